This is an optimization exercise on Yosys and OpenROAD, whose aim is small area, not a production implementation.
RTL that was checked went through simulation tests only; none was proved equivalent to the original.
Order is by start time. A run may have started before the one above it ended, and the first run may already hold edits.
Some runs may be left out. An edit can pass the tests and still lose a function that they never use.
For runs 3 to 5 and 10, only the layout was checked, not whether the RTL still works.

`flow/design.v`:
```
`timescale 1ns / 1ps
module bpm_from_interval(
    input [31:0] counter, 			   
	 input wire [7:0] default_bpm,   
    output wire [7:0] counted_bpm   
    );
	assign counted_bpm = (counter < 32'd23529 ) ? 254 :  
								(counter < 32'd23622 ) ? 253 :  
								(counter < 32'd23715 ) ? 252 :  
								(counter < 32'd23809 ) ? 251 : 
								(counter < 32'd23904 ) ? 250 :
								(counter < 32'd24000 ) ? 249 :
								(counter < 32'd24096 ) ? 248 :
								(counter < 32'd24193 ) ? 247 :
								(counter < 32'd24291 ) ? 246 :
								(counter < 32'd24390 ) ? 245 :
								(counter < 32'd24489 ) ? 244 :
								(counter < 32'd24590 ) ? 243 :
								(counter < 32'd24691 ) ? 242 :
								(counter < 32'd24793 ) ? 241 :
								(counter < 32'd24896 ) ? 240 :
								(counter < 32'd25000 ) ? 239 :
								(counter < 32'd25104 ) ? 238 :
								(counter < 32'd25210 ) ? 237 :
								(counter < 32'd25316 ) ? 236 :
								(counter < 32'd25423 ) ? 235 :
								(counter < 32'd25531 ) ? 234 :
								(counter < 32'd25641 ) ? 233 :
								(counter < 32'd25751 ) ? 232 :
								(counter < 32'd25862 ) ? 231 :
								(counter < 32'd25974 ) ? 230 :
								(counter < 32'd26086 ) ? 229 :
								(counter < 32'd26200 ) ? 228 :
								(counter < 32'd26315 ) ? 227 :
								(counter < 32'd26431 ) ? 226 :
								(counter < 32'd26548 ) ? 225 :
								(counter < 32'd26666 ) ? 224 :
								(counter < 32'd26785 ) ? 223 :
								(counter < 32'd26905 ) ? 222 :
								(counter < 32'd27027 ) ? 221 :
								(counter < 32'd27149 ) ? 220 :
								(counter < 32'd27272 ) ? 219 :
								(counter < 32'd27397 ) ? 218 :
								(counter < 32'd27522 ) ? 217 :
								(counter < 32'd27649 ) ? 216 :
								(counter < 32'd27777 ) ? 215 :
								(counter < 32'd27906 ) ? 214 :
								(counter < 32'd28037 ) ? 213 :
								(counter < 32'd28169 ) ? 212 :
								(counter < 32'd28301 ) ? 211 :
								(counter < 32'd28436 ) ? 210 :
								(counter < 32'd28571 ) ? 209 :
								(counter < 32'd28708 ) ? 208 :
								(counter < 32'd28846 ) ? 207 :
								(counter < 32'd28985 ) ? 206 :
								(counter < 32'd29126 ) ? 205 :
								(counter < 32'd29268 ) ? 204 :
								(counter < 32'd29411 ) ? 203 :
								(counter < 32'd29556 ) ? 202 :
								(counter < 32'd29702 ) ? 201 :
								(counter < 32'd29850 ) ? 200 :
								(counter < 32'd30000 ) ? 199 :
								(counter < 32'd30150 ) ? 198 :
								(counter < 32'd30303 ) ? 197 :
								(counter < 32'd30456 ) ? 196 :
								(counter < 32'd30612 ) ? 195 :
								(counter < 32'd30769 ) ? 194 :
								(counter < 32'd30927 ) ? 193 :
								(counter < 32'd31088 ) ? 192 :
								(counter < 32'd31250 ) ? 191 :
								(counter < 32'd31413 ) ? 190 :
								(counter < 32'd31578 ) ? 189 :
								(counter < 32'd31746 ) ? 188 :
								(counter < 32'd31914 ) ? 187 :
								(counter < 32'd32085 ) ? 186 :
								(counter < 32'd32258 ) ? 185 :
								(counter < 32'd32432 ) ? 184 :
								(counter < 32'd32608 ) ? 183 :
								(counter < 32'd32786 ) ? 182 :
								(counter < 32'd32967 ) ? 181 :
								(counter < 32'd33149 ) ? 180 :
								(counter < 32'd33333 ) ? 179 :
								(counter < 32'd33519 ) ? 178 :
								(counter < 32'd33707 ) ? 177 :
								(counter < 32'd33898 ) ? 176 :
								(counter < 32'd34090 ) ? 175 :
								(counter < 32'd34285 ) ? 174 :
								(counter < 32'd34482 ) ? 173 :
								(counter < 32'd34682 ) ? 172 :
								(counter < 32'd34883 ) ? 171 :
								(counter < 32'd35087 ) ? 170 :
								(counter < 32'd35294 ) ? 169 :
								(counter < 32'd35502 ) ? 168 :
								(counter < 32'd35714 ) ? 167 :
								(counter < 32'd35928 ) ? 166 :
								(counter < 32'd36144 ) ? 165 :
								(counter < 32'd36363 ) ? 164 :
								(counter < 32'd36585 ) ? 163 :
								(counter < 32'd36809 ) ? 162 :
								(counter < 32'd37037 ) ? 161 :
								(counter < 32'd37267 ) ? 160 :
								(counter < 32'd37500 ) ? 159 :
								(counter < 32'd37735 ) ? 158 :
								(counter < 32'd37974 ) ? 157 :
								(counter < 32'd38216 ) ? 156 :
								(counter < 32'd38461 ) ? 155 :
								(counter < 32'd38709 ) ? 154 :
								(counter < 32'd38961 ) ? 153 :
								(counter < 32'd39215 ) ? 152 :
								(counter < 32'd39473 ) ? 151 :
								(counter < 32'd39735 ) ? 150 :
								(counter < 32'd40000 ) ? 149 :
								(counter < 32'd40268 ) ? 148 :
								(counter < 32'd40540 ) ? 147 :
								(counter < 32'd40816 ) ? 146 :
								(counter < 32'd41095 ) ? 145 :
								(counter < 32'd41379 ) ? 144 :
								(counter < 32'd41666 ) ? 143 :
								(counter < 32'd41958 ) ? 142 :
								(counter < 32'd42253 ) ? 141 :
								(counter < 32'd42553 ) ? 140 :
								(counter < 32'd42857 ) ? 139 :
								(counter < 32'd43165 ) ? 138 :
								(counter < 32'd43478 ) ? 137 :
								(counter < 32'd43795 ) ? 136 :
								(counter < 32'd44117 ) ? 135 :
								(counter < 32'd44444 ) ? 134 :
								(counter < 32'd44776 ) ? 133 :
								(counter < 32'd45112 ) ? 132 :
								(counter < 32'd45454 ) ? 131 :
								(counter < 32'd45801 ) ? 130 :
								(counter < 32'd46153 ) ? 129 :
								(counter < 32'd46511 ) ? 128 :
								(counter < 32'd46875 ) ? 127 :
								(counter < 32'd47244 ) ? 126 :
								(counter < 32'd47619 ) ? 125 :
								(counter < 32'd48000 ) ? 124 :
								(counter < 32'd48387 ) ? 123 :
								(counter < 32'd48780 ) ? 122 :
								(counter < 32'd49180 ) ? 121 :
								(counter < 32'd49586 ) ? 120 :
								(counter < 32'd50000 ) ? 119 :
								(counter < 32'd50420 ) ? 118 :
								(counter < 32'd50847 ) ? 117 :
								(counter < 32'd51282 ) ? 116 :
								(counter < 32'd51724 ) ? 115 :
								(counter < 32'd52173 ) ? 114 :
								(counter < 32'd52631 ) ? 113 :
								(counter < 32'd53097 ) ? 112 :
								(counter < 32'd53571 ) ? 111 :
								(counter < 32'd54054 ) ? 110 :
								(counter < 32'd54545 ) ? 109 :
								(counter < 32'd55045 ) ? 108 :
								(counter < 32'd55555 ) ? 107 :
								(counter < 32'd56074 ) ? 106 :
								(counter < 32'd56603 ) ? 105 :
								(counter < 32'd57142 ) ? 104 :
								(counter < 32'd57692 ) ? 103 :
								(counter < 32'd58252 ) ? 102 :
								(counter < 32'd58823 ) ? 101 :
								(counter < 32'd59405 ) ? 100 :
								(counter < 32'd60000 ) ? 99 :
								(counter < 32'd60606 ) ? 98 :
								(counter < 32'd61224 ) ? 97 :
								(counter < 32'd61855 ) ? 96 :
								(counter < 32'd62500 ) ? 95 :
								(counter < 32'd63157 ) ? 94 :
								(counter < 32'd63829 ) ? 93 :
								(counter < 32'd64516 ) ? 92 :
								(counter < 32'd65217 ) ? 91 :
								(counter < 32'd65934 ) ? 90 :
								(counter < 32'd66666 ) ? 89 :
								(counter < 32'd67415 ) ? 88 :
								(counter < 32'd68181 ) ? 87 :
								(counter < 32'd68965 ) ? 86 :
								(counter < 32'd69767 ) ? 85 :
								(counter < 32'd70588 ) ? 84 :
								(counter < 32'd71428 ) ? 83 :
								(counter < 32'd72289 ) ? 82 :
								(counter < 32'd73170 ) ? 81 :
								(counter < 32'd74074 ) ? 80 :
								(counter < 32'd75000 ) ? 79 :
								(counter < 32'd75949 ) ? 78 :
								(counter < 32'd76923 ) ? 77 :
								(counter < 32'd77922 ) ? 76 :
								(counter < 32'd78947 ) ? 75 :
								(counter < 32'd80000 ) ? 74 :
								(counter < 32'd81081 ) ? 73 :
								(counter < 32'd82191 ) ? 72 :
								(counter < 32'd83333 ) ? 71 :
								(counter < 32'd84507 ) ? 70 :
								(counter < 32'd85714 ) ? 69 :
								(counter < 32'd86956 ) ? 68 :
								(counter < 32'd88235 ) ? 67 :
								(counter < 32'd89552 ) ? 66 :
								(counter < 32'd90909 ) ? 65 :
								(counter < 32'd92307 ) ? 64 :
								(counter < 32'd93750 ) ? 63 :
								(counter < 32'd95238 ) ? 62 :
								(counter < 32'd96774 ) ? 61 :
								(counter < 32'd98360 ) ? 60 :
								(counter < 32'd100000 ) ? 59 :
								(counter < 32'd101694 ) ? 58 :
								(counter < 32'd103448 ) ? 57 :
								(counter < 32'd105263 ) ? 56 :
								(counter < 32'd107142 ) ? 55 :
								(counter < 32'd109090 ) ? 54 :
								(counter < 32'd111111 ) ? 53 :
								(counter < 32'd113207 ) ? 52 :
								(counter < 32'd115384 ) ? 51 :
								(counter < 32'd117647 ) ? 50 :
								(counter < 32'd120000 ) ? 49 :
								(counter < 32'd122448 ) ? 48 :
								(counter < 32'd125000 ) ? 47 :
								(counter < 32'd127659 ) ? 46 :
								(counter < 32'd130434 ) ? 45 :
								(counter < 32'd133333 ) ? 44 :
								(counter < 32'd136363 ) ? 43 :
								(counter < 32'd139534 ) ? 42 :
								(counter < 32'd142857 ) ? 41 :
								(counter < 32'd146341 ) ? 40 :
								(counter < 32'd150000 ) ? 39 :
								(counter < 32'd153846 ) ? 38 :
								(counter < 32'd157894 ) ? 37 :
								(counter < 32'd162162 ) ? 36 :
								(counter < 32'd166666 ) ? 35 :
								(counter < 32'd171428 ) ? 34 :
								(counter < 32'd176470 ) ? 33 :
								(counter < 32'd181818 ) ? 32 :
								(counter < 32'd187500 ) ? 31 :
								(counter < 32'd193548 ) ? 30 : default_bpm;
endmodule
`timescale 1ns / 1ps
module bpmcalculator(
	 input wire clk,  		 	 	  
	 input wire rst,  		 	 	  
	 input wire tick,  		 	 	  
    input wire beat, 				  
	 input wire [7:0] default_bpm,  
    output wire [7:0] bpm_out  	  
    );
	parameter SMALLEST_ALLOWABLE_INTERVAL = 32'd23529;
	parameter LONGEST_ALLOWABLE_INTERVAL = 32'd200000;
	parameter STARTING_BPM = 8'd80; 
	reg [31:0] counter; 
	wire [7:0] counted_bpm; 
	reg [7:0] buffer[0:3]; 
	reg [1:0] oldest_index; 
	reg [9:0] bpm_sum; 
	reg prev_beat; 
	assign bpm_out = bpm_sum[9:2]; 
	bpm_from_interval bfi (
    .counter(counter), 
    .default_bpm(default_bpm), 
    .counted_bpm(counted_bpm)
    );
	always @(posedge clk) begin 
		if (rst) begin 
		bpm_sum <= STARTING_BPM*4; 
		buffer[0] <= STARTING_BPM; 
		buffer[1] <= STARTING_BPM; 
		buffer[2] <= STARTING_BPM; 
		buffer[3] <= STARTING_BPM; 
		counter <= 0; 
		oldest_index <= 0; 
		prev_beat <= 0; 
		end else if (!tick) begin 
		end else if ((counter > LONGEST_ALLOWABLE_INTERVAL) ||    
			 (beat && ~prev_beat && (counter >= SMALLEST_ALLOWABLE_INTERVAL)))   
		begin 
			bpm_sum <= bpm_sum + ({2'b00, counted_bpm} - {2'b00, buffer[oldest_index]}); 
			buffer[oldest_index] <= counted_bpm; 
			oldest_index <= (oldest_index == 3) ? 2'd0 : oldest_index+2'd1; 
			prev_beat <= 1; 
			counter <= 0; 
		end else begin 
			counter <= counter + 1; 
			prev_beat <= beat; 
		end 
	end
endmodule
`timescale 1ns / 1ps
module beatmaker(
	 input clk,
	 input rst,
    input signed [15:0] accel,
    output reg beat
    );
	reg signed [15:0] prev_accel; 
	always @(posedge clk) begin 
		if (rst) begin
			beat <= 0; 
			prev_accel <= 0; 
		end else if ( (accel > 10000 && prev_accel < 10000) || (accel < 10000 && prev_accel > 10000) ) begin
			beat <= ~beat;
			prev_accel <= accel;
		end else begin
			prev_accel <= accel;
		end
	end
endmodule
module BPM_lut(lookup, scaler);
	input [7:0] lookup;
	output [19:0] scaler;
	assign scaler =(lookup == 8'd1)   ? 10000 :
						(lookup == 8'd2)   ? 5000  :
						(lookup == 8'd3)   ? 3333  :
						(lookup == 8'd4)   ? 2500  :
						(lookup == 8'd5)   ? 2000  :
						(lookup == 8'd6)   ? 1667  :
						(lookup == 8'd7)   ? 1429  :
						(lookup == 8'd8)   ? 1250  :
						(lookup == 8'd9)   ? 1111  :
						(lookup == 8'd10)  ? 1000  :
						(lookup == 8'd11)  ? 909   :
						(lookup == 8'd12)  ? 833   : 
						(lookup == 8'd13)  ? 769   :
						(lookup == 8'd14)  ? 714   : 
						(lookup == 8'd15)  ? 667   :
						(lookup == 8'd16)  ? 625   :
						(lookup == 8'd17)  ? 588 :
						(lookup == 8'd18)  ? 556 :
						(lookup == 8'd19)  ? 526 : 
						(lookup == 8'd20)  ? 500 :
						(lookup == 8'd21)  ? 476 : 
						(lookup == 8'd22)  ? 455 :
						(lookup == 8'd23)  ? 435 :
						(lookup == 8'd24)  ? 417 :
						(lookup == 8'd25)  ? 400 :
						(lookup == 8'd26)  ? 385 :
						(lookup == 8'd27)  ? 370 :
						(lookup == 8'd28)  ? 357 :
						(lookup == 8'd29)  ? 345 :
						(lookup == 8'd30)  ? 333 : 
						(lookup == 8'd31)  ? 323 : 
						(lookup == 8'd32)  ? 313 :
						(lookup == 8'd33)  ? 303 :
						(lookup == 8'd34)  ? 294 :
						(lookup == 8'd35)  ? 286 :
						(lookup == 8'd36)  ? 278 :
						(lookup == 8'd37)  ? 270 :
						(lookup == 8'd38)  ? 263 :
						(lookup == 8'd39)  ? 256 :
						(lookup == 8'd40)  ? 250 :
						(lookup == 8'd41)  ? 244 :
						(lookup == 8'd42)  ? 238 :
						(lookup == 8'd43)  ? 233 :
						(lookup == 8'd44)  ? 227 :
						(lookup == 8'd45)  ? 222 :
						(lookup == 8'd46)  ? 217 :
						(lookup == 8'd47)  ? 213 :
						(lookup == 8'd48)  ? 208 :
						(lookup == 8'd49)  ? 204 :
						(lookup == 8'd50)  ? 200 :
						(lookup == 8'd51)  ? 196 :
						(lookup == 8'd52)  ? 192 : 
						(lookup == 8'd53)  ? 189 :
						(lookup == 8'd54)  ? 185 : 
						(lookup == 8'd55)  ? 182 :
						(lookup == 8'd56)  ? 179 :
						(lookup == 8'd57)  ? 175 : 
						(lookup == 8'd58)  ? 172 :
						(lookup == 8'd59)  ? 169 :
						(lookup == 8'd60)  ? 167 :
						(lookup == 8'd61)  ? 164 :
						(lookup == 8'd62)  ? 161 :
						(lookup == 8'd63)  ? 159 :
						(lookup == 8'd64)  ? 156 :
						(lookup == 8'd65)  ? 154 :
						(lookup == 8'd66)  ? 152 :
						(lookup == 8'd67)  ? 149 :
						(lookup == 8'd68)  ? 147 :
						(lookup == 8'd69)  ? 145 :
						(lookup == 8'd70)  ? 143 :
						(lookup == 8'd71)  ? 141 :
						(lookup == 8'd72)  ? 139 :
						(lookup == 8'd73)  ? 137 :
						(lookup == 8'd74)  ? 135 :
						(lookup == 8'd75)  ? 133 :
						(lookup == 8'd76)  ? 132 :
						(lookup == 8'd77)  ? 130 :
						(lookup == 8'd78)  ? 128 :
						(lookup == 8'd79)  ? 127 :
						(lookup == 8'd80)  ? 125 :
						(lookup == 8'd81)  ? 123 :
						(lookup == 8'd82)  ? 122 :
						(lookup == 8'd83)  ? 120 :
						(lookup == 8'd84)  ? 119 :
						(lookup == 8'd85)  ? 118 :
						(lookup == 8'd86)  ? 116 :
						(lookup == 8'd87)  ? 115 :
						(lookup == 8'd88)  ? 114 :
						(lookup == 8'd89)  ? 112 :
						(lookup == 8'd90)  ? 111 :
						(lookup == 8'd91)  ? 110 :
						(lookup == 8'd92)  ? 109 :
						(lookup == 8'd93)  ? 108 :
						(lookup == 8'd94)  ? 106 :
						(lookup == 8'd95)  ? 105 :
						(lookup == 8'd96)  ? 104 : 
						(lookup == 8'd97)  ? 103 :
						(lookup == 8'd98)  ? 102 :
						(lookup == 8'd99)  ? 101 :
						(lookup == 8'd100) ? 100 :
						(lookup == 8'd101) ? 99 : 
						(lookup == 8'd102) ? 98 :
						(lookup == 8'd103) ? 97 :
						(lookup == 8'd104) ? 96 :
						(lookup == 8'd105) ? 95 :
						(lookup == 8'd106) ? 94 :
						(lookup == 8'd107) ? 93 :
						(lookup == 8'd108) ? 93 :
						(lookup == 8'd109) ? 92 :
						(lookup == 8'd110) ? 91 :
						(lookup == 8'd111) ? 90 :
						(lookup == 8'd112) ? 89 :
						(lookup == 8'd113) ? 89 :
						(lookup == 8'd114) ? 88 :
						(lookup == 8'd115) ? 87 :
						(lookup == 8'd116) ? 86 :
						(lookup == 8'd117) ? 85 :
						(lookup == 8'd118) ? 85 :
						(lookup == 8'd119) ? 84 :
						(lookup == 8'd120) ? 83 :
						(lookup == 8'd121) ? 83 :
						(lookup == 8'd122) ? 82 :
						(lookup == 8'd123) ? 81 :
						(lookup == 8'd124) ? 81 :
						(lookup == 8'd125) ? 80 :
						(lookup == 8'd126) ? 79 :
						(lookup == 8'd127) ? 79 :
						(lookup == 8'd128) ? 78 :
						(lookup == 8'd129) ? 78 :
						(lookup == 8'd130) ? 77 :
						(lookup == 8'd131) ? 76 :
						(lookup == 8'd132) ? 76 :
						(lookup == 8'd133) ? 75 :
						(lookup == 8'd134) ? 75 :
						(lookup == 8'd135) ? 74 :
						(lookup == 8'd136) ? 74 :
						(lookup == 8'd137) ? 73 :
						(lookup == 8'd138) ? 72 :
						(lookup == 8'd139) ? 72 : 
						(lookup == 8'd140) ? 71 :
						(lookup == 8'd141) ? 71 :
						(lookup == 8'd142) ? 70 :
						(lookup == 8'd143) ? 70 :
						(lookup == 8'd144) ? 69 :
						(lookup == 8'd145) ? 69 :
						(lookup == 8'd146) ? 68 :
						(lookup == 8'd147) ? 68 :
						(lookup == 8'd148) ? 68 :
						(lookup == 8'd149) ? 67 :
						(lookup == 8'd150) ? 67 :
						(lookup == 8'd151) ? 66 :
						(lookup == 8'd152) ? 66 :
						(lookup == 8'd153) ? 65 :
						(lookup == 8'd154) ? 65 :
						(lookup == 8'd155) ? 65 :
						(lookup == 8'd156) ? 64 :
						(lookup == 8'd157) ? 64 :
						(lookup == 8'd158) ? 63 :
						(lookup == 8'd159) ? 63 :
						(lookup == 8'd160) ? 63 :
						(lookup == 8'd161) ? 62 :
						(lookup == 8'd162) ? 62 :
						(lookup == 8'd163) ? 61 :
						(lookup == 8'd164) ? 61 :
						(lookup == 8'd165) ? 61 : 
						(lookup == 8'd166) ? 60 :
						(lookup == 8'd167) ? 60 :
						(lookup == 8'd168) ? 60 :
						(lookup == 8'd169) ? 59 :
						(lookup == 8'd170) ? 59 :
						(lookup == 8'd171) ? 58 :
						(lookup == 8'd172) ? 58 :
						(lookup == 8'd173) ? 58 :
						(lookup == 8'd174) ? 57 :
						(lookup == 8'd175) ? 57 :
						(lookup == 8'd176) ? 57 :
						(lookup == 8'd177) ? 57 :
						(lookup == 8'd178) ? 56 :
						(lookup == 8'd179) ? 56 :
						(lookup == 8'd180) ? 56 :
						(lookup == 8'd181) ? 55 :
						(lookup == 8'd182) ? 55 :
						(lookup == 8'd183) ? 55 :
						(lookup == 8'd184) ? 54 :
						(lookup == 8'd185) ? 54 :
						(lookup == 8'd186) ? 54 :
						(lookup == 8'd187) ? 53 :
						(lookup == 8'd188) ? 53 :
						(lookup == 8'd189) ? 53 :
						(lookup == 8'd190) ? 53 :
						(lookup == 8'd191) ? 52 :
						(lookup == 8'd192) ? 52 :
						(lookup == 8'd193) ? 52 :
						(lookup == 8'd194) ? 52 :
						(lookup == 8'd195) ? 51 : 
						(lookup == 8'd196) ? 51 :
						(lookup == 8'd197) ? 51 :
						(lookup == 8'd198) ? 51 :
						(lookup == 8'd199) ? 50 :
						(lookup == 8'd200) ? 50 :
						(lookup == 8'd201) ? 50 :
						(lookup == 8'd202) ? 50 :
						(lookup == 8'd203) ? 49 :
						(lookup == 8'd204) ? 49 :
						(lookup == 8'd205) ? 49 :
						(lookup == 8'd206) ? 49 :
						(lookup == 8'd207) ? 48 :
						(lookup == 8'd208) ? 48 :
						(lookup == 8'd209) ? 48 :
						(lookup == 8'd210) ? 48 :
						(lookup == 8'd211) ? 47 :
						(lookup == 8'd212) ? 47 :
						(lookup == 8'd213) ? 47 :
						(lookup == 8'd214) ? 47 :
						(lookup == 8'd215) ? 47 :
						(lookup == 8'd216) ? 46 :
						(lookup == 8'd217) ? 46 :
						(lookup == 8'd218) ? 46 :
						(lookup == 8'd219) ? 46 :
						(lookup == 8'd220) ? 45 :
						(lookup == 8'd221) ? 45 : 
						(lookup == 8'd222) ? 45 :
						(lookup == 8'd223) ? 45 :
						(lookup == 8'd224) ? 45 :
						(lookup == 8'd225) ? 44 :
						(lookup == 8'd226) ? 44 :
						(lookup == 8'd227) ? 44 :
						(lookup == 8'd228) ? 44 :
						(lookup == 8'd229) ? 44 :
						(lookup == 8'd230) ? 43 :
						(lookup == 8'd231) ? 43 :
						(lookup == 8'd232) ? 43 :
						(lookup == 8'd233) ? 43 :
						(lookup == 8'd234) ? 43 :
						(lookup == 8'd235) ? 43 :
						(lookup == 8'd236) ? 42 :
						(lookup == 8'd237) ? 42 :
						(lookup == 8'd238) ? 42 :
						(lookup == 8'd239) ? 42 :
						(lookup == 8'd240) ? 42 :
						(lookup == 8'd241) ? 41 :
						(lookup == 8'd242) ? 41 :
						(lookup == 8'd243) ? 41 :
						(lookup == 8'd244) ? 41 :
						(lookup == 8'd245) ? 41 :
						(lookup == 8'd246) ? 41 :
						(lookup == 8'd247) ? 40 :
						(lookup == 8'd248) ? 40 : 
						(lookup == 8'd249) ? 40 :
						(lookup == 8'd250) ? 40 :
						(lookup == 8'd251) ? 40 :
						(lookup == 8'd252) ? 40 :
						(lookup == 8'd253) ? 40 :
						(lookup == 8'd254) ? 39 :
						(lookup == 8'd255) ? 39 :
						  20'hFFFFF;
endmodule
module BPM_prescaler(CLK, RST, TICK, BPM, slowCLK, slowRise);
	input CLK;
	input RST;
	input TICK;	 
	output slowRise;	 
	input [7:0] BPM;
	output reg slowCLK;
	wire [19:0] scaler;
	BPM_lut U1 (BPM, scaler);
	reg [19:0] counter;  
	wire [19:0] counter_inc = counter + 20'd1;
	assign slowRise = !RST && TICK && !slowCLK && (counter_inc >= scaler/2);
	always @ (posedge CLK) begin
		if (RST) begin
			counter <= 0;
			slowCLK <= 0;
		end else if (TICK) begin
		counter <= counter_inc;
		if (counter_inc >= scaler/2) begin
			counter <= 0;
			slowCLK <= ~slowCLK;
		end
		end
	end
endmodule
module  duration_lut (input [3:0] lookup, output [15:0] duration);
	parameter
		BREVE     			= 16'd48000,		 
		SEMIBREVE			= 16'd24000,		 
		DOTTED_MINIM		= 16'd18000,		 
		MINIM					= 16'd12000,		 
		DOTTED_CROTCHET	= 16'd9000,			 
		CROTCHET 			= 16'd6000,			 
		DOTTED_QUAVER 		= 16'd4500,			 
		QUAVER  				= 16'd3000,			 
		TUPLET				= 16'd2000,			 
		SEMIQUAVER			= 16'd1500,			 
		UNDEF					= 16'd1000;			 
	assign duration = (lookup == 4'd1)  ? SEMIQUAVER 	   :
						   (lookup == 4'd2)  ? TUPLET			   :
							(lookup == 4'd3)  ? QUAVER			   :
							(lookup == 4'd4)  ? DOTTED_QUAVER   :
							(lookup == 4'd5)  ? CROTCHET		   :
							(lookup == 4'd6)  ? DOTTED_CROTCHET :
							(lookup == 4'd7)  ? MINIM			   :
							(lookup == 4'd8)  ? DOTTED_MINIM	   :
							(lookup == 4'd9)  ? SEMIBREVE		   :
							(lookup == 4'd10) ? BREVE			   :
							    UNDEF			   ;
endmodule
module timing_controller (CLK, RST, TICK, BPM, MODE, NOTE, START, EN, DONE);
	input 				 CLK; 	 
	input 				 RST; 	 
	input 				 TICK; 	 
	input [1:0]		   MODE;		 
	input [3:0]			NOTE;		 
	input 			  START;     
	input [7:0] 	 	 BPM;		 
	output reg 			  EN;		 
	wire [15:0]	  DURATION;		 
	output reg 			DONE;		 
	reg [15:0] counter;
	parameter
		NORMAL   = 2'b00,
		STACCATO = 2'b01,
		SLURRED  = 2'b10,
		BPM_COMM = 2'b11;
	duration_lut dur_lut_blk (NOTE[3:0],  DURATION);
	wire slowCLK, slowRise;
	BPM_prescaler bpm_pre_blk (CLK, RST, TICK, BPM, slowCLK, slowRise);
	always @ (posedge CLK) begin
		if (RST) begin
			EN 	  <= 1;
			counter <= 0;
			DONE 	  <= 0;
		end else if (slowRise && START) begin
			DONE <= 0;
			counter <= counter + 1;
			case (MODE) 
				NORMAL  : begin if (counter <= DURATION/128*125) EN <= 1; else EN <= 0; end
				STACCATO: begin if (counter <= DURATION/128*102) EN <= 1; else EN <= 0; end
				SLURRED : begin if (counter <= DURATION)         EN <= 1; end
			endcase
			if (counter == DURATION) begin
				counter <= 0;
				DONE <= 1;
			end
		end
	end
endmodule
module sin_lut (input [5:0] lookup, output [7:0] value);
	assign value = (lookup == 6'd0)  ? 128 :
						(lookup == 6'd1)  ? 140 :
						(lookup == 6'd2)  ? 152 :
						(lookup == 6'd3)  ? 165 :
						(lookup == 6'd4)  ? 176 :
						(lookup == 6'd5)  ? 188 :
						(lookup == 6'd6)  ? 198 :
						(lookup == 6'd7)  ? 208 :
						(lookup == 6'd8)  ? 218 :
						(lookup == 6'd9)  ? 226 :
						(lookup == 6'd10) ? 234 :
						(lookup == 6'd11) ? 240 :
						(lookup == 6'd12) ? 245 :
						(lookup == 6'd13) ? 250 :
						(lookup == 6'd14) ? 253 :
						(lookup == 6'd15) ? 254 :
						(lookup == 6'd16) ? 255 :
						(lookup == 6'd17) ? 254 :
						(lookup == 6'd18) ? 253 :
						(lookup == 6'd19) ? 250 :
						(lookup == 6'd20) ? 245 :
						(lookup == 6'd21) ? 240 :
						(lookup == 6'd22) ? 234 :
						(lookup == 6'd23) ? 226 :
						(lookup == 6'd24) ? 218 :
						(lookup == 6'd25) ? 208 :
						(lookup == 6'd26) ? 198 :
						(lookup == 6'd27) ? 188 :
						(lookup == 6'd28) ? 176 : 
						(lookup == 6'd29) ? 165 : 
						(lookup == 6'd30) ? 152 :
						(lookup == 6'd31) ? 140 :
						(lookup == 6'd32) ? 128 :
						(lookup == 6'd33) ? 115 :
						(lookup == 6'd34) ? 103 :
						(lookup == 6'd35) ? 90  :
						(lookup == 6'd36) ? 79  :
						(lookup == 6'd37) ? 67  :
						(lookup == 6'd38) ? 57  : 
						(lookup == 6'd39) ? 47  :
						(lookup == 6'd40) ? 37  :
						(lookup == 6'd41) ? 29  :
						(lookup == 6'd42) ? 21  :
						(lookup == 6'd43) ? 15  :
						(lookup == 6'd44) ? 10  :
						(lookup == 6'd45) ? 5   :
						(lookup == 6'd46) ? 2   :
						(lookup == 6'd47) ? 1   :
						(lookup == 6'd48) ? 0   :
						(lookup == 6'd49) ? 1   :
						(lookup == 6'd50) ? 2   : 
						(lookup == 6'd51) ? 5   :
						(lookup == 6'd52) ? 10  :
						(lookup == 6'd53) ? 15  :
						(lookup == 6'd54) ? 21  :
						(lookup == 6'd55) ? 29  :
						(lookup == 6'd56) ? 37  :
						(lookup == 6'd57) ? 47  :
						(lookup == 6'd58) ? 57  :
						(lookup == 6'd59) ? 67  :
						(lookup == 6'd60) ? 79  : 
						(lookup == 6'd61) ? 90  : 
						(lookup == 6'd62) ? 103 :
						(lookup == 6'd63) ? 115 :
						  0  ;
endmodule
module tone_lut64 (input [5:0] tone, output [13:0] sixty_fourth_period);
	parameter
				REST= 14'd1000,	 
				C3  = 14'd11945,
				C3S = 14'd11275,
				D3  = 14'd10642,
				D3S = 14'd10045,
				E3  = 14'd9481,
				F3  = 14'd8949,
				F3S = 14'd8446,
				G3  = 14'd7972,
				G3S = 14'd7525,
				A3  = 14'd7103,
				A3S = 14'd6704,
				B3  = 14'd6328,
				C4  = 14'd5973,
				C4S = 14'd5638,
				D4  = 14'd5321,
				D4S = 14'd5022,
				E4  = 14'd4741,
				F4  = 14'd4475,
				F4S = 14'd4223,
				G4  = 14'd3986,
				G4S = 14'd3763,
				A4  = 14'd3552,
				A4S = 14'd3352,
				B4  = 14'd3164,
				C5  = 14'd2987,
				C5S = 14'd2819,
				D5  = 14'd2661,
				D5S = 14'd2511,
				E5  = 14'd2370,
				F5  = 14'd2237,
				F5S = 14'd2112,
				G5  = 14'd1993,
				G5S = 14'd1882,
				A5  = 14'd1776,
				A5S = 14'd1676,
				B5  = 14'd1582,
				C6  = 14'd1493,
				C6S = 14'd1410,
				D6  = 14'd1331,
				D6S = 14'd1256,
				E6  = 14'd1185,
				F6  = 14'd1119,
				F6S = 14'd1056,
				G6  = 14'd997,
				G6S = 14'd941,
				A6  = 14'd888,
				A6S = 14'd838,
				B6  = 14'd791;
	assign sixty_fourth_period =
										(tone == 6'd0)  ? REST:
									   (tone == 6'd1)  ? C3  :
									   (tone == 6'd2)  ? C3S :
									   (tone == 6'd3)  ? D3  :
										(tone == 6'd4)  ? D3S :
										(tone == 6'd5)  ? E3  :
										(tone == 6'd6)  ? F3  :
										(tone == 6'd7)  ? F3S :
										(tone == 6'd8)  ? G3  :
										(tone == 6'd9)  ? G3S :
										(tone == 6'd10)  ? A3  :
										(tone == 6'd11) ? A3S :
										(tone == 6'd12) ? B3  :
										(tone == 6'd13) ? C4  :
										(tone == 6'd14) ? C4S :
										(tone == 6'd15) ? D4  :
										(tone == 6'd16) ? D4S :
										(tone == 6'd17) ? E4  :
										(tone == 6'd18) ? F4  :
										(tone == 6'd19) ? F4S :
										(tone == 6'd20) ? G4  :
										(tone == 6'd21) ? G4S :
										(tone == 6'd22) ? A4  :
										(tone == 6'd23) ? A4S :
										(tone == 6'd24) ? B4  :
										(tone == 6'd25) ? C5  :
										(tone == 6'd26) ? C5S :
										(tone == 6'd27) ? D5  :
										(tone == 6'd28) ? D5S :
										(tone == 6'd29) ? E5  :
										(tone == 6'd30) ? F5  :
										(tone == 6'd31) ? F5S :
										(tone == 6'd32) ? G5  :
										(tone == 6'd33) ? G5S :
										(tone == 6'd34) ? A5  :
										(tone == 6'd35) ? A5S :
										(tone == 6'd36) ? B5  :
										(tone == 6'd37) ? C6  :
										(tone == 6'd38) ? C6S :
										(tone == 6'd39) ? D6  :
										(tone == 6'd40) ? D6S :
										(tone == 6'd41) ? E6  :
										(tone == 6'd42) ? F6  :
										(tone == 6'd43) ? F6S :
										(tone == 6'd44) ? G6  :
										(tone == 6'd45) ? G6S :
										(tone == 6'd46) ? A6  :
										(tone == 6'd47) ? A6S :
										(tone == 6'd48) ? B6  :
										   0 ;
endmodule
module pwm (input CLK, input RST, input [7:0] duty, input [3:0] VOL, output P);
	reg [11:0] counter;
	reg [11:0] latched_comp;
	assign P = (counter[11:0] < latched_comp) ? 1 : 0;
	always @ (posedge CLK) begin
		if (RST) begin
		counter <= 0;
		latched_comp <= 0;
		end else begin
		counter <= counter + 1;
		if (counter == 12'hFFF) begin
			latched_comp <= VOL*duty;
		end
		end
	end	
endmodule
module tone(CLK, RST, TONE, EN, VOL, P);
	input 				 CLK;		 
	input 				 RST;		 
	input 		[5:0] TONE; 	 
	input					  EN;		 
	input			[3:0]  VOL;		 
	output 					P;		 
	reg [5:0] lookup_value;		 
	wire [13:0] 	 period;			 
	wire [7:0] 	  duty_cmp;
	reg [13:0] 		counter;			 
	parameter TONE_MAX = 6'd48;
	pwm pwm_block (CLK, RST, duty_cmp, VOL, P);
	tone_lut64 tone_lut_block (TONE, period);
	sin_lut sin_lut_block (lookup_value, duty_cmp);
	parameter counter_max = 14'd11945;
	always @(posedge CLK) begin
		if (RST) begin
			counter <= 0;
			lookup_value <= 0;
		end else if (EN && (VOL != 4'h0) && (TONE != 6'd0 && TONE <= TONE_MAX)) begin
			counter <= counter + 1;
			if (counter > counter_max) counter <= 0;
			if (counter >= period) begin
				counter <= 14'd0;
				lookup_value <= lookup_value + 1;
			end	
		end
	end
endmodule
module byte_to_BCD(input [7:0] bin, output reg [11:0] BCD);
   reg [19:0] shift;
   integer i;
   always @(*)
   begin
      shift[19:8] = 0;
      shift[7:0] = bin;
      for (i=0; i<8; i=i+1) begin
         if (shift[11:8] >= 5)
            shift[11:8] = shift[11:8] + 3;
         if (shift[15:12] >= 5)
            shift[15:12] = shift[15:12] + 3;
         if (shift[19:16] >= 5)
            shift[19:16] = shift[19:16] + 3;
         shift = shift << 1;
      end
		BCD[11:0] = shift[19:8];
   end
endmodule
module bcdtoseg(nLT, nRBI, A3, A2, A1, A0, nBI,
				nRBO, nA, nB, nC, nD, nE, nF, nG);
	input  nLT, nRBI, A3, A2, A1, A0, nBI;
	output nRBO, nA, nB, nC, nD, nE, nF, nG;
	wire  [3:0] SEGIN;
	reg   [6:0] nSEGOUT;
	assign   SEGIN[3] = A3;
	assign   SEGIN[2] = A2;
	assign   SEGIN[1] = A1;
	assign   SEGIN[0] = A0;
	assign   nA = nSEGOUT[6];
	assign   nB = nSEGOUT[5];
	assign   nC = nSEGOUT[4];
	assign   nD = nSEGOUT[3];
	assign   nE = nSEGOUT[2];
	assign   nF = nSEGOUT[1];
	assign   nG = nSEGOUT[0];
	assign nRBO = ~(~nBI || (~nRBI && (SEGIN == 4'd0) && nLT));
	always @ (nRBO or nLT or SEGIN) begin
		if (~nRBO) begin
			nSEGOUT = ~7'b0000000; 
		end else if (~nLT) begin
			nSEGOUT = ~7'b1111111; 
		end else begin 
			case (SEGIN)
				4'd0:     nSEGOUT = ~7'b1111110; 
				4'd1:     nSEGOUT = ~7'b0110000;
				4'd2:     nSEGOUT = ~7'b1101101;
				4'd3:     nSEGOUT = ~7'b1111001;
				4'd4:     nSEGOUT = ~7'b0110011;
				4'd5:     nSEGOUT = ~7'b1011011;
				4'd6:     nSEGOUT = ~7'b1011111;
				4'd7:     nSEGOUT = ~7'b1110000;
				4'd8:     nSEGOUT = ~7'b1111111;
				4'd9:     nSEGOUT = ~7'b1111011;
				4'hF:		 nSEGOUT = ~7'b1100111;	 
				default:  nSEGOUT = ~7'b0000000;
			endcase
		end
	end
endmodule
module display(CLK, RST, BPM, PLAY, SEGA, SEGD);
	input 			CLK;		 
	input 			RST;		 
	input [7:0]		BPM;		 
	input 		  PLAY;		 
	output reg [3:0] 	SEGA; 		 
	output [7:0] 	SEGD; 		    
	wire [11:0] BCD;
	reg [3:0]			CURRENT_DIG; 
	byte_to_BCD btb_blk (BPM, BCD);
	bcdtoseg seg_disp_blk (1'b1, 1'b1, CURRENT_DIG[3], CURRENT_DIG[2], CURRENT_DIG[1], CURRENT_DIG[0], 1'b1,  
				, SEGD[7], SEGD[6], SEGD[5], SEGD[4], SEGD[3], SEGD[2], SEGD[1]);
	assign SEGD[0] = 1;
	reg [16:0] waveCount;
	wire [16:0] waveNext = waveCount + 17'd1;
	parameter
		KHZ_WAVE = 17'd100000,  
		DISP_D0  = ~4'b0001,
		DISP_D1  = ~4'b0010,
		DISP_D2  = ~4'b0100,
		DISP_D3  = ~4'b1000,
		DISP_OFF = ~4'b0000;
	always @(posedge CLK) begin
		if (RST) begin
		waveCount <= 0;
		SEGA <= ~4'h0;
		CURRENT_DIG[3:0] <= 4'h0;
		end else begin
		waveCount <= waveNext;
	if (waveNext < KHZ_WAVE/4) begin
			if (~PLAY)  begin
				SEGA <= DISP_D0;
				CURRENT_DIG <= 4'hF;
			end else begin
				SEGA <= DISP_OFF;
				CURRENT_DIG <= 4'd0;
			end
		end else if (waveNext < KHZ_WAVE/2) begin
			SEGA <= DISP_D1;
			CURRENT_DIG <= BCD[11:8];
		end else if (waveNext < KHZ_WAVE*3/4) begin
			SEGA <= DISP_D2;
			CURRENT_DIG <= BCD[7:4];
		end else if (waveNext < KHZ_WAVE)begin
			SEGA <= DISP_D3;
			CURRENT_DIG <= BCD[3:0];		
		end else 
			waveCount <= 0;
		end
	end
endmodule
`timescale 1ns / 1ps
module double_thermometer(
    input signed [15:0] accel,
    output wire [7:0] out
    );
	 assign out = 	(accel == 16'd0)     ? 8'b00011000 :
						(accel < -16'd24576) ? 8'b10000000 : 
						(accel < -16'd16384) ? 8'b01000000 : 
						(accel < -16'd8192 ) ? 8'b00100000 : 
						(accel <  16'd0    ) ? 8'b00010000 : 
						(accel <  16'd8192 ) ? 8'b00001000 : 
						(accel <  16'd16384) ? 8'b00000100 : 
						(accel <  16'd24576) ? 8'b00000010 : 8'b00000001;
endmodule
`timescale 1ns / 1ps
module audio_core(
	input clk,          
	input rst,          
	input tick,         
	input tick_1m,      
	input [15:0] accel_z,     
	input accel_valid,        
	output wire beat,   
	output [7:0] LED,   
	input PB_PLY, 	     
	input [3:0]  VOL,	  
	output P,		     
	output [3:0] SEGA,  
	output [7:0] SEGD,  
	output [7:0] BPM,   
	input [15:0] DATA,	  
	output note_req,      
	output song_end       
	);
	parameter
		NORMAL   = 2'b00,
		STACCATO = 2'b01,
		SLURRED  = 2'b10,
		BPM_COMM = 2'b11;
	reg [15:0] accel_out;        
	wire  [1:0] MODE;    
	wire  [3:0] NOTE;	   
	wire  [5:0] TONE;	   
	wire        DONE;   
	wire 	  END_SONG;
	wire 			  EN;
	reg PLAY;
	wire [7:0] DEFAULT_BPM = 8'd80;  
	reg LATCH_PB_PLY;      
	always @(posedge clk) begin
		if (rst) begin
			PLAY <= 0;
			LATCH_PB_PLY <= 0;
		end else begin
			if (PB_PLY && ~LATCH_PB_PLY)
				PLAY <= ~PLAY;
			LATCH_PB_PLY <= PB_PLY;
		end
	end
	always @ (posedge clk) begin
		if (rst)
			accel_out <= 0;
		else if (accel_valid)
			accel_out <= accel_z; 
	end
	assign MODE 	 = (DATA[15:14] == BPM_COMM) ? NORMAL :  DATA[15:14];
	assign NOTE 	 = (DATA[15:14] == BPM_COMM) ? 4'b0	 :  DATA[3:0];
	assign TONE 	 = DATA[13:8];
	assign END_SONG = PLAY && (DATA[15:14] == BPM_COMM) && (DATA[7:0] == 0);
	assign song_end = END_SONG;
	assign note_req = DONE & PLAY;
	double_thermometer LED_display (
		.accel(accel_out), 
		.out(LED)
		);
	beatmaker bm (
		 .clk(clk), 
		 .rst(rst),
		 .accel(accel_out), 
		 .beat(beat)
		 );
	bpmcalculator bpmcalc (
		.clk(clk), 
		.rst(rst),
		.tick(tick),
		.beat(beat), 
		.default_bpm(DEFAULT_BPM),
		.bpm_out(BPM)
	);
	timing_controller timing_ctrl_blk (clk, rst, tick_1m, BPM, MODE, NOTE, PLAY, EN, DONE);
	display  disp_blk (clk, rst, BPM, PLAY, SEGA, SEGD);
	tone     tone_blk (clk, rst, TONE, EN & PLAY ,VOL, P);
endmodule
```
`flow/config.mk`:
```
export PLATFORM = sky130hd
export DESIGN_NAME = audio_core
export DESIGN_NICKNAME = audio_core
export VERILOG_FILES = /design/flow/design.v
export SDC_FILE = /design/flow/constraint.sdc
export NUM_CORES = 4
export LEC_CHECK = 0
export CAP_MARGIN = 20
export CORE_MARGIN = 2
export CORE_UTILIZATION = 35
export PLACE_DENSITY = 0.55
export SLEW_MARGIN = 20
```
`flow/constraint.sdc`:
```
create_clock -name core_clock -period 10.0 [get_ports {clk}]
set_input_delay 2.0000 -clock core_clock [delete_from_list [all_inputs] [get_ports {clk}]]
set_output_delay 2.0000 -clock core_clock [all_outputs]
set_load 0.01 [all_outputs]
```
`flow/run.sh`:
```
#!/bin/bash
# synth_recipe.tcl (not shown) runs the flow's synth.tcl, then flattens the netlist and writes it again
# the make line also repeats each setting of config.mk as NAME=value (left out here)
make -C /OpenROAD-flow-scripts/flow DESIGN_CONFIG=/design/flow/config.mk WORK_HOME=/design/flow/orfs CLKGATE_MAP_FILE= SYNTH_SCRIPT=/design/flow/synth_recipe.tcl finish
```
==> flow_metrics.tcl, run 1 <==
set metrics [dict create \
    ys_seq_area_frac 0.174 \
    min_period_over_period 0.848 \
    r2r-end "bpmcalc.bpm_sum[9]$_SDFFE_PP0P_" \
    rows 103 \
    yosysTopAreaCell "dfxtp_1" \
    hpwl_um 90200 \
    hold_buffers 0 \
    relSlewSlack 0.154 \
    antenna_found_initial 5 \
    fin_crit_ps 8480 \
    drtIter0Drc 3607 \
    synth.distinct_cells 112 \
    area_growth_pct 9.91 \
    finalMaxSlewViolations 0 \
    fill_cells 8420 \
    grt_pass1_vias 29500 \
    pin_count 74 \
    die_h_um 287 \
    hold_violations 0 \
    postRouteAntennaNets 0 \
    via_per_inst 6.30 \
    grt_first_pass_wirelength_um 187000 \
    wl_per_cell_um 25.1 \
    synth-xor-area-share 0.0405 \
    min_from "tone_blk.pwm_block.counter[0]$_SDFF_PP0_" \
    synth_area_um2 28100 \
    drive_gt1_frac 0.0685 \
    synth_compound_area_frac 0.311 \
    vias 31000 \
    muxShareOfSynthArea 0.0229 \
    clockBufferDepth 3 \
    clock_sinks 229 \
    htree_levels 1 \
    fin_tns_setup_ps 0 \
    r2r_start "bpmcalc.counter[0]$_SDFFE_PP0P_" \
    skew_ps 19.1 \
    post-cts-setup-buffers 0 \
    synthAdderAreaFrac 0.135 \
    max_clock_freq_ghz 0.118 \
    min_to "tone_blk.pwm_block.counter[0]$_SDFF_PP0_" \
    synthSimpleGateAreaFrac 0.247 \
    reg2reg_depth 28 \
    port_buffers 70 \
    grt_usage 0.292 \
    cp_data_arrival_time_ps 8980 \
    async_reset_ff_frac 0 \
    critPathCaptureType "register" \
    whs_ps 472 \
    coreArea_um2 79300 \
    r2r_slack_ps 2230 \
    hold_class "reg -> reg" \
    ys_ff_latch 229 \
    numCtsBuffers 27 \
    die_x_um 287 \
    nets 4160 \
    synth_edf_count 32 \
    yosys-top-cells-count "410 x nor2_1, 367 x a21oi_1, 340 x o21ai_0" \
    firstDrtPassIters 8 \
    synthFlopType "dfxtp_1" \
    cts_resized 0 \
    root_buffer "clkbuf_16" \
    crit_type "in -> reg" \
    critPathMaxFanout 10 \
    clk_latency_ps 590 \
    worstMarginPinSlew_ps 1270 \
    synth_warnings 10 \
    cts_tree "yes" \
    whs_path_depth 1 \
    synth_top_area_share 0.140 \
    rsz0062_at_grt "false" \
    gp_congestion 1.08 \
    cp.required_ps 10500 \
    yosysMostFrequentCell "nor2_1" \
    overflow 0 \
    grt_max_degree 69 \
    setup_viol 0 \
    cap_violations 0 \
    synth_top_family_by_area "compound AO/OA/AOI/OAI gates" \
    status "finished clean" \
    dieArea_um2 82600 \
    syn_avg_cell_area_um2 7.15 \
    wirelength_um 124000 \
    start_util 0.355 \
    synth.area.top_cells "dfxtp_1 14%, ha_1 9.9%, a21oi_1 6.5%, o21ai_0 6.1%, nor2_1 5.5%" \
    drc 0 \
    clk_pin_slew_worst_paths_ps 70 \
    cp-start-kind "input pin" \
    syn-instance-count 3930 \
]
[worst max-delay path, stage by stage]
cell and delay [ps]:
clkdlybuf4s50_1 590, nor2_1 310, nand2_1 110, a211oi_1 500
inv_1 290, fa_1 560, fa_1 520, inv_1 50
fa_1 530, inv_1 50, fa_1 450, ha_1 320
o21ai_0 110, a21oi_1 130, o21ai_0 300, a21oi_1 130
o21ai_0 220, a21oi_1 120, o21a_1 170, nor2_1 140
o21ai_0 130, xnor2_1 140, ha_1 300, nand4_1 130
o41ai_1 370, a21oi_1 70, o31ai_1 220
[metal layers]
| layer | part of all wire | GRT usage | wire (µm) | vias to the layer above |
|---|---|---|---|---|
| met5 | 0.00028 | 0 | 35 | - |
| met4 | 0.063 | 0.152 | 7760 | 6 |
| met3 | 0.095 | 0.0700 | 11800 | 450 |
| met1 | 0.41 | 0.375 | 50300 | 14500 |
| li1 | - | - | - | 14300 |
| met2 | 0.43 | 0.454 | 53700 | 1738 |
[state kept, by name (all words and copies together), names as in the netlist, 2 cells and up, named ones only]
signal,count
timing_ctrl_blk.bpm_pre_blk.counter,20
tone_blk.pwm_block.counter,12
bpmcalc.counter,32
disp_blk.CURRENT_DIG,4
disp_blk.waveCount,17
bpmcalc.buffer,32
tone_blk.counter,14
disp_blk.SEGA,4
bpmcalc.bpm_sum,10
tone_blk.pwm_block.latched_comp,12
bpmcalc.oldest_index,2
tone_blk.lookup_value,6
bm.prev_accel,16
disp_blk.seg_disp_blk.nSEGOUT,7
accel_out,16
timing_ctrl_blk.counter,16
[worst max path at each step]
stage | start | to | slack [ps]
after floorplan | DATA[0] | timing_ctrl_blk.EN$_SDFFE_PP1P_ | 2150
after global placement | DATA[0] | timing_ctrl_blk.EN$_SDFFE_PP1P_ | 940
after detailed placement | DATA[0] | timing_ctrl_blk.EN$_SDFFE_PP1P_ | 960
after CTS | DATA[0] | timing_ctrl_blk.EN$_SDFFE_PP1P_ | 1560
after global routing | DATA[0] | timing_ctrl_blk.EN$_SDFFE_PP1P_ | 960
final | DATA[0] | timing_ctrl_blk.EN$_SDFFE_PP1P_ | 1520
[cells by family (layout without fill, tap and decap cells)]
family	Yosys count	in the layout
muxes	53	53
buffers and inverters	487	422
adders and majority gates	273	273
xor gates and xnor gates	130	130
and+or+nand+nor	1410	1410
other	2	9
DFF	229	229
AOI/OAI and AO/OA	1346	1346
[final cells by class]
cell class                 count  area (µm²)  share of cell area
timing repair buffer         181        1530              0.0494
antenna                        6        15.0            0.000486
tap                         1050        1310              0.0425
clock buffer                  34         786              0.0254
clock inverter                16         285             0.00923
sequential                   229        4910               0.159
multi-input combinational   3215       21300               0.691
inverter                     191         722              0.0234
[metrics by stage]
| stage | worst slack (ps) | instances | util | instance area (µm²) |
|---|---|---|---|---|
| 6_report | 1520 | 4922 | 0.390 | 30900 |
| 5_1_grt | 956 | 4916 | 0.390 | 30900 |
| 4_1_cts | 1560 | 4914 | 0.389 | 30900 |
| 3_5_place_dp | 958 | 4864 | 0.376 | 29800 |
| 3_3_place_gp | 945 | 4864 | 0.376 | 29800 |
| 2_1_floorplan | 2150 | 3931 | - | 28100 |
[layout by cell type (no fill, tap or decap), types with 18 or more instances in the layout]
cell,netlist,layout
a2111oi_0,20,19
a211oi_1,44,42
a21o_1,58,58
a21oi_1,367,367
a22o_1,23,23
a22oi_1,21,21
a31oi_1,61,60
a32oi_1,18,18
and2_1,33,33
and3_1,35,35
buf_4,20,112
clkbuf_16,0,29
clkdlybuf4s50_1,0,68
dfxtp_1,197,192
edfxtp_1,32,32
fa_1,50,50
ha_1,223,223
inv_1,183,183
mux2i_1,40,40
nand2_1,334,334
nand2b_1,73,73
nand3_1,114,114
nand4_1,55,55
nor2_1,410,409
nor2b_1,72,72
nor3_1,93,90
nor4_1,38,36
o2111ai_1,19,19
o211ai_1,40,40
o21a_1,33,33
o21ai_0,340,339
o21bai_1,21,21
o22ai_1,28,28
o31ai_1,37,36
or2_2,22,22
or3_1,45,45
xnor2_1,79,79
xor2_1,51,51
Power of run 1 is not shown: the default activity estimate is doubtful for this run.
==> run 2, diff against run 1 <==
==> flow/design.v (replaced) <==
module bpm_from_interval(input [7:0] b, output reg [12:0] reload);
	always @(*) begin
		case (b)
			8'd0: reload = 13'd7842;
			8'd1: reload = 13'd7842;
			8'd2: reload = 13'd7842;
			8'd3: reload = 13'd7842;
			8'd4: reload = 13'd7842;
			8'd5: reload = 13'd7842;
			8'd6: reload = 13'd7842;
			8'd7: reload = 13'd7842;
			8'd8: reload = 13'd7842;
			8'd9: reload = 13'd7842;
			8'd10: reload = 13'd7842;
			8'd11: reload = 13'd7842;
			8'd12: reload = 13'd7842;
			8'd13: reload = 13'd7842;
			8'd14: reload = 13'd7842;
			8'd15: reload = 13'd7842;
			8'd16: reload = 13'd6453;
			8'd17: reload = 13'd6453;
			8'd18: reload = 13'd6453;
			8'd19: reload = 13'd6453;
			8'd20: reload = 13'd6453;
			8'd21: reload = 13'd6453;
			8'd22: reload = 13'd6453;
			8'd23: reload = 13'd6453;
			8'd24: reload = 13'd6453;
			8'd25: reload = 13'd6453;
			8'd26: reload = 13'd6453;
			8'd27: reload = 13'd6453;
			8'd28: reload = 13'd6453;
			8'd29: reload = 13'd6453;
			8'd30: reload = 13'd6453;
			8'd31: reload = 13'd6047;
			8'd32: reload = 13'd5681;
			8'd33: reload = 13'd5347;
			8'd34: reload = 13'd5041;
			8'd35: reload = 13'd4761;
			8'd36: reload = 13'd4503;
			8'd37: reload = 13'd4267;
			8'd38: reload = 13'd4047;
			8'd39: reload = 13'd3845;
			8'd40: reload = 13'd3658;
			8'd41: reload = 13'd3483;
			8'd42: reload = 13'd3322;
			8'd43: reload = 13'd3170;
			8'd44: reload = 13'd3029;
			8'd45: reload = 13'd2898;
			8'd46: reload = 13'd2774;
			8'd47: reload = 13'd2658;
			8'd48: reload = 13'd2551;
			8'd49: reload = 13'd2447;
			8'd50: reload = 13'd2352;
			8'd51: reload = 13'd2262;
			8'd52: reload = 13'd2176;
			8'd53: reload = 13'd2095;
			8'd54: reload = 13'd2020;
			8'd55: reload = 13'd1947;
			8'd56: reload = 13'd1878;
			8'd57: reload = 13'd1814;
			8'd58: reload = 13'd1753;
			8'd59: reload = 13'd1693;
			8'd60: reload = 13'd1639;
			8'd61: reload = 13'd1585;
			8'd62: reload = 13'd1535;
			8'd63: reload = 13'd1487;
			8'd64: reload = 13'd1442;
			8'd65: reload = 13'd1397;
			8'd66: reload = 13'd1356;
			8'd67: reload = 13'd1316;
			8'd68: reload = 13'd1278;
			8'd69: reload = 13'd1241;
			8'd70: reload = 13'd1206;
			8'd71: reload = 13'd1173;
			8'd72: reload = 13'd1141;
			8'd73: reload = 13'd1109;
			8'd74: reload = 13'd1080;
			8'd75: reload = 13'd1052;
			8'd76: reload = 13'd1024;
			8'd77: reload = 13'd998;
			8'd78: reload = 13'd973;
			8'd79: reload = 13'd948;
			8'd80: reload = 13'd925;
			8'd81: reload = 13'd903;
			8'd82: reload = 13'd880;
			8'd83: reload = 13'd860;
			8'd84: reload = 13'd839;
			8'd85: reload = 13'd820;
			8'd86: reload = 13'd801;
			8'd87: reload = 13'd783;
			8'd88: reload = 13'd765;
			8'd89: reload = 13'd748;
			8'd90: reload = 13'd731;
			8'd91: reload = 13'd716;
			8'd92: reload = 13'd700;
			8'd93: reload = 13'd686;
			8'd94: reload = 13'd671;
			8'd95: reload = 13'd656;
			8'd96: reload = 13'd644;
			8'd97: reload = 13'd630;
			8'd98: reload = 13'd617;
			8'd99: reload = 13'd605;
			8'd100: reload = 13'd594;
			8'd101: reload = 13'd581;
			8'd102: reload = 13'd570;
			8'd103: reload = 13'd559;
			8'd104: reload = 13'd549;
			8'd105: reload = 13'd538;
			8'd106: reload = 13'd528;
			8'd107: reload = 13'd518;
			8'd108: reload = 13'd509;
			8'd109: reload = 13'd499;
			8'd110: reload = 13'd490;
			8'd111: reload = 13'd482;
			8'd112: reload = 13'd473;
			8'd113: reload = 13'd465;
			8'd114: reload = 13'd457;
			8'd115: reload = 13'd448;
			8'd116: reload = 13'd441;
			8'd117: reload = 13'd434;
			8'd118: reload = 13'd426;
			8'd119: reload = 13'd419;
			8'd120: reload = 13'd413;
			8'd121: reload = 13'd405;
			8'd122: reload = 13'd399;
			8'd123: reload = 13'd392;
			8'd124: reload = 13'd386;
			8'd125: reload = 13'd380;
			8'd126: reload = 13'd374;
			8'd127: reload = 13'd368;
			8'd128: reload = 13'd363;
			8'd129: reload = 13'd357;
			8'd130: reload = 13'd351;
			8'd131: reload = 13'd346;
			8'd132: reload = 13'd341;
			8'd133: reload = 13'd335;
			8'd134: reload = 13'd331;
			8'd135: reload = 13'd326;
			8'd136: reload = 13'd321;
			8'd137: reload = 13'd316;
			8'd138: reload = 13'd312;
			8'd139: reload = 13'd307;
			8'd140: reload = 13'd303;
			8'd141: reload = 13'd299;
			8'd142: reload = 13'd294;
			8'd143: reload = 13'd291;
			8'd144: reload = 13'd286;
			8'd145: reload = 13'd283;
			8'd146: reload = 13'd278;
			8'd147: reload = 13'd275;
			8'd148: reload = 13'd271;
			8'd149: reload = 13'd267;
			8'd150: reload = 13'd264;
			8'd151: reload = 13'd261;
			8'd152: reload = 13'd257;
			8'd153: reload = 13'd253;
			8'd154: reload = 13'd251;
			8'd155: reload = 13'd247;
			8'd156: reload = 13'd244;
			8'd157: reload = 13'd241;
			8'd158: reload = 13'd238;
			8'd159: reload = 13'd234;
			8'd160: reload = 13'd232;
			8'd161: reload = 13'd229;
			8'd162: reload = 13'd227;
			8'd163: reload = 13'd223;
			8'd164: reload = 13'd221;
			8'd165: reload = 13'd218;
			8'd166: reload = 13'd215;
			8'd167: reload = 13'd213;
			8'd168: reload = 13'd211;
			8'd169: reload = 13'd207;
			8'd170: reload = 13'd206;
			8'd171: reload = 13'd203;
			8'd172: reload = 13'd200;
			8'd173: reload = 13'd199;
			8'd174: reload = 13'd196;
			8'd175: reload = 13'd194;
			8'd176: reload = 13'd191;
			8'd177: reload = 13'd190;
			8'd178: reload = 13'd187;
			8'd179: reload = 13'd185;
			8'd180: reload = 13'd183;
			8'd181: reload = 13'd181;
			8'd182: reload = 13'd180;
			8'd183: reload = 13'd177;
			8'd184: reload = 13'd175;
			8'd185: reload = 13'd173;
			8'd186: reload = 13'd172;
			8'd187: reload = 13'd170;
			8'd188: reload = 13'd167;
			8'd189: reload = 13'd167;
			8'd190: reload = 13'd164;
			8'd191: reload = 13'd162;
			8'd192: reload = 13'd161;
			8'd193: reload = 13'd160;
			8'd194: reload = 13'd157;
			8'd195: reload = 13'd156;
			8'd196: reload = 13'd155;
			8'd197: reload = 13'd152;
			8'd198: reload = 13'd152;
			8'd199: reload = 13'd149;
			8'd200: reload = 13'd149;
			8'd201: reload = 13'd147;
			8'd202: reload = 13'd145;
			8'd203: reload = 13'd144;
			8'd204: reload = 13'd142;
			8'd205: reload = 13'd141;
			8'd206: reload = 13'd140;
			8'd207: reload = 13'd138;
			8'd208: reload = 13'd137;
			8'd209: reload = 13'd136;
			8'd210: reload = 13'd134;
			8'd211: reload = 13'd134;
			8'd212: reload = 13'd131;
			8'd213: reload = 13'd131;
			8'd214: reload = 13'd130;
			8'd215: reload = 13'd128;
			8'd216: reload = 13'd127;
			8'd217: reload = 13'd126;
			8'd218: reload = 13'd124;
			8'd219: reload = 13'd124;
			8'd220: reload = 13'd122;
			8'd221: reload = 13'd121;
			8'd222: reload = 13'd121;
			8'd223: reload = 13'd119;
			8'd224: reload = 13'd118;
			8'd225: reload = 13'd117;
			8'd226: reload = 13'd116;
			8'd227: reload = 13'd115;
			8'd228: reload = 13'd114;
			8'd229: reload = 13'd113;
			8'd230: reload = 13'd111;
			8'd231: reload = 13'd111;
			8'd232: reload = 13'd110;
			8'd233: reload = 13'd109;
			8'd234: reload = 13'd109;
			8'd235: reload = 13'd107;
			8'd236: reload = 13'd106;
			8'd237: reload = 13'd105;
			8'd238: reload = 13'd105;
			8'd239: reload = 13'd103;
			8'd240: reload = 13'd103;
			8'd241: reload = 13'd102;
			8'd242: reload = 13'd101;
			8'd243: reload = 13'd100;
			8'd244: reload = 13'd100;
			8'd245: reload = 13'd98;
			8'd246: reload = 13'd98;
			8'd247: reload = 13'd97;
			8'd248: reload = 13'd96;
			8'd249: reload = 13'd95;
			8'd250: reload = 13'd95;
			8'd251: reload = 13'd94;
			8'd252: reload = 13'd93;
			8'd253: reload = 13'd92;
			8'd254: reload = 13'd92;
			8'd255: reload = 13'd7842;
			default: reload = 13'd0;
		endcase
	end
endmodule
`timescale 1ns / 1ps
module bpmcalculator(
	input wire clk,
	input wire rst,
	input wire tick,
	input wire beat,
	output wire [7:0] bpm_out
	);
	parameter STARTING_BPM = 8'd80;
	parameter DEFAULT_BPM  = 8'd80;
	reg [7:0]  b;
	reg [12:0] d;
	reg [7:0]  buf0, buf1, buf2, buf3;
	reg        prev_beat;
	wire [12:0] reload;
	bpm_from_interval bfi (.b(b), .reload(reload));
	wire early   = (b == 8'd0) | (b[7:1] == 7'h7F);    
	wire dflt    = (b == 8'd29);
	wire timeout = dflt & (d == 13'd0);
	wire [7:0] counted_bpm = dflt ? DEFAULT_BPM : b;
	wire event_  = timeout | (beat & ~prev_beat & ~early);
	wire [9:0] bpm_sum = ({2'b00, buf0} + {2'b00, buf1}) + ({2'b00, buf2} + {2'b00, buf3});
	assign bpm_out = bpm_sum[9:2];
	always @(posedge clk) begin
		if (rst) begin
			buf0 <= STARTING_BPM;
			buf1 <= STARTING_BPM;
			buf2 <= STARTING_BPM;
			buf3 <= STARTING_BPM;
			b <= 8'd0;
			d <= 13'd7842;
			prev_beat <= 0;
		end else if (tick) begin
			if (event_) begin
				buf0 <= counted_bpm;
				buf1 <= buf0;
				buf2 <= buf1;
				buf3 <= buf2;
				prev_beat <= 1;
				b <= 8'd0;
				d <= 13'd7842;
			end else begin
				prev_beat <= beat;
				if (d == 13'd0) begin
					b <= b - 8'd1;
					d <= reload;
				end else
					d <= d - 13'd1;
			end
		end
	end
endmodule
`timescale 1ns / 1ps
module beatmaker(
	input clk,
	input rst,
	input [15:0] accel_z,
	input accel_valid,
	input [2:0] cls,        
	output reg beat
	);
	wire signed [15:0] a = accel_z;
	wire new_gt = a > 16'sd10000;
	wire new_lt = a < 16'sd10000;
	wire old_gt = (cls == 3'd3);
	wire old_lt = cls[2] | ~cls[1];
	reg xing;
	always @(posedge clk) begin
		if (rst) begin
			beat <= 0;
			xing <= 0;
		end else begin
			xing <= accel_valid & ((new_gt & old_lt) | (new_lt & old_gt));
			if (xing)
				beat <= ~beat;
		end
	end
endmodule
module BPM_lut(input [7:0] bpm, output reg [7:0] half);
	always @(*) begin
		case (bpm)
			8'd0: half = 8'd166;
			8'd1: half = 8'd166;
			8'd2: half = 8'd166;
			8'd3: half = 8'd166;
			8'd4: half = 8'd166;
			8'd5: half = 8'd166;
			8'd6: half = 8'd166;
			8'd7: half = 8'd166;
			8'd8: half = 8'd166;
			8'd9: half = 8'd166;
			8'd10: half = 8'd166;
			8'd11: half = 8'd166;
			8'd12: half = 8'd166;
			8'd13: half = 8'd166;
			8'd14: half = 8'd166;
			8'd15: half = 8'd166;
			8'd16: half = 8'd166;
			8'd17: half = 8'd166;
			8'd18: half = 8'd166;
			8'd19: half = 8'd166;
			8'd20: half = 8'd166;
			8'd21: half = 8'd166;
			8'd22: half = 8'd166;
			8'd23: half = 8'd166;
			8'd24: half = 8'd166;
			8'd25: half = 8'd166;
			8'd26: half = 8'd166;
			8'd27: half = 8'd166;
			8'd28: half = 8'd166;
			8'd29: half = 8'd166;
			8'd30: half = 8'd166;
			8'd31: half = 8'd161;
			8'd32: half = 8'd156;
			8'd33: half = 8'd151;
			8'd34: half = 8'd147;
			8'd35: half = 8'd143;
			8'd36: half = 8'd139;
			8'd37: half = 8'd135;
			8'd38: half = 8'd131;
			8'd39: half = 8'd128;
			8'd40: half = 8'd125;
			8'd41: half = 8'd122;
			8'd42: half = 8'd119;
			8'd43: half = 8'd116;
			8'd44: half = 8'd113;
			8'd45: half = 8'd111;
			8'd46: half = 8'd108;
			8'd47: half = 8'd106;
			8'd48: half = 8'd104;
			8'd49: half = 8'd102;
			8'd50: half = 8'd100;
			8'd51: half = 8'd98;
			8'd52: half = 8'd96;
			8'd53: half = 8'd94;
			8'd54: half = 8'd92;
			8'd55: half = 8'd91;
			8'd56: half = 8'd89;
			8'd57: half = 8'd87;
			8'd58: half = 8'd86;
			8'd59: half = 8'd84;
			8'd60: half = 8'd83;
			8'd61: half = 8'd82;
			8'd62: half = 8'd80;
			8'd63: half = 8'd79;
			8'd64: half = 8'd78;
			8'd65: half = 8'd77;
			8'd66: half = 8'd76;
			8'd67: half = 8'd74;
			8'd68: half = 8'd73;
			8'd69: half = 8'd72;
			8'd70: half = 8'd71;
			8'd71: half = 8'd70;
			8'd72: half = 8'd69;
			8'd73: half = 8'd68;
			8'd74: half = 8'd67;
			8'd75: half = 8'd66;
			8'd76: half = 8'd66;
			8'd77: half = 8'd65;
			8'd78: half = 8'd64;
			8'd79: half = 8'd63;
			8'd80: half = 8'd62;
			8'd81: half = 8'd61;
			8'd82: half = 8'd61;
			8'd83: half = 8'd60;
			8'd84: half = 8'd59;
			8'd85: half = 8'd59;
			8'd86: half = 8'd58;
			8'd87: half = 8'd57;
			8'd88: half = 8'd57;
			8'd89: half = 8'd56;
			8'd90: half = 8'd55;
			8'd91: half = 8'd55;
			8'd92: half = 8'd54;
			8'd93: half = 8'd54;
			8'd94: half = 8'd53;
			8'd95: half = 8'd52;
			8'd96: half = 8'd52;
			8'd97: half = 8'd51;
			8'd98: half = 8'd51;
			8'd99: half = 8'd50;
			8'd100: half = 8'd50;
			8'd101: half = 8'd49;
			8'd102: half = 8'd49;
			8'd103: half = 8'd48;
			8'd104: half = 8'd48;
			8'd105: half = 8'd47;
			8'd106: half = 8'd47;
			8'd107: half = 8'd46;
			8'd108: half = 8'd46;
			8'd109: half = 8'd46;
			8'd110: half = 8'd45;
			8'd111: half = 8'd45;
			8'd112: half = 8'd44;
			8'd113: half = 8'd44;
			8'd114: half = 8'd44;
			8'd115: half = 8'd43;
			8'd116: half = 8'd43;
			8'd117: half = 8'd42;
			8'd118: half = 8'd42;
			8'd119: half = 8'd42;
			8'd120: half = 8'd41;
			8'd121: half = 8'd41;
			8'd122: half = 8'd41;
			8'd123: half = 8'd40;
			8'd124: half = 8'd40;
			8'd125: half = 8'd40;
			8'd126: half = 8'd39;
			8'd127: half = 8'd39;
			8'd128: half = 8'd39;
			8'd129: half = 8'd39;
			8'd130: half = 8'd38;
			8'd131: half = 8'd38;
			8'd132: half = 8'd38;
			8'd133: half = 8'd37;
			8'd134: half = 8'd37;
			8'd135: half = 8'd37;
			8'd136: half = 8'd37;
			8'd137: half = 8'd36;
			8'd138: half = 8'd36;
			8'd139: half = 8'd36;
			8'd140: half = 8'd35;
			8'd141: half = 8'd35;
			8'd142: half = 8'd35;
			8'd143: half = 8'd35;
			8'd144: half = 8'd34;
			8'd145: half = 8'd34;
			8'd146: half = 8'd34;
			8'd147: half = 8'd34;
			8'd148: half = 8'd34;
			8'd149: half = 8'd33;
			8'd150: half = 8'd33;
			8'd151: half = 8'd33;
			8'd152: half = 8'd33;
			8'd153: half = 8'd32;
			8'd154: half = 8'd32;
			8'd155: half = 8'd32;
			8'd156: half = 8'd32;
			8'd157: half = 8'd32;
			8'd158: half = 8'd31;
			8'd159: half = 8'd31;
			8'd160: half = 8'd31;
			8'd161: half = 8'd31;
			8'd162: half = 8'd31;
			8'd163: half = 8'd30;
			8'd164: half = 8'd30;
			8'd165: half = 8'd30;
			8'd166: half = 8'd30;
			8'd167: half = 8'd30;
			8'd168: half = 8'd30;
			8'd169: half = 8'd29;
			8'd170: half = 8'd29;
			8'd171: half = 8'd29;
			8'd172: half = 8'd29;
			8'd173: half = 8'd29;
			8'd174: half = 8'd28;
			8'd175: half = 8'd28;
			8'd176: half = 8'd28;
			8'd177: half = 8'd28;
			8'd178: half = 8'd28;
			8'd179: half = 8'd28;
			8'd180: half = 8'd28;
			8'd181: half = 8'd27;
			8'd182: half = 8'd27;
			8'd183: half = 8'd27;
			8'd184: half = 8'd27;
			8'd185: half = 8'd27;
			8'd186: half = 8'd27;
			8'd187: half = 8'd26;
			8'd188: half = 8'd26;
			8'd189: half = 8'd26;
			8'd190: half = 8'd26;
			8'd191: half = 8'd26;
			8'd192: half = 8'd26;
			8'd193: half = 8'd26;
			8'd194: half = 8'd26;
			8'd195: half = 8'd25;
			8'd196: half = 8'd25;
			8'd197: half = 8'd25;
			8'd198: half = 8'd25;
			8'd199: half = 8'd25;
			8'd200: half = 8'd25;
			8'd201: half = 8'd25;
			8'd202: half = 8'd25;
			8'd203: half = 8'd24;
			8'd204: half = 8'd24;
			8'd205: half = 8'd24;
			8'd206: half = 8'd24;
			8'd207: half = 8'd24;
			8'd208: half = 8'd24;
			8'd209: half = 8'd24;
			8'd210: half = 8'd24;
			8'd211: half = 8'd23;
			8'd212: half = 8'd23;
			8'd213: half = 8'd23;
			8'd214: half = 8'd23;
			8'd215: half = 8'd23;
			8'd216: half = 8'd23;
			8'd217: half = 8'd23;
			8'd218: half = 8'd23;
			8'd219: half = 8'd23;
			8'd220: half = 8'd22;
			8'd221: half = 8'd22;
			8'd222: half = 8'd22;
			8'd223: half = 8'd22;
			8'd224: half = 8'd22;
			8'd225: half = 8'd22;
			8'd226: half = 8'd22;
			8'd227: half = 8'd22;
			8'd228: half = 8'd22;
			8'd229: half = 8'd22;
			8'd230: half = 8'd21;
			8'd231: half = 8'd21;
			8'd232: half = 8'd21;
			8'd233: half = 8'd21;
			8'd234: half = 8'd21;
			8'd235: half = 8'd21;
			8'd236: half = 8'd21;
			8'd237: half = 8'd21;
			8'd238: half = 8'd21;
			8'd239: half = 8'd21;
			8'd240: half = 8'd21;
			8'd241: half = 8'd20;
			8'd242: half = 8'd20;
			8'd243: half = 8'd20;
			8'd244: half = 8'd20;
			8'd245: half = 8'd20;
			8'd246: half = 8'd20;
			8'd247: half = 8'd20;
			8'd248: half = 8'd20;
			8'd249: half = 8'd20;
			8'd250: half = 8'd20;
			8'd251: half = 8'd20;
			8'd252: half = 8'd20;
			8'd253: half = 8'd20;
			8'd254: half = 8'd19;
			8'd255: half = 8'd19;
			default: half = 8'd0;
		endcase
	end
endmodule
 module BPM_prescaler(CLK, RST, TICK, BPM, slowCLK, slowRise);
	input CLK;
	input RST;
	input TICK;	 
	output slowRise;	 
	input [7:0] BPM;
	output reg slowCLK;
	wire [7:0] half;
	BPM_lut U1 (BPM, half);
	reg [7:0] counter;
	wire [7:0] counter_inc = counter + 8'd1;
	wire wrap = (counter_inc >= half);
	assign slowRise = !RST && TICK && !slowCLK && wrap;
	always @ (posedge CLK) begin
		if (RST) begin
			counter <= 0;
			slowCLK <= 0;
		end else if (TICK) begin
			counter <= counter_inc;
			if (wrap) begin
				counter <= 0;
				slowCLK <= ~slowCLK;
			end
		end
	end
endmodule
module  duration_lut (input [3:0] lookup, input [1:0] mode, output reg [15:0] duration, output reg [15:0] on_limit);
	always @(*) begin
		case (lookup)
			4'd0: duration = 16'd1000;
			4'd1: duration = 16'd1500;
			4'd2: duration = 16'd2000;
			4'd3: duration = 16'd3000;
			4'd4: duration = 16'd4500;
			4'd5: duration = 16'd6000;
			4'd6: duration = 16'd9000;
			4'd7: duration = 16'd12000;
			4'd8: duration = 16'd18000;
			4'd9: duration = 16'd24000;
			4'd10: duration = 16'd48000;
			4'd11: duration = 16'd1000;
			4'd12: duration = 16'd1000;
			4'd13: duration = 16'd1000;
			4'd14: duration = 16'd1000;
			4'd15: duration = 16'd1000;
		endcase
		case ({mode[1], mode[0], lookup})
			6'd0: on_limit = 16'd875;
			6'd1: on_limit = 16'd1375;
			6'd2: on_limit = 16'd1875;
			6'd3: on_limit = 16'd2875;
			6'd4: on_limit = 16'd4375;
			6'd5: on_limit = 16'd5750;
			6'd6: on_limit = 16'd8750;
			6'd7: on_limit = 16'd11625;
			6'd8: on_limit = 16'd17500;
			6'd9: on_limit = 16'd23375;
			6'd10: on_limit = 16'd46875;
			6'd11: on_limit = 16'd875;
			6'd12: on_limit = 16'd875;
			6'd13: on_limit = 16'd875;
			6'd14: on_limit = 16'd875;
			6'd15: on_limit = 16'd875;
			6'd16: on_limit = 16'd714;
			6'd17: on_limit = 16'd1122;
			6'd18: on_limit = 16'd1530;
			6'd19: on_limit = 16'd2346;
			6'd20: on_limit = 16'd3570;
			6'd21: on_limit = 16'd4692;
			6'd22: on_limit = 16'd7140;
			6'd23: on_limit = 16'd9486;
			6'd24: on_limit = 16'd14280;
			6'd25: on_limit = 16'd19074;
			6'd26: on_limit = 16'd38250;
			6'd27: on_limit = 16'd714;
			6'd28: on_limit = 16'd714;
			6'd29: on_limit = 16'd714;
			6'd30: on_limit = 16'd714;
			6'd31: on_limit = 16'd714;
			6'd32: on_limit = 16'd1000;
			6'd33: on_limit = 16'd1500;
			6'd34: on_limit = 16'd2000;
			6'd35: on_limit = 16'd3000;
			6'd36: on_limit = 16'd4500;
			6'd37: on_limit = 16'd6000;
			6'd38: on_limit = 16'd9000;
			6'd39: on_limit = 16'd12000;
			6'd40: on_limit = 16'd18000;
			6'd41: on_limit = 16'd24000;
			6'd42: on_limit = 16'd48000;
			6'd43: on_limit = 16'd1000;
			6'd44: on_limit = 16'd1000;
			6'd45: on_limit = 16'd1000;
			6'd46: on_limit = 16'd1000;
			6'd47: on_limit = 16'd1000;
			default: on_limit = 16'd0;
		endcase
	end
endmodule
module timing_controller (CLK, RST, TICK, BPM, MODE, NOTE, START, EN, DONE);
	input 				 CLK; 	 
	input 				 RST; 	 
	input 				 TICK; 	 
	input [1:0]		   MODE;		 
	input [3:0]			NOTE;		 
	input 			  START;     
	input [7:0] 	 	 BPM;		 
	output reg 			  EN;		 
	output reg 			DONE;		 
	wire [15:0] DURATION, ON_LIMIT;
	reg [15:0] counter;
	duration_lut dur_lut_blk (NOTE, MODE, DURATION, ON_LIMIT);
	wire slowCLK, slowRise;
	BPM_prescaler bpm_pre_blk (CLK, RST, TICK, BPM, slowCLK, slowRise);
	wire at_end = (counter == DURATION);
	wire on = (counter <= ON_LIMIT);
	always @ (posedge CLK) begin
		if (RST) begin
			EN 	  <= 1;
			counter <= 0;
			DONE 	  <= 0;
		end else if (slowRise && START) begin
			DONE <= at_end;
			counter <= at_end ? 16'd0 : counter + 16'd1;
			if (on)
				EN <= 1;
			else if (!MODE[1])
				EN <= 0;
		end
	end
endmodule
module sin_lut (input [5:0] lookup, output [7:0] value);
	assign value = (lookup == 6'd0)  ? 128 :
						(lookup == 6'd1)  ? 140 :
						(lookup == 6'd2)  ? 152 :
						(lookup == 6'd3)  ? 165 :
						(lookup == 6'd4)  ? 176 :
						(lookup == 6'd5)  ? 188 :
						(lookup == 6'd6)  ? 198 :
						(lookup == 6'd7)  ? 208 :
						(lookup == 6'd8)  ? 218 :
						(lookup == 6'd9)  ? 226 :
						(lookup == 6'd10) ? 234 :
						(lookup == 6'd11) ? 240 :
						(lookup == 6'd12) ? 245 :
						(lookup == 6'd13) ? 250 :
						(lookup == 6'd14) ? 253 :
						(lookup == 6'd15) ? 254 :
						(lookup == 6'd16) ? 255 :
						(lookup == 6'd17) ? 254 :
						(lookup == 6'd18) ? 253 :
						(lookup == 6'd19) ? 250 :
						(lookup == 6'd20) ? 245 :
						(lookup == 6'd21) ? 240 :
						(lookup == 6'd22) ? 234 :
						(lookup == 6'd23) ? 226 :
						(lookup == 6'd24) ? 218 :
						(lookup == 6'd25) ? 208 :
						(lookup == 6'd26) ? 198 :
						(lookup == 6'd27) ? 188 :
						(lookup == 6'd28) ? 176 : 
						(lookup == 6'd29) ? 165 : 
						(lookup == 6'd30) ? 152 :
						(lookup == 6'd31) ? 140 :
						(lookup == 6'd32) ? 128 :
						(lookup == 6'd33) ? 115 :
						(lookup == 6'd34) ? 103 :
						(lookup == 6'd35) ? 90  :
						(lookup == 6'd36) ? 79  :
						(lookup == 6'd37) ? 67  :
						(lookup == 6'd38) ? 57  : 
						(lookup == 6'd39) ? 47  :
						(lookup == 6'd40) ? 37  :
						(lookup == 6'd41) ? 29  :
						(lookup == 6'd42) ? 21  :
						(lookup == 6'd43) ? 15  :
						(lookup == 6'd44) ? 10  :
						(lookup == 6'd45) ? 5   :
						(lookup == 6'd46) ? 2   :
						(lookup == 6'd47) ? 1   :
						(lookup == 6'd48) ? 0   :
						(lookup == 6'd49) ? 1   :
						(lookup == 6'd50) ? 2   : 
						(lookup == 6'd51) ? 5   :
						(lookup == 6'd52) ? 10  :
						(lookup == 6'd53) ? 15  :
						(lookup == 6'd54) ? 21  :
						(lookup == 6'd55) ? 29  :
						(lookup == 6'd56) ? 37  :
						(lookup == 6'd57) ? 47  :
						(lookup == 6'd58) ? 57  :
						(lookup == 6'd59) ? 67  :
						(lookup == 6'd60) ? 79  : 
						(lookup == 6'd61) ? 90  : 
						(lookup == 6'd62) ? 103 :
						(lookup == 6'd63) ? 115 :
						  0  ;
endmodule
module tone_lut64 (input [5:0] tone, output reg [13:0] sixty_fourth_period);
	always @(*) begin
		case (tone)
			6'd0: sixty_fourth_period = 14'd11945;
			6'd1: sixty_fourth_period = 14'd11945;
			6'd2: sixty_fourth_period = 14'd11275;
			6'd3: sixty_fourth_period = 14'd10642;
			6'd4: sixty_fourth_period = 14'd10045;
			6'd5: sixty_fourth_period = 14'd9481;
			6'd6: sixty_fourth_period = 14'd8949;
			6'd7: sixty_fourth_period = 14'd8446;
			6'd8: sixty_fourth_period = 14'd7972;
			6'd9: sixty_fourth_period = 14'd7525;
			6'd10: sixty_fourth_period = 14'd7103;
			6'd11: sixty_fourth_period = 14'd6704;
			6'd12: sixty_fourth_period = 14'd6328;
			6'd13: sixty_fourth_period = 14'd5973;
			6'd14: sixty_fourth_period = 14'd5638;
			6'd15: sixty_fourth_period = 14'd5321;
			6'd16: sixty_fourth_period = 14'd5022;
			6'd17: sixty_fourth_period = 14'd4741;
			6'd18: sixty_fourth_period = 14'd4475;
			6'd19: sixty_fourth_period = 14'd4223;
			6'd20: sixty_fourth_period = 14'd3986;
			6'd21: sixty_fourth_period = 14'd3763;
			6'd22: sixty_fourth_period = 14'd3552;
			6'd23: sixty_fourth_period = 14'd3352;
			6'd24: sixty_fourth_period = 14'd3164;
			6'd25: sixty_fourth_period = 14'd2987;
			6'd26: sixty_fourth_period = 14'd2819;
			6'd27: sixty_fourth_period = 14'd2661;
			6'd28: sixty_fourth_period = 14'd2511;
			6'd29: sixty_fourth_period = 14'd2370;
			6'd30: sixty_fourth_period = 14'd2237;
			6'd31: sixty_fourth_period = 14'd2112;
			6'd32: sixty_fourth_period = 14'd1993;
			6'd33: sixty_fourth_period = 14'd1882;
			6'd34: sixty_fourth_period = 14'd1776;
			6'd35: sixty_fourth_period = 14'd1676;
			6'd36: sixty_fourth_period = 14'd1582;
			6'd37: sixty_fourth_period = 14'd1493;
			6'd38: sixty_fourth_period = 14'd1410;
			6'd39: sixty_fourth_period = 14'd1331;
			6'd40: sixty_fourth_period = 14'd1256;
			6'd41: sixty_fourth_period = 14'd1185;
			6'd42: sixty_fourth_period = 14'd1119;
			6'd43: sixty_fourth_period = 14'd1056;
			6'd44: sixty_fourth_period = 14'd997;
			6'd45: sixty_fourth_period = 14'd941;
			6'd46: sixty_fourth_period = 14'd888;
			6'd47: sixty_fourth_period = 14'd838;
			6'd48: sixty_fourth_period = 14'd791;
			6'd49: sixty_fourth_period = 14'd791;
			6'd50: sixty_fourth_period = 14'd791;
			6'd51: sixty_fourth_period = 14'd791;
			6'd52: sixty_fourth_period = 14'd791;
			6'd53: sixty_fourth_period = 14'd791;
			6'd54: sixty_fourth_period = 14'd791;
			6'd55: sixty_fourth_period = 14'd791;
			6'd56: sixty_fourth_period = 14'd791;
			6'd57: sixty_fourth_period = 14'd791;
			6'd58: sixty_fourth_period = 14'd791;
			6'd59: sixty_fourth_period = 14'd791;
			6'd60: sixty_fourth_period = 14'd791;
			6'd61: sixty_fourth_period = 14'd791;
			6'd62: sixty_fourth_period = 14'd791;
			6'd63: sixty_fourth_period = 14'd791;
		endcase
	end
endmodule
module pwm (input CLK, input RST, input [7:0] duty, input [3:0] VOL, input [4:0] cnt_lo, output P);
	reg [6:0] cnt_hi;        
	reg [7:0] x;
	reg [3:0] r;
	reg [3:0] vm1;           
	wire lo_end = &cnt_lo;
	wire last = lo_end & (&cnt_hi);
	wire step = (r == 4'd0);
	assign P = |x;
	always @ (posedge CLK) begin
		if (RST) begin
			cnt_hi <= 0;
			x <= 0;
		end else begin
			if (lo_end)
				cnt_hi <= cnt_hi + 7'd1;
			if (last)
				x <= (VOL == 4'd0) ? 8'd0 : duty;
			else if (step && P)
				x <= x - 8'd1;
		end
	end
	always @ (posedge CLK) begin
		if (last) begin
			r <= VOL - 4'd1;
			vm1 <= VOL - 4'd1;
		end else
			r <= step ? vm1 : r - 4'd1;
	end
endmodule
module tone(CLK, RST, TONE, EN, VOL, CNT_LO, P);
	input 				 CLK;		 
	input 				 RST;		 
	input 		[5:0] TONE; 	 
	input					  EN;		 
	input			[3:0]  VOL;		 
	input			[4:0]  CNT_LO;	 
	output 					P;		 
	reg [5:0] lookup_value;		 
	wire [13:0] 	 period;			 
	wire [7:0] 	  duty_cmp;
	reg [13:0] 		counter;			 
	parameter TONE_MAX = 6'd48;
	pwm pwm_block (CLK, RST, duty_cmp, VOL, CNT_LO, P);
	tone_lut64 tone_lut_block (TONE, period);
	sin_lut sin_lut_block (lookup_value, duty_cmp);
	always @(posedge CLK) begin
		if (RST) begin
			counter <= 0;
			lookup_value <= 0;
		end else if (EN && (VOL != 4'h0) && (TONE != 6'd0 && TONE <= TONE_MAX)) begin
			counter <= counter + 14'd1;
			if (counter >= period) begin
				counter <= 14'd0;
				lookup_value <= lookup_value + 6'd1;
			end
		end
	end
endmodule
module byte_to_BCD(input [7:0] bin, output reg [11:0] BCD);
   reg [19:0] shift;
   integer i;
   always @(*)
   begin
      shift[19:8] = 0;
      shift[7:0] = bin;
      for (i=0; i<8; i=i+1) begin
         if (shift[11:8] >= 5)
            shift[11:8] = shift[11:8] + 3;
         if (shift[15:12] >= 5)
            shift[15:12] = shift[15:12] + 3;
         if (shift[19:16] >= 5)
            shift[19:16] = shift[19:16] + 3;
         shift = shift << 1;
      end
		BCD[11:0] = shift[19:8];
   end
endmodule
module bcdtoseg(input [3:0] dig, output reg [6:0] nseg);
	always @(*) begin
		case (dig)
			4'd0:     nseg = ~7'b1111110;
			4'd1:     nseg = ~7'b0110000;
			4'd2:     nseg = ~7'b1101101;
			4'd3:     nseg = ~7'b1111001;
			4'd4:     nseg = ~7'b0110011;
			4'd5:     nseg = ~7'b1011011;
			4'd6:     nseg = ~7'b1011111;
			4'd7:     nseg = ~7'b1110000;
			4'd8:     nseg = ~7'b1111111;
			4'd9:     nseg = ~7'b1111011;
			4'hF:     nseg = ~7'b1100111;	 
			default:  nseg = ~7'b0000000;
		endcase
	end
endmodule
module display(CLK, RST, BPM, PLAY, SEGA, SEGD, CNT_LO);
	input 			CLK;		 
	input 			RST;		 
	input [7:0]		BPM;		 
	input 		  PLAY;		 
	output reg [3:0] 	SEGA; 		 
	output [7:0] 	SEGD; 		    
	output [4:0]   CNT_LO;      
	wire [11:0] BCD;
	reg [3:0]			CURRENT_DIG; 
	byte_to_BCD btb_blk (BPM, BCD);
	bcdtoseg seg_disp_blk (CURRENT_DIG, SEGD[7:1]);
	assign SEGD[0] = 1;
	reg [16:0] waveCount;
	wire [16:0] waveNext = waveCount + 17'd1;
	assign CNT_LO = waveCount[4:0];
	parameter
		KHZ_WAVE = 17'd100000,
		DISP_D0  = ~4'b0001,
		DISP_D1  = ~4'b0010,
		DISP_D2  = ~4'b0100,
		DISP_D3  = ~4'b1000,
		DISP_OFF = ~4'b0000;
	always @(posedge CLK) begin
		if (RST) begin
			waveCount <= 0;
			SEGA <= ~4'h0;
			CURRENT_DIG[3:0] <= 4'h0;
		end else begin
			waveCount <= waveNext;
			if (waveNext < KHZ_WAVE/4) begin
				if (~PLAY)  begin
					SEGA <= DISP_D0;
					CURRENT_DIG <= 4'hF;
				end else begin
					SEGA <= DISP_OFF;
					CURRENT_DIG <= 4'd0;
				end
			end else if (waveNext < KHZ_WAVE/2) begin
				SEGA <= DISP_D1;
				CURRENT_DIG <= BCD[11:8];
			end else if (waveNext < KHZ_WAVE*3/4) begin
				SEGA <= DISP_D2;
				CURRENT_DIG <= BCD[7:4];
			end else if (waveNext < KHZ_WAVE) begin
				SEGA <= DISP_D3;
				CURRENT_DIG <= BCD[3:0];
			end else
				waveCount <= 0;
		end
	end
endmodule
`timescale 1ns / 1ps
module double_thermometer(
	input clk,
	input rst,
	input [15:0] accel_z,
	input accel_valid,
	output reg [2:0] cls,
	output wire [7:0] out
	);
	wire signed [15:0] a = accel_z;
	reg [2:0] ncls;
	always @(*) begin
		if (a == 16'd0)            ncls = 3'd0;
		else if (a[15:13] == 3'b101) ncls = 3'd4;
		else if (a[15:13] == 3'b110) ncls = 3'd5;
		else if (a[15:13] == 3'b111) ncls = 3'd6;
		else if (a > 16'sd10000)   ncls = 3'd3;
		else if (a == 16'sd10000)  ncls = 3'd2;
		else                       ncls = 3'd1;
	end
	always @(posedge clk) begin
		if (rst)
			cls <= 3'd0;
		else if (accel_valid)
			cls <= ncls;
	end
	wire z = (cls == 3'd0);
	assign out = {~cls[2] & (cls[1] | cls[0]), cls == 3'd4, cls == 3'd5, z, z, 2'b00, cls[2] & cls[1]};
endmodule
`timescale 1ns / 1ps
module audio_core(
	input clk,          
	input rst,          
	input tick,         
	input tick_1m,      
	input [15:0] accel_z,     
	input accel_valid,        
	output wire beat,   
	output [7:0] LED,   
	input PB_PLY, 	     
	input [3:0]  VOL,	  
	output P,		     
	output [3:0] SEGA,  
	output [7:0] SEGD,  
	output [7:0] BPM,   
	input [15:0] DATA,	  
	output note_req,      
	output song_end       
	);
	wire [1:0] MODE;
	wire [3:0] NOTE;
	wire [5:0] TONE;
	wire       DONE;
	wire       EN;
	reg PLAY;
	reg LATCH_PB_PLY;
	always @(posedge clk) begin
		if (rst) begin
			PLAY <= 0;
			LATCH_PB_PLY <= 0;
		end else begin
			if (PB_PLY && ~LATCH_PB_PLY)
				PLAY <= ~PLAY;
			LATCH_PB_PLY <= PB_PLY;
		end
	end
	wire cmd = DATA[15] & DATA[14];
	assign MODE     = cmd ? 2'b00 : DATA[15:14];
	assign NOTE     = cmd ? 4'b0  : DATA[3:0];
	assign TONE     = DATA[13:8];
	assign song_end = PLAY && cmd && (DATA[7:0] == 0);
	assign note_req = DONE & PLAY;
	wire [2:0] acls;
	double_thermometer LED_display (
		.clk(clk), .rst(rst), .accel_z(accel_z), .accel_valid(accel_valid),
		.cls(acls), .out(LED));
	beatmaker bm (
		.clk(clk), .rst(rst), .accel_z(accel_z), .accel_valid(accel_valid),
		.cls(acls), .beat(beat));
	bpmcalculator bpmcalc (
		.clk(clk), .rst(rst), .tick(tick), .beat(beat), .bpm_out(BPM));
	timing_controller timing_ctrl_blk (clk, rst, tick_1m, BPM, MODE, NOTE, PLAY, EN, DONE);
	wire [4:0] cnt_lo;
	display  disp_blk (clk, rst, BPM, PLAY, SEGA, SEGD, cnt_lo);
	tone     tone_blk (clk, rst, TONE, EN & PLAY, VOL, cnt_lo, P);
endmodule
==> run 2 against run 1 <==
  * Still clean
  * Utilization rose by 0.74 points
  * Fmax fell by 12%
  * Routed wire length fell by 53%
  * Die area fell by 35%
  * Synthesized cell count fell by 35%
  * Register-to-register slack got worse by 1800 ps
  * Clock-buffer cell count fell by 16
  * First-iteration DRC count fell by 47%
  * Global-route usage fell by 7.9 points
  * Highest routed layer is now met4
==> flow_metrics.tcl, run 2 <==
set metrics [dict create \
    reg2reg_depth 50 \
    coreArea_um2 51200 \
    crit_type "reg -> reg" \
    synth.distinct_cells 103 \
    cp_data_arrival_time_ps 9940 \
    critPathCaptureType "register" \
    whs_ps 464 \
    fin_crit_ps 9590 \
    ys_seq_area_frac 0.197 \
    finalWorstSetupSlack_ps 410 \
    largest_reg_flops 17 \
    skew_ps 8.20 \
    synth_edf_count 4 \
    finalMaxSlewViolations 0 \
    dieArea_um2 53400 \
    relSlewSlack 0.322 \
    numCtsBuffers 17 \
    synth-xor-area-share 0.0504 \
    grt_max_degree 61 \
    cp.required_ps 10360 \
    firstDrtPassIters 7 \
    hold_class "reg -> reg" \
    max_clock_freq_ghz 0.104 \
    diodes 0 \
    wl_per_cell_um 18.1 \
    yosysTopAreaCell "dfxtp_1" \
    gp_congestion 0.954 \
    drtIter0Drc 1916 \
    ys_ff_latch 176 \
    r2r-end "disp_blk.seg_disp_blk.nseg[6]$_DFF_P_" \
    rows 83 \
    cp.depth 50 \
    cts_tree "yes" \
    crit_path_start "bpmcalc.buf1[0]$_SDFFE_PP0P_" \
    muxShareOfSynthArea 0.0195 \
    final_common_cell "nand2_1" \
    hold_buffers 0 \
    endpoint "disp_blk.seg_disp_blk.nseg[6]$_DFF_P_" \
    synth_top_area_share 0.191 \
    dp_slack_ps -83.7 \
    drc 0 \
    final_cell_area_um2 20300 \
    regMostFlops "disp_blk.waveCount" \
    slowest_stage "or4b_4" \
    postRouteAntennaNets 0 \
    clockBufferDepth 2 \
    root_buffer "clkbuf_16" \
    synthFlopType "dfxtp_1" \
    htree_levels 4 \
    cap_violations 0 \
    top_regs "disp_blk.waveCount (17), timing_ctrl_blk.counter (16), tone_blk.counter (14)" \
    hpwl_um 41000 \
    cpMostUsedCell "inv_1" \
    synth_compound_area_frac 0.325 \
    clk_latency_ps 470 \
    drive_gt1_frac 0.0855 \
    clock_sinks 176 \
    async_reset_ff_frac 0 \
    clk_pin_slew_worst_paths_ps 70 \
    syn_avg_cell_area_um2 7.05 \
    r2r_slack_ps 410 \
    synth_area_um2 18100 \
    pin_count 74 \
    wirelength_um 58300 \
    via_per_inst 6.02 \
    cp-start-kind "register" \
    die_x_um 231 \
    vias 19400 \
    layout_common_cells "275 x nand2_1, 255 x nor2_1, 221 x a21oi_1" \
    synth.area.top_cells "dfxtp_1 19%, ha_1 9.9%, a21oi_1 6.5%, nand2_1 5.7%, o21ai_0 5.3%" \
    hold_violations 0 \
    antenna_found_initial 1 \
    overflow 0 \
    setup_viol 0 \
    status "finished clean" \
    slowest_delay_ps 550 \
    crit_family "compound AO/OA/AOI/OAI gates" \
    grt_first_pass_wirelength_um 95200 \
    synth_top_family_by_area "compound AO/OA/AOI/OAI gates" \
    nets 2723 \
    cp_num_buf_inv 6 \
    port_buffers 70 \
    yosysMostFrequentCell "nand2_1" \
    min_period_over_period 0.959 \
    synthAdderAreaFrac 0.101 \
    yosys-top-cells-count "275 x nand2_1, 255 x nor2_1, 235 x a21oi_1" \
    grt_usage 0.213 \
    syn-instance-count 2560 \
    critPathMaxFanout 6 \
    place_area_um2 19400 \
    synthSimpleGateAreaFrac 0.244 \
    synth_warnings 15 \
    worstMarginPinSlew_ps 1020 \
    die_h_um 231 \
    r2r_start "bpmcalc.buf1[0]$_SDFFE_PP0P_" \
    grt_pass1_vias 18200 \
    start_util 0.353 \
    final_core_util 0.397 \
    area_growth_pct 12.6 \
]
## run 2: per-stage QoR
stage               TNS [ps]  std cells
global placement           0       3181
CTS                        0       3213
finish                     0       3229
floorplan                  0       2561
global route            -141       3229
detailed placement      -162       3181
## run 2: area by class of cell
cell class	count	area, µm²
timing repair buffer	148	1280
multi-input combinational	2097	13600
inverter	96	360
clock inverter	14	204
fill	5318	30900
clock buffer	18	439
tap	680	851
sequential	176	3570
## run 2: what timing repair did
item | CTS | global route
pin swaps | 1 | 21
setup endpoints to repair | 4 | 7
gates resized for setup | 3 | 46
cloned | 0 | 0
setup buffers | 0 | 16
## run 2: logic make-up after synthesis
family | after synthesis
other | 2
muxes | 33
adders and majority gates | 145
xor gates and xnor gates | 103
buffers and inverters | 288
AOI/OAI and AO/OA | 889
and+or+nand+nor | 924
DFF | 176
## run 2: worst min-delay path by stage
stage                                                                   start                                             endpoint  slack, ps  depth (start not counted)
final                                       timing_ctrl_blk.DONE$_SDFFE_PP0P_                    timing_ctrl_blk.DONE$_SDFFE_PP0P_        460                          2
after global routing      timing_ctrl_blk.bpm_pre_blk.counter[1]$_SDFFE_PP0P_  timing_ctrl_blk.bpm_pre_blk.counter[1]$_SDFFE_PP0P_        500                          2
after CTS                                   timing_ctrl_blk.DONE$_SDFFE_PP0P_                    timing_ctrl_blk.DONE$_SDFFE_PP0P_        470                          2
after detailed placement                    timing_ctrl_blk.DONE$_SDFFE_PP0P_                    timing_ctrl_blk.DONE$_SDFFE_PP0P_        460                          2
after global placement                      timing_ctrl_blk.DONE$_SDFFE_PP0P_                    timing_ctrl_blk.DONE$_SDFFE_PP0P_        450                          2
after floorplan                             timing_ctrl_blk.DONE$_SDFFE_PP0P_                    timing_ctrl_blk.DONE$_SDFFE_PP0P_        430                          2
## run 2: routing by layer
layer  share of wire  track usage  vias to the layer above
li1                -            -                     9387
met2            0.45        0.339                      813
met1            0.45        0.290                     9106
met5               0            0                        -
met3           0.064       0.0273                      130
met4           0.027       0.0885                        0
## run 2: worst register-to-register path: cells and delay by family, from the launching register on
kind / cells / cell delay (ps)
AO/OA/AOI/OAI: 18 / 3280
AND/OR/NAND/NOR: 13 / 2700
adder cells (fa/ha/maj): 10 / 2110
buffers and inverters: 6 / 410
XOR/XNOR: 2 / 390
flip-flops: 1 / 330
multiplexers: 1 / 290
Power of run 2 is not shown: the default activity estimate is doubtful for this run.
==> run 3, diff against run 2 <==
--- a/flow/design.v
+++ b/flow/design.v
@@ -735,69 +735,30 @@
 endmodule
 module sin_lut (input [5:0] lookup, output [7:0] value);
-	assign value = (lookup == 6'd0)  ? 128 :
-						(lookup == 6'd1)  ? 140 :
-						(lookup == 6'd2)  ? 152 :
-						(lookup == 6'd3)  ? 165 :
-						(lookup == 6'd4)  ? 176 :
-						(lookup == 6'd5)  ? 188 :
-						(lookup == 6'd6)  ? 198 :
-						(lookup == 6'd7)  ? 208 :
-						(lookup == 6'd8)  ? 218 :
-						(lookup == 6'd9)  ? 226 :
-						(lookup == 6'd10) ? 234 :
-						(lookup == 6'd11) ? 240 :
-						(lookup == 6'd12) ? 245 :
-						(lookup == 6'd13) ? 250 :
-						(lookup == 6'd14) ? 253 :
-						(lookup == 6'd15) ? 254 :
-						(lookup == 6'd16) ? 255 :
-						(lookup == 6'd17) ? 254 :
-						(lookup == 6'd18) ? 253 :
-						(lookup == 6'd19) ? 250 :
-						(lookup == 6'd20) ? 245 :
-						(lookup == 6'd21) ? 240 :
-						(lookup == 6'd22) ? 234 :
-						(lookup == 6'd23) ? 226 :
-						(lookup == 6'd24) ? 218 :
-						(lookup == 6'd25) ? 208 :
-						(lookup == 6'd26) ? 198 :
-						(lookup == 6'd27) ? 188 :
-						(lookup == 6'd28) ? 176 : 
-						(lookup == 6'd29) ? 165 : 
-						(lookup == 6'd30) ? 152 :
-						(lookup == 6'd31) ? 140 :
-						(lookup == 6'd32) ? 128 :
-						(lookup == 6'd33) ? 115 :
-						(lookup == 6'd34) ? 103 :
-						(lookup == 6'd35) ? 90  :
-						(lookup == 6'd36) ? 79  :
-						(lookup == 6'd37) ? 67  :
-						(lookup == 6'd38) ? 57  : 
-						(lookup == 6'd39) ? 47  :
-						(lookup == 6'd40) ? 37  :
-						(lookup == 6'd41) ? 29  :
-						(lookup == 6'd42) ? 21  :
-						(lookup == 6'd43) ? 15  :
-						(lookup == 6'd44) ? 10  :
-						(lookup == 6'd45) ? 5   :
-						(lookup == 6'd46) ? 2   :
-						(lookup == 6'd47) ? 1   :
-						(lookup == 6'd48) ? 0   :
-						(lookup == 6'd49) ? 1   :
-						(lookup == 6'd50) ? 2   : 
-						(lookup == 6'd51) ? 5   :
-						(lookup == 6'd52) ? 10  :
-						(lookup == 6'd53) ? 15  :
-						(lookup == 6'd54) ? 21  :
-						(lookup == 6'd55) ? 29  :
-						(lookup == 6'd56) ? 37  :
-						(lookup == 6'd57) ? 47  :
-						(lookup == 6'd58) ? 57  :
-						(lookup == 6'd59) ? 67  :
-						(lookup == 6'd60) ? 79  : 
-						(lookup == 6'd61) ? 90  : 
-						(lookup == 6'd62) ? 103 :
-						(lookup == 6'd63) ? 115 :
-						  0  ;
+	wire [4:0] idx = lookup[4:0];
+	wire [4:0] j = lookup[4] ? (5'd0 - idx) : idx;     
+	reg [6:0] q;
+	always @(*) begin
+		case (j)
+			5'd0:  q = 7'd0;
+			5'd1:  q = 7'd12;
+			5'd2:  q = 7'd24;
+			5'd3:  q = 7'd37;
+			5'd4:  q = 7'd48;
+			5'd5:  q = 7'd60;
+			5'd6:  q = 7'd70;
+			5'd7:  q = 7'd80;
+			5'd8:  q = 7'd90;
+			5'd9:  q = 7'd98;
+			5'd10: q = 7'd106;
+			5'd11: q = 7'd112;
+			5'd12: q = 7'd117;
+			5'd13: q = 7'd122;
+			5'd14: q = 7'd125;
+			5'd15: q = 7'd126;
+			default: q = 7'd127;
+		endcase
+	end
+	wire zero = (idx == 5'd0);
+	assign value = zero ? 8'd128 : {~lookup[5], q ^ {7{lookup[5]}}};
 endmodule
 module tone_lut64 (input [5:0] tone, output reg [13:0] sixty_fourth_period);
@@ -871,20 +832,19 @@
 	end
 endmodule
-module pwm (input CLK, input RST, input [7:0] duty, input [3:0] VOL, input [4:0] cnt_lo, output P);
-	reg [6:0] cnt_hi;        
+module pwm (input CLK, input RST, input [7:0] duty, input [3:0] VOL, output P);
+	reg [11:0] cnt;
 	reg [7:0] x;
 	reg [3:0] r;
 	reg [3:0] vm1;           
-	wire lo_end = &cnt_lo;
-	wire last = lo_end & (&cnt_hi);
+	wire last = (cnt == 12'h800);
+	wire fb = cnt[11] ^ cnt[10] ^ cnt[9] ^ cnt[3] ^ (cnt[10:0] == 11'd0);
 	wire step = (r == 4'd0);
 	assign P = |x;
 	always @ (posedge CLK) begin
 		if (RST) begin
-			cnt_hi <= 0;
+			cnt <= 0;
 			x <= 0;
 		end else begin
-			if (lo_end)
-				cnt_hi <= cnt_hi + 7'd1;
+			cnt <= {cnt[10:0], fb};
 			if (last)
 				x <= (VOL == 4'd0) ? 8'd0 : duty;
@@ -901,5 +861,5 @@
 	end
 endmodule
-module tone(CLK, RST, TONE, EN, VOL, CNT_LO, P);
+module tone(CLK, RST, TONE, EN, VOL, P);
 	input 				 CLK;		 
 	input 				 RST;		 
@@ -907,5 +867,4 @@
 	input					  EN;		 
 	input			[3:0]  VOL;		 
-	input			[4:0]  CNT_LO;	 
 	output 					P;		 
 	reg [5:0] lookup_value;		 
@@ -914,5 +873,5 @@
 	reg [13:0] 		counter;			 
 	parameter TONE_MAX = 6'd48;
-	pwm pwm_block (CLK, RST, duty_cmp, VOL, CNT_LO, P);
+	pwm pwm_block (CLK, RST, duty_cmp, VOL, P);
 	tone_lut64 tone_lut_block (TONE, period);
 	sin_lut sin_lut_block (lookup_value, duty_cmp);
@@ -967,5 +926,5 @@
 	end
 endmodule
-module display(CLK, RST, BPM, PLAY, SEGA, SEGD, CNT_LO);
+module display(CLK, RST, BPM, PLAY, SEGA, SEGD);
 	input 			CLK;		 
 	input 			RST;		 
@@ -974,5 +933,4 @@
 	output reg [3:0] 	SEGA; 		 
 	output [7:0] 	SEGD; 		    
-	output [4:0]   CNT_LO;      
 	wire [11:0] BCD;
 	reg [3:0]			CURRENT_DIG; 
@@ -980,40 +938,39 @@
 	bcdtoseg seg_disp_blk (CURRENT_DIG, SEGD[7:1]);
 	assign SEGD[0] = 1;
-	reg [16:0] waveCount;
-	wire [16:0] waveNext = waveCount + 17'd1;
-	assign CNT_LO = waveCount[4:0];
-	parameter
-		KHZ_WAVE = 17'd100000,
-		DISP_D0  = ~4'b0001,
-		DISP_D1  = ~4'b0010,
-		DISP_D2  = ~4'b0100,
-		DISP_D3  = ~4'b1000,
-		DISP_OFF = ~4'b0000;
+	reg [16:0] wave;
+	wire at_0     = (wave == 17'h00001);    
+	wire at_24999 = (wave == 17'h0A094);
+	wire at_49999 = (wave == 17'h0E622);
+	wire at_74999 = (wave == 17'h01E56);
+	wire at_99999 = (wave == 17'h0FCBC);    
+	reg [1:0] q;
+	always @(*) begin
+		if (at_0)           q = 2'd0;
+		else if (at_24999)  q = 2'd1;
+		else if (at_49999)  q = 2'd2;
+		else if (at_74999)  q = 2'd3;
+		else if (!SEGA[1])  q = 2'd1;
+		else if (!SEGA[2])  q = 2'd2;
+		else if (!SEGA[3])  q = 2'd3;
+		else                q = 2'd0;
+	end
 	always @(posedge CLK) begin
 		if (RST) begin
-			waveCount <= 0;
-			SEGA <= ~4'h0;
-			CURRENT_DIG[3:0] <= 4'h0;
+			wave <= 17'h00001;
+			SEGA <= 4'b1111;
+			CURRENT_DIG <= 4'h0;
+		end else if (at_99999) begin
+			wave <= 17'h00001;
 		end else begin
-			waveCount <= waveNext;
-			if (waveNext < KHZ_WAVE/4) begin
-				if (~PLAY)  begin
-					SEGA <= DISP_D0;
-					CURRENT_DIG <= 4'hF;
-				end else begin
-					SEGA <= DISP_OFF;
-					CURRENT_DIG <= 4'd0;
+			wave <= {wave[15:0], wave[16] ^ wave[13]};
+			case (q)
+				2'd0: begin
+					SEGA <= PLAY ? 4'b1111 : 4'b1110;
+					CURRENT_DIG <= PLAY ? 4'h0 : 4'hF;
 				end
-			end else if (waveNext < KHZ_WAVE/2) begin
-				SEGA <= DISP_D1;
-				CURRENT_DIG <= BCD[11:8];
-			end else if (waveNext < KHZ_WAVE*3/4) begin
-				SEGA <= DISP_D2;
-				CURRENT_DIG <= BCD[7:4];
-			end else if (waveNext < KHZ_WAVE) begin
-				SEGA <= DISP_D3;
-				CURRENT_DIG <= BCD[3:0];
-			end else
-				waveCount <= 0;
+				2'd1: begin SEGA <= 4'b1101; CURRENT_DIG <= BCD[11:8]; end
+				2'd2: begin SEGA <= 4'b1011; CURRENT_DIG <= BCD[7:4]; end
+				default: begin SEGA <= 4'b0111; CURRENT_DIG <= BCD[3:0]; end
+			endcase
 		end
 	end
@@ -1101,6 +1058,5 @@
 		.clk(clk), .rst(rst), .tick(tick), .beat(beat), .bpm_out(BPM));
 	timing_controller timing_ctrl_blk (clk, rst, tick_1m, BPM, MODE, NOTE, PLAY, EN, DONE);
-	wire [4:0] cnt_lo;
-	display  disp_blk (clk, rst, BPM, PLAY, SEGA, SEGD, cnt_lo);
-	tone     tone_blk (clk, rst, TONE, EN & PLAY, VOL, cnt_lo, P);
+	display  disp_blk (clk, rst, BPM, PLAY, SEGA, SEGD);
+	tone     tone_blk (clk, rst, TONE, EN & PLAY, VOL, P);
 endmodule
==> flow/flow/run.sh (new file) <==
#!/bin/bash
# The standard layout (standard.sh) with two changes to its synthesis, both in
# how the logic between the registers is mapped to cells:
#  - Yosys's abc step runs flow/area.abc (ABC's area-oriented mapping with
#    area recovery) instead of ORFS's script;
#  - adders are not first cut out into half/full-adder cells
#    (ADDER_MAP_FILE empty), so that ABC maps them with the rest.
# The synthesis is otherwise synth_recipe.tcl as it is, so the registers, their
# names and their cells are the standard synthesis's. Every step after
# synthesis is the standard one.
set -euo pipefail
W=$(pwd)
F=$W/flow
# synthesis script: an abc wrapper put in front of synth_recipe.tcl
{
	echo "proc abc {args} {"
	echo "  set i [lsearch -exact \$args -script]"
	echo "  if {\$i >= 0} { lset args [expr {\$i + 1}] {$F/area.abc} }"
	echo "  yosys abc {*}\$args"
	echo "}"
	cat "$W/synth_recipe.tcl"
} > "$W/area_synth.tcl"
# standard.sh with the synthesis script replaced
sed "s#SYNTH_SCRIPT=[^ ]*#SYNTH_SCRIPT=$W/area_synth.tcl ADDER_MAP_FILE=#" "$W/standard.sh" > "$W/area_standard.sh"
grep -q "SYNTH_SCRIPT=$W/area_synth.tcl ADDER_MAP_FILE=" "$W/area_standard.sh"
bash "$W/area_standard.sh" "${@:-finish}" > "$W/flow_make.log" 2>&1
==> flow/flow/area.abc (new file) <==
strash
&get -n
&fraig -x
&put
dc2
strash
&get -n
&dch -f
&nf -R 1000
&put
==> flow/standard.sh (new file) <==
#!/bin/bash
# synth_recipe.tcl (not shown) runs the flow's synth.tcl, then flattens the netlist and writes it again
# the make line also repeats each setting of config.mk as NAME=value (left out here)
make -C /OpenROAD-flow-scripts/flow DESIGN_CONFIG=/design/flow/config.mk WORK_HOME=/design/flow/orfs CLKGATE_MAP_FILE= SYNTH_SCRIPT=/design/flow/synth_recipe.tcl "${@:-finish}"
removed: flow/run.sh
==> run 3 against run 2 <==
  * Worst setup slack improved by 640 ps
  * Global-route usage fell by 0.26 points
  * Register-to-register slack better by 640 ps
  * Routed wire length down 30%
  * Critical path depth shrank 10
  * Synthesized cell count decreased by 28%
  * First-iteration DRC count shrank 25%
  * Sequential share of layout area grew 7.4 points
  * Critical path type unchanged
==> flow_metrics.tcl, run 3 <==
set metrics [dict create \
    status "finished clean" \
    worstMarginPinSlew_ps 1110 \
    cp_data_arrival_time_ps 9270 \
    overflow 0 \
    diodes 0 \
    cts_tree "yes" \
    dieArea_um2 37700 \
    cpMostUsedCell "nor2_1" \
    wl_per_cell_um 16.8 \
    synth.distinct_cells 59 \
    cap_violations 0 \
    die_h_um 194 \
    firstDrtPassIters 6 \
    antenna_found_initial 0 \
    drc 0 \
    synth_edf_count 4 \
    clk_latency_ps 440 \
    slowest_delay_ps 450 \
    setup_viol 0 \
    hold_class "reg -> reg" \
    clockBufferDepth 2 \
    clk_pin_slew_worst_paths_ps 80 \
    die_x_um 194 \
    hold_violations 0 \
    yosys-top-cells-count "297 x nand2_1, 253 x nor2_1, 190 x a21oi_1" \
    yosysMostFrequentCell "nand2_1" \
    cp-start-kind "register" \
    root_buffer "clkbuf_16" \
    synth_area_um2 12700 \
    relSlewSlack 0.254 \
    top_regs "disp_blk.wave (17), timing_ctrl_blk.counter (16), tone_blk.counter (14)" \
    nets 1985 \
    critPathCaptureType "register" \
    syn-instance-count 1838 \
    drtIter0Drc 1440 \
    slowest_stage "o21ai_1" \
    finalMaxSlewViolations 0 \
    numCtsBuffers 17 \
    clock_sinks 181 \
    area_growth_pct 15.8 \
    port_buffers 70 \
    largest_reg_flops 17 \
    regMostFlops "disp_blk.wave" \
    vias 14000 \
    syn_avg_cell_area_um2 6.89 \
    grt_max_degree 60 \
    hpwl_um 29900 \
    fin_tns_setup_ps 0 \
    rsz0062_at_grt "false" \
    gp_congestion 0.994 \
    drive_gt1_frac 0.0281 \
    cp.required_ps 10310 \
    hold_buffers 0 \
    final_core_util 0.413 \
    max_clock_freq_ghz 0.112 \
    crit_type "reg -> reg" \
    via_per_inst 5.80 \
    crit_path_start "bpmcalc.buf2[1]$_SDFFE_PP0P_" \
    synthFlopType "dfxtp_1" \
    fill_cells 3746 \
    synth_warnings 16 \
    grt_usage 0.211 \
    min_period_over_period 0.895 \
    fin_crit_ps 8950 \
    grt_first_pass_wirelength_um 66500 \
    synth_top_area_share 0.280 \
    post-cts-setup-buffers 0 \
    wirelength_um 40700 \
    final_common_cell "nand2_1" \
    grt_pass1_vias 12900 \
    ys_seq_area_frac 0.289 \
    ys_ff_latch 181 \
    r2r_start "bpmcalc.buf2[1]$_SDFFE_PP0P_" \
    cts_resized 0 \
    layout_common_cells "296 x nand2_1, 253 x nor2_1, 190 x a21oi_1" \
    synth.area.top_cells "dfxtp_1 28%, nand2_1 8.8%, a21oi_1 7.5%, nor2_1 7.5%, o21ai_0 7.1%" \
    min_from "tone_blk.pwm_block.cnt[5]$_SDFF_PP0_" \
    skew_ps 12.7 \
    start_util 0.356 \
    coreArea_um2 35600 \
    pin_count 74 \
    htree_levels 4 \
    postRouteAntennaNets 0 \
    async_reset_ff_frac 0 \
    critPathMaxFanout 19 \
    rows 69 \
    yosysTopAreaCell "dfxtp_1" \
]
run 3: cell count changes after synthesis, sizes merged, moves of 25 or more:
cell and change:
clkbuf -148, clkinv +42, ha -143, mux2i -25, a21oi -47, maj3 +26
inv -94, o22ai -28, buf -39, o211ai -32, nand3 -31
run 3: worst paths after layout:
path	end	slack (ps)	cells past startpoint
worst max-delay path	disp_blk.seg_disp_blk.nseg[5]$_DFF_P_	1050	40
worst min-delay path	tone_blk.pwm_block.cnt[6]$_SDFF_PP0_	460	1
worst max register to register	disp_blk.seg_disp_blk.nseg[5]$_DFF_P_	1050	40
worst min register to register	tone_blk.pwm_block.cnt[6]$_SDFF_PP0_	460	1
run 3: logic make-up after synthesis:
logic type      share of synthesized area
compound gates                      0.278
xor+xnor                           0.0774
flops                               0.289
other cells                      0.000593
simple gates                        0.319
fa+ha+maj                          0.0205
buf+inv                            0.0160
run 3: routing by layer:
layer	up-vias	part of all wire	GRT usage	wire (µm)
met5	-	0	0	0
met4	0	0.039	0.0951	1600
met3	110	0.062	0.0303	2520
met2	532	0.45	0.338	18300
met1	6475	0.45	0.280	18200
li1	6907	-	-	-
run 3: cell type report:
class	count	area (µm²)	share of cell area
timing repair buffer	90	848	0.0578
clock inverter	14	168	0.0114
inverter	44	165	0.0113
clock buffer	18	429	0.0292
sequential	181	3660	0.250
multi-input combinational	1609	8820	0.601
tap	461	577	0.0393
run 3: worst max-delay path: cells and delay by family, from the launching register on:
| kind | cells | cell delay (ps) |
|---|---|---|
| AND/OR/NAND/NOR | 15 | 2420 |
| AO/OA/AOI/OAI | 11 | 2200 |
| adder cells (fa/ha/maj) | 5 | 2070 |
| buffers and inverters | 5 | 960 |
| XOR/XNOR | 4 | 800 |
| flip-flops | 1 | 360 |
run 3: stage by stage:
stage          setup WS (ps)  cell area (µm²)  cells  hold WS (ps)
4_1_cts                  885            14700   2417           467
3_3_place_gp            1220            14100   2385           447
6_report                1050            14700   2417           458
3_5_place_dp             920            14100   2385           456
5_1_grt                  219            14700   2417           475
2_1_floorplan           1130            12700   1839           419
Power of run 3 is not shown: the default activity estimate is doubtful for this run.
==> run 4, diff against run 3 <==
--- a/flow/design.v
+++ b/flow/design.v
@@ -17,5 +17,5 @@
 			8'd13: reload = 13'd7842;
 			8'd14: reload = 13'd7842;
-			8'd15: reload = 13'd7842;
+			8'd15: reload = 13'd6453;
 			8'd16: reload = 13'd6453;
 			8'd17: reload = 13'd6453;
@@ -32,229 +32,229 @@
 			8'd28: reload = 13'd6453;
 			8'd29: reload = 13'd6453;
-			8'd30: reload = 13'd6453;
-			8'd31: reload = 13'd6047;
-			8'd32: reload = 13'd5681;
-			8'd33: reload = 13'd5347;
-			8'd34: reload = 13'd5041;
-			8'd35: reload = 13'd4761;
-			8'd36: reload = 13'd4503;
-			8'd37: reload = 13'd4267;
-			8'd38: reload = 13'd4047;
-			8'd39: reload = 13'd3845;
-			8'd40: reload = 13'd3658;
-			8'd41: reload = 13'd3483;
-			8'd42: reload = 13'd3322;
-			8'd43: reload = 13'd3170;
-			8'd44: reload = 13'd3029;
-			8'd45: reload = 13'd2898;
-			8'd46: reload = 13'd2774;
-			8'd47: reload = 13'd2658;
-			8'd48: reload = 13'd2551;
-			8'd49: reload = 13'd2447;
-			8'd50: reload = 13'd2352;
-			8'd51: reload = 13'd2262;
-			8'd52: reload = 13'd2176;
-			8'd53: reload = 13'd2095;
-			8'd54: reload = 13'd2020;
-			8'd55: reload = 13'd1947;
-			8'd56: reload = 13'd1878;
-			8'd57: reload = 13'd1814;
-			8'd58: reload = 13'd1753;
-			8'd59: reload = 13'd1693;
-			8'd60: reload = 13'd1639;
-			8'd61: reload = 13'd1585;
-			8'd62: reload = 13'd1535;
-			8'd63: reload = 13'd1487;
-			8'd64: reload = 13'd1442;
-			8'd65: reload = 13'd1397;
-			8'd66: reload = 13'd1356;
-			8'd67: reload = 13'd1316;
-			8'd68: reload = 13'd1278;
-			8'd69: reload = 13'd1241;
-			8'd70: reload = 13'd1206;
-			8'd71: reload = 13'd1173;
-			8'd72: reload = 13'd1141;
-			8'd73: reload = 13'd1109;
-			8'd74: reload = 13'd1080;
-			8'd75: reload = 13'd1052;
-			8'd76: reload = 13'd1024;
-			8'd77: reload = 13'd998;
-			8'd78: reload = 13'd973;
-			8'd79: reload = 13'd948;
-			8'd80: reload = 13'd925;
-			8'd81: reload = 13'd903;
-			8'd82: reload = 13'd880;
-			8'd83: reload = 13'd860;
-			8'd84: reload = 13'd839;
-			8'd85: reload = 13'd820;
-			8'd86: reload = 13'd801;
-			8'd87: reload = 13'd783;
-			8'd88: reload = 13'd765;
-			8'd89: reload = 13'd748;
-			8'd90: reload = 13'd731;
-			8'd91: reload = 13'd716;
-			8'd92: reload = 13'd700;
-			8'd93: reload = 13'd686;
-			8'd94: reload = 13'd671;
-			8'd95: reload = 13'd656;
-			8'd96: reload = 13'd644;
-			8'd97: reload = 13'd630;
-			8'd98: reload = 13'd617;
-			8'd99: reload = 13'd605;
-			8'd100: reload = 13'd594;
-			8'd101: reload = 13'd581;
-			8'd102: reload = 13'd570;
-			8'd103: reload = 13'd559;
-			8'd104: reload = 13'd549;
-			8'd105: reload = 13'd538;
-			8'd106: reload = 13'd528;
-			8'd107: reload = 13'd518;
-			8'd108: reload = 13'd509;
-			8'd109: reload = 13'd499;
-			8'd110: reload = 13'd490;
-			8'd111: reload = 13'd482;
-			8'd112: reload = 13'd473;
-			8'd113: reload = 13'd465;
-			8'd114: reload = 13'd457;
-			8'd115: reload = 13'd448;
-			8'd116: reload = 13'd441;
-			8'd117: reload = 13'd434;
-			8'd118: reload = 13'd426;
-			8'd119: reload = 13'd419;
-			8'd120: reload = 13'd413;
-			8'd121: reload = 13'd405;
-			8'd122: reload = 13'd399;
-			8'd123: reload = 13'd392;
-			8'd124: reload = 13'd386;
-			8'd125: reload = 13'd380;
-			8'd126: reload = 13'd374;
-			8'd127: reload = 13'd368;
-			8'd128: reload = 13'd363;
-			8'd129: reload = 13'd357;
-			8'd130: reload = 13'd351;
-			8'd131: reload = 13'd346;
-			8'd132: reload = 13'd341;
-			8'd133: reload = 13'd335;
-			8'd134: reload = 13'd331;
-			8'd135: reload = 13'd326;
-			8'd136: reload = 13'd321;
-			8'd137: reload = 13'd316;
-			8'd138: reload = 13'd312;
-			8'd139: reload = 13'd307;
-			8'd140: reload = 13'd303;
-			8'd141: reload = 13'd299;
-			8'd142: reload = 13'd294;
-			8'd143: reload = 13'd291;
-			8'd144: reload = 13'd286;
-			8'd145: reload = 13'd283;
-			8'd146: reload = 13'd278;
-			8'd147: reload = 13'd275;
-			8'd148: reload = 13'd271;
-			8'd149: reload = 13'd267;
-			8'd150: reload = 13'd264;
-			8'd151: reload = 13'd261;
-			8'd152: reload = 13'd257;
-			8'd153: reload = 13'd253;
-			8'd154: reload = 13'd251;
-			8'd155: reload = 13'd247;
-			8'd156: reload = 13'd244;
-			8'd157: reload = 13'd241;
-			8'd158: reload = 13'd238;
-			8'd159: reload = 13'd234;
-			8'd160: reload = 13'd232;
-			8'd161: reload = 13'd229;
-			8'd162: reload = 13'd227;
-			8'd163: reload = 13'd223;
-			8'd164: reload = 13'd221;
-			8'd165: reload = 13'd218;
-			8'd166: reload = 13'd215;
-			8'd167: reload = 13'd213;
-			8'd168: reload = 13'd211;
-			8'd169: reload = 13'd207;
-			8'd170: reload = 13'd206;
-			8'd171: reload = 13'd203;
-			8'd172: reload = 13'd200;
-			8'd173: reload = 13'd199;
-			8'd174: reload = 13'd196;
-			8'd175: reload = 13'd194;
-			8'd176: reload = 13'd191;
-			8'd177: reload = 13'd190;
-			8'd178: reload = 13'd187;
-			8'd179: reload = 13'd185;
-			8'd180: reload = 13'd183;
-			8'd181: reload = 13'd181;
-			8'd182: reload = 13'd180;
-			8'd183: reload = 13'd177;
-			8'd184: reload = 13'd175;
-			8'd185: reload = 13'd173;
-			8'd186: reload = 13'd172;
-			8'd187: reload = 13'd170;
+			8'd30: reload = 13'd6047;
+			8'd31: reload = 13'd5681;
+			8'd32: reload = 13'd5347;
+			8'd33: reload = 13'd5041;
+			8'd34: reload = 13'd4761;
+			8'd35: reload = 13'd4503;
+			8'd36: reload = 13'd4267;
+			8'd37: reload = 13'd4047;
+			8'd38: reload = 13'd3845;
+			8'd39: reload = 13'd3658;
+			8'd40: reload = 13'd3483;
+			8'd41: reload = 13'd3322;
+			8'd42: reload = 13'd3170;
+			8'd43: reload = 13'd3029;
+			8'd44: reload = 13'd2898;
+			8'd45: reload = 13'd2774;
+			8'd46: reload = 13'd2658;
+			8'd47: reload = 13'd2551;
+			8'd48: reload = 13'd2447;
+			8'd49: reload = 13'd2352;
+			8'd50: reload = 13'd2262;
+			8'd51: reload = 13'd2176;
+			8'd52: reload = 13'd2095;
+			8'd53: reload = 13'd2020;
+			8'd54: reload = 13'd1947;
+			8'd55: reload = 13'd1878;
+			8'd56: reload = 13'd1814;
+			8'd57: reload = 13'd1753;
+			8'd58: reload = 13'd1693;
+			8'd59: reload = 13'd1639;
+			8'd60: reload = 13'd1585;
+			8'd61: reload = 13'd1535;
+			8'd62: reload = 13'd1487;
+			8'd63: reload = 13'd1442;
+			8'd64: reload = 13'd1397;
+			8'd65: reload = 13'd1356;
+			8'd66: reload = 13'd1316;
+			8'd67: reload = 13'd1278;
+			8'd68: reload = 13'd1241;
+			8'd69: reload = 13'd1206;
+			8'd70: reload = 13'd1173;
+			8'd71: reload = 13'd1141;
+			8'd72: reload = 13'd1109;
+			8'd73: reload = 13'd1080;
+			8'd74: reload = 13'd1052;
+			8'd75: reload = 13'd1024;
+			8'd76: reload = 13'd998;
+			8'd77: reload = 13'd973;
+			8'd78: reload = 13'd948;
+			8'd79: reload = 13'd925;
+			8'd80: reload = 13'd903;
+			8'd81: reload = 13'd880;
+			8'd82: reload = 13'd860;
+			8'd83: reload = 13'd839;
+			8'd84: reload = 13'd820;
+			8'd85: reload = 13'd801;
+			8'd86: reload = 13'd783;
+			8'd87: reload = 13'd765;
+			8'd88: reload = 13'd748;
+			8'd89: reload = 13'd731;
+			8'd90: reload = 13'd716;
+			8'd91: reload = 13'd700;
+			8'd92: reload = 13'd686;
+			8'd93: reload = 13'd671;
+			8'd94: reload = 13'd656;
+			8'd95: reload = 13'd644;
+			8'd96: reload = 13'd630;
+			8'd97: reload = 13'd617;
+			8'd98: reload = 13'd605;
+			8'd99: reload = 13'd594;
+			8'd100: reload = 13'd581;
+			8'd101: reload = 13'd570;
+			8'd102: reload = 13'd559;
+			8'd103: reload = 13'd549;
+			8'd104: reload = 13'd538;
+			8'd105: reload = 13'd528;
+			8'd106: reload = 13'd518;
+			8'd107: reload = 13'd509;
+			8'd108: reload = 13'd499;
+			8'd109: reload = 13'd490;
+			8'd110: reload = 13'd482;
+			8'd111: reload = 13'd473;
+			8'd112: reload = 13'd465;
+			8'd113: reload = 13'd457;
+			8'd114: reload = 13'd448;
+			8'd115: reload = 13'd441;
+			8'd116: reload = 13'd434;
+			8'd117: reload = 13'd426;
+			8'd118: reload = 13'd419;
+			8'd119: reload = 13'd413;
+			8'd120: reload = 13'd405;
+			8'd121: reload = 13'd399;
+			8'd122: reload = 13'd392;
+			8'd123: reload = 13'd386;
+			8'd124: reload = 13'd380;
+			8'd125: reload = 13'd374;
+			8'd126: reload = 13'd368;
+			8'd127: reload = 13'd363;
+			8'd128: reload = 13'd357;
+			8'd129: reload = 13'd351;
+			8'd130: reload = 13'd346;
+			8'd131: reload = 13'd341;
+			8'd132: reload = 13'd335;
+			8'd133: reload = 13'd331;
+			8'd134: reload = 13'd326;
+			8'd135: reload = 13'd321;
+			8'd136: reload = 13'd316;
+			8'd137: reload = 13'd312;
+			8'd138: reload = 13'd307;
+			8'd139: reload = 13'd303;
+			8'd140: reload = 13'd299;
+			8'd141: reload = 13'd294;
+			8'd142: reload = 13'd291;
+			8'd143: reload = 13'd286;
+			8'd144: reload = 13'd283;
+			8'd145: reload = 13'd278;
+			8'd146: reload = 13'd275;
+			8'd147: reload = 13'd271;
+			8'd148: reload = 13'd267;
+			8'd149: reload = 13'd264;
+			8'd150: reload = 13'd261;
+			8'd151: reload = 13'd257;
+			8'd152: reload = 13'd253;
+			8'd153: reload = 13'd251;
+			8'd154: reload = 13'd247;
+			8'd155: reload = 13'd244;
+			8'd156: reload = 13'd241;
+			8'd157: reload = 13'd238;
+			8'd158: reload = 13'd234;
+			8'd159: reload = 13'd232;
+			8'd160: reload = 13'd229;
+			8'd161: reload = 13'd227;
+			8'd162: reload = 13'd223;
+			8'd163: reload = 13'd221;
+			8'd164: reload = 13'd218;
+			8'd165: reload = 13'd215;
+			8'd166: reload = 13'd213;
+			8'd167: reload = 13'd211;
+			8'd168: reload = 13'd207;
+			8'd169: reload = 13'd206;
+			8'd170: reload = 13'd203;
+			8'd171: reload = 13'd200;
+			8'd172: reload = 13'd199;
+			8'd173: reload = 13'd196;
+			8'd174: reload = 13'd194;
+			8'd175: reload = 13'd191;
+			8'd176: reload = 13'd190;
+			8'd177: reload = 13'd187;
+			8'd178: reload = 13'd185;
+			8'd179: reload = 13'd183;
+			8'd180: reload = 13'd181;
+			8'd181: reload = 13'd180;
+			8'd182: reload = 13'd177;
+			8'd183: reload = 13'd175;
+			8'd184: reload = 13'd173;
+			8'd185: reload = 13'd172;
+			8'd186: reload = 13'd170;
+			8'd187: reload = 13'd167;
 			8'd188: reload = 13'd167;
-			8'd189: reload = 13'd167;
-			8'd190: reload = 13'd164;
-			8'd191: reload = 13'd162;
-			8'd192: reload = 13'd161;
-			8'd193: reload = 13'd160;
-			8'd194: reload = 13'd157;
-			8'd195: reload = 13'd156;
-			8'd196: reload = 13'd155;
+			8'd189: reload = 13'd164;
+			8'd190: reload = 13'd162;
+			8'd191: reload = 13'd161;
+			8'd192: reload = 13'd160;
+			8'd193: reload = 13'd157;
+			8'd194: reload = 13'd156;
+			8'd195: reload = 13'd155;
+			8'd196: reload = 13'd152;
 			8'd197: reload = 13'd152;
-			8'd198: reload = 13'd152;
+			8'd198: reload = 13'd149;
 			8'd199: reload = 13'd149;
-			8'd200: reload = 13'd149;
-			8'd201: reload = 13'd147;
-			8'd202: reload = 13'd145;
-			8'd203: reload = 13'd144;
-			8'd204: reload = 13'd142;
-			8'd205: reload = 13'd141;
-			8'd206: reload = 13'd140;
-			8'd207: reload = 13'd138;
-			8'd208: reload = 13'd137;
-			8'd209: reload = 13'd136;
+			8'd200: reload = 13'd147;
+			8'd201: reload = 13'd145;
+			8'd202: reload = 13'd144;
+			8'd203: reload = 13'd142;
+			8'd204: reload = 13'd141;
+			8'd205: reload = 13'd140;
+			8'd206: reload = 13'd138;
+			8'd207: reload = 13'd137;
+			8'd208: reload = 13'd136;
+			8'd209: reload = 13'd134;
 			8'd210: reload = 13'd134;
-			8'd211: reload = 13'd134;
+			8'd211: reload = 13'd131;
 			8'd212: reload = 13'd131;
-			8'd213: reload = 13'd131;
-			8'd214: reload = 13'd130;
-			8'd215: reload = 13'd128;
-			8'd216: reload = 13'd127;
-			8'd217: reload = 13'd126;
+			8'd213: reload = 13'd130;
+			8'd214: reload = 13'd128;
+			8'd215: reload = 13'd127;
+			8'd216: reload = 13'd126;
+			8'd217: reload = 13'd124;
 			8'd218: reload = 13'd124;
-			8'd219: reload = 13'd124;
-			8'd220: reload = 13'd122;
+			8'd219: reload = 13'd122;
+			8'd220: reload = 13'd121;
 			8'd221: reload = 13'd121;
-			8'd222: reload = 13'd121;
-			8'd223: reload = 13'd119;
-			8'd224: reload = 13'd118;
-			8'd225: reload = 13'd117;
-			8'd226: reload = 13'd116;
-			8'd227: reload = 13'd115;
-			8'd228: reload = 13'd114;
-			8'd229: reload = 13'd113;
+			8'd222: reload = 13'd119;
+			8'd223: reload = 13'd118;
+			8'd224: reload = 13'd117;
+			8'd225: reload = 13'd116;
+			8'd226: reload = 13'd115;
+			8'd227: reload = 13'd114;
+			8'd228: reload = 13'd113;
+			8'd229: reload = 13'd111;
 			8'd230: reload = 13'd111;
-			8'd231: reload = 13'd111;
-			8'd232: reload = 13'd110;
+			8'd231: reload = 13'd110;
+			8'd232: reload = 13'd109;
 			8'd233: reload = 13'd109;
-			8'd234: reload = 13'd109;
-			8'd235: reload = 13'd107;
-			8'd236: reload = 13'd106;
+			8'd234: reload = 13'd107;
+			8'd235: reload = 13'd106;
+			8'd236: reload = 13'd105;
 			8'd237: reload = 13'd105;
-			8'd238: reload = 13'd105;
+			8'd238: reload = 13'd103;
 			8'd239: reload = 13'd103;
-			8'd240: reload = 13'd103;
-			8'd241: reload = 13'd102;
-			8'd242: reload = 13'd101;
+			8'd240: reload = 13'd102;
+			8'd241: reload = 13'd101;
+			8'd242: reload = 13'd100;
 			8'd243: reload = 13'd100;
-			8'd244: reload = 13'd100;
+			8'd244: reload = 13'd98;
 			8'd245: reload = 13'd98;
-			8'd246: reload = 13'd98;
-			8'd247: reload = 13'd97;
-			8'd248: reload = 13'd96;
+			8'd246: reload = 13'd97;
+			8'd247: reload = 13'd96;
+			8'd248: reload = 13'd95;
 			8'd249: reload = 13'd95;
-			8'd250: reload = 13'd95;
-			8'd251: reload = 13'd94;
-			8'd252: reload = 13'd93;
+			8'd250: reload = 13'd94;
+			8'd251: reload = 13'd93;
+			8'd252: reload = 13'd92;
 			8'd253: reload = 13'd92;
-			8'd254: reload = 13'd92;
+			8'd254: reload = 13'd7842;
 			8'd255: reload = 13'd7842;
 			default: reload = 13'd0;
@@ -277,5 +277,6 @@
 	reg        prev_beat;
 	wire [12:0] reload;
-	bpm_from_interval bfi (.b(b), .reload(reload));
+	wire [7:0] bm1 = b - 8'd1;
+	bpm_from_interval bfi (.b(bm1), .reload(reload));
 	wire early   = (b == 8'd0) | (b[7:1] == 7'h7F);    
 	wire dflt    = (b == 8'd29);
@@ -306,5 +307,5 @@
 				prev_beat <= beat;
 				if (d == 13'd0) begin
-					b <= b - 8'd1;
+					b <= bm1;
 					d <= reload;
 				end else
@@ -908,21 +909,18 @@
    end
 endmodule
-module bcdtoseg(input [3:0] dig, output reg [6:0] nseg);
-	always @(*) begin
-		case (dig)
-			4'd0:     nseg = ~7'b1111110;
-			4'd1:     nseg = ~7'b0110000;
-			4'd2:     nseg = ~7'b1101101;
-			4'd3:     nseg = ~7'b1111001;
-			4'd4:     nseg = ~7'b0110011;
-			4'd5:     nseg = ~7'b1011011;
-			4'd6:     nseg = ~7'b1011111;
-			4'd7:     nseg = ~7'b1110000;
-			4'd8:     nseg = ~7'b1111111;
-			4'd9:     nseg = ~7'b1111011;
-			4'hF:     nseg = ~7'b1100111;	 
-			default:  nseg = ~7'b0000000;
-		endcase
-	end
+module bcdtoseg(input [3:0] dig, output [6:0] nseg);
+	assign nseg =
+		(dig == 4'd0) ? ~7'b1111110 :
+		(dig == 4'd1) ? ~7'b0110000 :
+		(dig == 4'd2) ? ~7'b1101101 :
+		(dig == 4'd3) ? ~7'b1111001 :
+		(dig == 4'd4) ? ~7'b0110011 :
+		(dig == 4'd5) ? ~7'b1011011 :
+		(dig == 4'd6) ? ~7'b1011111 :
+		(dig == 4'd7) ? ~7'b1110000 :
+		(dig == 4'd8) ? ~7'b1111111 :
+		(dig == 4'd9) ? ~7'b1111011 :
+		(dig == 4'hF) ? ~7'b1100111 :	 
+		~7'b0000000;
 endmodule
 module display(CLK, RST, BPM, PLAY, SEGA, SEGD);
==> flow/flow/run.sh (replaced) <==
#!/bin/bash
# The standard layout (standard.sh) with these changes:
#  - synthesis: Yosys's abc step, which maps the logic between the registers
#    to cells, runs flow/area.abc (ABC's area-oriented mapping with area
#    recovery) instead of ORFS's script, and adders are not first cut out into
#    half/full-adder cells (ADDER_MAP_FILE empty), so that ABC maps them with
#    the rest. The synthesis is otherwise synth_recipe.tcl as it is, so the
#    registers, their names and their cells are the standard synthesis's.
#  - placement: every input and output port still gets a buffer, but a buf_1
#    (BUFFER_PORTS_ARGS) rather than the delay buffer buffer_ports picks.
# Every other step is the standard one. Make's output goes to flow_make.log,
# each step's log to orfs/logs/.
set -euo pipefail
W=$(pwd)
F=$W/flow
# synthesis script: an abc wrapper put in front of synth_recipe.tcl
{
	echo "proc abc {args} {"
	echo "  set i [lsearch -exact \$args -script]"
	echo "  if {\$i >= 0} { lset args [expr {\$i + 1}] {$F/area.abc} }"
	echo "  yosys abc {*}\$args"
	echo "}"
	cat "$W/synth_recipe.tcl"
} > "$W/area_synth.tcl"
# standard.sh with the synthesis script replaced and the extra settings
EXTRA="ADDER_MAP_FILE= 'BUFFER_PORTS_ARGS=-buffer_cell sky130_fd_sc_hd__buf_1'"
sed "s#SYNTH_SCRIPT=[^ ]*#SYNTH_SCRIPT=$W/area_synth.tcl $EXTRA#" "$W/standard.sh" > "$W/area_standard.sh"
grep -q "SYNTH_SCRIPT=$W/area_synth.tcl ADDER_MAP_FILE=" "$W/area_standard.sh"
bash "$W/area_standard.sh" "${@:-finish}" > "$W/flow_make.log" 2>&1
==> flow/flow/area.abc (replaced) <==
strash
&get -n
&fraig -x
&put
dc2
strash
&get -n
&deepsyn -T 100
&dch -f
&nf -R 1000
&put
--- a/flow/config.mk
+++ b/flow/config.mk
@@ -9,4 +9,6 @@
 export CORE_MARGIN = 2
 export CORE_UTILIZATION = 35
+export CTS_BUF_LIST = sky130_fd_sc_hd__clkbuf_8
+export GPL_TIMING_DRIVEN = 0
 export PLACE_DENSITY = 0.55
 export SLEW_MARGIN = 20
==> run 4 against run 3 <==
  * Still clean on timing, DRC and antenna
  * Die area is 6.8% lower
  * Utilization is 0.91 points lower
  * Global-route usage is 0.96 points lower
  * Sequential share of layout area is 0.72 points lower
  * Register-to-register slack worse by 110 ps
  * Synthesized cell count is 6.7% lower
  * Routed wire length is 10% lower
  * Highest routed layer unchanged
==> flow_metrics.tcl, run 4 <==
set metrics [dict create \
    critPathCaptureType "register" \
    port_buffers 70 \
    synth_top_area_share 0.267 \
    skew_ps 17.5 \
    cp.required_ps 10330 \
    grt_usage 0.201 \
    cp-start-kind "register" \
    relSlewSlack 0.246 \
    worstMarginPinSlew_ps 1130 \
    yosysTopAreaCell "dfxtp_1" \
    hold_violations 0 \
    cpMostUsedCell "maj3_1" \
    area_growth_pct 14.2 \
    r2r-end "timing_ctrl_blk.counter[15]$_SDFFE_PP0P_" \
    fin_crit_ps 9070 \
    cp_data_arrival_time_ps 9400 \
    crit_type "reg -> reg" \
    async_reset_ff_frac 0 \
    clock_sinks 161 \
    final_common_cell "nand2_1" \
    wirelength_um 36400 \
    vias 13300 \
    synth_warnings 15 \
    synthFlopType "dfxtp_1" \
    overflow 0 \
    slowest_stage "maj3_1" \
    nets 1868 \
    htree_levels 4 \
    cts_tree "yes" \
    syn-instance-count 1715 \
    grt_first_pass_wirelength_um 59800 \
    min_period_over_period 0.907 \
    setup_viol 0 \
    crit_path_start "bpmcalc.buf2[1]$_SDFFE_PP0P_" \
    min_from "timing_ctrl_blk.DONE$_SDFFE_PP0P_" \
    rsz0062_at_grt "false" \
    largest_reg_flops 17 \
    slowest_delay_ps 430 \
    grt_pass1_vias 12200 \
    synth_edf_count 4 \
    die_x_um 188 \
    r2r_slack_ps 930 \
    syn_avg_cell_area_um2 6.88 \
    status "finished clean" \
    root_buffer "clkbuf_8" \
    firstDrtPassIters 6 \
    ys_seq_area_frac 0.277 \
    dieArea_um2 35200 \
    clockBufferDepth 2 \
    clk_latency_ps 460 \
    yosysMostFrequentCell "nand2_1" \
    rows 67 \
    die_h_um 188 \
    reg2reg_depth 37 \
    coreArea_um2 33400 \
    gp_congestion 0.988 \
    postRouteAntennaNets 0 \
    antenna_found_initial 0 \
    via_per_inst 5.82 \
    cap_violations 0 \
    fill_cells 3572 \
    wl_per_cell_um 15.9 \
    critPathMaxFanout 12 \
    numCtsBuffers 17 \
    yosys-top-cells-count "269 x nand2_1, 231 x nor2_1, 194 x a21oi_1" \
    finalMaxSlewViolations 0 \
    r2r_start "bpmcalc.buf2[1]$_SDFFE_PP0P_" \
    regMostFlops "disp_blk.wave" \
    hold_buffers 0 \
    diodes 0 \
    fin_tns_setup_ps 0 \
    hold_class "reg -> reg" \
    synth_area_um2 11800 \
    drive_gt1_frac 0.0419 \
    min_to "timing_ctrl_blk.DONE$_SDFFE_PP0P_" \
    top_regs "disp_blk.wave (17), timing_ctrl_blk.counter (16), tone_blk.counter (14)" \
    synth.distinct_cells 64 \
    whs_path_depth 2 \
    pin_count 74 \
    hpwl_um 26100 \
    synth.area.top_cells "dfxtp_1 27%, nand2_1 8.6%, a21oi_1 8.2%, nor2_1 7.4%, o21ai_0 5.8%" \
    clk_pin_slew_worst_paths_ps 90 \
    layout_common_cells "268 x nand2_1, 228 x nor2_1, 193 x a21oi_1" \
    drc 0 \
    grt_max_degree 35 \
    drtIter0Drc 1237 \
    start_util 0.353 \
    max_clock_freq_ghz 0.110 \
    ys_ff_latch 161 \
]
==> run 4: cell types whose count changed in the layout (fill, tap and decap cells not counted), moves of 20 or more <==
cell	change
buf_1	+69
clkdlybuf4s50_1	-69
o21ai_0	-43
nand2_1	-28
nor2_1	-25
dfxtp_1	-20
==> run 4: cell families after synthesis <==
logic type	synth area share
fa+ha+maj	0.0144
other cells	0.000637
mux	0.00361
simple gates	0.326
buf+inv	0.0153
flops	0.277
xor+xnor	0.0691
compound gates	0.294
==> run 4: how the worst max path moves through the flow <==
stage	end	slack [ps]	cells past startpoint
5_1_grt	timing_ctrl_blk.counter[15]$_SDFFE_PP0P_	20	37
2_1_floorplan	timing_ctrl_blk.counter[15]$_SDFFE_PP0P_	1300	37
4_1_cts	timing_ctrl_blk.counter[15]$_SDFFE_PP0P_	90	39
6_report	timing_ctrl_blk.counter[15]$_SDFFE_PP0P_	930	37
3_3_place_gp	timing_ctrl_blk.counter[15]$_SDFFE_PP0P_	-500	37
3_5_place_dp	timing_ctrl_blk.counter[15]$_SDFFE_PP0P_	30	38
==> run 4: repair_timing <==
item                       4_1_cts  5_1_grt
cloned                           0        1
resized for setup                1       16
setup buffers                    0       11
setup endpoints to repair        1        7
==> run 4: layout make-up <==
cell class / count / area (µm²) / share of cell area
Buffer: 5 / 37.5 / 0.00279
Multi-Input combinational cell: 1513 / 8520 / 0.633
Timing Repair Buffer: 90 / 520 / 0.0387
Sequential cell: 161 / 3260 / 0.242
Tap cell: 448 / 561 / 0.0416
Inverter: 38 / 156 / 0.0116
Clock buffer: 18 / 248 / 0.0184
Clock inverter: 13 / 159 / 0.0118
==> run 4: critical path, delay by kind of cell, from the launching register on <==
| kind | cells | cell delay [ps] |
|---|---|---|
| simple gates | 17 | 3310 |
| flops | 1 | 350 |
| buf+inv | 2 | 220 |
| compound gates | 8 | 1570 |
| xor+xnor | 4 | 1040 |
| fa+ha+maj | 6 | 2460 |
==> run 4: metrics by stage <==
stage / area, µm² / setup slack, ps / hold slack [ps] / util / instances
after global routing: 13500 / 23.1 / 479 / 0.403 / 2286
final: 13500 / 933 / 445 / 0.403 / 2286
after global placement: 12600 / -501 / 435 / 0.378 / 2234
after detailed placement: 12900 / 28.9 / 439 / 0.385 / 2243
after CTS: 13300 / 87.5 / 454 / 0.398 / 2274
after floorplan: 11800 / 1300 / 416 / - / 1716
==> run 4: metal layers <==
metal / share of wire / GRT usage / vias up
met5: 0 / 0 / -
met4: 0.033 / 0.0860 / 0
met3: 0.072 / 0.0314 / 110
met2: 0.44 / 0.318 / 620
met1: 0.46 / 0.271 / 6014
li1: - / - / 6552
Power of run 4 is not shown: the default activity estimate is doubtful for this run.
==> run 5, diff against run 4 <==
--- a/flow/flow/run.sh
+++ b/flow/flow/run.sh
@@ -9,4 +9,6 @@
 #  - placement: every input and output port still gets a buffer, but a buf_1
 #    (BUFFER_PORTS_ARGS) rather than the delay buffer buffer_ports picks.
+#  - clock tree: no dummy loads (CTS_ARGS: the standard arguments and the
+#    buffer list, with -dont_use_dummy_load).
 # Every other step is the standard one. Make's output goes to flow_make.log,
 # each step's log to orfs/logs/.
@@ -27,3 +29,4 @@
 sed "s#SYNTH_SCRIPT=[^ ]*#SYNTH_SCRIPT=$W/area_synth.tcl $EXTRA#" "$W/standard.sh" > "$W/area_standard.sh"
 grep -q "SYNTH_SCRIPT=$W/area_synth.tcl ADDER_MAP_FILE=" "$W/area_standard.sh"
+export CTS_ARGS="-sink_clustering_enable -repair_clock_nets -buf_list {sky130_fd_sc_hd__clkbuf_4 sky130_fd_sc_hd__clkbuf_8} -dont_use_dummy_load"
 bash "$W/area_standard.sh" "${@:-finish}" > "$W/flow_make.log" 2>&1
--- a/flow/config.mk
+++ b/flow/config.mk
@@ -9,5 +9,5 @@
 export CORE_MARGIN = 2
 export CORE_UTILIZATION = 35
-export CTS_BUF_LIST = sky130_fd_sc_hd__clkbuf_8
+export CTS_BUF_LIST = sky130_fd_sc_hd__clkbuf_4 sky130_fd_sc_hd__clkbuf_8
 export GPL_TIMING_DRIVEN = 0
 export PLACE_DENSITY = 0.55
==> run 5 against run 4 <==
  * Global-route usage hardly changed
  * Worst setup slack lost 4.9 ps
  * Non-clock buffer count unchanged
  * Hold slack hardly changed
  * Fmax about the same
  * Still clean
  * Largest cell class unchanged
  * Design area down 1.3%
  * Routed wire length is essentially flat
  * Highest routed layer unchanged
  * Register-to-register slack about the same
==> flow_metrics.tcl, run 5 <==
set metrics [dict create \
    fin_crit_ps 9070 \
    muxShareOfSynthArea 0.00361 \
    start_util 0.353 \
    hold_violations 0 \
    relSlewSlack 0.238 \
    numCtsBuffers 17 \
    grt_first_pass_wirelength_um 59600 \
    clock_sinks 161 \
    rows 67 \
    coreArea_um2 33400 \
    cp.required_ps 10320 \
    postRouteAntennaNets 0 \
    hpwl_um 26100 \
    worstMarginPinSlew_ps 1140 \
    die_h_um 188 \
    final_common_cell "nand2_1" \
    synth_top_family_by_area "simple AND/OR/NAND/NOR gates" \
    diodes 0 \
    critPathMaxFanout 12 \
    cts_tree "yes" \
    grt_usage 0.201 \
    synth.area.top_cells "dfxtp_1 27%, nand2_1 8.6%, a21oi_1 8.2%, nor2_1 7.4%, o21ai_0 5.8%" \
    yosysMostFrequentCell "nand2_1" \
    die_x_um 188 \
    slowest_stage "maj3_1" \
    instances_no_fill 2272 \
    async_reset_ff_frac 0 \
    synthFlopType "dfxtp_1" \
    largest_reg_flops 17 \
    synthAdderAreaFrac 0.0144 \
    cap_violations 0 \
    clockBufferDepth 2 \
    area_growth_pct 12.7 \
    synth_area_um2 11800 \
    grt_max_degree 35 \
    syn_avg_cell_area_um2 6.88 \
    status "finished clean" \
    yosysTopAreaCell "dfxtp_1" \
    top_regs "disp_blk.wave (17), timing_ctrl_blk.counter (16), tone_blk.counter (14)" \
    whs_ps 445 \
    hold_buffers 0 \
    ys_seq_area_frac 0.277 \
    slowest_delay_ps 430 \
    drtIter0Drc 1340 \
    skew_ps 37.2 \
    whs_path_depth 2 \
    yosys-top-cells-count "269 x nand2_1, 231 x nor2_1, 194 x a21oi_1" \
    pin_count 74 \
    cp-start-kind "register" \
    synth_compound_area_frac 0.294 \
    clk_latency_ps 460 \
    port_buffers 70 \
    synth_edf_count 4 \
    setup_viol 0 \
    dp_slack_ps 28.9 \
    gp_congestion 0.988 \
    crit_type "reg -> reg" \
    min_period_over_period 0.907 \
    drc 0 \
    nets 1868 \
    drive_gt1_frac 0.0362 \
    vias 13300 \
    antenna_found_initial 0 \
    cp_data_arrival_time_ps 9390 \
    dieArea_um2 35200 \
    overflow 0 \
    wl_per_cell_um 16.0 \
    critPathCaptureType "register" \
    via_per_inst 5.85 \
    cpMostUsedCell "maj3_1" \
    hold_class "reg -> reg" \
    syn-instance-count 1715 \
    root_buffer "clkbuf_8" \
    max_clock_freq_ghz 0.110 \
    firstDrtPassIters 6 \
    place_inst 2243 \
    reg2reg_depth 36 \
    synth_top_area_share 0.267 \
    synth_warnings 15 \
    fin_tns_setup_ps 0 \
    clk_pin_slew_worst_paths_ps 90 \
    regMostFlops "disp_blk.wave" \
    finalWorstSetupSlack_ps 928 \
    synth.distinct_cells 64 \
    grt_pass1_vias 12100 \
    finalMaxSlewViolations 0 \
    wirelength_um 36400 \
    layout_common_cells "268 x nand2_1, 228 x nor2_1, 193 x a21oi_1" \
    rsz0062_at_grt "false" \
    synth-xor-area-share 0.0691 \
    synthSimpleGateAreaFrac 0.326 \
    ys_ff_latch 161 \
    htree_levels 4 \
]
run 5: cell type report:
cell class              count  area (µm²)
fillers                  3588       20100
plain buffers               5        37.5
well taps                 448         561
clock buffers              17         234
flip-flops and latches    161        3260
inverters                  38         156
repair buffers             90         520
multi-input cells        1513        8520
run 5: what timing repair did:
item | 4_1_cts | 5_1_grt
endpoints found under the setup margin | 1 | 7
resized for setup | 1 | 16
setup buffers | 0 | 11
endpoints found under the hold margin | 0 | 0
gates cloned | 0 | 1
run 5: path summary, 6_finish.rpt:
| path | startpoint | end | slack, ps |
|---|---|---|---|
| hold / removal | timing_ctrl_blk.DONE$_SDFFE_PP0P_ | timing_ctrl_blk.DONE$_SDFFE_PP0P_ | 450 |
| hold reg to reg | timing_ctrl_blk.DONE$_SDFFE_PP0P_ | timing_ctrl_blk.DONE$_SDFFE_PP0P_ | 450 |
| setup reg to reg | bpmcalc.buf2[1]$_SDFFE_PP0P_ | timing_ctrl_blk.counter[15]$_SDFFE_PP0P_ | 930 |
| setup / recovery | bpmcalc.buf2[1]$_SDFFE_PP0P_ | timing_ctrl_blk.counter[15]$_SDFFE_PP0P_ | 930 |
run 5: critical path, delay by kind of cell (launching register included):
family	cells	cell delay, ps
simple gates	17	3350
compound gates	6	1050
xor+xnor	4	1220
flops	1	340
fa+ha+maj	6	2450
buf+inv	3	530
run 5: kinds of logic after synthesis:
family          count (synthesis)
simple gates                  831
xor+xnor                       93
buf+inv                        43
fa+ha+maj                      17
mux                             4
flops                         161
other cells                     2
compound gates                564
run 5: layer usage:
layer  wire length (µm)  part of all wire  global-route usage  up-vias
li1                   -                 -                   -     6524
met1              16700              0.46               0.271     6041
met2              15700              0.43               0.318      618
met3               2700             0.074              0.0318      113
met4               1260             0.035              0.0845        0
met5                  0                 0                   0        -
run 5: through the flow:
step                      utilization  area, µm²
after floorplan                     -      11800
after global placement          0.378      12600
after detailed placement        0.385      12900
after CTS                       0.392      13100
after global routing            0.398      13300
final                           0.398      13300
Power of run 5 is not shown: the default activity estimate is doubtful for this run.
==> run 6, diff against run 5 <==
--- a/flow/design.v
+++ b/flow/design.v
@@ -2,19 +2,19 @@
 	always @(*) begin
 		case (b)
-			8'd0: reload = 13'd7842;
-			8'd1: reload = 13'd7842;
-			8'd2: reload = 13'd7842;
-			8'd3: reload = 13'd7842;
-			8'd4: reload = 13'd7842;
-			8'd5: reload = 13'd7842;
-			8'd6: reload = 13'd7842;
-			8'd7: reload = 13'd7842;
-			8'd8: reload = 13'd7842;
-			8'd9: reload = 13'd7842;
-			8'd10: reload = 13'd7842;
-			8'd11: reload = 13'd7842;
-			8'd12: reload = 13'd7842;
-			8'd13: reload = 13'd7842;
-			8'd14: reload = 13'd7842;
+			8'd0: reload = 13'd6453;
+			8'd1: reload = 13'd6453;
+			8'd2: reload = 13'd6453;
+			8'd3: reload = 13'd6453;
+			8'd4: reload = 13'd6453;
+			8'd5: reload = 13'd6453;
+			8'd6: reload = 13'd6453;
+			8'd7: reload = 13'd6453;
+			8'd8: reload = 13'd6453;
+			8'd9: reload = 13'd6453;
+			8'd10: reload = 13'd6453;
+			8'd11: reload = 13'd6453;
+			8'd12: reload = 13'd6453;
+			8'd13: reload = 13'd6453;
+			8'd14: reload = 13'd6453;
 			8'd15: reload = 13'd6453;
 			8'd16: reload = 13'd6453;
@@ -936,39 +936,29 @@
 	bcdtoseg seg_disp_blk (CURRENT_DIG, SEGD[7:1]);
 	assign SEGD[0] = 1;
-	reg [16:0] wave;
-	wire at_0     = (wave == 17'h00001);    
-	wire at_24999 = (wave == 17'h0A094);
-	wire at_49999 = (wave == 17'h0E622);
-	wire at_74999 = (wave == 17'h01E56);
-	wire at_99999 = (wave == 17'h0FCBC);    
-	reg [1:0] q;
-	always @(*) begin
-		if (at_0)           q = 2'd0;
-		else if (at_24999)  q = 2'd1;
-		else if (at_49999)  q = 2'd2;
-		else if (at_74999)  q = 2'd3;
-		else if (!SEGA[1])  q = 2'd1;
-		else if (!SEGA[2])  q = 2'd2;
-		else if (!SEGA[3])  q = 2'd3;
-		else                q = 2'd0;
-	end
+	reg [14:0] wave;
+	reg [1:0]  quart;
+	wire qend = (wave == 15'h18CA);
+	wire last = qend & (&quart);            
+	wire [1:0] q = quart + {1'b0, qend};
 	always @(posedge CLK) begin
 		if (RST) begin
-			wave <= 17'h00001;
+			wave <= 15'h0001;
+			quart <= 2'd0;
 			SEGA <= 4'b1111;
 			CURRENT_DIG <= 4'h0;
-		end else if (at_99999) begin
-			wave <= 17'h00001;
 		end else begin
-			wave <= {wave[15:0], wave[16] ^ wave[13]};
-			case (q)
-				2'd0: begin
-					SEGA <= PLAY ? 4'b1111 : 4'b1110;
-					CURRENT_DIG <= PLAY ? 4'h0 : 4'hF;
-				end
-				2'd1: begin SEGA <= 4'b1101; CURRENT_DIG <= BCD[11:8]; end
-				2'd2: begin SEGA <= 4'b1011; CURRENT_DIG <= BCD[7:4]; end
-				default: begin SEGA <= 4'b0111; CURRENT_DIG <= BCD[3:0]; end
-			endcase
+			wave <= qend ? 15'h0001 : {wave[13:0], wave[14] ^ wave[13]};
+			quart <= q;
+			if (!last) begin
+				case (q)
+					2'd0: begin
+						SEGA <= PLAY ? 4'b1111 : 4'b1110;
+						CURRENT_DIG <= PLAY ? 4'h0 : 4'hF;
+					end
+					2'd1: begin SEGA <= 4'b1101; CURRENT_DIG <= BCD[11:8]; end
+					2'd2: begin SEGA <= 4'b1011; CURRENT_DIG <= BCD[7:4]; end
+					default: begin SEGA <= 4'b0111; CURRENT_DIG <= BCD[3:0]; end
+				endcase
+			end
 		end
 	end
--- a/flow/config.mk
+++ b/flow/config.mk
@@ -6,5 +6,5 @@
 export NUM_CORES = 4
 export LEC_CHECK = 0
-export CAP_MARGIN = 20
+export CAP_MARGIN = 10
 export CORE_MARGIN = 2
 export CORE_UTILIZATION = 35
@@ -12,3 +12,3 @@
 export GPL_TIMING_DRIVEN = 0
 export PLACE_DENSITY = 0.55
-export SLEW_MARGIN = 20
+export SLEW_MARGIN = 10
==> run 6 against run 5 <==
  * Register-to-register slack got worse by 30 ps
  * Critical path depth rose by 3
  * Via count fell by 5.0%
  * Critical path type unchanged
==> flow_metrics.tcl, run 6 <==
set metrics [dict create \
    critPathMaxFanout 15 \
    finalMaxSlewViolations 0 \
    vias 12600 \
    drc 0 \
    syn-instance-count 1659 \
    top_layer_used "met4" \
    synth_warnings 15 \
    r2r_slack_ps 900 \
    clock_sinks 161 \
    die_h_um 186 \
    syn_avg_cell_area_um2 6.98 \
    min_period_over_period 0.910 \
    start_util 0.356 \
    setup_viol 0 \
    final_common_cell "nand2_1" \
    grt_usage 0.199 \
    top_regs "timing_ctrl_blk.counter (16), disp_blk.wave (15), tone_blk.counter (14)" \
    overflow 0 \
    m1WireLength_um 15700 \
    rsz0062_at_grt "false" \
    grt_max_degree 46 \
    hold_violations 0 \
    synth_top_area_share 0.271 \
    crit_family "simple AND/OR/NAND/NOR gates" \
    port_buffers 70 \
    max_clock_freq_ghz 0.110 \
    wirelength_um 34500 \
    route.met2.wl_um 15600 \
    drive_gt1_frac 0.0240 \
    crit_type "reg -> reg" \
    area_growth_pct 10.7 \
    clk_latency_ps 460 \
    cap_violations 0 \
    numCtsBuffers 17 \
    nets 1797 \
    wl_per_cell_um 15.7 \
    worstMarginPinSlew_ps 1330 \
    yosysTopAreaCell "dfxtp_1" \
    final_cell_area_um2 12800 \
    skew_ps 35.1 \
    cp.required_ps 10290 \
    rows 66 \
    reg2reg_depth 39 \
    postRouteAntennaNets 0 \
    antenna_found_initial 0 \
    status "finished clean" \
    grt_pass1_vias 11300 \
    crit_path_start "bpmcalc.buf0[1]$_SDFFE_PP0P_" \
    coreArea_um2 32500 \
    slowest_delay_ps 430 \
    layout_common_cells "256 x nand2_1, 223 x nor2_1, 164 x a21oi_1" \
    r2r_start "bpmcalc.buf0[1]$_SDFFE_PP0P_" \
    firstDrtPassIters 6 \
    dieArea_um2 34600 \
    post-cts-setup-buffers 0 \
    largest_reg_flops 16 \
    drtIter0Drc 1113 \
    clockBufferDepth 2 \
    die_x_um 186 \
    root_buffer "clkbuf_8" \
    hold_class "reg -> reg" \
    cp-start-kind "register" \
    synth_area_um2 11600 \
    pin_count 74 \
    gp_congestion 0.959 \
    hpwl_um 25300 \
    synth.area.top_cells "dfxtp_1 27%, nand2_1 8.3%, nor2_1 7.3%, a21oi_1 7.1%, o21ai_0 6.2%" \
    synth_edf_count 4 \
    endpoint "timing_ctrl_blk.counter[15]$_SDFFE_PP0P_" \
    via_per_inst 5.75 \
    synthFlopType "dfxtp_1" \
    async_reset_ff_frac 0 \
    diodes 0 \
    ys_seq_area_frac 0.282 \
    htree_levels 4 \
    place_area_um2 12500 \
    cp.depth 39 \
    clk_pin_slew_worst_paths_ps 90 \
    cts_tree "yes" \
    relSlewSlack 0.113 \
    r2r-end "timing_ctrl_blk.counter[15]$_SDFFE_PP0P_" \
    cp_num_buf_inv 1 \
    regMostFlops "timing_ctrl_blk.counter" \
    synth.distinct_cells 63 \
    cp_data_arrival_time_ps 9400 \
    fin_crit_ps 9100 \
    critPathCaptureType "register" \
    grt_first_pass_wirelength_um 56500 \
    ys_ff_latch 161 \
    yosys-top-cells-count "256 x nand2_1, 224 x nor2_1, 165 x a21oi_1" \
    yosysMostFrequentCell "nand2_1" \
    slowest_stage "xor2_4" \
    met3_wirelength_um 2240 \
]
run 6: cell types whose count changed in the layout (fill, tap and decap cells not counted), moves of 7 or more:
cell     delta
xnor2_1     +9
a22oi_1    +10
buf_4      -10
nor3_1     -12
nand2_1    -12
a21oi_1    -29
nand3_1    -10
o22ai_1     +7
nor2b_1     -8
run 6: worst min path at each step:
stage,start,to,depth (start not counted),slack (ps)
2_1_floorplan,disp_blk.wave[8]$_SDFF_PP0_,disp_blk.wave[9]$_SDFF_PP0_,1,420
3_3_place_gp,disp_blk.wave[1]$_SDFF_PP0_,disp_blk.wave[2]$_SDFF_PP0_,1,430
3_5_place_dp,disp_blk.wave[2]$_SDFF_PP0_,disp_blk.wave[3]$_SDFF_PP0_,1,440
4_1_cts,tone_blk.pwm_block.cnt[1]$_SDFF_PP0_,tone_blk.pwm_block.cnt[2]$_SDFF_PP0_,1,450
5_1_grt,tone_blk.pwm_block.cnt[1]$_SDFF_PP0_,tone_blk.pwm_block.cnt[2]$_SDFF_PP0_,1,450
6_report,disp_blk.wave[2]$_SDFF_PP0_,disp_blk.wave[3]$_SDFF_PP0_,1,440
run 6: worst register-to-register path: cells and delay by family, from the launching register on:
family                     cells  cell delay [ps]
and+or+nand+nor               18             3640
AOI/OAI and AO/OA             10             1640
adders and majority gates      4             1510
xor gates and xnor gates       6             1440
DFF                            1              400
buffers and inverters          1              380
run 6: area by class of cell:
cell class | count | area, µm²
fill | 3510 | 19700
multi-input combinational | 1458 | 8230
sequential | 161 | 3260
tap | 442 | 553
timing repair buffer | 76 | 358
clock buffer | 17 | 234
inverter | 36 | 143
buffer | 5 | 37.5
run 6: cells by family after synthesis:
| kind of cell | Yosys count | share of synthesized area |
|---|---|---|
| simple gates | 773 | 0.308 |
| compound gates | 558 | 0.298 |
| flops | 161 | 0.282 |
| xor+xnor | 99 | 0.0749 |
| buf+inv | 41 | 0.0149 |
| fa+ha+maj | 19 | 0.0164 |
| mux | 6 | 0.00540 |
| other cells | 2 | 0.000648 |
run 6: per-stage QoR:
step	setup slack, ps	setup TNS (ps)	hold WS (ps)	std cells	utilization
after floorplan	1760	0	422	1660	-
after global placement	-187	-287	434	2172	0.381
after detailed placement	23.0	0	436	2178	0.385
after CTS	18.2	0	447	2195	0.393
after global routing	27.0	0	455	2195	0.394
final	897	0	440	2195	0.394
run 6: what timing repair did:
item,4_1_cts,5_1_grt
hold buffers,0,0
endpoints found under the hold margin,0,0
setup endpoints to repair,0,6
resized for setup,0,7
run 6: per-layer routing:
metal / GRT usage / up-vias
li1: - / 6277
met1: 0.269 / 5781
met2: 0.313 / 489
met3: 0.0317 / 85
met4: 0.0816 / 0
met5: 0 / -
Power of run 6 is not shown: the default activity estimate is doubtful for this run.
==> run 7, diff against run 6 <==
--- a/flow/config.mk
+++ b/flow/config.mk
@@ -8,7 +8,7 @@
 export CAP_MARGIN = 10
 export CORE_MARGIN = 2
-export CORE_UTILIZATION = 35
+export CORE_UTILIZATION = 60
 export CTS_BUF_LIST = sky130_fd_sc_hd__clkbuf_4 sky130_fd_sc_hd__clkbuf_8
 export GPL_TIMING_DRIVEN = 0
-export PLACE_DENSITY = 0.55
+export PLACE_DENSITY = 0.7
 export SLEW_MARGIN = 10
==> run 7 against run 6 <==
  * Still clean on timing, DRC and antenna
  * Sequential share of layout area is 0.43 points higher
  * Routed wire length is 2.4% lower
  * Via count up 4.1%
  * Flip-flop and latch count unchanged
  * Utilization increased by 28 points
  * Hold slack gained 8.4 ps
  * Global-route usage up 13 points
  * Critical path depth fell by 2
  * Critical path type unchanged
  * Critical endpoint unchanged
  * Largest cell class unchanged
==> flow_metrics.tcl, run 7 <==
set metrics [dict create \
    min_period_over_period 0.906 \
    place_area_um2 12300 \
    start_util 0.615 \
    die_h_um 143 \
    status "finished clean" \
    largest_reg_flops 16 \
    gp_congestion 1.02 \
    top_layer_used "met4" \
    rows 50 \
    hold_class "reg -> reg" \
    pin_count 74 \
    regMostFlops "timing_ctrl_blk.counter" \
    synth_area_um2 11600 \
    cts_resized 0 \
    slowest_stage "xor2_4" \
    ys_ff_latch 161 \
    synth-xor-area-share 0.0749 \
    fin_tns_setup_ps 0 \
    yosys-top-cells-count "256 x nand2_1, 224 x nor2_1, 165 x a21oi_1" \
    dp_slack_ps 130 \
    syn_avg_cell_area_um2 6.98 \
    setup_viol 0 \
    crit_type "reg -> reg" \
    yosysTopAreaCell "dfxtp_1" \
    whs_path_depth 1 \
    muxShareOfSynthArea 0.00540 \
    synth_top_area_share 0.271 \
    layout_common_cells "256 x nand2_1, 223 x nor2_1, 164 x a21oi_1" \
    drtIter0Drc 1445 \
    synth_warnings 15 \
    r2r_start "bpmcalc.buf0[0]$_SDFFE_PP0P_" \
    synthAdderAreaFrac 0.0164 \
    wl_per_cell_um 16.7 \
    finalMaxSlewViolations 0 \
    post-cts-setup-buffers 0 \
    final_common_cell "nand2_1" \
    vias 13100 \
    multi_input_area_um2 8240 \
    relSlewSlack 0.155 \
    synth_top_family_by_area "simple AND/OR/NAND/NOR gates" \
    synth.distinct_cells 63 \
    finalWorstSetupSlack_ps 943 \
    synth_edf_count 4 \
    clk_latency_ps 450 \
    ys_seq_area_frac 0.282 \
    route.met2.wl_um 15400 \
    grt_max_degree 44 \
    numCtsBuffers 17 \
    antenna_found_initial 0 \
    cap_violations 0 \
    place_inst 1998 \
    htree_levels 4 \
    fin_crit_ps 9060 \
    instances_no_fill 2015 \
    wirelength_um 33700 \
    async_reset_ff_frac 0 \
    coreArea_um2 18800 \
    cpMostUsedCell "and3_1" \
    cp_data_arrival_time_ps 9390 \
    grt_usage 0.330 \
    reg2reg_depth 37 \
    min_from "disp_blk.wave[7]$_SDFF_PP0_" \
    via_per_inst 6.52 \
    synth.area.top_cells "dfxtp_1 27%, nand2_1 8.3%, nor2_1 7.3%, a21oi_1 7.1%, o21ai_0 6.2%" \
    grt_pass1_vias 11700 \
    overflow 0 \
    skew_ps 41.4 \
    clk_pin_slew_worst_paths_ps 100 \
    diodes 0 \
    cp.required_ps 10330 \
    area_growth_pct 8.86 \
    dieArea_um2 20400 \
    drc 0 \
    synth_compound_area_frac 0.298 \
    yosysMostFrequentCell "nand2_1" \
    fill_cells 1665 \
    slowest_delay_ps 440 \
    clockBufferDepth 2 \
    min_to "disp_blk.wave[8]$_SDFF_PP0_" \
    nets 1799 \
    syn-instance-count 1659 \
    synthSimpleGateAreaFrac 0.308 \
    cp-start-kind "register" \
    hold_violations 0 \
    synthFlopType "dfxtp_1" \
    hpwl_um 24600 \
    firstDrtPassIters 5 \
    max_clock_freq_ghz 0.110 \
    hold_buffers 0 \
    clock_sinks 161 \
    seq_area_um2 3260 \
    root_buffer "clkbuf_8" \
    final_cell_area_um2 12600 \
    die_x_um 143 \
    m1WireLength_um 13900 \
    worstMarginPinSlew_ps 1270 \
    critPathCaptureType "register" \
    top_regs "timing_ctrl_blk.counter (16), disp_blk.wave (15), tone_blk.counter (14)" \
    cts_tree "yes" \
    drive_gt1_frac 0.0251 \
    port_buffers 70 \
    postRouteAntennaNets 0 \
    rsz0062_at_grt "false" \
    r2r_slack_ps 940 \
    r2r-end "timing_ctrl_blk.counter[15]$_SDFFE_PP0P_" \
    critPathMaxFanout 15 \
    met3_wirelength_um 3260 \
    grt_first_pass_wirelength_um 56200 \
]
-- run 7: area by class of cell --
| cell class | count | area share |
|---|---|---|
| clock buffers | 17 | 0.0186 |
| inverters | 36 | 0.0110 |
| multi-input cells | 1458 | 0.653 |
| plain buffers | 5 | 0.00298 |
| well taps | 260 | 0.0258 |
| repair buffers | 78 | 0.0296 |
| flip-flops and latches | 161 | 0.259 |
-- run 7: kinds of logic after synthesis --
logic type,Yosys count
buffers and inverters,41
multiplexers,6
flip-flops,161
adder cells (fa/ha/maj),19
AO/OA/AOI/OAI,558
XOR/XNOR,99
AND/OR/NAND/NOR,773
other,2
-- run 7: per-layer routing --
metal	global-route usage	up-vias
met2	0.535	752
met5	0	-
met3	0.0617	128
met4	0.124	0
li1	-	6288
met1	0.435	5979
-- run 7: stage by stage --
stage / utilization / hold slack [ps]
5_1_grt: 0.670 / 463
4_1_cts: 0.666 / 453
2_1_floorplan: - / 422
3_3_place_gp: 0.647 / 433
6_report: 0.670 / 448
3_5_place_dp: 0.654 / 443
-- run 7: worst max path at each step --
stage	slack (ps)	depth (start not counted)	to	startpoint
finish	940	37	timing_ctrl_blk.counter[15]$_SDFFE_PP0P_	bpmcalc.buf0[0]$_SDFFE_PP0P_
global route	4	39	timing_ctrl_blk.counter[15]$_SDFFE_PP0P_	bpmcalc.buf1[1]$_SDFFE_PP0P_
CTS	120	39	timing_ctrl_blk.counter[15]$_SDFFE_PP0P_	bpmcalc.buf0[1]$_SDFFE_PP0P_
detailed placement	130	39	timing_ctrl_blk.counter[15]$_SDFFE_PP0P_	bpmcalc.buf0[1]$_SDFFE_PP0P_
global placement	50	38	timing_ctrl_blk.counter[15]$_SDFFE_PP0P_	bpmcalc.buf0[0]$_SDFFE_PP0P_
floorplan	1760	40	timing_ctrl_blk.counter[15]$_SDFFE_PP0P_	bpmcalc.buf1[1]$_SDFFE_PP0P_
-- run 7: critical path: cells and delay by family, from the launching register on --
kind / cells / cell delay, ps
buffers and inverters: 2 / 480
DFF: 1 / 360
AOI/OAI and AO/OA: 11 / 1640
xor gates and xnor gates: 4 / 1200
adders and majority gates: 5 / 1990
and+or+nand+nor: 15 / 3260
Power of run 7 is not shown: the default activity estimate is doubtful for this run.
==> run 8, diff against run 7 <==
==> flow/flow/area.abc (replaced) <==
strash
&get -n
&fraig -x
&put
dc2
strash
&get -n
&deepsyn -T 100
&dch -f
&nf -R 1000
&put
strash
&get -n
&dch -f
&nf -R 1000
&put
--- a/flow/config.mk
+++ b/flow/config.mk
@@ -8,7 +8,7 @@
 export CAP_MARGIN = 10
 export CORE_MARGIN = 2
-export CORE_UTILIZATION = 60
+export CORE_UTILIZATION = 35
 export CTS_BUF_LIST = sky130_fd_sc_hd__clkbuf_4 sky130_fd_sc_hd__clkbuf_8
 export GPL_TIMING_DRIVEN = 0
-export PLACE_DENSITY = 0.7
+export PLACE_DENSITY = 0.55
 export SLEW_MARGIN = 10
==> run 8 against run 7 <==
  * Global-route usage shrank 12 points
  * Die area rose by 68%
  * Critical path depth decreased by 2
  * Hold slack got worse by 10 ps
  * First-iteration DRC count shrank 3.6%
  * Synthesized cell count about the same
  * Cell count grew 9.2%
  * Flip-flop and latch count stayed put
  * Largest cell class unchanged
==> flow_metrics.tcl, run 8 <==
set metrics [dict create \
    status "finished clean" \
    htree_levels 4 \
    instances_no_fill 2201 \
    place_inst 2178 \
    drc 0 \
    gp_congestion 0.969 \
    cts_tree "yes" \
    yosysTopAreaCell "dfxtp_1" \
    overflow 0 \
    die_h_um 185 \
    area_growth_pct 11.5 \
    clock_sinks 161 \
    skew_ps 35.5 \
    regMostFlops "timing_ctrl_blk.counter" \
    async_reset_ff_frac 0 \
    final_common_cell "nor2_1" \
    cp_data_arrival_time_ps 9390 \
    synthFlopType "dfxtp_1" \
    nets 1802 \
    root_buffer "clkbuf_8" \
    grt_pass1_vias 11600 \
    yosys-top-cells-count "255 x nor2_1, 241 x nand2_1, 159 x o21ai_0" \
    cap_violations 0 \
    die_x_um 185 \
    firstDrtPassIters 8 \
    synth.area.top_cells "dfxtp_1 27%, nor2_1 8.3%, nand2_1 7.9%, o21ai_0 6.9%, a21oi_1 6.6%" \
    cp.required_ps 10310 \
    synth.distinct_cells 62 \
    postRouteAntennaNets 0 \
    rows 66 \
    synth_warnings 15 \
    max_clock_freq_ghz 0.110 \
    drive_gt1_frac 0.0279 \
    syn-instance-count 1658 \
    wl_per_cell_um 16.4 \
    slowest_stage "maj3_1" \
    setup_viol 0 \
    hold_buffers 0 \
    finalMaxSlewViolations 0 \
    fin_crit_ps 9080 \
    pin_count 74 \
    via_per_inst 5.88 \
    numCtsBuffers 17 \
    worstMarginPinSlew_ps 1270 \
    dieArea_um2 34200 \
    fill_cells 3434 \
    dp_slack_ps 513 \
    clockBufferDepth 2 \
    synth_area_um2 11500 \
    ys_seq_area_frac 0.285 \
    crit_type "reg -> reg" \
    yosysMostFrequentCell "nor2_1" \
    layout_common_cells "253 x nor2_1, 241 x nand2_1, 158 x o21ai_0" \
    finalWorstSetupSlack_ps 924 \
    critPathMaxFanout 7 \
    wirelength_um 36100 \
    start_util 0.354 \
    grt_first_pass_wirelength_um 58100 \
    drtIter0Drc 1393 \
    critPathCaptureType "register" \
    syn_avg_cell_area_um2 6.92 \
    coreArea_um2 32400 \
    synth_edf_count 4 \
    final_core_util 0.395 \
    antenna_found_initial 1 \
    synth_top_area_share 0.274 \
    ys_ff_latch 161 \
    grt_max_degree 38 \
    clk_latency_ps 470 \
    hpwl_um 26100 \
    grt_usage 0.207 \
    cp-start-kind "register" \
    clk_pin_slew_worst_paths_ps 100 \
    port_buffers 70 \
    largest_reg_flops 16 \
    relSlewSlack 0.152 \
    vias 12900 \
    slowest_delay_ps 440 \
    rsz0062_at_grt "false" \
    hold_class "reg -> reg" \
    top_regs "timing_ctrl_blk.counter (16), disp_blk.wave (15), tone_blk.counter (14)" \
    hold_violations 0 \
    min_period_over_period 0.908 \
]
## run 8: cell types whose count changed after synthesis, sizes merged, moves of 13 or more
| cell | before | now |
|---|---|---|
| a21oi | 165 | 151 |
| o21ai | 143 | 159 |
| nor2 | 224 | 255 |
| nand3 | 29 | 44 |
| nor3 | 62 | 77 |
| nand2b | 35 | 22 |
| nand2 | 256 | 241 |
## run 8: logic make-up (layout without fill, tap and decap cells)
kind of cell / Yosys count / in the layout / synth area share
other: 2 / 4 / 0.000655
AOI/OAI and AO/OA: 549 / 549 / 0.298
adders and majority gates: 14 / 14 / 0.0122
xor gates and xnor gates: 83 / 84 / 0.0634
buffers and inverters: 30 / 128 / 0.0115
DFF: 161 / 161 / 0.285
and+or+nand+nor: 813 / 813 / 0.324
muxes: 6 / 6 / 0.00535
## run 8: layout make-up
type                    count  area [µm²]  share of cell area
repair buffers             81         432              0.0338
inverters                  25         101             0.00793
multi-input cells        1469        8160               0.638
clock buffers              17         234              0.0183
plain buffers               5        37.5             0.00294
diodes                      1        2.50            0.000196
flip-flops and latches    161        3260               0.255
well taps                 442         553              0.0432
## run 8: metal layers
layer | GRT usage | vias up | part of all wire
li1 | - | 6328 | -
met1 | 0.270 | 5870 | 0.44
met2 | 0.329 | 606 | 0.44
met3 | 0.0399 | 139 | 0.080
met4 | 0.0946 | 0 | 0.041
met5 | 0 | - | 0
## run 8: path summary, 6_finish.rpt
path	slack [ps]	depth (start not counted)	end	from
worst min-delay path	440	1	tone_blk.pwm_block.cnt[6]$_SDFF_PP0_	tone_blk.pwm_block.cnt[5]$_SDFF_PP0_
worst min register to register	440	1	tone_blk.pwm_block.cnt[6]$_SDFF_PP0_	tone_blk.pwm_block.cnt[5]$_SDFF_PP0_
worst max-delay path	920	35	timing_ctrl_blk.counter[15]$_SDFFE_PP0P_	bpmcalc.buf2[0]$_SDFFE_PP0P_
worst max register to register	920	35	timing_ctrl_blk.counter[15]$_SDFFE_PP0P_	bpmcalc.buf2[0]$_SDFFE_PP0P_
## run 8: worst max-delay path, delay by kind of cell, from the launching register on
family	cells	cell delay [ps]
and+or+nand+nor	18	3710
adders and majority gates	6	2510
AOI/OAI and AO/OA	8	1760
xor gates and xnor gates	2	510
DFF	1	330
buffers and inverters	1	110
## run 8: what timing repair did
item,in CTS,in global routing
buffers inserted,0,4
hold endpoints to repair,0,0
gates resized for setup,0,9
setup endpoints to repair,0,4
## run 8: stage by stage
stage               setup TNS (ps)  hold slack [ps]  cell area, µm²
floorplan                        0              428           11500
finish                           0              438           12800
detailed placement               0              443           12500
global placement             -21.4              436           12300
CTS                              0              440           12700
global route                     0              462           12800
Power of run 8 is not shown: the default activity estimate is doubtful for this run.
==> run 9, diff against run 8 <==
--- a/flow/flow/run.sh
+++ b/flow/flow/run.sh
@@ -29,4 +29,4 @@
 sed "s#SYNTH_SCRIPT=[^ ]*#SYNTH_SCRIPT=$W/area_synth.tcl $EXTRA#" "$W/standard.sh" > "$W/area_standard.sh"
 grep -q "SYNTH_SCRIPT=$W/area_synth.tcl ADDER_MAP_FILE=" "$W/area_standard.sh"
-export CTS_ARGS="-sink_clustering_enable -repair_clock_nets -buf_list {sky130_fd_sc_hd__clkbuf_4 sky130_fd_sc_hd__clkbuf_8} -dont_use_dummy_load"
+export CTS_ARGS="-sink_clustering_enable -repair_clock_nets -buf_list {sky130_fd_sc_hd__clkbuf_8} -sink_clustering_size 20 -dont_use_dummy_load"
 bash "$W/area_standard.sh" "${@:-finish}" > "$W/flow_make.log" 2>&1
==> flow/flow/area.abc (replaced) <==
strash
&get -n
&fraig -x
&put
dc2
strash
&get -n
&dch -f
&nf -R 1000
&put
==> run 9 against run 8 <==
  * Utilization fell by 0.33 points
  * Still clean
  * Clock skew grew 16 ps
  * Critical path type unchanged
  * Highest routed layer unchanged
  * Clock-buffer cell count unchanged
  * Routed wire length is 3.1% higher
  * Worst setup slack improved by 93 ps
  * Synthesized cell count increased by 5.9%
==> flow_metrics.tcl, run 9 <==
set metrics [dict create \
    synth.area.top_cells "dfxtp_1 26%, a21oi_1 8.4%, nand2_1 7.8%, nor2_1 7.2%, o21ai_0 6.9%" \
    firstDrtPassIters 6 \
    min_from "disp_blk.wave[1]$_SDFF_PP0_" \
    final_cell_area_um2 13400 \
    rows 68 \
    crit_type "reg -> reg" \
    critPathMaxFanout 17 \
    synth_top_area_share 0.260 \
    port_buffers 70 \
    synth_edf_count 4 \
    cts_resized 0 \
    min_period_over_period 0.898 \
    hold_violations 0 \
    yosysMostFrequentCell "nand2_1" \
    layout_common_cells "250 x nand2_1, 230 x nor2_1, 204 x a21oi_1" \
    cp-start-kind "register" \
    drive_gt1_frac 0.0265 \
    reg2reg_depth 35 \
    synth_area_um2 12100 \
    async_reset_ff_frac 0 \
    post-cts-setup-buffers 0 \
    numCtsBuffers 17 \
    regMostFlops "timing_ctrl_blk.counter" \
    pin_count 74 \
    hold_class "reg -> reg" \
    start_util 0.353 \
    largest_reg_flops 16 \
    ys_seq_area_frac 0.270 \
    syn-instance-count 1755 \
    grt_pass1_vias 12200 \
    htree_levels 4 \
    synthFlopType "dfxtp_1" \
    cts_tree "yes" \
    nets 1896 \
    cp.required_ps 10320 \
    via_per_inst 5.93 \
    whs_path_depth 1 \
    coreArea_um2 34300 \
    grt_max_degree 47 \
    area_growth_pct 11.0 \
    cp_data_arrival_time_ps 9300 \
    slowest_stage "clkinv_1" \
    r2r_start "bpmcalc.buf0[1]$_SDFFE_PP0P_" \
    fin_crit_ps 8980 \
    clockBufferDepth 2 \
    postRouteAntennaNets 0 \
    grt_first_pass_wirelength_um 60800 \
    wl_per_cell_um 16.1 \
    overflow 0 \
    clock_sinks 161 \
    synth.distinct_cells 63 \
    crit_path_start "bpmcalc.buf0[1]$_SDFFE_PP0P_" \
    max_clock_freq_ghz 0.111 \
    yosysTopAreaCell "dfxtp_1" \
    finalMaxSlewViolations 0 \
    ys_ff_latch 161 \
    die_x_um 190 \
    clk_pin_slew_worst_paths_ps 100 \
    hpwl_um 26300 \
    cap_violations 0 \
    top_regs "timing_ctrl_blk.counter (16), disp_blk.wave (15), tone_blk.counter (14)" \
    root_buffer "clkbuf_8" \
    critPathCaptureType "register" \
    slowest_delay_ps 490 \
    drc 0 \
    rsz0062_at_grt "false" \
    yosys-top-cells-count "250 x nand2_1, 233 x nor2_1, 204 x a21oi_1" \
    grt_usage 0.200 \
    hold_buffers 0 \
    synth_warnings 15 \
    final_common_cell "nand2_1" \
    diodes 0 \
    wirelength_um 37200 \
    antenna_found_initial 0 \
    dieArea_um2 36100 \
    syn_avg_cell_area_um2 6.89 \
    place_area_um2 13100 \
    cpMostUsedCell "maj3_1" \
    gp_congestion 0.959 \
    vias 13700 \
    skew_ps 51.0 \
    relSlewSlack 0.165 \
    drtIter0Drc 1653 \
    status "finished clean" \
    worstMarginPinSlew_ps 1240 \
    clk_latency_ps 470 \
    die_h_um 190 \
    setup_viol 0 \
    fill_cells 3606 \
]
run 9: cells by family (layout without fill, tap and decap cells):
group | after synthesis | after routing | share of synthesized area
adder cells (fa/ha/maj) | 25 | 25 | 0.0207
XOR/XNOR | 108 | 108 | 0.0782
multiplexers | 1 | 1 | 0.000828
other | 2 | 3 | 0.000621
AO/OA/AOI/OAI | 608 | 608 | 0.306
AND/OR/NAND/NOR | 809 | 809 | 0.310
flip-flops | 161 | 161 | 0.270
buffers and inverters | 41 | 137 | 0.0143
run 9: through the flow:
stage / hold slack, ps / std cells / worst slack, ps / utilization / setup TNS [ps]
after floorplan: 422 / 1756 / 1870 / - / 0
after global placement: 433 / 2281 / -55.1 / 0.377 / -71.5
after detailed placement: 441 / 2288 / 175 / 0.383 / 0
after CTS: 439 / 2305 / 140 / 0.390 / 0
after global routing: 471 / 2307 / 79.7 / 0.392 / 0
final: 436 / 2307 / 1020 / 0.392 / 0
run 9: layer usage:
| metal | share of wire | global-route usage | vias to the layer above |
|---|---|---|---|
| li1 | - | - | 6703 |
| met1 | 0.46 | 0.276 | 6268 |
| met2 | 0.45 | 0.321 | 614 |
| met3 | 0.073 | 0.0301 | 99 |
| met4 | 0.026 | 0.0626 | 0 |
| met5 | 0 | 0 | - |
run 9: worst paths after layout:
| check | endpoint | slack [ps] |
|---|---|---|
| worst min register to register | disp_blk.wave[2]$_SDFF_PP0_ | 440 |
| worst max-delay path | timing_ctrl_blk.counter[15]$_SDFFE_PP0P_ | 1020 |
| worst max register to register | timing_ctrl_blk.counter[15]$_SDFFE_PP0P_ | 1020 |
| worst min-delay path | disp_blk.wave[2]$_SDFF_PP0_ | 440 |
run 9: cell type report:
class / instances / area (µm²) / area share
Inverter: 36 / 143 / 0.0106
Buffer: 5 / 37.5 / 0.00279
Sequential cell: 161 / 3260 / 0.243
Clock buffer: 17 / 234 / 0.0174
Timing Repair Buffer: 78 / 388 / 0.0289
Timing Repair inverter: 1 / 5.00 / 0.000373
Multi-Input combinational cell: 1554 / 8790 / 0.654
Tap cell: 455 / 569 / 0.0424
run 9: critical path, delay by kind of cell, from the launching register on:
family                   cells  cell delay [ps]
AO/OA/AOI/OAI                5              740
adder cells (fa/ha/maj)      5             2050
AND/OR/NAND/NOR             19             3720
flip-flops                   1              340
buffers and inverters        1              490
XOR/XNOR                     5             1520
Power of run 9 is not shown: the default activity estimate is doubtful for this run.
==> run 10, diff against run 9 <==
--- a/flow/design.v
+++ b/flow/design.v
@@ -929,5 +929,5 @@
 	input [7:0]		BPM;		 
 	input 		  PLAY;		 
-	output reg [3:0] 	SEGA; 		 
+	output [3:0] 	SEGA; 		 
 	output [7:0] 	SEGD; 		    
 	wire [11:0] BCD;
@@ -941,22 +941,27 @@
 	wire last = qend & (&quart);            
 	wire [1:0] q = quart + {1'b0, qend};
+	reg play_d, held;
+	assign SEGA = held ? 4'b0111 :
+	              (quart == 2'd0) ? {3'b111, play_d} :
+	              (quart == 2'd1) ? 4'b1101 :
+	              (quart == 2'd2) ? 4'b1011 : 4'b0111;
 	always @(posedge CLK) begin
 		if (RST) begin
 			wave <= 15'h0001;
 			quart <= 2'd0;
-			SEGA <= 4'b1111;
+			play_d <= 1'b1;
+			held <= 1'b0;
 			CURRENT_DIG <= 4'h0;
 		end else begin
 			wave <= qend ? 15'h0001 : {wave[13:0], wave[14] ^ wave[13]};
 			quart <= q;
+			play_d <= PLAY;
+			held <= last;
 			if (!last) begin
 				case (q)
-					2'd0: begin
-						SEGA <= PLAY ? 4'b1111 : 4'b1110;
-						CURRENT_DIG <= PLAY ? 4'h0 : 4'hF;
-					end
-					2'd1: begin SEGA <= 4'b1101; CURRENT_DIG <= BCD[11:8]; end
-					2'd2: begin SEGA <= 4'b1011; CURRENT_DIG <= BCD[7:4]; end
-					default: begin SEGA <= 4'b0111; CURRENT_DIG <= BCD[3:0]; end
+					2'd0:    CURRENT_DIG <= PLAY ? 4'h0 : 4'hF;
+					2'd1:    CURRENT_DIG <= BCD[11:8];
+					2'd2:    CURRENT_DIG <= BCD[7:4];
+					default: CURRENT_DIG <= BCD[3:0];
 				endcase
 			end
--- a/flow/flow/run.sh
+++ b/flow/flow/run.sh
@@ -7,4 +7,6 @@
 #    the rest. The synthesis is otherwise synth_recipe.tcl as it is, so the
 #    registers, their names and their cells are the standard synthesis's.
+#  - the buffers synthesis puts between a net and each further output port it
+#    drives (insbuf) are buf_1 rather than buf_4 (MIN_BUF_CELL_AND_PORTS).
 #  - placement: every input and output port still gets a buffer, but a buf_1
 #    (BUFFER_PORTS_ARGS) rather than the delay buffer buffer_ports picks.
@@ -26,7 +28,7 @@
 } > "$W/area_synth.tcl"
 # standard.sh with the synthesis script replaced and the extra settings
-EXTRA="ADDER_MAP_FILE= 'BUFFER_PORTS_ARGS=-buffer_cell sky130_fd_sc_hd__buf_1'"
+EXTRA="ADDER_MAP_FILE= 'BUFFER_PORTS_ARGS=-buffer_cell sky130_fd_sc_hd__buf_1' 'MIN_BUF_CELL_AND_PORTS=sky130_fd_sc_hd__buf_1 A X'"
 sed "s#SYNTH_SCRIPT=[^ ]*#SYNTH_SCRIPT=$W/area_synth.tcl $EXTRA#" "$W/standard.sh" > "$W/area_standard.sh"
 grep -q "SYNTH_SCRIPT=$W/area_synth.tcl ADDER_MAP_FILE=" "$W/area_standard.sh"
-export CTS_ARGS="-sink_clustering_enable -repair_clock_nets -buf_list {sky130_fd_sc_hd__clkbuf_8} -sink_clustering_size 20 -dont_use_dummy_load"
+export CTS_ARGS="-sink_clustering_enable -repair_clock_nets -buf_list {sky130_fd_sc_hd__clkbuf_4 sky130_fd_sc_hd__clkbuf_8} -dont_use_dummy_load"
 bash "$W/area_standard.sh" "${@:-finish}" > "$W/flow_make.log" 2>&1
==> flow/flow/area.abc (replaced) <==
strash
&get -n
&fraig -x
&put
dc2
strash
&get -n
&deepsyn -T 100
&dch -f
&nf -R 1000
&put
strash
&get -n
&dch -f
&nf -R 1000
&put
==> run 10 against run 9 <==
  * Non-clock buffer count increased by 1
  * Routed wire length decreased by 5.0%
  * Register-to-register slack got worse by 350 ps
  * Sequential share of layout area increased by 0.87 points
  * Synthesized cell count decreased by 4.5%
  * Largest cell class unchanged
  * Design area decreased by 4.6%
  * Clock-buffer cell count unchanged
==> flow_metrics.tcl, run 10 <==
set metrics [dict create \
    status "finished clean" \
    dieArea_um2 34200 \
    ys_ff_latch 159 \
    final_common_cell "nor2_1" \
    min_period_over_period 0.933 \
    fin_crit_ps 9330 \
    crit_family "simple AND/OR/NAND/NOR gates" \
    yosys-top-cells-count "242 x nor2_1, 240 x nand2_1, 193 x a21oi_1" \
    synth_top_family_by_area "simple AND/OR/NAND/NOR gates" \
    hpwl_um 25300 \
    coreArea_um2 32400 \
    r2r_slack_ps 670 \
    cp.required_ps 10370 \
    rows 66 \
    drtIter0Drc 1357 \
    yosysTopAreaCell "dfxtp_1" \
    synth_warnings 15 \
    clockBufferDepth 2 \
    firstDrtPassIters 5 \
    root_buffer "clkbuf_8" \
    muxShareOfSynthArea 0.00185 \
    whs_ps 449 \
    critPathCaptureType "register" \
    cp_num_buf_inv 1 \
    synth_top_area_share 0.270 \
    grt_max_degree 45 \
    grt_first_pass_wirelength_um 57800 \
    critPathMaxFanout 9 \
    synth_edf_count 4 \
    synth_compound_area_frac 0.286 \
    overflow 0 \
    cap_violations 0 \
    die_x_um 185 \
    pin_count 74 \
    diodes 0 \
    crit_type "reg -> reg" \
    clk_latency_ps 450 \
    grt_usage 0.203 \
    via_per_inst 5.80 \
    synthSimpleGateAreaFrac 0.332 \
    vias 12800 \
    grt_pass1_vias 11600 \
    finalMaxSlewViolations 0 \
    relSlewSlack 0.199 \
    hold_buffers 0 \
    nets 1817 \
    finalWorstSetupSlack_ps 665 \
    seq_area_um2 3230 \
    worstMarginPinSlew_ps 1200 \
    port_buffers 70 \
    multi_input_area_um2 8290 \
    top_regs "timing_ctrl_blk.counter (16), disp_blk.wave (15), tone_blk.counter (14)" \
    yosysMostFrequentCell "nor2_1" \
    synthAdderAreaFrac 0.0157 \
    synthFlopType "dfxtp_1" \
    wirelength_um 35300 \
    fill_cells 3459 \
    wl_per_cell_um 16.0 \
    ys_seq_area_frac 0.281 \
    synth-xor-area-share 0.0733 \
    dp_slack_ps -652 \
    area_growth_pct 11.6 \
    slowest_stage "maj3_1" \
    drive_gt1_frac 0.0316 \
    drc 0 \
    postRouteAntennaNets 0 \
    hold_class "reg -> reg" \
    die_h_um 185 \
    hold_violations 0 \
    syn-instance-count 1676 \
    regMostFlops "timing_ctrl_blk.counter" \
    cpMostUsedCell "maj3_1" \
    syn_avg_cell_area_um2 6.85 \
    synth_area_um2 11500 \
    cp-start-kind "register" \
    synth.distinct_cells 61 \
    skew_ps 41.3 \
    cts_tree "yes" \
    largest_reg_flops 16 \
    gp_congestion 0.968 \
    numCtsBuffers 17 \
    layout_common_cells "241 x nor2_1, 238 x nand2_1, 192 x a21oi_1" \
    clock_sinks 159 \
    clk_pin_slew_worst_paths_ps 80 \
    start_util 0.354 \
    async_reset_ff_frac 0 \
    setup_viol 0 \
    synth.area.top_cells "dfxtp_1 27%, a21oi_1 8.4%, nor2_1 7.9%, nand2_1 7.9%, o21ai_0 6.0%" \
    cp_data_arrival_time_ps 9710 \
    antenna_found_initial 0 \
    max_clock_freq_ghz 0.107 \
    slowest_delay_ps 440 \
    htree_levels 4 \
]
run 10: cell families (layout without fill, tap and decap cells):
kind of cell               count (synthesis)  after routing
and+or+nand+nor                          824            824
adders and majority gates                 18             18
xor gates and xnor gates                  96             96
DFF                                      159            159
buffers and inverters                     31            127
other                                      2              3
muxes                                      2              2
AOI/OAI and AO/OA                        544            544
run 10: final cells by class:
| type | instances | share of cell area |
|---|---|---|
| well taps | 442 | 0.0432 |
| flip-flops and latches | 159 | 0.252 |
| repair buffers | 79 | 0.0301 |
| multi-input cells | 1487 | 0.647 |
| clock buffers | 17 | 0.0183 |
| inverters | 26 | 0.00820 |
| plain buffers | 5 | 0.00146 |
run 10: metal layers:
layer  GRT usage  vias up  share of wire
met5           0        -              0
met4      0.0695        0          0.026
met3      0.0269       80          0.062
met2       0.325      553           0.45
met1       0.281     5859           0.47
li1            -     6352              -
run 10: what timing repair did:
action	4_1_cts	5_1_grt
gates resized for setup	8	24
setup buffers	0	5
pin swaps	0	4
setup endpoints to repair	6	14
run 10: per-stage QoR:
stage / cells / setup TNS [ps] / cell area [µm²] / util
2_1_floorplan: 1677 / 0 / 11500 / -
3_3_place_gp: 2189 / -5310 / 12300 / 0.380
3_5_place_dp: 2193 / -2400 / 12400 / 0.384
4_1_cts: 2210 / 0 / 12700 / 0.392
5_1_grt: 2215 / -1.18 / 12800 / 0.396
6_report: 2215 / 0 / 12800 / 0.396
run 10: final timing paths:
check / cells past startpoint / endpoint / from
worst max-delay path: 42 / timing_ctrl_blk.counter[15]$_SDFFE_PP0P_ / bpmcalc.buf3[0]$_SDFFE_PP0P_
worst min-delay path: 1 / disp_blk.wave[2]$_SDFF_PP0_ / disp_blk.wave[1]$_SDFF_PP0_
worst max register to register: 42 / timing_ctrl_blk.counter[15]$_SDFFE_PP0P_ / bpmcalc.buf3[0]$_SDFFE_PP0P_
worst min register to register: 1 / disp_blk.wave[2]$_SDFF_PP0_ / disp_blk.wave[1]$_SDFF_PP0_
Power of run 10 is not shown: the default activity estimate is doubtful for this run.
==> run 11, diff against run 10 <==
--- a/flow/design.v
+++ b/flow/design.v
@@ -929,5 +929,5 @@
 	input [7:0]		BPM;		 
 	input 		  PLAY;		 
-	output [3:0] 	SEGA; 		 
+	output reg [3:0] 	SEGA; 		 
 	output [7:0] 	SEGD; 		    
 	wire [11:0] BCD;
@@ -941,27 +941,22 @@
 	wire last = qend & (&quart);            
 	wire [1:0] q = quart + {1'b0, qend};
-	reg play_d, held;
-	assign SEGA = held ? 4'b0111 :
-	              (quart == 2'd0) ? {3'b111, play_d} :
-	              (quart == 2'd1) ? 4'b1101 :
-	              (quart == 2'd2) ? 4'b1011 : 4'b0111;
 	always @(posedge CLK) begin
 		if (RST) begin
 			wave <= 15'h0001;
 			quart <= 2'd0;
-			play_d <= 1'b1;
-			held <= 1'b0;
+			SEGA <= 4'b1111;
 			CURRENT_DIG <= 4'h0;
 		end else begin
 			wave <= qend ? 15'h0001 : {wave[13:0], wave[14] ^ wave[13]};
 			quart <= q;
-			play_d <= PLAY;
-			held <= last;
 			if (!last) begin
 				case (q)
-					2'd0:    CURRENT_DIG <= PLAY ? 4'h0 : 4'hF;
-					2'd1:    CURRENT_DIG <= BCD[11:8];
-					2'd2:    CURRENT_DIG <= BCD[7:4];
-					default: CURRENT_DIG <= BCD[3:0];
+					2'd0: begin
+						SEGA <= PLAY ? 4'b1111 : 4'b1110;
+						CURRENT_DIG <= PLAY ? 4'h0 : 4'hF;
+					end
+					2'd1: begin SEGA <= 4'b1101; CURRENT_DIG <= BCD[11:8]; end
+					2'd2: begin SEGA <= 4'b1011; CURRENT_DIG <= BCD[7:4]; end
+					default: begin SEGA <= 4'b0111; CURRENT_DIG <= BCD[3:0]; end
 				endcase
 			end
--- a/flow/flow/run.sh
+++ b/flow/flow/run.sh
@@ -7,6 +7,4 @@
 #    the rest. The synthesis is otherwise synth_recipe.tcl as it is, so the
 #    registers, their names and their cells are the standard synthesis's.
-#  - the buffers synthesis puts between a net and each further output port it
-#    drives (insbuf) are buf_1 rather than buf_4 (MIN_BUF_CELL_AND_PORTS).
 #  - placement: every input and output port still gets a buffer, but a buf_1
 #    (BUFFER_PORTS_ARGS) rather than the delay buffer buffer_ports picks.
@@ -28,7 +26,7 @@
 } > "$W/area_synth.tcl"
 # standard.sh with the synthesis script replaced and the extra settings
-EXTRA="ADDER_MAP_FILE= 'BUFFER_PORTS_ARGS=-buffer_cell sky130_fd_sc_hd__buf_1' 'MIN_BUF_CELL_AND_PORTS=sky130_fd_sc_hd__buf_1 A X'"
+EXTRA="ADDER_MAP_FILE= 'BUFFER_PORTS_ARGS=-buffer_cell sky130_fd_sc_hd__buf_1'"
 sed "s#SYNTH_SCRIPT=[^ ]*#SYNTH_SCRIPT=$W/area_synth.tcl $EXTRA#" "$W/standard.sh" > "$W/area_standard.sh"
 grep -q "SYNTH_SCRIPT=$W/area_synth.tcl ADDER_MAP_FILE=" "$W/area_standard.sh"
-export CTS_ARGS="-sink_clustering_enable -repair_clock_nets -buf_list {sky130_fd_sc_hd__clkbuf_4 sky130_fd_sc_hd__clkbuf_8} -dont_use_dummy_load"
+export CTS_ARGS="-sink_clustering_enable -repair_clock_nets -buf_list {sky130_fd_sc_hd__clkbuf_8} -sink_clustering_size 30 -sink_clustering_max_diameter 120 -dont_use_dummy_load"
 bash "$W/area_standard.sh" "${@:-finish}" > "$W/flow_make.log" 2>&1
--- a/flow/config.mk
+++ b/flow/config.mk
@@ -6,5 +6,5 @@
 export NUM_CORES = 4
 export LEC_CHECK = 0
-export CAP_MARGIN = 10
+export CAP_MARGIN = 5
 export CORE_MARGIN = 2
 export CORE_UTILIZATION = 35
@@ -12,3 +12,3 @@
 export GPL_TIMING_DRIVEN = 0
 export PLACE_DENSITY = 0.55
-export SLEW_MARGIN = 10
+export SLEW_MARGIN = 5
==> run 11 against run 10 <==
  * Fmax increased by 3.2%
  * Via count grew 0.54%
  * Clock-buffer cell count did not move
  * Routed wire length up 1.5%
  * Sequential share of layout area rose by 0.34 points
  * Critical endpoint unchanged
  * Area after synthesis about the same
==> flow_metrics.tcl, run 11 <==
set metrics [dict create \
    status "finished clean" \
    met2_usage 0.321 \
    crit_family "simple AND/OR/NAND/NOR gates" \
    drive_gt1_frac 0.0285 \
    cp_num_buf_inv 2 \
    slowest_delay_ps 570 \
    dp_slack_ps 36.2 \
    clockBufferDepth 2 \
    cp.required_ps 10300 \
    finalMaxSlewViolations 0 \
    seq_area_um2 3260 \
    wl_per_cell_um 16.3 \
    cap_violations 0 \
    rsz0062_at_grt "false" \
    clk_latency_ps 470 \
    multi_input_area_um2 8180 \
    grt_usage 0.205 \
    syn-instance-count 1658 \
    overflow 0 \
    relSlewSlack 0.155 \
    ys_ff_latch 161 \
    via_per_inst 5.87 \
    htree_levels 4 \
    yosysMostFrequentCell "nor2_1" \
    hold_violations 0 \
    ys_seq_area_frac 0.285 \
    drc 0 \
    gp_congestion 0.969 \
    diodes 0 \
    yosys-top-cells-count "255 x nor2_1, 241 x nand2_1, 159 x o21ai_0" \
    hpwl_um 26000 \
    die_h_um 185 \
    yosysTopAreaCell "dfxtp_1" \
    crit_type "reg -> reg" \
    met3_usage 0.0407 \
    synth_edf_count 4 \
    cts_tree "yes" \
    coreArea_um2 32400 \
    skew_ps 44.0 \
    postRouteAntennaNets 0 \
    clk_pin_slew_worst_paths_ps 100 \
    hold_class "reg -> reg" \
    critPathMaxFanout 14 \
    top_regs "timing_ctrl_blk.counter (16), disp_blk.wave (15), tone_blk.counter (14)" \
    grt_first_pass_wirelength_um 57700 \
    fin_tns_setup_ps 0 \
    grt_max_degree 45 \
    fin_crit_ps 9050 \
    die_x_um 185 \
    start_util 0.354 \
    critPathCaptureType "register" \
    worstMarginPinSlew_ps 1270 \
    syn_avg_cell_area_um2 6.92 \
    cp_data_arrival_time_ps 9350 \
    top_usage_layer "met2" \
    regMostFlops "timing_ctrl_blk.counter" \
    finalWorstSetupSlack_ps 952 \
    synth_top_area_share 0.274 \
    area_growth_pct 11.5 \
    async_reset_ff_frac 0 \
    whs_path_depth 1 \
    cpMostUsedCell "and3_1" \
    synth.area.top_cells "dfxtp_1 27%, nor2_1 8.3%, nand2_1 7.9%, o21ai_0 6.9%, a21oi_1 6.6%" \
    synthFlopType "dfxtp_1" \
    final_core_util 0.395 \
    cp.depth 36 \
    wirelength_um 35900 \
    vias 12900 \
    antenna_found_initial 0 \
    drtIter0Drc 1387 \
    largest_reg_flops 16 \
    fill_cells 3421 \
    pin_count 74 \
    dieArea_um2 34200 \
    nets 1801 \
    firstDrtPassIters 6 \
    reg2reg_depth 36 \
    whs_ps 440 \
    synth.distinct_cells 62 \
    use_met1 0.270 \
    clock_sinks 161 \
    min_period_over_period 0.905 \
    rows 66 \
    synth_warnings 15 \
    final_common_cell "nor2_1" \
    slowest_stage "xnor2_2" \
    setup_viol 0 \
    layout_common_cells "253 x nor2_1, 241 x nand2_1, 157 x dfxtp_1, 157 x o21ai_0, 149 x a21oi_1" \
    root_buffer "clkbuf_8" \
    grt_pass1_vias 11700 \
    max_clock_freq_ghz 0.111 \
    numCtsBuffers 17 \
    cp-start-kind "register" \
    synth_area_um2 11500 \
    port_buffers 70 \
]
## run 11: through the flow
step | cell area (µm²) | cells
2_1_floorplan | 11500 | 1659
3_3_place_gp | 12300 | 2171
3_5_place_dp | 12400 | 2177
4_1_cts | 12700 | 2194
5_1_grt | 12800 | 2199
6_report | 12800 | 2199
## run 11: cell type report
type,instances,area share
inverters,25,0.00822
flip-flops and latches,161,0.255
multi-input cells,1469,0.640
repair buffers,80,0.0321
well taps,442,0.0432
clock buffers,17,0.0183
plain buffers,5,0.00294
## run 11: final timing paths
path | from | endpoint | slack, ps
setup / recovery | bpmcalc.buf2[0]$_SDFFE_PP0P_ | timing_ctrl_blk.counter[15]$_SDFFE_PP0P_ | 950
hold / removal | tone_blk.pwm_block.cnt[4]$_SDFF_PP0_ | tone_blk.pwm_block.cnt[5]$_SDFF_PP0_ | 440
setup reg to reg | bpmcalc.buf2[0]$_SDFFE_PP0P_ | timing_ctrl_blk.counter[15]$_SDFFE_PP0P_ | 950
hold reg to reg | tone_blk.pwm_block.cnt[4]$_SDFF_PP0_ | tone_blk.pwm_block.cnt[5]$_SDFF_PP0_ | 440
## run 11: repair_timing
item	CTS	global route
pin swaps	0	0
gates resized for setup	1	14
setup buffers	0	3
cloned	0	1
hold buffers	0	0
endpoints found under the setup margin	1	7
## run 11: routing by layer
| metal | vias up | wire, µm | share of wire |
|---|---|---|---|
| li1 | 6336 | - | - |
| met1 | 5801 | 15900 | 0.44 |
| met2 | 657 | 15700 | 0.44 |
| met3 | 119 | 3090 | 0.086 |
| met4 | 0 | 1250 | 0.035 |
| met5 | - | 0 | 0 |
## run 11: cells by family (layout without fill, tap and decap cells)
logic type | count (synthesis) | count (layout) | share of synthesized area
buffers and inverters | 30 | 127 | 0.0115
and+or+nand+nor | 813 | 813 | 0.324
xor gates and xnor gates | 83 | 84 | 0.0634
DFF | 161 | 161 | 0.285
muxes | 6 | 6 | 0.00535
adders and majority gates | 14 | 14 | 0.0122
other | 2 | 3 | 0.000655
AOI/OAI and AO/OA | 549 | 549 | 0.298
Power of run 11 is not shown: the default activity estimate is doubtful for this run.
==> run 12, diff against run 11 <==
--- a/flow/flow/run.sh
+++ b/flow/flow/run.sh
@@ -29,4 +29,4 @@
 sed "s#SYNTH_SCRIPT=[^ ]*#SYNTH_SCRIPT=$W/area_synth.tcl $EXTRA#" "$W/standard.sh" > "$W/area_standard.sh"
 grep -q "SYNTH_SCRIPT=$W/area_synth.tcl ADDER_MAP_FILE=" "$W/area_standard.sh"
-export CTS_ARGS="-sink_clustering_enable -repair_clock_nets -buf_list {sky130_fd_sc_hd__clkbuf_8} -sink_clustering_size 30 -sink_clustering_max_diameter 120 -dont_use_dummy_load"
+export CTS_ARGS="-sink_clustering_enable -repair_clock_nets -buf_list {sky130_fd_sc_hd__clkbuf_16} -sink_clustering_size 40 -sink_clustering_max_diameter 150 -dont_use_dummy_load"
 bash "$W/area_standard.sh" "${@:-finish}" > "$W/flow_make.log" 2>&1
--- a/flow/config.mk
+++ b/flow/config.mk
@@ -6,5 +6,5 @@
 export NUM_CORES = 4
 export LEC_CHECK = 0
-export CAP_MARGIN = 5
+export CAP_MARGIN = 10
 export CORE_MARGIN = 2
 export CORE_UTILIZATION = 35
@@ -12,3 +12,3 @@
 export GPL_TIMING_DRIVEN = 0
 export PLACE_DENSITY = 0.55
-export SLEW_MARGIN = 5
+export SLEW_MARGIN = 10
==> run 12 against run 11 <==
  * Clock-buffer cell count is the same
  * Global-route usage grew 0.27 points
  * Register-to-register slack lost 60 ps
  * Utilization grew 0.60 points
  * Design area grew 1.5%
  * Die area is the same
  * Non-clock buffer count grew 1
  * Critical path depth shrank 1
  * Flip-flop and latch count is the same
  * Area after synthesis is the same
  * Fmax shrank 0.66%
  * Worst setup slack lost 60 ps
  * Critical path type unchanged
  * Largest cell class unchanged
==> flow_metrics.tcl, run 12 <==
set metrics [dict create \
    status "finished clean" \
    setup_viol 0 \
    synth_warnings 15 \
    ys_seq_area_frac 0.285 \
    drc 0 \
    cp-start-kind "register" \
    rows 66 \
    firstDrtPassIters 6 \
    antenna_found_initial 1 \
    slowest_stage "maj3_1" \
    yosys-top-cells-count "255 x nor2_1, 241 x nand2_1, 159 x o21ai_0" \
    grt_pass1_vias 11700 \
    fin_tns_setup_ps 0 \
    drive_gt1_frac 0.0284 \
    fill_cells 3415 \
    synth_area_um2 11500 \
    cp.required_ps 10290 \
    synthAdderAreaFrac 0.0122 \
    final_core_util 0.401 \
    synth_edf_count 4 \
    clock_sinks 161 \
    place_inst 2178 \
    clk_latency_ps 440 \
    fin_crit_ps 9110 \
    top_regs "timing_ctrl_blk.counter (16), disp_blk.wave (15), tone_blk.counter (14)" \
    critPathCaptureType "register" \
    largest_reg_flops 16 \
    port_buffers 70 \
    nets 1802 \
    synth_compound_area_frac 0.298 \
    hold_class "reg -> reg" \
    postRouteAntennaNets 0 \
    synthFlopType "dfxtp_1" \
    dieArea_um2 34200 \
    relSlewSlack 0.162 \
    synthSimpleGateAreaFrac 0.324 \
    finalWorstSetupSlack_ps 891 \
    clk_pin_slew_worst_paths_ps 60 \
    slowest_delay_ps 440 \
    synth_top_area_share 0.274 \
    muxShareOfSynthArea 0.00535 \
    grt_usage 0.208 \
    htree_levels 4 \
    root_buffer "clkbuf_16" \
    cp_data_arrival_time_ps 9390 \
    start_util 0.354 \
    synth.distinct_cells 62 \
    syn_avg_cell_area_um2 6.92 \
    area_growth_pct 13.2 \
    async_reset_ff_frac 0 \
    pin_count 74 \
    route.met2.wl_um 15800 \
    crit_type "reg -> reg" \
    coreArea_um2 32400 \
    grt_first_pass_wirelength_um 58200 \
    critPathMaxFanout 7 \
    die_x_um 185 \
    instances_no_fill 2201 \
    overflow 0 \
    clockBufferDepth 2 \
    met3_wirelength_um 2740 \
    finalMaxSlewViolations 0 \
    top_layer_used "met4" \
    synth-xor-area-share 0.0634 \
    yosysMostFrequentCell "nor2_1" \
    hold_violations 0 \
    layout_common_cells "253 x nor2_1, 241 x nand2_1, 158 x o21ai_0" \
    worstMarginPinSlew_ps 1260 \
    wirelength_um 36100 \
    final_common_cell "nor2_1" \
    cap_violations 0 \
    wl_per_cell_um 16.4 \
    ys_ff_latch 161 \
    synth.area.top_cells "dfxtp_1 27%, nor2_1 8.3%, nand2_1 7.9%, o21ai_0 6.9%, a21oi_1 6.6%" \
    hpwl_um 26100 \
    dp_slack_ps 513 \
    rsz0062_at_grt "false" \
    drtIter0Drc 1390 \
    regMostFlops "timing_ctrl_blk.counter" \
    cts_tree "yes" \
    yosysTopAreaCell "dfxtp_1" \
    vias 13000 \
    max_clock_freq_ghz 0.110 \
    min_period_over_period 0.911 \
    via_per_inst 5.90 \
    synth_top_family_by_area "simple AND/OR/NAND/NOR gates" \
    numCtsBuffers 17 \
    m1WireLength_um 16000 \
    die_h_um 185 \
    hold_buffers 0 \
    gp_congestion 0.969 \
    grt_max_degree 38 \
    skew_ps 25.2 \
    syn-instance-count 1658 \
]
## run 12: cell counts after synthesis
No cell type changed its count.
## run 12: metrics by stage
stage	instance area (µm²)	hold slack, ps
after floorplan	11500	428
after global placement	12300	436
after detailed placement	12500	443
after CTS	12900	444
after global routing	13000	471
final	13000	444
## run 12: area by class of cell
| class | count | area, µm² | area share |
|---|---|---|---|
| Multi-Input combinational cell | 1469 | 8160 | 0.629 |
| Sequential cell | 161 | 3260 | 0.251 |
| Tap cell | 442 | 553 | 0.0426 |
| Timing Repair Buffer | 81 | 432 | 0.0332 |
| Clock buffer | 17 | 425 | 0.0328 |
| Inverter | 25 | 105 | 0.00810 |
| Buffer | 5 | 37.5 | 0.00289 |
| Antenna cell | 1 | 2.50 | 0.000193 |
## run 12: final timing paths
check	startpoint	endpoint	slack (ps)	depth (start not counted)
max	bpmcalc.buf2[0]$_SDFFE_PP0P_	timing_ctrl_blk.counter[15]$_SDFFE_PP0P_	890	35
min	disp_blk.wave[3]$_SDFF_PP0_	disp_blk.wave[4]$_SDFF_PP0_	440	1
max reg2reg	bpmcalc.buf2[0]$_SDFFE_PP0P_	timing_ctrl_blk.counter[15]$_SDFFE_PP0P_	890	35
min reg2reg	disp_blk.wave[3]$_SDFF_PP0_	disp_blk.wave[4]$_SDFF_PP0_	440	1
## run 12: metal layers
metal / global-route usage / vias up
met2: 0.330 / 617
met3: 0.0407 / 151
li1: - / 6333
met1: 0.271 / 5883
met4: 0.0984 / 0
met5: 0 / -
## run 12: logic make-up after synthesis
kind of cell             Yosys count
other                              2
flip-flops                       161
XOR/XNOR                          83
buffers and inverters             30
adder cells (fa/ha/maj)           14
multiplexers                       6
AND/OR/NAND/NOR                  813
AO/OA/AOI/OAI                    549
## run 12: worst max-delay path, delay by kind of cell (launching register included)
kind | cells | cell delay, ps
buffers and inverters | 1 | 110
AND/OR/NAND/NOR | 18 | 3730
AO/OA/AOI/OAI | 8 | 1760
flip-flops | 1 | 330
adder cells (fa/ha/maj) | 6 | 2510
XOR/XNOR | 2 | 510
## run 12: timing repair
action                     CTS  global route
buffers inserted             0             4
setup endpoints to repair    0             4
resized for setup            0            10
Power of run 12 is not shown: the default activity estimate is doubtful for this run.
==> run 13, diff against run 12 <==
--- a/flow/flow/run.sh
+++ b/flow/flow/run.sh
@@ -29,4 +29,4 @@
 sed "s#SYNTH_SCRIPT=[^ ]*#SYNTH_SCRIPT=$W/area_synth.tcl $EXTRA#" "$W/standard.sh" > "$W/area_standard.sh"
 grep -q "SYNTH_SCRIPT=$W/area_synth.tcl ADDER_MAP_FILE=" "$W/area_standard.sh"
-export CTS_ARGS="-sink_clustering_enable -repair_clock_nets -buf_list {sky130_fd_sc_hd__clkbuf_16} -sink_clustering_size 40 -sink_clustering_max_diameter 150 -dont_use_dummy_load"
+export CTS_ARGS="-repair_clock_nets -buf_list {sky130_fd_sc_hd__clkbuf_8} -dont_use_dummy_load"
 bash "$W/area_standard.sh" "${@:-finish}" > "$W/flow_make.log" 2>&1
==> flow/flow/area.abc (replaced) <==
strash
&get -n
&fraig -x
&put
dc2
strash
&get -n
&dch -f
&nf -R 1000
&put
==> run 13 against run 12 <==
  * Register-to-register slack improved by 130 ps
  * Sequential share of layout area decreased by 0.83 points
  * Flip-flop and latch count unchanged
==> flow_metrics.tcl, run 13 <==
set metrics [dict create \
    status "finished clean" \
    root_buffer "clkbuf_8" \
    slowest_delay_ps 490 \
    synth.area.top_cells "dfxtp_1 26%, a21oi_1 8.4%, nand2_1 7.8%, nor2_1 7.2%, o21ai_0 6.9%" \
    r2r_slack_ps 1020 \
    post-cts-setup-buffers 0 \
    layout_common_cells "250 x nand2_1, 230 x nor2_1, 204 x a21oi_1" \
    yosysMostFrequentCell "nand2_1" \
    clk_latency_ps 470 \
    htree_levels 4 \
    whs_path_depth 1 \
    start_util 0.353 \
    postRouteAntennaNets 0 \
    synth_area_um2 12100 \
    overflow 0 \
    die_x_um 190 \
    synth_edf_count 4 \
    nets 1896 \
    hold_violations 0 \
    area_growth_pct 11.0 \
    skew_ps 51.0 \
    rows 68 \
    critPathCaptureType "register" \
    wl_per_cell_um 16.1 \
    relSlewSlack 0.165 \
    ys_ff_latch 161 \
    crit_type "reg -> reg" \
    reg2reg_depth 35 \
    cpMostUsedCell "maj3_1" \
    regMostFlops "timing_ctrl_blk.counter" \
    whs_ps 436 \
    synth.distinct_cells 63 \
    firstDrtPassIters 6 \
    slowest_stage "clkinv_1" \
    synth_warnings 15 \
    gp_congestion 0.959 \
    min_to "disp_blk.wave[2]$_SDFF_PP0_" \
    drive_gt1_frac 0.0265 \
    syn_avg_cell_area_um2 6.89 \
    grt_first_pass_wirelength_um 60800 \
    die_h_um 190 \
    diodes 0 \
    critPathMaxFanout 17 \
    ys_seq_area_frac 0.270 \
    cap_violations 0 \
    final_common_cell "nand2_1" \
    seq_area_um2 3260 \
    grt_max_degree 47 \
    r2r_start "bpmcalc.buf0[1]$_SDFFE_PP0P_" \
    dieArea_um2 36100 \
    worstMarginPinSlew_ps 1240 \
    grt_usage 0.200 \
    wirelength_um 37200 \
    drc 0 \
    vias 13700 \
    clk_pin_slew_worst_paths_ps 100 \
    cp_data_arrival_time_ps 9300 \
    min_period_over_period 0.898 \
    rsz0062_at_grt "false" \
    coreArea_um2 34300 \
    hpwl_um 26300 \
    cp.required_ps 10320 \
    pin_count 74 \
    clock_sinks 161 \
    via_per_inst 5.93 \
    finalMaxSlewViolations 0 \
    top_regs "timing_ctrl_blk.counter (16), disp_blk.wave (15), tone_blk.counter (14)" \
    hold_class "reg -> reg" \
    synth_top_area_share 0.260 \
    max_clock_freq_ghz 0.111 \
    setup_viol 0 \
    multi_input_area_um2 8790 \
    fill_cells 3606 \
    port_buffers 70 \
    syn-instance-count 1755 \
    grt_pass1_vias 12200 \
    yosysTopAreaCell "dfxtp_1" \
    drtIter0Drc 1653 \
    cts_tree "yes" \
    numCtsBuffers 17 \
    fin_crit_ps 8980 \
    cp-start-kind "register" \
    min_from "disp_blk.wave[1]$_SDFF_PP0_" \
    largest_reg_flops 16 \
    clockBufferDepth 2 \
    antenna_found_initial 0 \
    async_reset_ff_frac 0 \
    yosys-top-cells-count "250 x nand2_1, 233 x nor2_1, 204 x a21oi_1" \
    synthFlopType "dfxtp_1" \
    r2r-end "timing_ctrl_blk.counter[15]$_SDFFE_PP0P_" \
]
[run 13: changes by cell type after synthesis, sizes merged, moves of 11 or more]
cell / delta
a22oi: -11
maj3: +11
a21oi: +53
nor2: -22
nand2b: +11
clkinv: +11
xor2: +15
nor4: +16
[run 13: worst max-delay path: cells and delay by family (launching register included)]
| kind | cells | cell delay [ps] |
|---|---|---|
| AOI/OAI and AO/OA | 5 | 740 |
| xor gates and xnor gates | 5 | 1520 |
| adders and majority gates | 5 | 2050 |
| buffers and inverters | 1 | 490 |
| DFF | 1 | 340 |
| and+or+nand+nor | 19 | 3720 |
[run 13: cell type report]
| cell class | count | share of cell area |
|---|---|---|
| plain buffers | 5 | 0.00279 |
| repair inverters | 1 | 0.000373 |
| inverters | 36 | 0.0106 |
| multi-input cells | 1554 | 0.654 |
| flip-flops and latches | 161 | 0.243 |
| well taps | 455 | 0.0424 |
| clock buffers | 17 | 0.0174 |
| repair buffers | 78 | 0.0289 |
[run 13: timing repair]
item	in CTS	in global routing
hold buffers	0	0
resized for setup	0	7
setup endpoints to repair	0	6
[run 13: through the flow]
| step | cell area, µm² | util | instances | setup WS, ps | setup TNS [ps] |
|---|---|---|---|---|---|
| 2_1_floorplan | 12100 | - | 1756 | 1870 | 0 |
| 5_1_grt | 13400 | 0.392 | 2307 | 79.7 | 0 |
| 6_report | 13400 | 0.392 | 2307 | 1020 | 0 |
| 3_3_place_gp | 12900 | 0.377 | 2281 | -55.1 | -71.5 |
| 3_5_place_dp | 13100 | 0.383 | 2288 | 175 | 0 |
| 4_1_cts | 13400 | 0.390 | 2305 | 140 | 0 |
[run 13: how the worst max path moves through the flow]
| stage | from | endpoint | slack, ps | cells after the start |
|---|---|---|---|---|
| 6_report | bpmcalc.buf0[1]$_SDFFE_PP0P_ | timing_ctrl_blk.counter[15]$_SDFFE_PP0P_ | 1020 | 35 |
| 2_1_floorplan | bpmcalc.buf0[1]$_SDFFE_PP0P_ | timing_ctrl_blk.counter[15]$_SDFFE_PP0P_ | 1870 | 35 |
| 3_3_place_gp | bpmcalc.buf0[1]$_SDFFE_PP0P_ | timing_ctrl_blk.counter[15]$_SDFFE_PP0P_ | -60 | 35 |
| 3_5_place_dp | bpmcalc.buf0[1]$_SDFFE_PP0P_ | timing_ctrl_blk.counter[15]$_SDFFE_PP0P_ | 180 | 35 |
| 5_1_grt | bpmcalc.buf0[1]$_SDFFE_PP0P_ | timing_ctrl_blk.counter[15]$_SDFFE_PP0P_ | 80 | 35 |
| 4_1_cts | bpmcalc.buf0[1]$_SDFFE_PP0P_ | timing_ctrl_blk.counter[15]$_SDFFE_PP0P_ | 140 | 35 |
[run 13: cell families (layout without fill, tap and decap cells)]
kind of cell / Yosys count / after routing / share of synthesized area
AND/OR/NAND/NOR: 809 / 809 / 0.310
adder cells (fa/ha/maj): 25 / 25 / 0.0207
multiplexers: 1 / 1 / 0.000828
buffers and inverters: 41 / 137 / 0.0143
other: 2 / 3 / 0.000621
AO/OA/AOI/OAI: 608 / 608 / 0.306
flip-flops: 161 / 161 / 0.270
XOR/XNOR: 108 / 108 / 0.0782
[run 13: per-layer routing]
| layer | routed length, µm | part of all wire | GRT usage | vias up |
|---|---|---|---|---|
| met2 | 16600 | 0.45 | 0.321 | 614 |
| li1 | - | - | - | 6703 |
| met3 | 2710 | 0.073 | 0.0301 | 99 |
| met1 | 17000 | 0.46 | 0.276 | 6268 |
| met4 | 965 | 0.026 | 0.0626 | 0 |
| met5 | 0 | 0 | 0 | - |
Power of run 13 is not shown: the default activity estimate is doubtful for this run.
==> run 14, diff against run 13 <==
--- a/flow/flow/run.sh
+++ b/flow/flow/run.sh
@@ -29,4 +29,4 @@
 sed "s#SYNTH_SCRIPT=[^ ]*#SYNTH_SCRIPT=$W/area_synth.tcl $EXTRA#" "$W/standard.sh" > "$W/area_standard.sh"
 grep -q "SYNTH_SCRIPT=$W/area_synth.tcl ADDER_MAP_FILE=" "$W/area_standard.sh"
-export CTS_ARGS="-repair_clock_nets -buf_list {sky130_fd_sc_hd__clkbuf_8} -dont_use_dummy_load"
+export CTS_ARGS="-sink_clustering_enable -repair_clock_nets -buf_list {sky130_fd_sc_hd__clkbuf_8} -sink_clustering_size 30 -sink_clustering_levels 1 -dont_use_dummy_load"
 bash "$W/area_standard.sh" "${@:-finish}" > "$W/flow_make.log" 2>&1
==> run 14 against run 13 <==
  * Register-to-register slack about the same
  * Flip-flop and latch count stayed put
  * Utilization unchanged
  * Design area unchanged
  * Hold slack unchanged
  * First-iteration DRC count unchanged
  * Synthesized cell count unchanged
  * Clock-buffer cell count unchanged
  * Die area unchanged
  * Routed wire length is the same
  * Largest cell class unchanged
==> flow_metrics.tcl, run 14 <==
set metrics [dict create \
    min_from "disp_blk.wave[1]$_SDFF_PP0_" \
    ys_ff_latch 161 \
    dieArea_um2 36100 \
    clockBufferDepth 2 \
    min_to "disp_blk.wave[2]$_SDFF_PP0_" \
    root_buffer "clkbuf_8" \
    nets 1896 \
    final_common_cell "nand2_1" \
    grt_pass1_vias 12200 \
    crit_family "simple AND/OR/NAND/NOR gates" \
    area_growth_pct 11.0 \
    r2r_start "bpmcalc.buf0[1]$_SDFFE_PP0P_" \
    synth_area_um2 12100 \
    slowest_delay_ps 490 \
    wirelength_um 37200 \
    die_h_um 190 \
    hold_class "reg -> reg" \
    crit_type "reg -> reg" \
    place_area_um2 13100 \
    hold_violations 0 \
    dp_slack_ps 175 \
    drc 0 \
    critPathMaxFanout 17 \
    r2r_slack_ps 1020 \
    syn-instance-count 1755 \
    cpMostUsedCell "maj3_1" \
    cp_num_buf_inv 1 \
    cp-start-kind "register" \
    fin_tns_setup_ps 0 \
    final_cell_area_um2 13400 \
    wl_per_cell_um 16.1 \
    numCtsBuffers 17 \
    diodes 0 \
    rows 68 \
    regMostFlops "timing_ctrl_blk.counter" \
    synth_warnings 15 \
    skew_ps 51.0 \
    rsz0062_at_grt "false" \
    max_clock_freq_ghz 0.111 \
    cp_data_arrival_time_ps 9300 \
    yosysMostFrequentCell "nand2_1" \
    clock_sinks 161 \
    via_per_inst 5.93 \
    grt_first_pass_wirelength_um 60800 \
    relSlewSlack 0.165 \
    synthFlopType "dfxtp_1" \
    ys_seq_area_frac 0.270 \
    r2r-end "timing_ctrl_blk.counter[15]$_SDFFE_PP0P_" \
    overflow 0 \
    coreArea_um2 34300 \
    top_regs "timing_ctrl_blk.counter (16), disp_blk.wave (15), tone_blk.counter (14)" \
    reg2reg_depth 35 \
    drive_gt1_frac 0.0265 \
    final_core_util 0.392 \
    yosys-top-cells-count "250 x nand2_1, 233 x nor2_1, 204 x a21oi_1" \
    synth.distinct_cells 63 \
    finalWorstSetupSlack_ps 1020 \
    cp.required_ps 10320 \
    worstMarginPinSlew_ps 1240 \
    largest_reg_flops 16 \
    antenna_found_initial 0 \
    fill_cells 3606 \
    grt_max_degree 47 \
    cap_violations 0 \
    start_util 0.353 \
    hpwl_um 26300 \
    synth_top_area_share 0.260 \
    port_buffers 70 \
    vias 13700 \
    finalMaxSlewViolations 0 \
    grt_usage 0.200 \
    firstDrtPassIters 6 \
    pin_count 74 \
    critPathCaptureType "register" \
    cts_tree "yes" \
    gp_congestion 0.959 \
    clk_pin_slew_worst_paths_ps 100 \
    min_period_over_period 0.898 \
    synth.area.top_cells "dfxtp_1 26%, a21oi_1 8.4%, nand2_1 7.8%, nor2_1 7.2%, o21ai_0 6.9%" \
    drtIter0Drc 1653 \
    status "finished clean" \
    slowest_stage "clkinv_1" \
    async_reset_ff_frac 0 \
    whs_path_depth 1 \
    htree_levels 4 \
    postRouteAntennaNets 0 \
    synth_edf_count 4 \
    syn_avg_cell_area_um2 6.89 \
    die_x_um 190 \
    setup_viol 0 \
    clk_latency_ps 470 \
    fin_crit_ps 8980 \
    layout_common_cells "250 x nand2_1, 230 x nor2_1, 204 x a21oi_1" \
    yosysTopAreaCell "dfxtp_1" \
]
==> run 14: kinds of logic (layout without fill, tap and decap cells) <==
group           count (synthesis)  count (layout)  share of synthesized area
flops                         161             161                      0.270
buf+inv                        41             137                     0.0143
compound gates                608             608                      0.306
mux                             1               1                   0.000828
fa+ha+maj                      25              25                     0.0207
simple gates                  809             809                      0.310
xor+xnor                      108             108                     0.0782
other cells                     2               3                   0.000621
==> run 14: worst max-delay path by stage <==
stage	from	endpoint	slack, ps	cells after the start
after floorplan	bpmcalc.buf0[1]$_SDFFE_PP0P_	timing_ctrl_blk.counter[15]$_SDFFE_PP0P_	1870	35
after global placement	bpmcalc.buf0[1]$_SDFFE_PP0P_	timing_ctrl_blk.counter[15]$_SDFFE_PP0P_	-60	35
after detailed placement	bpmcalc.buf0[1]$_SDFFE_PP0P_	timing_ctrl_blk.counter[15]$_SDFFE_PP0P_	180	35
after CTS	bpmcalc.buf0[1]$_SDFFE_PP0P_	timing_ctrl_blk.counter[15]$_SDFFE_PP0P_	140	35
after global routing	bpmcalc.buf0[1]$_SDFFE_PP0P_	timing_ctrl_blk.counter[15]$_SDFFE_PP0P_	80	35
final	bpmcalc.buf0[1]$_SDFFE_PP0P_	timing_ctrl_blk.counter[15]$_SDFFE_PP0P_	1020	35
==> run 14: what timing repair did <==
item | CTS | global route
setup endpoints to repair | 0 | 6
resized for setup | 0 | 7
buffers inserted | 0 | 0
hold buffers | 0 | 0
==> run 14: cell type report <==
| cell class | instances | area (µm²) | share of cell area |
|---|---|---|---|
| Inverter | 36 | 143 | 0.0106 |
| Sequential cell | 161 | 3260 | 0.243 |
| Timing Repair inverter | 1 | 5.00 | 0.000373 |
| Clock buffer | 17 | 234 | 0.0174 |
| Tap cell | 455 | 569 | 0.0424 |
| Multi-Input combinational cell | 1554 | 8790 | 0.654 |
| Timing Repair Buffer | 78 | 388 | 0.0289 |
| Buffer | 5 | 37.5 | 0.00279 |
==> run 14: through the flow <==
stage | std cells | hold slack, ps
after global placement | 2281 | 433
after global routing | 2307 | 471
final | 2307 | 436
after floorplan | 1756 | 422
after detailed placement | 2288 | 441
after CTS | 2305 | 439
==> run 14: worst register-to-register path, delay by kind of cell, from the launching register on <==
kind / cells / cell delay (ps)
simple gates: 19 / 3740
fa+ha+maj: 5 / 2050
xor+xnor: 5 / 1520
compound gates: 5 / 740
buf+inv: 1 / 490
flops: 1 / 340
==> run 14: per-layer routing <==
| layer | vias to the layer above | wire length, µm | part of all wire | GRT usage |
|---|---|---|---|---|
| met1 | 6268 | 17000 | 0.46 | 0.276 |
| met4 | 0 | 965 | 0.026 | 0.0626 |
| met5 | - | 0 | 0 | 0 |
| li1 | 6703 | - | - | - |
| met3 | 99 | 2710 | 0.073 | 0.0301 |
| met2 | 614 | 16600 | 0.45 | 0.321 |
Power of run 14 is not shown: the default activity estimate is doubtful for this run.

[re-timing with driven ports]
The flow's constraints put no driver on any port. The routed layouts listed below were extracted and timed again, unchanged, in two steps.
Step 1, drivers: a clkbuf_16 drives clk and a buf_2 each remaining input, both assumed.
Step 2, shift: input delay + t, output delay - t, t = (earliest + latest rising clock arrival at the registers) / 2. This alone moves slack from input paths to output paths.
a / b / c = no drivers / after step 1 / after step 2; a / b = the first two.
run	shift t [ns]	setup slack, ns	worst setup path after step 2
run 1	0.645	1.522 / 1.567 / 0.921	input to register
run 2	0.524	0.410 / 0.410 / 0.410	register to register
run 3	0.481	1.045 / 1.045 / 1.045	register to register
run 4	0.502	0.933 / 0.933 / 0.933	register to register
run 5	0.494	0.928 / 0.928 / 0.928	register to register
run 6	0.484	0.897 / 0.897 / 0.897	register to register
run 7	0.473	0.943 / 0.943 / 0.943	register to register
run 8	0.490	0.924 / 0.924 / 0.924	register to register
run 9	0.484	1.017 / 1.017 / 1.017	register to register
run 10	0.474	0.665 / 0.665 / 0.665	register to register
run 11	0.496	0.952 / 0.952 / 0.952	register to register
run 12	0.474	0.891 / 0.891 / 0.891	register to register
run 13	0.484	1.017 / 1.017 / 1.017	register to register
run 14	0.484	1.017 / 1.017 / 1.017	register to register
After both steps every run listed still meets setup and hold. The setup slack of run 1, which loses most, moves by +0.045 ns with the drivers and by -0.601 ns with both steps.
